Context: an optimization exercise on an open-source flow, tuned for small area. The choices shown serve that exercise and are no tape-out recipe.
Where RTL was checked, it was by simulation tests only, not by an equivalence proof against the original.
Runs are listed by start time; runs that overlapped did not see each other's results, and the first one shown may already differ from the original design.
Some runs may be left out. An edit can pass the tests and still lose a function that they never use.
Function not checked in runs 4, 15, 17, 21, 25 and 27 to 29: the RTL went through the layout flow alone.

==> design/flow/design.v <==
module VM ( i_product,
            i_money,
            i_buy,
            i_clk,
            i_rst_n,
            o_product,
            o_change,
            o_busy,
            o_no_change,
            o_strobe,
            o_need_more_money,
            o_future_change,
            o_empty);
input          i_clk, i_rst_n;
input   [3:0]  i_product;
input   [15:0] i_money;
input          i_buy;
output reg  [3:0]  o_product;
output reg  [20:0] o_change;
output reg  [20:0] o_future_change;
output reg     o_busy;
output reg     o_no_change;
output reg     o_strobe;
output reg     o_need_more_money;
output reg     o_empty;
parameter LIMIT_50000 = 10;
parameter LIMIT_20000 = 10;
parameter LIMIT_10000 = 10;
parameter LIMIT_5000  = 10;
parameter LIMIT_2000  = 10;
parameter LIMIT_1000  = 10;
parameter LIMIT_500   = 10;
parameter LIMIT_200   = 10;
parameter LIMIT_100   = 10;
parameter LIMIT_50    = 10;
parameter LIMIT_25    = 10;
parameter LIMIT_10    = 10;
parameter LIMIT_5     = 10;
parameter LIMIT_2     = 10;
parameter LIMIT_1     = 10;
parameter LIMIT_TEA       = 10;
parameter LIMIT_AMERICANO = 10;
parameter LIMIT_ESPRESSO  = 10;
parameter LIMIT_LATTE     = 10;
parameter LIMIT_CACAO     = 10;
parameter LIMIT_CHOCOLATE = 10;
parameter LIMIT_MILK      = 10;
parameter LIMIT_CAPUCHINO = 10;
parameter LIMIT_JUSE      = 10;
parameter LIMIT_WATER     = 10;
localparam TEA       = 1;
localparam AMERICANO = 2;
localparam ESPRESSO  = 3;
localparam LATTE     = 4;
localparam CACAO     = 5;
localparam CHOCOLATE = 6;
localparam MILK      = 7;
localparam CAPUCHINO = 8;
localparam JUSE      = 9;
localparam WATER     = 10;  
parameter PRICE_TEA       = 100;
parameter PRICE_AMERICANO = 100;
parameter PRICE_ESPRESSO  = 100;
parameter PRICE_LATTE     = 100;
parameter PRICE_CACAO     = 100;
parameter PRICE_CHOCOLATE = 100;
parameter PRICE_MILK      = 100;
parameter PRICE_CAPUCHINO = 100;
parameter PRICE_JUSE      = 100;
parameter PRICE_WATER     = 100;  
localparam EMPTY              = 0;
localparam START              = 1;
localparam CHOOSE_PRODUCT     = 2;
localparam WAIT_MONEY         = 3;
localparam CALC_CHANGE        = 4;
localparam CALK_AMOUNT_CHANGE = 5;
localparam NO_CHANGE          = 6;
localparam EMPTY_VM           = 7;  
reg [2:0] state_VM, next_state_VM;
reg [clog2(LIMIT_TEA)-1:0]        lim_tea_r, next_lim_tea;
reg [clog2(LIMIT_AMERICANO)-1:0]  lim_americano_r, next_lim_americano;
reg [clog2(LIMIT_ESPRESSO)-1:0]   lim_espresso_r, next_lim_espresso;
reg [clog2(LIMIT_LATTE)-1:0]      lim_latte_r, next_lim_latte;
reg [clog2(LIMIT_CACAO)-1:0]      lim_cacao_r, next_lim_cacao;
reg [clog2(LIMIT_CHOCOLATE)-1:0]  lim_chocolate_r, next_lim_chocolate;
reg [clog2(LIMIT_MILK)-1:0]       lim_milk_r, next_lim_milk;
reg [clog2(LIMIT_CAPUCHINO)-1:0]  lim_capuchino_r, next_lim_capuchino;
reg [clog2(LIMIT_JUSE)-1:0]       lim_juse_r, next_lim_juse;
reg [clog2(LIMIT_WATER)-1:0]      lim_water_r, next_lim_water;
integer product_limit;
reg [clog2(LIMIT_50000):0]     limit_50000, next_limit_50000;
reg [clog2(LIMIT_20000):0]     limit_20000, next_limit_20000;
reg [clog2(LIMIT_10000):0]     limit_10000, next_limit_10000;
reg [clog2(LIMIT_5000):0]      limit_5000, next_limit_5000;
reg [clog2(LIMIT_2000):0]      limit_2000, next_limit_2000;
reg [clog2(LIMIT_1000):0]      limit_1000, next_limit_1000;
reg [clog2(LIMIT_500):0]       limit_500, next_limit_500;
reg [clog2(LIMIT_200):0]       limit_200, next_limit_200;
reg [clog2(LIMIT_100):0]       limit_100, next_limit_100;
reg [clog2(LIMIT_50):0]        limit_50, next_limit_50;
reg [clog2(LIMIT_25):0]        limit_25, next_limit_25;
reg [clog2(LIMIT_10):0]        limit_10, next_limit_10;
reg [clog2(LIMIT_5):0]         limit_5, next_limit_5;
reg [clog2(LIMIT_2):0]         limit_2, next_limit_2;
reg [clog2(LIMIT_1):0]         limit_1, next_limit_1;
integer limit_money;
reg [20:0] money, next_money, change, next_change;
reg [20:0] future_change, next_future_change;
reg [15:0] price, next_price;
reg strobe, take_other_product;
reg [3:0] code_product, next_code_product;
wire empty;
assign empty =  !(|lim_tea_r || |lim_americano_r || 
                  |lim_espresso_r || |lim_latte_r || |lim_cacao_r ||
                  |lim_chocolate_r || |lim_milk_r || |lim_capuchino_r || 
                  |lim_juse_r || |lim_water_r);
always @(posedge i_clk or negedge i_rst_n) begin
  if (!i_rst_n) begin
    state_VM <= START;
    lim_tea_r       <= LIMIT_TEA       ;
    lim_americano_r <= LIMIT_AMERICANO ;
    lim_espresso_r  <= LIMIT_ESPRESSO  ;
    lim_latte_r     <= LIMIT_LATTE     ;
    lim_cacao_r     <= LIMIT_CACAO     ;
    lim_chocolate_r <= LIMIT_CHOCOLATE ;
    lim_milk_r      <= LIMIT_MILK      ;
    lim_capuchino_r <= LIMIT_CAPUCHINO ;
    lim_juse_r      <= LIMIT_JUSE      ;
    lim_water_r     <= LIMIT_WATER     ;
    limit_50000  <= LIMIT_50000 ;
    limit_20000  <= LIMIT_20000 ;
    limit_10000  <= LIMIT_10000 ;
    limit_5000   <= LIMIT_5000  ;
    limit_2000   <= LIMIT_2000  ;
    limit_1000   <= LIMIT_1000  ;
    limit_500    <= LIMIT_500   ;
    limit_200    <= LIMIT_200   ;
    limit_100    <= LIMIT_100   ;
    limit_50     <= LIMIT_50    ;
    limit_25     <= LIMIT_25    ;
    limit_10     <= LIMIT_10    ;
    limit_5      <= LIMIT_5     ;
    limit_2      <= LIMIT_2     ;
    limit_1      <= LIMIT_1     ;
    price  <= 0;
    money  <= 0;
    change <= 0;
    code_product  <= 0; 
    future_change <= 0;  
  end 
  else begin
    state_VM        <= next_state_VM;
    lim_tea_r       <= next_lim_tea;
    lim_americano_r <= next_lim_americano;
    lim_espresso_r  <= next_lim_espresso;
    lim_latte_r     <= next_lim_latte;
    lim_cacao_r     <= next_lim_cacao;
    lim_chocolate_r <= next_lim_chocolate;
    lim_milk_r      <= next_lim_milk;
    lim_capuchino_r <= next_lim_capuchino;
    lim_juse_r      <= next_lim_juse;
    lim_water_r     <= next_lim_water;
    limit_50000  <= next_limit_50000;
    limit_20000  <= next_limit_20000;
    limit_10000  <= next_limit_10000;
    limit_5000   <= next_limit_5000;
    limit_2000   <= next_limit_2000;
    limit_1000   <= next_limit_1000;
    limit_500    <= next_limit_500;
    limit_200    <= next_limit_200;
    limit_100    <= next_limit_100;
    limit_50     <= next_limit_50;
    limit_25     <= next_limit_25;
    limit_10     <= next_limit_10;
    limit_5      <= next_limit_5;
    limit_2      <= next_limit_2;
    limit_1      <= next_limit_1;
    price  <= next_price;
    money  <= next_money;
    change <= next_change;
    future_change <= next_future_change;
    code_product  <= next_code_product;
  end
end
always @* begin
  next_state_VM = state_VM;
  next_lim_tea        = lim_tea_r       ;
  next_lim_americano  = lim_americano_r ;
  next_lim_espresso   = lim_espresso_r  ;
  next_lim_latte      = lim_latte_r     ;
  next_lim_cacao      = lim_cacao_r     ;
  next_lim_chocolate  = lim_chocolate_r ;
  next_lim_milk       = lim_milk_r      ;
  next_lim_capuchino  = lim_capuchino_r ;
  next_lim_juse       = lim_juse_r      ;
  next_lim_water      = lim_water_r     ;
  next_limit_50000 = limit_50000  ;
  next_limit_20000 = limit_20000  ;
  next_limit_10000 = limit_10000  ;
  next_limit_5000  = limit_5000   ;
  next_limit_2000  = limit_2000   ;
  next_limit_1000  = limit_1000   ;
  next_limit_500   = limit_500    ;
  next_limit_200   = limit_200    ;
  next_limit_100   = limit_100    ;
  next_limit_50    = limit_50     ;
  next_limit_25    = limit_25     ;
  next_limit_10    = limit_10     ;
  next_limit_5     = limit_5      ;
  next_limit_2     = limit_2      ;
  next_limit_1     = limit_1      ;
  next_price  = price  ;
  next_money  = money  ;
  next_change = 0 ;
  next_future_change = future_change;
  next_code_product  = code_product ;
  product_limit = 0;
  limit_money = 0;
  take_other_product = 1'b0;
  o_strobe = 1'b0;
  o_no_change = 1'b0;
  o_busy = 1'b0;
  o_empty = 1'b0;
  o_need_more_money = 1'b0;
  case(state_VM)
    START             : if(empty)       next_state_VM = EMPTY;
                        else
                        if(i_buy)       next_state_VM = CHOOSE_PRODUCT;
    CHOOSE_PRODUCT    : begin
                        next_code_product = i_product;
                        o_busy = 1'b1;
                        case(next_code_product)
                          TEA:          product_limit = lim_tea_r;
                          AMERICANO:    product_limit = lim_americano_r;
                          ESPRESSO:     product_limit = lim_espresso_r;
                          LATTE:        product_limit = lim_latte_r;
                          CACAO:        product_limit = lim_cacao_r;
                          CHOCOLATE:    product_limit = lim_chocolate_r;
                          MILK:         product_limit = lim_milk_r;
                          CAPUCHINO:    product_limit = lim_capuchino_r;
                          JUSE:         product_limit = lim_juse_r;
                          WATER:        product_limit = lim_water_r;
                          default:      product_limit = 0;
                        endcase
                        if(product_limit != 0) begin
                          product_limit = product_limit - 1'b1;
                          case(next_code_product)
                            TEA:          begin
                                            next_lim_tea        = product_limit;
                                            next_price          = PRICE_TEA; 
                                          end
                            AMERICANO:    begin
                                            next_lim_americano  = product_limit;
                                            next_price          = PRICE_AMERICANO;
                                          end
                            ESPRESSO:     begin
                                            next_lim_espresso   = product_limit;
                                            next_price          = PRICE_ESPRESSO;
                                          end
                            LATTE:        begin
                                            next_lim_latte      = product_limit;
                                            next_price          = PRICE_LATTE;
                                          end
                            CACAO:        begin
                                            next_lim_cacao      = product_limit;
                                            next_price          = PRICE_CACAO;
                                          end
                            CHOCOLATE:    begin
                                            next_lim_chocolate  = product_limit;
                                            next_price          = PRICE_CHOCOLATE; 
                                          end
                            MILK:         begin
                                            next_lim_milk       = product_limit;
                                            next_price          = PRICE_MILK; 
                                          end
                            CAPUCHINO:    begin
                                            next_lim_capuchino  = product_limit;
                                            next_price          = PRICE_CAPUCHINO; 
                                          end
                            JUSE:         begin
                                            next_lim_juse       = product_limit;
                                            next_price          = PRICE_JUSE; 
                                          end
                            WATER:        begin
                                            next_lim_water      = product_limit;
                                            next_price          = PRICE_WATER; 
                                          end
                            default:      ;
                          endcase
                          take_other_product = 1'b0;
                          next_state_VM = WAIT_MONEY;
                        end
                        else begin
                          take_other_product = 1'b1;
                        end
                      end 
    WAIT_MONEY        : begin
                        o_busy = 1'b1;
                        next_money = money + i_money;
                        case(i_money)
                          50000: limit_money = limit_50000;
                          20000: limit_money = limit_20000;
                          10000: limit_money = limit_10000;
                          5000 : limit_money = limit_5000;
                          2000 : limit_money = limit_2000;
                          1000 : limit_money = limit_1000;
                          500  : limit_money = limit_500;
                          200  : limit_money = limit_200;
                          100  : limit_money = limit_100;
                          50   : limit_money = limit_50;
                          25   : limit_money = limit_25;
                          10   : limit_money = limit_10;
                          5    : limit_money = limit_5;
                          2    : limit_money = limit_2;
                          1    : limit_money = limit_1;
                          default: limit_money = 0;
                        endcase
                        limit_money = limit_money + 1'b1;
                        case(i_money)
                          50000:   next_limit_50000 = limit_money;
                          20000:   next_limit_20000 = limit_money;
                          10000:   next_limit_10000 = limit_money;
                          5000 :   next_limit_5000  = limit_money;
                          2000 :   next_limit_2000  = limit_money;
                          1000 :   next_limit_1000  = limit_money;
                          500  :   next_limit_500   = limit_money;
                          200  :   next_limit_200   = limit_money;
                          100  :   next_limit_100   = limit_money;
                          50   :   next_limit_50    = limit_money;
                          25   :   next_limit_25    = limit_money;
                          10   :   next_limit_10    = limit_money;
                          5    :   next_limit_5     = limit_money;
                          2    :   next_limit_2     = limit_money;
                          1    :   next_limit_1     = limit_money;
                          default:   ;
                        endcase
                        if(next_money >= price) begin
                          next_state_VM = CALC_CHANGE;
                          o_need_more_money = 0;
                        end
                        else o_need_more_money = 1;
                        end
    CALC_CHANGE       : begin
                          next_future_change   = money - price;
                          next_money           = money - price;
                          next_state_VM        = CALK_AMOUNT_CHANGE;
                          o_busy = 1'b1;
                        end
    CALK_AMOUNT_CHANGE: begin
                         case(1'b1)
                          (money >= 50000)&&(limit_50000 != 0): begin
                                                                  next_change = 50000;
                                                                  next_money = money - 50000;
                                                                  next_limit_50000 = limit_50000 - 1'b1;
                                                                 end
                          (money >= 20000)&&(limit_20000 != 0): begin
                                                                  next_change = 20000;
                                                                  next_money = money - 20000;
                                                                  next_limit_20000 = limit_20000 - 1'b1;
                                                                 end
                          (money >= 10000)&&(limit_10000 != 0) :begin
                                                                  next_change = 10000;
                                                                  next_money = money - 10000;
                                                                  next_limit_10000 = limit_10000 - 1'b1;
                                                                 end
                          (money >= 5000)&&(limit_5000 != 0) :begin
                                                                  next_change = 5000;
                                                                  next_money = money - 5000;
                                                                  next_limit_5000 = limit_5000 - 1'b1;
                                                                 end
                          (money >= 2000)&&(limit_2000 != 0) :begin
                                                                  next_change = 2000;
                                                                  next_money = money - 2000;
                                                                  next_limit_2000 = limit_2000 - 1'b1;
                                                                 end
                          (money >= 1000)&&(limit_1000 != 0): begin
                                                                  next_change = 1000;
                                                                  next_money = money - 1000;
                                                                  next_limit_1000 = limit_1000 - 1'b1;
                                                                 end
                          (money >= 500)&&(limit_500 != 0) :begin
                                                                  next_change = 500;
                                                                  next_money = money - 500;
                                                                  next_limit_500 = limit_500 - 1'b1;
                                                                 end
                          (money >= 200)&&(limit_200 != 0): begin
                                                                  next_change = 200;
                                                                  next_money = money - 200;
                                                                  next_limit_200 = limit_200 - 1'b1;
                                                                 end
                          (money >= 100)&&(limit_100 != 0)     : begin
                                                                  next_change = 100;
                                                                  next_money = money - 100;
                                                                  next_limit_100 = limit_100 - 1'b1;
                                                                 end
                          (money >= 50)&&(limit_50 != 0)        : begin
                                                                  next_change = 50;
                                                                  next_money = money - 50;
                                                                  next_limit_50 = limit_50 - 1'b1;
                                                                 end
                          (money >= 25)&&(limit_25 != 0)       : begin
                                                                  next_change = 25;
                                                                  next_money = money - 25;
                                                                  next_limit_25 = limit_25 - 1'b1;
                                                                 end
                          (money >= 10)&&(limit_10 != 0)       : begin
                                                                  next_change = 10;
                                                                  next_money = money - 10;
                                                                  next_limit_10 = limit_10 - 1'b1;
                                                                 end
                          (money >= 5)&&(limit_5 != 0)         : begin
                                                                  next_change = 5;
                                                                  next_money = money - 5;
                                                                  next_limit_5 = limit_5 - 1'b1;
                                                                 end
                          (money >= 2)&&(limit_2 != 0)         : begin
                                                                  next_change = 2;
                                                                  next_money = money - 2;
                                                                  next_limit_2 = limit_2 - 1'b1;
                                                                 end
                          (money >= 1)&&(limit_1 != 0)         : begin
                                                                  next_change = 1;
                                                                  next_money = money - 1;
                                                                  next_limit_1 = limit_1 - 1'b1;
                                                                 end
                        endcase
                        o_busy = 1'b1;
                        if(next_money == 0) begin
                          next_state_VM = START;
                          o_strobe = 1'b1; 
                        end
                        else begin
                          if(limit_1 == 0) next_state_VM = NO_CHANGE;
                        end
                      end
   NO_CHANGE          : begin
                          next_state_VM = START;
                          o_no_change = 1;
                          o_strobe = 1'b1; 
                        end
   EMPTY              : o_empty = 1;
  endcase
end 
always @* begin
  o_change = change;
  o_product = code_product;
  o_future_change = future_change;
end
function integer clog2; 
   input integer value; 
   begin 
     value = value-1; 
     for (clog2=0; value>0; clog2=clog2+1) 
       value = value>>1; 
   end 
endfunction
endmodule
==> design/flow/run.sh <==
#!/bin/bash
# synth_recipe.tcl (not shown) runs the flow's synth.tcl, then flattens the netlist and writes it again
# the make line also repeats each setting of config.mk as NAME=value (left out here)
make -C /OpenROAD-flow-scripts/flow DESIGN_CONFIG=/design/flow/config.mk WORK_HOME=/design/flow/orfs CLKGATE_MAP_FILE= SYNTH_SCRIPT=/design/flow/synth_recipe.tcl finish
==> design/flow/config.mk <==
export PLATFORM = sky130hd
export DESIGN_NAME = VM
export DESIGN_NICKNAME = VM
export VERILOG_FILES = /design/flow/design.v
export SDC_FILE = /design/flow/constraint.sdc
export NUM_CORES = 4
export LEC_CHECK = 0
export CAP_MARGIN = 20
export CORE_MARGIN = 2
export CORE_UTILIZATION = 40
export SLEW_MARGIN = 20
==> design/flow/constraint.sdc <==
create_clock -name core_clock -period 12.0 [get_ports {i_clk}]
set_input_delay 2.4000 -clock core_clock [delete_from_list [all_inputs] [get_ports {i_clk}]]
set_output_delay 2.4000 -clock core_clock [all_outputs]
set_load 0.01 [all_outputs]
==> flow_summary.ini, run 1 <==
[outcome]
status = no timing/DRC/antenna violations

[sta]
setup_viol_count_final = 0
finalHoldViolations = 0
slew_violations = 0
fin_skew_ps = 23.3
rsz0062_at_grt = false
min_period_ps = 9480
slew_headroom_pct = 20.7
period_share_pct = 79.0
hold_ws_ps = 477
tightest_slew_ps = 1180
finalSetupTns_ps = 0
fmax_mhz = 105

[route]
wl_per_cell_um = 27.9
drc = 0
ant_nets = 0
routed_wl_um = 78400
dr_total_vias = 19600
firstDrtPassIters = 10
first_iter_violations = 3373
viasPerCell = 6.98

[clock_network]
numCtsBuffers = 17
cts-root-buf = clkbuf_16
clkSinkCount = 181
ctsHoldBuffers = 0
cts_resized = 0
cts.reportedPaths.clkPinSlew_ps = 80
cts_buffer_depth = 2
post_cts_buffers = 0
cts_tree = done
clock_latency_ps = 480
htree_levels = 4

[placement]
placed_cells = 2779
io_buffers = 68
dp_hpwl_um = 58100
gp_congestion = 1.07

[floorplan]
die-area_mm2 = 0.0444
die_h_um = 211
die_x_um = 211
fp-row-count = 75
initial_core_util_pct = 40.7
core_mm2 = 0.0420
ios = 74

[layout]
syn_to_final_growth_pct = 10.8
drive_gt1_share_pct = 11.0
antenna_cells = 0
fillers = 4284
ff_latch_area_mm2 = 0.00459
finish.utilization_pct = 45.1
layout_common_cells = nand2_1, o21ai_0, nor2_1
multi_input_area_mm2 = 0.0117
layout.nets = 2347
stdcell_count = 2811
layout_commonest_cell = nand2_1

[yosys]
ys_types = 104
netlist_instances = 2246
ys_ff_latch = 181
synth-edff-count = 0
yosys_warnings = 1
synth_area_per_cell_um2 = 7.61
yosysSeqAreaShare_pct = 26.9
ys.flop_type = dfrtp_1
synthesis.area_mm2 = 0.0171
async_flop_share_pct = 100

[global_routing]
antenna_found_initial = 1
grt_max_degree = 86
grt_overflow = 0
grt_pass1_vias = 18200
grt_pass1_wl_um = 117000
grtUsageTotal_pct = 34.8

[worst_setup_path]
reg2reg_slack_ps = 5630
worstPathRequired_ps = 9600
cp-end-kind = output pin
worstSetupPathType = flop to output pin
path_max_fanout = 20
arrival_ps = 7080
cp-start-kind = flop

[min_path]
hold_class = flop to flop

[run]
maxCapViolations = 0
==> registers in the layout, indices dropped and copies added, names as in the netlist, 5 cells and up <==
| signal | count |
|---|---|
| limit_500 | 5 |
| money | 21 |
| limit_5 | 5 |
| limit_50 | 5 |
| change | 16 |
| limit_2000 | 5 |
| limit_50000 | 5 |
| limit_2 | 5 |
| limit_10000 | 5 |
| limit_100 | 5 |
| limit_5000 | 5 |
| limit_10 | 5 |
| limit_1 | 5 |
| limit_200 | 5 |
| limit_20000 | 5 |
| future_change | 21 |
| limit_25 | 5 |
| limit_1000 | 5 |
==> synthesized netlist by cell type, types with 42 or more instances <==
master	n	share of area (%)
ha_1	64	4.7
nand3_1	65	1.9
dfstp_2	51	7.8
o211ai_1	44	1.9
nor2_1	221	4.9
a31oi_1	42	1.5
dfrtp_1	130	19
nor3_1	94	2.8
o21ai_0	225	6.6
clkbuf_1	100	2.2
nand2_1	251	5.5
inv_1	72	1.6
a21oi_1	136	4.0
mux2_2	44	2.9
==> kinds of logic (layout without fill, tap and decap cells) <==
group                      after synthesis  count (layout)  synth area share [%]
AOI/OAI and AO/OA                      763             763                  29.6
adders and majority gates               66              66                  4.86
DFF                                    181             181                  26.9
xor gates and xnor gates                50              50                  2.56
buffers and inverters                  213             235                  5.12
and+or+nand+nor                        916             916                  27.1
other                                    1               5                0.0219
muxes                                   56              56                  3.84
==> through the flow <==
stage	worst slack (ps)	area [µm²]
after CTS	2780	18900
after global routing	2430	18900
after global placement	2800	18400
after detailed placement	2800	18400
after floorplan	4340	17100
final	2520	18900
==> worst max-delay path, stage by stage (launching register included) <==
cell and delay (ps):
dfrtp_1 380, clkinv_1 330, ha_1 810, nand2_1 360, a31oi_1 560, a31oi_2 240
buf_4 290, a221oi_1 500, nor4bb_1 460, nand3_1 340, mux2_2 380, nor3_1 200
nor4bb_1 630, nand3_1 340, o21bai_1 220, clkdlybuf4s50_1 550
==> per-layer routing <==
layer	wire, µm	vias to the layer above	track usage [%]
met5	0	-	0
met4	5170	0	20.0
met3	8440	330	7.37
met2	33300	1314	51.9
met1	31500	9465	46.6
li1	-	8515	-
==> layout make-up <==
cell class              count  share of cell area, %
flip-flops and latches    181                   24.2
inverters                  75                   1.49
repair buffers            128                   5.99
well taps                 539                   3.56
clock inverters            13                  0.680
multi-input cells        1856                   61.6
clock buffers              19                   2.39
==> final timing paths <==
| check | from | depth (start not counted) | endpoint |
|---|---|---|---|
| min | future_change[15] | 2 | future_change[15] |
| max reg2reg | money[3] | 14 | state_VM[1] |
| min reg2reg | future_change[15] | 2 | future_change[15] |
| max in group asynchronous | i_rst_n | 3 | lim_juse_r[0] |
| min in group asynchronous | i_rst_n | 1 | change[15] |
| max | money[3] | 15 | o_strobe |
Power of run 1 is not shown: the default activity estimate is doubtful for this run.
==> run 2: changes to the inputs <==
==> design/flow/design.v (replaced) <==
module VM ( i_product,
            i_money,
            i_buy,
            i_clk,
            i_rst_n,
            o_product,
            o_change,
            o_busy,
            o_no_change,
            o_strobe,
            o_need_more_money,
            o_future_change,
            o_empty);
input          i_clk, i_rst_n;
input   [3:0]  i_product;
input   [15:0] i_money;
input          i_buy;
output     [3:0]  o_product;
output reg [20:0] o_change;
output     [20:0] o_future_change;
output            o_busy;
output            o_no_change;
output            o_strobe;
output            o_need_more_money;
output            o_empty;
localparam PRICE = 100;
localparam S_START  = 3'b000;
localparam S_NOCH   = 3'b001;
localparam S_EMPTY  = 3'b010;
localparam S_CHOOSE = 3'b100;
localparam S_WAIT   = 3'b101;
localparam S_CALC   = 3'b110;
localparam S_PAY    = 3'b111;
reg [2:0] state, next_state;
reg [3:0] sold [1:10];
reg [4:0] cnt [0:14];
reg [20:0] money;
reg [20:0] future_change;
reg [3:0]  code_product;
reg [3:0]  chg;                
function [15:0] denom;
  input integer k;
  case (k)
    0:  denom = 16'd50000;
    1:  denom = 16'd20000;
    2:  denom = 16'd10000;
    3:  denom = 16'd5000;
    4:  denom = 16'd2000;
    5:  denom = 16'd1000;
    6:  denom = 16'd500;
    7:  denom = 16'd200;
    8:  denom = 16'd100;
    9:  denom = 16'd50;
    10: denom = 16'd25;
    11: denom = 16'd10;
    12: denom = 16'd5;
    13: denom = 16'd2;
    default: denom = 16'd1;
  endcase
endfunction
wire st_choose = (state == S_CHOOSE);
wire st_wait   = (state == S_WAIT);
wire st_calc   = (state == S_CALC);
wire st_pay    = (state == S_PAY);
wire st_start  = (state == S_START);
reg [10:1] soldout;
reg        empty;
integer i;
always @* begin
  empty = 1'b1;
  for (i = 1; i <= 10; i = i + 1) begin
    soldout[i] = sold[i][3] & sold[i][1];    
    empty = empty & soldout[i];
  end
end
reg [10:1] sel_prod;
reg        prod_ok;
always @* begin
  prod_ok = 1'b0;
  for (i = 1; i <= 10; i = i + 1) begin
    sel_prod[i] = (i_product == i);
    prod_ok = prod_ok | (sel_prod[i] & ~soldout[i]);
  end
end
reg [14:0] avail, grant;
reg [15:0] dsel;
reg [3:0]  gidx;
reg        seen;
always @* begin
  seen = 1'b0;
  dsel = 16'd0;
  gidx = 4'd0;
  for (i = 0; i < 15; i = i + 1) begin
    avail[i] = (money >= denom(i)) && (cnt[i] != 5'd22);
    grant[i] = avail[i] & ~seen;
    seen = seen | avail[i];
    if (grant[i]) begin
      dsel = dsel | denom(i);
      gidx = gidx | (i + 1);
    end
  end
end
wire [15:0] d_eff = st_pay ? dsel : st_calc ? PRICE[15:0] : 16'd0;
wire [20:0] op    = st_wait ? {5'd0, i_money} : ~{5'd0, d_eff};
wire [20:0] next_money = money + op + {20'd0, ~st_wait};
wire enough    = (next_money >= PRICE);
wire paid_off  = (next_money == 21'd0);
wire one_empty = (cnt[14] == 5'd22);
assign o_busy            = state[2];
assign o_need_more_money = st_wait & ~enough;
assign o_strobe          = (st_pay & paid_off) | (state == S_NOCH);
assign o_no_change       = (state == S_NOCH);
assign o_empty           = (state == S_EMPTY);
assign o_product         = code_product;
assign o_future_change   = future_change;
always @* begin
  o_change = 21'd0;
  for (i = 0; i < 15; i = i + 1)
    if (chg == i + 1) o_change = {5'd0, denom(i)};
end
always @* begin
  next_state = state;
  case (state)
    S_START:  if (empty) next_state = S_EMPTY;
              else if (i_buy) next_state = S_CHOOSE;
    S_CHOOSE: if (prod_ok) next_state = S_WAIT;
    S_WAIT:   if (enough) next_state = S_CALC;
    S_CALC:   next_state = S_PAY;
    S_PAY:    if (paid_off) next_state = S_START;
              else if (one_empty) next_state = S_NOCH;
    S_NOCH:   next_state = S_START;
    default:  ;
  endcase
end
always @(posedge i_clk or negedge i_rst_n) begin
  if (!i_rst_n) begin
    state         <= S_START;
    money         <= 21'd0;
    future_change <= 21'd0;
    code_product  <= 4'd0;
    chg           <= 4'd0;
  end else begin
    state <= next_state;
    money <= next_money;
    if (st_calc) future_change <= next_money;
    if (st_choose) code_product <= i_product;
    chg <= st_pay ? gidx : 4'd0;
  end
end
genvar g;
generate
  for (g = 1; g <= 10; g = g + 1) begin : g_prod
    wire [3:0] tp = {4{st_choose & sel_prod[g] & ~soldout[g]}};
    always @(posedge i_clk or negedge i_rst_n)
      if (!i_rst_n) sold[g] <= 4'd0;
      else sold[g] <= sold[g] ^ (tp & {&sold[g][2:0], &sold[g][1:0], sold[g][0], 1'b1});
  end
  for (g = 0; g < 15; g = g + 1) begin : g_cnt
    wire inc = st_wait & (i_money == denom(g));
    wire dec = st_pay & grant[g];
    wire [4:0] c = cnt[g];
    wire [4:0] t = {5{inc}} & {&c[3:0], &c[2:0], &c[1:0], c[0], 1'b1}
                 | {5{dec}} & {~|c[3:0], ~|c[2:0], ~|c[1:0], ~c[0], 1'b1};
    always @(posedge i_clk or negedge i_rst_n)
      if (!i_rst_n) cnt[g] <= 5'd0;
      else cnt[g] <= cnt[g] ^ t;
  end
endgenerate
endmodule
==> run 2 against run 1 <==
Final area down 40%. Largest cell class unchanged. Non-clock buffer count fell by 55. Critical endpoint unchanged. Global-route usage is 15 points lower. Worst setup slack got worse by 120 ps. Maximum frequency is 1.2% lower. Clock-buffer cell count shrank 2. Register-to-register slack worse by 370 ps. Still clean. Via count decreased by 60%. Critical path depth increased by 4. Hold slack got worse by 16 ps. First-iteration DRC count down 80%. Final cell count shrank 50%.
==> flow_summary.ini, run 2 <==
[outcome]
status = no timing/DRC/antenna violations

[route]
firstDrtPassIters = 5
dr_total_vias = 7887
first_iter_violations = 675
wl_per_cell_um = 17.1
dr_wl_met2_um = 10300
routed_wl_um = 24100
wl_met1_um = 12200
wl_met3_um = 1300
highest_layer = met4
ant_nets = 0
viasPerCell = 5.57
drc = 0

[worst_setup_path]
r2r-start = money[19]
crit_chain = or4_4, nor4_4, and2b_1, a21oi_1, nor4_4, and3_1, o21ai_0, o22a_1, fa_1, fa_1, a21o_1, a221oi_1, o31a_1, o21ai_0, a221oi_1, xnor2_1, or4b_4, o22ai_1, clkdlybuf4s50_1
rr_worst_depth = 20
reg2reg_slack_ps = 5260
slowest_stage = or4b_4
r2r-end = state[2]
critPathMaxStageDelay_ps = 590
path_max_fanout = 7
arrival_ps = 7200
path_delay_family = simple AND/OR/NAND/NOR gates
cp-start-kind = flop
worstPathRequired_ps = 9600
cp-end-kind = output pin
path_buf_inv = 1
worstSetupPathType = flop to output pin

[global_routing]
grt_max_degree = 96
grt_overflow = 0
grtUsageTotal_pct = 19.4
antenna_found_initial = 0
grt_pass1_wl_um = 40100
grt_pass1_vias = 7507

[floorplan]
die_h_um = 160
fp-row-count = 57
ios = 74
core_mm2 = 0.0241
die_x_um = 160
initial_core_util_pct = 40.5
die-area_mm2 = 0.0257

[sta]
finalHoldViolations = 0
rsz0062_at_grt = false
min_period_ps = 9600
slew_violations = 0
period_share_pct = 80.0
tightest_slew_ps = 910
fmax_mhz = 104
fin_skew_ps = 13.9
finalSetupTns_ps = 0
slew_headroom_pct = 39.3
setup_viol_count_final = 0

[min_path]
worstHoldEndpoint = cnt[13][4]
min_from = cnt[13][4]
holdPathStages = 1
hold_class = flop to flop

[layout]
regMostFlops = cnt
largest_reg_flops = 75
reg_top3 = cnt: 75 flops, sold: 40 flops
drive_gt1_share_pct = 6.69
antenna_cells = 0
layout_common_cells = dfrtp_1, nor2_1, nand2_1
syn_to_final_growth_pct = 16.2
layout_commonest_cell = dfrtp_1
design_area_mm2 = 0.0113
layout.nets = 1132

[clock_network]
cts_tree = done
cts.reportedPaths.clkPinSlew_ps = 70
cts_buffer_depth = 2
post_cts_buffers = 0
clock_latency_ps = 440
clkSinkCount = 168
numCtsBuffers = 17
ctsHoldBuffers = 0
cts-root-buf = clkbuf_16
cts_resized = 0
htree_levels = 4

[yosys]
yosysSeqAreaShare_pct = 43.1
yosysMostFrequentCell = dfrtp_1
ys_types = 77
synthesis.area_mm2 = 0.00976
synth_area_leader_cell = dfrtp_1
synth_top_area_share_pct = 43.1
netlist_instances = 1021
synth-edff-count = 0
synth_area_per_cell_um2 = 9.56
synth_commonest_cells = dfrtp_1, nor2_1, nand2_1
ys_top_cells_by_area = dfrtp_1, xnor2_1, xor2_1
ys.flop_type = dfrtp_1
async_flop_share_pct = 100
yosys_warnings = 3
ys_ff_latch = 168

[placement]
placed_cell_area_mm2 = 0.0107
dp_hpwl_um = 17500
io_buffers = 68
gp_congestion = 0.895

[run]
maxCapViolations = 0
## run 2: changes by cell type in the layout (fill, tap and decap cells not counted), moves of 40 or more
cell      before  now
nor3_1        94   39
dfstp_2       51    0
inv_1         72   16
nor2_1       219   98
a21oi_1      135   51
nand2_1      250   79
o21ai_0      225   36
buf_4         60    4
o211ai_1      44    4
## run 2: worst max path at each step
| stage | slack (ps) | depth (start not counted) | to | from |
|---|---|---|---|---|
| 6_report | 2400 | 19 | o_strobe | money[19] |
| 5_1_grt | 2040 | 19 | o_strobe | money[19] |
| 4_1_cts | 2400 | 19 | o_strobe | money[19] |
| 3_5_place_dp | 2510 | 13 | o_strobe | i_money[0] |
| 3_3_place_gp | 2530 | 13 | o_strobe | i_money[1] |
| 2_1_floorplan | 4040 | 11 | o_strobe | i_money[0] |
## run 2: layout make-up
cell class,count,area [µm²]
well taps,324,405
repair buffers,73,723
multi-input cells,802,5330
flip-flops and latches,168,4200
clock buffers,17,425
clock inverters,15,199
inverters,16,60.1
fillers,2310,12800
## run 2: metal layers
layer | up-vias | GRT usage (%)
met5 | - | 0
met1 | 3786 | 29.5
met2 | 236 | 28.5
li1 | 3841 | -
met3 | 24 | 3.87
met4 | 0 | 4.38
## run 2: through the flow
step | cells | worst slack (ps) | hold slack [ps] | util (%)
finish | 1415 | 2400 | 461 | 47.1
global route | 1415 | 2040 | 485 | 47.1
CTS | 1414 | 2400 | 462 | 47.0
detailed placement | 1382 | 2510 | 452 | 44.4
global placement | 1382 | 2530 | 443 | 44.4
floorplan | 1025 | 4040 | 428 | -
## run 2: kinds of logic (layout without fill, tap and decap cells)
logic type                 count (synthesis)  in the layout  share of synthesized area, %
other                                      1              5                        0.0384
and+or+nand+nor                          434            434                          23.9
buffers and inverters                     55            121                          2.49
DFF                                      168            168                          43.1
muxes                                     26             26                          2.90
AOI/OAI and AO/OA                        193            193                          13.3
adders and majority gates                 31             31                          4.13
xor gates and xnor gates                 113            113                          10.1
Power of run 2 is not shown: the default activity estimate is doubtful for this run.
==> run 3: changes to the inputs <==
--- a/design/flow/design.v
+++ b/design/flow/design.v
@@ -58,14 +58,25 @@
     default: denom = 16'd1;
   endcase
 endfunction
+function ge_c;
+  input [20:0] x;
+  input [20:0] k;
+  integer j;
+  reg r;
+  begin
+    r = 1'b1;
+    for (j = 0; j < 21; j = j + 1)
+      r = k[j] ? (x[j] & r) : (x[j] | r);
+    ge_c = r;
+  end
+endfunction
 wire st_choose = (state == S_CHOOSE);
 wire st_wait   = (state == S_WAIT);
 wire st_calc   = (state == S_CALC);
 wire st_pay    = (state == S_PAY);
-wire st_start  = (state == S_START);
+integer i;
 reg [10:1] soldout;
 reg        empty;
-integer i;
 always @* begin
   empty = 1'b1;
   for (i = 1; i <= 10; i = i + 1) begin
@@ -82,7 +93,7 @@
     prod_ok = prod_ok | (sel_prod[i] & ~soldout[i]);
   end
 end
-reg [14:0] avail, grant;
+reg [14:0] avail, grant, nz, hit, upd;
 reg [15:0] dsel;
 reg [3:0]  gidx;
 reg        seen;
@@ -91,21 +102,33 @@
   dsel = 16'd0;
   gidx = 4'd0;
   for (i = 0; i < 15; i = i + 1) begin
-    avail[i] = (money >= denom(i)) && (cnt[i] != 5'd22);
+    nz[i]    = (cnt[i] != 5'd22);
+    hit[i]   = (i_money == denom(i));
+    avail[i] = ge_c(money, {5'd0, denom(i)}) & nz[i];
     grant[i] = avail[i] & ~seen;
     seen = seen | avail[i];
     if (grant[i]) begin
       dsel = dsel | denom(i);
       gidx = gidx | (i + 1);
     end
+    upd[i] = st_wait ? hit[i] : (st_pay & grant[i]);
   end
 end
 wire [15:0] d_eff = st_pay ? dsel : st_calc ? PRICE[15:0] : 16'd0;
 wire [20:0] op    = st_wait ? {5'd0, i_money} : ~{5'd0, d_eff};
-wire [20:0] next_money = money + op + {20'd0, ~st_wait};
-wire enough    = (next_money >= PRICE);
-wire paid_off  = (next_money == 21'd0);
-wire one_empty = (cnt[14] == 5'd22);
+wire [21:0] cy;
+wire [20:0] next_money;
+assign cy[0] = ~st_wait;
+genvar g;
+generate
+  for (g = 0; g < 21; g = g + 1) begin : g_add
+    assign next_money[g] = money[g] ^ op[g] ^ cy[g];
+    assign cy[g+1] = (money[g] & op[g]) | (cy[g] & (money[g] ^ op[g]));
+  end
+endgenerate
+wire enough    = ge_c(next_money, PRICE);
+wire paid_off  = ~|next_money;
+wire one_empty = ~nz[14];
 assign o_busy            = state[2];
 assign o_need_more_money = st_wait & ~enough;
 assign o_strobe          = (st_pay & paid_off) | (state == S_NOCH);
@@ -147,23 +170,18 @@
     chg <= st_pay ? gidx : 4'd0;
   end
 end
-genvar g;
 generate
   for (g = 1; g <= 10; g = g + 1) begin : g_prod
-    wire [3:0] tp = {4{st_choose & sel_prod[g] & ~soldout[g]}};
+    wire tp = st_choose & sel_prod[g] & ~soldout[g];
     always @(posedge i_clk or negedge i_rst_n)
       if (!i_rst_n) sold[g] <= 4'd0;
-      else sold[g] <= sold[g] ^ (tp & {&sold[g][2:0], &sold[g][1:0], sold[g][0], 1'b1});
+      else sold[g] <= sold[g] ^ ({4{tp}} & {&sold[g][2:0], &sold[g][1:0], sold[g][0], 1'b1});
   end
   for (g = 0; g < 15; g = g + 1) begin : g_cnt
-    wire inc = st_wait & (i_money == denom(g));
-    wire dec = st_pay & grant[g];
-    wire [4:0] c = cnt[g];
-    wire [4:0] t = {5{inc}} & {&c[3:0], &c[2:0], &c[1:0], c[0], 1'b1}
-                 | {5{dec}} & {~|c[3:0], ~|c[2:0], ~|c[1:0], ~c[0], 1'b1};
+    wire [4:0] px = cnt[g] ^ {5{~st_wait}};
     always @(posedge i_clk or negedge i_rst_n)
       if (!i_rst_n) cnt[g] <= 5'd0;
-      else cnt[g] <= cnt[g] ^ t;
+      else cnt[g] <= cnt[g] ^ ({5{upd[g]}} & {&px[3:0], &px[2:0], &px[1:0], px[0], 1'b1});
   end
 endgenerate
 endmodule
==> run 3 against run 2 <==
The layout now fails its checks (negative setup slack). Largest cell class unchanged. Critical path depth is 7 higher. Sequential cell count stayed put. Utilization is 6.9 points higher. Clock skew is 2.1 ps lower. Synthesized cell count is 2.3% lower. Non-clock buffer count is 190 higher. Maximum frequency is 28% lower. Sequential share of layout area is 3.9 points lower. Register-to-register slack worse by 4700 ps.
==> flow_summary.ini, run 3 <==
[yosys]
ys.flop_type = dfrtp_1
netlist_instances = 998
yosys.area_share.xor_xnor_pct = 10.0
synth-edff-count = 0
synth_fa_ha_area_share_pct = 5.48
yosysMostFrequentCell = dfrtp_1
synth_area_leader_cell = dfrtp_1
synth_top_area_share_pct = 43.8
synthesis.area_mm2 = 0.00959
async_flop_share_pct = 100
ys_ff_latch = 168
synth_commonest_cells = dfrtp_1, nor2_1, xor2_1
synth_top_family_by_area = simple AND/OR/NAND/NOR gates
synth-compound-area-share_pct = 12.0
ys_types = 65
yosys.area_share.simple_pct = 22.8
yosys_warnings = 3
synth_mux_area_share_pct = 1.63
ys_top_cells_by_area = dfrtp_1, xor2_1, fa_1
synth_area_per_cell_um2 = 9.61
yosysSeqAreaShare_pct = 43.8

[outcome]
check-failures = negative setup slack
status = finished with violations

[worst_setup_path]
worstSetupPathType = input port to output pin
arrival_ps = 10940
slowest_stage = fa_2
cp-start-kind = input port
critPathMaxStageDelay_ps = 550
path_max_fanout = 2
cp-end-kind = output pin
worstPathRequired_ps = 9600
cpMostUsedCell = fa_2

[global_routing]
grt_pass1_vias = 7944
antenna_found_initial = 0
grt_pass1_wl_um = 42200
grtUsageTotal_pct = 21.1
grt_overflow = 0
grt_max_degree = 94

[layout]
layout_common_cells = buf_4, dfrtp_1, nor2_1
antenna_cells = 0
drive_gt1_share_pct = 22.3
regMostFlops = cnt
largest_reg_flops = 75
syn_to_final_growth_pct = 32.0
fillers = 2100
layout_commonest_cell = buf_4
layout.nets = 1285
reg_top3 = cnt: 75 flops, sold: 40 flops

[floorplan]
die_x_um = 159
ios = 74
core_mm2 = 0.0235
die-area_mm2 = 0.0252
initial_core_util_pct = 40.9
die_h_um = 159
fp-row-count = 56

[placement]
io_buffers = 68
dp_hpwl_um = 19700
gp_congestion = 0.930

[sta]
tightest_slew_ps = 985
hold_ws_ps = 465
fmax_mhz = 75.0
period_share_pct = 111
slew_violations = 0
setup_ws_ps = -1340
fin_skew_ps = 11.8
setup_viol_count_final = 2
finalHoldViolations = 0
rsz0062_at_grt = true
min_period_ps = 13340
slew_headroom_pct = 34.4

[clock_network]
clock_latency_ps = 440
htree_levels = 4
cts-root-buf = clkbuf_16
numCtsBuffers = 17
cts_tree = done
clkSinkCount = 168
cts_buffer_depth = 2
cts.reportedPaths.clkPinSlew_ps = 70
ctsHoldBuffers = 0

[route]
firstDrtPassIters = 5
wl_per_cell_um = 16.5
first_iter_violations = 659
dr_total_vias = 8317
drc = 0
viasPerCell = 5.32
ant_nets = 0
routed_wl_um = 25900

[run]
maxCapViolations = 0

[min_path]
hold_class = flop to flop
[run 3: what timing repair did]
action | 4_1_cts | 5_1_grt
resized for setup | 15 | 6
buffers inserted | 3 | 1
endpoints found under the setup margin | 3 | 5
pin swaps | 2 | 1
[run 3: area by class of cell]
type	instances	area (µm²)	share of cell area [%]
clock buffer	17	425	3.36
sequential	168	4200	33.2
clock inverter	15	191	1.51
inverter	46	173	1.36
tap	319	399	3.15
multi-input combinational	736	5130	40.5
timing repair buffer	263	2140	16.9
[run 3: worst max-delay path, delay by kind of cell]
kind            cells  cell delay, ps
buf+inv             2             270
compound gates      1              60
fa+ha+maj          20            7600
simple gates        3             600
[run 3: worst paths after layout]
path                       startpoint                 to  slack, ps  depth (start not counted)
min reg2reg                sold[9][3]         sold[9][3]        460                          1
min                        sold[9][3]         sold[9][3]        460                          1
max in group asynchronous     i_rst_n         cnt[11][1]       8480                          2
max                        i_money[0]  o_need_more_money      -1340                         26
min in group asynchronous     i_rst_n         sold[2][0]       2000                          1
max reg2reg                  money[7]           state[1]        580                         38
[run 3: cell families (layout without fill, tap and decap cells)]
family          after synthesis  in the layout
flops                       168            168
simple gates                400            400
mux                          15             15
fa+ha+maj                    30             30
compound gates              176            176
xor+xnor                    110            110
buf+inv                      98            341
other cells                   1              5
[run 3: metrics by stage]
stage                     worst slack [ps]  instance area [µm²]  utilization [%]  setup TNS, ps  std cells
final                                -1340                12700             53.9          -2670       1564
after global routing                 -1600                12700             53.9          -3200       1564
after CTS                            -1640                12600             53.8          -3240       1564
after detailed placement             -2350                12000             51.1          -5810       1529
after global placement               -2330                12000             51.1          -5670       1529
after floorplan                      -1010                 9700                -          -1980       1002
[run 3: per-layer routing]
layer  GRT usage [%]  vias to the layer above  wire length, µm
li1                -                     4037                -
met1            29.8                     4006            12000
met2            33.2                      238            12100
met3            3.29                       36             1310
met4            7.05                        0              486
met5               0                        -                0
Power of run 3 is not shown: the default activity estimate is doubtful for this run.
==> run 4: changes to the inputs <==
--- a/design/flow/design.v
+++ b/design/flow/design.v
@@ -99,23 +99,22 @@
 reg        seen;
 always @* begin
   seen = 1'b0;
-  dsel = 16'd0;
+  dsel = st_calc ? PRICE[15:0] : 16'd0;
   gidx = 4'd0;
   for (i = 0; i < 15; i = i + 1) begin
     nz[i]    = (cnt[i] != 5'd22);
     hit[i]   = (i_money == denom(i));
-    avail[i] = ge_c(money, {5'd0, denom(i)}) & nz[i];
+    avail[i] = st_pay & ge_c(money, {5'd0, denom(i)}) & nz[i];
     grant[i] = avail[i] & ~seen;
     seen = seen | avail[i];
     if (grant[i]) begin
       dsel = dsel | denom(i);
       gidx = gidx | (i + 1);
     end
-    upd[i] = st_wait ? hit[i] : (st_pay & grant[i]);
+    upd[i] = (st_wait & hit[i]) | grant[i];
   end
 end
-wire [15:0] d_eff = st_pay ? dsel : st_calc ? PRICE[15:0] : 16'd0;
-wire [20:0] op    = st_wait ? {5'd0, i_money} : ~{5'd0, d_eff};
+wire [20:0] op    = st_wait ? {5'd0, i_money} : ~{5'd0, dsel};
 wire [21:0] cy;
 wire [20:0] next_money;
 assign cy[0] = ~st_wait;
@@ -167,7 +166,7 @@
     money <= next_money;
     if (st_calc) future_change <= next_money;
     if (st_choose) code_product <= i_product;
-    chg <= st_pay ? gidx : 4'd0;
+    chg <= gidx;
   end
 end
 generate
==> design/flow/flow/run.sh (new file) <==
#!/bin/bash
# Own layout flow: the standard layout (standard.sh), with
#  - an area-oriented ABC script for the combinational logic (registers are mapped as in the
#    standard synthesis, before ABC runs, so they keep their names and cells),
#  - the smallest buffer on each input and output port,
#  - a clock tree without dummy loads.
# Each tool's full output is in orfs/logs/; make's output is in flow.log here.
set -euo pipefail
W=$PWD
F=$W/flow
cat > "$W/own_synth.tcl" <<EOT
proc abc {args} {
  set i [lsearch -exact \$args -script]
  if {\$i >= 0} { lset args [expr {\$i + 1}] $F/abc_area.script }
  yosys abc {*}\$args
}
source $W/synth_recipe.tcl
EOT
CTS="-sink_clustering_enable -repair_clock_nets -dont_use_dummy_load"
[[ -f $F/cts_args ]] && CTS=$(cat "$F/cts_args")
bash "$W/standard.sh" "SYNTH_SCRIPT=$W/own_synth.tcl" \
  "BUFFER_PORTS_ARGS=-buffer_cell sky130_fd_sc_hd__buf_1" \
  "CTS_ARGS=$CTS" finish > "$W/flow.log" 2>&1
==> design/flow/flow/abc_area.script (new file) <==
strash
&get -n
&st
&synch2
&if -K 6 -a
&mfs
&st
&synch2
&if -K 6 -a
&mfs
&st
&dch -f
&nf -R 1000
&put
topo
dnsize -c
==> design/flow/standard.sh (new file) <==
#!/bin/bash
# synth_recipe.tcl (not shown) runs the flow's synth.tcl, then flattens the netlist and writes it again
# the make line also repeats each setting of config.mk as NAME=value (left out here)
make -C /OpenROAD-flow-scripts/flow DESIGN_CONFIG=/design/flow/config.mk WORK_HOME=/design/flow/orfs CLKGATE_MAP_FILE= SYNTH_SCRIPT=/design/flow/synth_recipe.tcl "${@:-finish}"
removed: design/flow/run.sh
==> run 4 against run 3 <==
First-iteration DRC count is 24% lower. Non-clock buffer count is 11 higher. Critical path depth stayed put. Clock-buffer cell count stayed put. Routed wire length is 9.7% lower. Register-to-register slack worse by 120 ps. The layout still fails its checks (negative setup slack). Sequential cell count stayed put. Final cell count is 4.5% lower. Highest routed layer is now met5. Clock skew is 11 ps higher.
==> flow_summary.ini, run 4 <==
[floorplan]
die_h_um = 154
fp-row-count = 54
die_x_um = 154
die-area_mm2 = 0.0236
initial_core_util_pct = 40.9
ios = 74
core_mm2 = 0.0219

[yosys]
ys_types = 47
synth_top_area_share_pct = 47.0
synthesis.area_mm2 = 0.00895
synth-edff-count = 0
ys_top_cells_by_area = dfrtp_1, xor2_1, xnor2_1
yosys_warnings = 3
synth_commonest_cells = dfrtp_1, nor2_1, nand2_1
yosysMostFrequentCell = dfrtp_1
netlist_instances = 920
synth_area_leader_cell = dfrtp_1
synth_area_per_cell_um2 = 9.73
ys_ff_latch = 168
yosysSeqAreaShare_pct = 47.0
async_flop_share_pct = 100
ys.flop_type = dfrtp_1

[route]
ant_nets = 0
dr_wl_met2_um = 10500
drc = 0
wl_per_cell_um = 15.6
viasPerCell = 5.16
routed_wl_um = 23400
dr_total_vias = 7706
wl_met1_um = 11300
wl_met3_um = 1020
firstDrtPassIters = 5
first_iter_violations = 498
highest_layer = met5

[worst_setup_path]
worstPathRequired_ps = 9600
worstSetupPathType = input port to output pin
cp-end-kind = output pin
arrival_ps = 11430
path_max_fanout = 4
r2r-start = money[18]
cp-start-kind = input port
cp-startpoint = i_money[0]

[sta]
rsz0062_at_grt = true
tightest_slew_ps = 790
setup_ws_ps = -1830
finalHoldViolations = 0
fin_skew_ps = 22.3
period_share_pct = 115
hold_ws_ps = 468
min_period_ps = 13830
setup_viol_count_final = 2
fmax_mhz = 72.3
slew_violations = 0
slew_headroom_pct = 47.3

[global_routing]
grtUsageTotal_pct = 20.4
grt_overflow = 0
grt_pass1_vias = 7519
grt_pass1_wl_um = 38400
antenna_found_initial = 5
grt_max_degree = 67

[clock_network]
ctsHoldBuffers = 0
cts-root-buf = clkbuf_16
htree_levels = 4
numCtsBuffers = 17
clkSinkCount = 168
clock_latency_ps = 440
cts.reportedPaths.clkPinSlew_ps = 60
cts_buffer_depth = 2
cts_tree = done

[min_path]
hold_class = flop to flop
min_from = sold[8][3]

[layout]
stdcell_count = 1493
reg_top3 = cnt: 75 flops, sold: 40 flops
largest_reg_flops = 75
drive_gt1_share_pct = 22.1
layout.nets = 1265
fillers = 1947
regMostFlops = cnt
layout_common_cells = buf_4, dfrtp_1, nor2_1
syn_to_final_growth_pct = 30.9
layout_commonest_cell = buf_4
design_area_mm2 = 0.0117

[placement]
dp_hpwl_um = 17500
gp_congestion = 0.949
io_buffers = 68
placed_cells = 1458
placed_cell_area_mm2 = 0.0111

[outcome]
status = finished with violations
check-failures = negative setup slack

[run]
maxCapViolations = 0
[run 4: cell types whose count changed after synthesis, moves of 12 or more]
cell / delta
clkinv_1: +53
xnor2_1: +18
and4_1: -13
nand4_1: -14
inv_1: -46
nor3_1: +16
clkbuf_1: -43
nand2_1: +31
or3_1: -12
[run 4: worst paths after layout]
| check | cells after the start | slack, ps | end |
|---|---|---|---|
| worst max register to register | 43 | 460 | state[1] |
| worst min register to register | 1 | 470 | sold[8][3] |
| worst max-delay path | 26 | -1830 | o_need_more_money |
| min in group asynchronous | 1 | 2030 | cnt[10][0] |
| worst min-delay path | 1 | 470 | sold[8][3] |
| max in group asynchronous | 3 | 8050 | money[10] |
[run 4: repair_timing]
item	CTS	global route
setup endpoints to repair	2	5
endpoints found under the hold margin	0	0
pin swaps	10	10
setup buffers	10	5
gates resized for setup	12	13
[run 4: cell type report]
type	instances	area [µm²]	area share, %
antenna	3	7.51	0.0640
clock buffer	17	425	3.63
inverter	53	200	1.71
multi-input combinational	698	4710	40.2
sequential	168	4200	35.9
tap	280	350	2.99
timing repair buffer	274	1830	15.6
[run 4: logic make-up after synthesis]
group	Yosys count	share of synthesized area, %
AND/OR/NAND/NOR	371	20.3
flip-flops	168	47.0
AO/OA/AOI/OAI	167	11.9
XOR/XNOR	123	12.0
buffers and inverters	58	2.64
adder cells (fa/ha/maj)	30	5.87
multiplexers	2	0.238
other	1	0.0419
[run 4: critical path, stage by stage]
cell,delay [ps]
buf_2,150
a21oi_4,70
fa_2,370
fa_2,380
fa_2,370
fa_2,370
fa_2,380
fa_2,370
fa_2,370
fa_2,370
fa_2,370
fa_2,370
fa_2,370
fa_2,370
fa_2,380
fa_2,380
fa_2,370
fa_2,370
fa_2,370
fa_2,370
fa_2,370
fa_2,580
nand2_1,60
or4_4,540
a2111oi_4,330
buf_2,200
[run 4: through the flow]
step                setup TNS, ps  setup WS [ps]  utilization [%]
floorplan                   -2460          -1390                -
global placement            -4060          -1990             50.6
detailed placement          -4150          -2000             50.6
CTS                         -3480          -1810             53.1
global route                -4050          -2140             53.5
finish                      -3370          -1830             53.5
[run 4: metal layers]
metal / vias to the layer above / GRT usage (%)
li1: 3819 / -
met1: 3668 / 28.8
met2: 177 / 31.6
met3: 38 / 3.66
met4: 4 / 7.34
met5: - / 0
Power of run 4 is not shown: the default activity estimate is doubtful for this run.
==> run 5: changes to the inputs <==
--- a/design/flow/design.v
+++ b/design/flow/design.v
@@ -114,17 +114,34 @@
     upd[i] = (st_wait & hit[i]) | grant[i];
   end
 end
-wire [20:0] op    = st_wait ? {5'd0, i_money} : ~{5'd0, dsel};
-wire [21:0] cy;
+wire        sub = ~st_wait;
+wire [20:0] op  = st_wait ? {5'd0, i_money} : ~{5'd0, dsel};
 wire [20:0] next_money;
-assign cy[0] = ~st_wait;
+wire [11:0] cl;
+wire [5:0]  c0, c1;
+wire [15:11] s0, s1;
+assign cl[0] = sub;
+assign c0[0] = 1'b0;
+assign c1[0] = 1'b1;
 genvar g;
 generate
-  for (g = 0; g < 21; g = g + 1) begin : g_add
-    assign next_money[g] = money[g] ^ op[g] ^ cy[g];
-    assign cy[g+1] = (money[g] & op[g]) | (cy[g] & (money[g] ^ op[g]));
+  for (g = 0; g < 11; g = g + 1) begin : g_lo
+    assign next_money[g] = money[g] ^ op[g] ^ cl[g];
+    assign cl[g+1] = (money[g] & op[g]) | (cl[g] & (money[g] ^ op[g]));
+  end
+  for (g = 11; g < 16; g = g + 1) begin : g_mid
+    assign s0[g] = money[g] ^ op[g] ^ c0[g-11];
+    assign c0[g-10] = (money[g] & op[g]) | (c0[g-11] & (money[g] ^ op[g]));
+    assign s1[g] = money[g] ^ op[g] ^ c1[g-11];
+    assign c1[g-10] = (money[g] & op[g]) | (c1[g-11] & (money[g] ^ op[g]));
   end
 endgenerate
+assign next_money[15:11] = cl[11] ? s1 : s0;
+wire c16 = cl[11] ? c1[5] : c0[5];
+wire [4:0] hi = money[20:16];
+wire [4:0] hx = hi ^ {5{sub}};
+wire [4:0] hpm = hi ^ {&hx[3:0], &hx[2:0], &hx[1:0], hx[0], 1'b1};    
+assign next_money[20:16] = (c16 ^ sub) ? hpm : hi;
 wire enough    = ge_c(next_money, PRICE);
 wire paid_off  = ~|next_money;
 wire one_empty = ~nz[14];
==> design/flow/run.sh (new file) <==
#!/bin/bash
# synth_recipe.tcl (not shown) runs the flow's synth.tcl, then flattens the netlist and writes it again
# the make line also repeats each setting of config.mk as NAME=value (left out here)
make -C /OpenROAD-flow-scripts/flow DESIGN_CONFIG=/design/flow/config.mk WORK_HOME=/design/flow/orfs CLKGATE_MAP_FILE= SYNTH_SCRIPT=/design/flow/synth_recipe.tcl finish
removed: design/flow/flow/run.sh
removed: design/flow/flow/abc_area.script
removed: design/flow/standard.sh
==> run 5 against run 4 <==
The layout still fails its checks (negative setup slack). Global-route usage grew 0.74 points. Hold slack lost 8.4 ps. Sequential share of layout area shrank 2.9 points. Clock skew decreased by 10 ps. Sequential cell count unchanged. Clock-buffer cell count stayed put. Routed wire length is 15% higher.
==> flow_summary.ini, run 5 <==
[worst_setup_path]
r2r-end = state[1]
r2r-start = money[10]
reg2reg_slack_ps = 1510
worstPathRequired_ps = 9600
rr_worst_depth = 32
worstSetupPathType = flop to output pin
slowest_stage = or4_4
arrival_ps = 10250
cp-start-kind = flop
cpMostUsedCell = fa_2
path_max_fanout = 5
cp-end-kind = output pin
critPathMaxStageDelay_ps = 550

[layout]
reg_top3 = cnt: 75 flops, sold: 40 flops
drive_gt1_share_pct = 19.3
largest_reg_flops = 75
layout.nets = 1303
syn_to_final_growth_pct = 28.0
stdcell_count = 1590
antenna_cells = 0
layout_common_cells = dfrtp_1, buf_4, nor2_1
regMostFlops = cnt
layout_commonest_cell = dfrtp_1

[yosys]
netlist_instances = 1059
yosys.area_share.xor_xnor_pct = 8.97
yosysMostFrequentCell = dfrtp_1
yosys.area_share.simple_pct = 23.9
synth_area_leader_cell = dfrtp_1
ys_types = 70
ys.flop_type = dfrtp_1
ys_ff_latch = 168
synth_mux_area_share_pct = 2.84
async_flop_share_pct = 100
yosys_warnings = 3
synth_area_per_cell_um2 = 9.40
synthesis.area_mm2 = 0.00996
synth_top_family_by_area = simple AND/OR/NAND/NOR gates
synth_fa_ha_area_share_pct = 4.52
synth_commonest_cells = dfrtp_1, nor2_1, nand3_1
synth_top_area_share_pct = 42.2
yosysSeqAreaShare_pct = 42.2
ys_top_cells_by_area = dfrtp_1, xor2_1, xnor2_1
synth-compound-area-share_pct = 13.6
synth-edff-count = 0

[floorplan]
die-area_mm2 = 0.0262
die_h_um = 162
die_x_um = 162
core_mm2 = 0.0244
initial_core_util_pct = 40.8
ios = 74
fp-row-count = 57

[sta]
finalHoldViolations = 0
setup_ws_ps = -650
period_share_pct = 105
tightest_slew_ps = 858
slew_violations = 0
fin_skew_ps = 11.8
fmax_mhz = 79.1
rsz0062_at_grt = true
min_period_ps = 12650
slew_headroom_pct = 42.5
finalSetupTns_ps = -1290
setup_viol_count_final = 2

[global_routing]
grt_max_degree = 77
grtUsageTotal_pct = 21.1
grt_overflow = 0
grt_pass1_vias = 8532
grt_pass1_wl_um = 43900
antenna_found_initial = 0

[route]
firstDrtPassIters = 5
ant_nets = 0
dr_total_vias = 8788
drc = 0
first_iter_violations = 657
wl_per_cell_um = 16.8
routed_wl_um = 26800
viasPerCell = 5.53

[clock_network]
cts.reportedPaths.clkPinSlew_ps = 80
clock_latency_ps = 450
clkSinkCount = 168
htree_levels = 4
cts_buffer_depth = 2
cts_tree = done
ctsHoldBuffers = 0
numCtsBuffers = 17
cts-root-buf = clkbuf_16

[run]
maxCapViolations = 0

[min_path]
worstHoldEndpoint = sold[9][3]
hold_class = flop to flop
min_from = sold[9][3]
holdPathStages = 1

[placement]
placed_cells = 1549
io_buffers = 68
dp_hpwl_um = 20000
gp_congestion = 0.913

[outcome]
status = finished with violations
check-failures = negative setup slack
run 5: metal layers:
layer | routed length (µm) | global-route usage [%]
met1 | 11900 | 27.3
met2 | 12900 | 35.1
met3 | 1130 | 3.73
met4 | 853 | 8.73
met5 | 0 | 0
run 5: cell type report:
cell class	instances	area (µm²)
fill	2256	11600
multi-input combinational	799	5500
sequential	168	4200
timing repair buffer	227	1870
clock buffer	17	425
tap	324	405
clock inverter	15	193
inverter	40	150
run 5: worst max path at each step:
| stage | endpoint | from | slack [ps] |
|---|---|---|---|
| after floorplan | o_need_more_money | i_money[0] | -110 |
| after global placement | o_need_more_money | i_money[0] | -1290 |
| after detailed placement | o_need_more_money | i_money[0] | -1380 |
| after CTS | o_strobe | money[10] | -620 |
| after global routing | o_strobe | money[10] | -900 |
| final | o_strobe | money[10] | -650 |
run 5: stage by stage:
stage / instance area, µm² / util, % / setup slack [ps] / hold WS (ps)
detailed placement: 12000 / 49.3 / -1380 / 449
floorplan: 10000 / - / -110 / 428
CTS: 12700 / 52.1 / -615 / 468
finish: 12700 / 52.2 / -650 / 459
global placement: 12000 / 49.3 / -1290 / 447
global route: 12700 / 52.2 / -901 / 489
run 5: worst max-delay path, delay by kind of cell, from the launching register on:
family	cells	cell delay (ps)
mux	1	170
flops	1	380
buf+inv	4	510
fa+ha+maj	15	5710
compound gates	6	970
simple gates	6	2050
run 5: logic make-up after synthesis:
| group | after synthesis |
|---|---|
| DFF | 168 |
| muxes | 27 |
| adders and majority gates | 27 |
| and+or+nand+nor | 433 |
| AOI/OAI and AO/OA | 205 |
| buffers and inverters | 96 |
| other | 1 |
| xor gates and xnor gates | 102 |
run 5: timing repair:
| item | 4_1_cts | 5_1_grt |
|---|---|---|
| pin swaps | 2 | 7 |
| setup endpoints to repair | 2 | 2 |
| buffers inserted | 5 | 4 |
| gates resized for setup | 22 | 1 |
Power of run 5 is not shown: the default activity estimate is doubtful for this run.
==> run 6: changes to the inputs <==
==> design/flow/flow/run.sh (new file) <==
#!/bin/bash
# Own layout flow: the standard layout (standard.sh), with
#  - an area-oriented ABC script for the combinational logic (registers are mapped as in the
#    standard synthesis, before ABC runs, so they keep their names and cells),
#  - the smallest buffer on each input and output port,
#  - a clock tree without dummy loads.
# Each tool's full output is in orfs/logs/; make's output is in flow.log here.
set -euo pipefail
W=$PWD
F=$W/flow
cat > "$W/own_synth.tcl" <<EOT
proc abc {args} {
  set i [lsearch -exact \$args -script]
  if {\$i >= 0} { lset args [expr {\$i + 1}] $F/abc_area.script }
  yosys abc {*}\$args
}
source $W/synth_recipe.tcl
EOT
CTS="-sink_clustering_enable -repair_clock_nets -dont_use_dummy_load"
[[ -f $F/cts_args ]] && CTS=$(cat "$F/cts_args")
bash "$W/standard.sh" "SYNTH_SCRIPT=$W/own_synth.tcl" \
  "BUFFER_PORTS_ARGS=-buffer_cell sky130_fd_sc_hd__buf_1" \
  "CTS_ARGS=$CTS" finish > "$W/flow.log" 2>&1
==> design/flow/flow/abc_area.script (new file) <==
strash
&get -n
&st
&synch2
&if -K 6 -a
&mfs
&st
&synch2
&if -K 6 -a
&mfs
&st
&dch -f
&nf -R 1000
&put
topo
dnsize -c
==> design/flow/standard.sh (new file) <==
#!/bin/bash
# synth_recipe.tcl (not shown) runs the flow's synth.tcl, then flattens the netlist and writes it again
# the make line also repeats each setting of config.mk as NAME=value (left out here)
make -C /OpenROAD-flow-scripts/flow DESIGN_CONFIG=/design/flow/config.mk WORK_HOME=/design/flow/orfs CLKGATE_MAP_FILE= SYNTH_SCRIPT=/design/flow/synth_recipe.tcl "${@:-finish}"
removed: design/flow/run.sh
==> run 6 against run 5 <==
Hold slack better by 5.6 ps. Sequential cell count stayed put. Area after synthesis is 10% lower. The layout still fails its checks (negative setup slack). Synthesized cell count is 13% lower. Routed wire length is 19% lower.
==> flow_summary.ini, run 6 <==
[route]
routed_wl_um = 21600
ant_nets = 0
drc = 0
firstDrtPassIters = 6
viasPerCell = 5.25
dr_total_vias = 7188
first_iter_violations = 378
wl_per_cell_um = 15.8

[layout]
syn_to_final_growth_pct = 20.3
layout_commonest_cell = dfrtp_1
ff_latch_area_mm2 = 0.00420
fillers = 2110
multi_input_area_mm2 = 0.00472
reg_top3 = cnt: 75 flops, sold: 40 flops
regMostFlops = cnt
design_area_mm2 = 0.0108
layout_common_cells = dfrtp_1, nor2_1, buf_4
drive_gt1_share_pct = 12.9
largest_reg_flops = 75
layout.nets = 1138

[yosys]
synth-edff-count = 0
synth_area_leader_cell = dfrtp_1
synth_commonest_cells = dfrtp_1, nor2_1, nand2_1
ys_ff_latch = 168
yosysSeqAreaShare_pct = 46.9
yosysMostFrequentCell = dfrtp_1
synthesis.area_mm2 = 0.00896
netlist_instances = 917
yosys_warnings = 3
synth_area_per_cell_um2 = 9.78
ys.flop_type = dfrtp_1
ys_types = 51
async_flop_share_pct = 100
synth_top_area_share_pct = 46.9
ys_top_cells_by_area = dfrtp_1, xor2_1, xnor2_1

[outcome]
status = finished with violations
check-failures = negative setup slack

[worst_setup_path]
slowest_stage = or4_4
r2r-end = state[1]
worstPathRequired_ps = 9600
cpMostUsedCell = fa_2
rr_worst_depth = 39
worstSetupPathType = flop to output pin
cp-end-kind = output pin
path_max_fanout = 4
reg2reg_slack_ps = 1000
critPathMaxStageDelay_ps = 540
arrival_ps = 10390
cp-start-kind = flop
r2r-start = money[16]

[min_path]
holdPathStages = 1
min_from = sold[3][3]
worstHoldEndpoint = sold[3][3]
hold_class = flop to flop

[global_routing]
grt_pass1_vias = 7031
grt_overflow = 0
grt_max_degree = 74
grtUsageTotal_pct = 18.7
antenna_found_initial = 3
grt_pass1_wl_um = 35600

[sta]
rsz0062_at_grt = true
tightest_slew_ps = 935
slew_violations = 0
min_period_ps = 12790
period_share_pct = 107
setup_ws_ps = -787
slew_headroom_pct = 36.1
finalHoldViolations = 0
setup_viol_count_final = 2
fmax_mhz = 78.2
fin_skew_ps = 23.1

[floorplan]
die_x_um = 154
ios = 74
die_h_um = 154
initial_core_util_pct = 41.0
die-area_mm2 = 0.0236
fp-row-count = 54
core_mm2 = 0.0219

[clock_network]
clkSinkCount = 168
cts.reportedPaths.clkPinSlew_ps = 80
cts_buffer_depth = 2
htree_levels = 4
clock_latency_ps = 430
cts-root-buf = clkbuf_16
ctsHoldBuffers = 0
numCtsBuffers = 17
cts_tree = done

[placement]
gp_congestion = 0.924
placed_cell_area_mm2 = 0.0102
io_buffers = 68
pre_cts_ws_ps = -600
dp_hpwl_um = 16200

[run]
maxCapViolations = 0
[run 6: timing repair]
| action | in CTS | in global routing |
|---|---|---|
| buffers inserted | 7 | 6 |
| pin swaps | 3 | 7 |
| hold endpoints to repair | 0 | 0 |
| setup endpoints to repair | 2 | 2 |
| gates resized for setup | 5 | 16 |
[run 6: cells by family after synthesis]
family / count (synthesis) / synth area share [%]
and+or+nand+nor: 376 / 21.0
xor gates and xnor gates: 123 / 12.0
buffers and inverters: 52 / 2.39
other: 1 / 0.0418
DFF: 168 / 46.9
muxes: 12 / 1.45
adders and majority gates: 27 / 5.02
AOI/OAI and AO/OA: 158 / 11.2
[run 6: layer usage]
layer  vias to the layer above  track usage (%)  routed length, µm
li1                       3561                -                  -
met3                        30             3.80                932
met4                         2             5.46                365
met1                      3458             25.1               9950
met5                         -                0                 16
met2                       137             30.6              10400
[run 6: final cells by class]
| class | instances | area share (%) |
|---|---|---|
| clock buffer | 17 | 3.95 |
| multi-input combinational | 701 | 43.8 |
| tap | 280 | 3.25 |
| antenna | 2 | 0.0464 |
| timing repair buffer | 153 | 8.34 |
| inverter | 47 | 1.66 |
| sequential | 168 | 39.0 |
[run 6: worst max-delay path, delay by kind of cell, from the launching register on]
kind	cells	cell delay, ps
fa+ha+maj	15	5740
simple gates	12	2990
buf+inv	3	420
compound gates	5	420
flops	1	380
[run 6: worst max-delay path by stage]
stage	end	cells past startpoint	slack, ps	startpoint
CTS	o_strobe	35	-710	money[16]
finish	o_need_more_money	35	-790	money[16]
global placement	o_need_more_money	26	-580	i_money[0]
global route	o_need_more_money	35	-1090	money[16]
floorplan	o_strobe	24	-60	i_money[0]
detailed placement	o_need_more_money	26	-600	i_money[0]
[run 6: per-stage QoR]
stage	util [%]	hold slack (ps)	TNS, ps	std cells
2_1_floorplan	-	428	-104	921
3_3_place_gp	46.4	446	-1100	1336
6_report	49.3	465	-1570	1368
5_1_grt	49.2	479	-2170	1367
3_5_place_dp	46.4	448	-1190	1336
4_1_cts	48.7	466	-1410	1360
Power of run 6 is not shown: the default activity estimate is doubtful for this run.
==> run 7: changes to the inputs <==
--- a/design/flow/design.v
+++ b/design/flow/design.v
@@ -114,6 +114,14 @@
     upd[i] = (st_wait & hit[i]) | grant[i];
   end
 end
+reg [4:0] csel;
+always @* begin
+  csel = 5'd0;
+  for (i = 0; i < 15; i = i + 1)
+    csel = csel | ({5{upd[i]}} & cnt[i]);
+end
+wire [4:0] cx = csel ^ {5{~st_wait}};
+wire [4:0] cnew = csel ^ {&cx[3:0], &cx[2:0], &cx[1:0], cx[0], 1'b1};
 wire        sub = ~st_wait;
 wire [20:0] op  = st_wait ? {5'd0, i_money} : ~{5'd0, dsel};
 wire [20:0] next_money;
@@ -136,8 +144,8 @@
     assign c1[g-10] = (money[g] & op[g]) | (c1[g-11] & (money[g] ^ op[g]));
   end
 endgenerate
-assign next_money[15:11] = cl[11] ? s1 : s0;
-wire c16 = cl[11] ? c1[5] : c0[5];
+assign next_money[15:11] = ({5{cl[11]}} & s1) | ({5{~cl[11]}} & s0);
+wire c16 = (cl[11] & c1[5]) | (~cl[11] & c0[5]);
 wire [4:0] hi = money[20:16];
 wire [4:0] hx = hi ^ {5{sub}};
 wire [4:0] hpm = hi ^ {&hx[3:0], &hx[2:0], &hx[1:0], hx[0], 1'b1};    
@@ -194,10 +202,9 @@
       else sold[g] <= sold[g] ^ ({4{tp}} & {&sold[g][2:0], &sold[g][1:0], sold[g][0], 1'b1});
   end
   for (g = 0; g < 15; g = g + 1) begin : g_cnt
-    wire [4:0] px = cnt[g] ^ {5{~st_wait}};
     always @(posedge i_clk or negedge i_rst_n)
       if (!i_rst_n) cnt[g] <= 5'd0;
-      else cnt[g] <= cnt[g] ^ ({5{upd[g]}} & {&px[3:0], &px[2:0], &px[1:0], px[0], 1'b1});
+      else if (upd[g]) cnt[g] <= cnew;
   end
 endgenerate
 endmodule
==> run 7 against run 6 <==
First-iteration DRC count up 70%. Sequential share of layout area up 1.6 points. Non-clock buffer count down 46. Global-route usage up 1.3 points. Critical endpoint unchanged. Now clean on timing, DRC and antenna. Largest cell class unchanged.
==> flow_summary.ini, run 7 <==
[worst_setup_path]
reg2reg_slack_ps = 2420
slowest_stage = or4_4
critPathMaxStageDelay_ps = 610
r2r-start = money[17]
path_max_fanout = 6
worstPathRequired_ps = 9600
r2r-end = state[1]
cp-end-kind = output pin
arrival_ps = 9250
cpMostUsedCell = fa_2
rr_worst_depth = 38
worstSetupPathType = flop to output pin
cp-start-kind = flop

[sta]
min_period_ps = 11650
fmax_mhz = 85.8
setup_viol_count_final = 0
slew_violations = 0
fin_skew_ps = 25.8
slew_headroom_pct = 31.5
period_share_pct = 97.1
finalHoldViolations = 0
rsz0062_at_grt = true
tightest_slew_ps = 1020

[floorplan]
die_x_um = 153
die-area_mm2 = 0.0233
ios = 74
core_mm2 = 0.0218
initial_core_util_pct = 40.6
fp-row-count = 54
die_h_um = 153

[yosys]
synthesis.area_mm2 = 0.00884
synth_commonest_cells = dfrtp_1, nand2_1, nor2_1
synth_top_area_share_pct = 47.6
synth_area_leader_cell = dfrtp_1
yosysMostFrequentCell = dfrtp_1
yosysSeqAreaShare_pct = 47.6
ys_top_cells_by_area = dfrtp_1, mux2_1, nand2_1
synth-edff-count = 0
synth_area_per_cell_um2 = 10.3
yosys_warnings = 3
ys_ff_latch = 168
ys.flop_type = dfrtp_1
ys_types = 52
async_flop_share_pct = 100
netlist_instances = 856

[route]
wl_per_cell_um = 18.0
firstDrtPassIters = 5
first_iter_violations = 643
ant_nets = 0
routed_wl_um = 22700
viasPerCell = 5.60
drc = 0
dr_total_vias = 7061

[run]
maxCapViolations = 0

[layout]
reg_top3 = cnt: 75 flops, sold: 40 flops
layout.nets = 1035
largest_reg_flops = 75
regMostFlops = cnt
drive_gt1_share_pct = 9.70
design_area_mm2 = 0.0103
syn_to_final_growth_pct = 17.1
layout_common_cells = dfrtp_1, nand2_1, nor2_1
layout_commonest_cell = dfrtp_1
fillers = 2036

[global_routing]
grt_overflow = 0
grtUsageTotal_pct = 19.9
antenna_found_initial = 3
grt_max_degree = 62
grt_pass1_wl_um = 37300
grt_pass1_vias = 6942

[placement]
gp_congestion = 0.955
dp_hpwl_um = 16800
placed_cell_area_mm2 = 0.00966
io_buffers = 68

[min_path]
min_from = sold[9][3]
holdPathStages = 1
hold_class = flop to flop
worstHoldEndpoint = sold[9][3]

[clock_network]
clock_latency_ps = 430
ctsHoldBuffers = 0
clkSinkCount = 168
cts-root-buf = clkbuf_16
htree_levels = 4
numCtsBuffers = 17
cts.reportedPaths.clkPinSlew_ps = 60
cts_tree = done
cts_buffer_depth = 2

[outcome]
status = no timing/DRC/antenna violations
[run 7: repair_timing]
item / CTS / global route
setup endpoints to repair: 2 / 2
hold endpoints to repair: 0 / 0
setup buffers: 1 / 9
pin swaps: 2 / 8
resized for setup: 16 / 26
[run 7: worst max path at each step]
stage / startpoint / end / slack [ps] / cells past startpoint
after CTS: money[10] / o_need_more_money / 9 / 35
final: money[17] / o_need_more_money / 350 / 35
after detailed placement: money[16] / o_strobe / 20 / 35
after global routing: money[17] / o_need_more_money / -80 / 35
after global placement: money[16] / o_strobe / 190 / 35
after floorplan: money[16] / o_need_more_money / 470 / 33
[run 7: worst max-delay path: cells and delay by family, from the launching register on]
family,cells,cell delay (ps)
flops,1,390
compound gates,2,270
buf+inv,5,470
mux,1,260
simple gates,15,3580
fa+ha+maj,10,3470
xor+xnor,2,370
[run 7: routing by layer]
metal  up-vias  global-route usage (%)  share of wire (%)
li1       3356                       -                  -
met1      3515                    28.9                 49
met2       168                    30.7                 46
met3        20                    4.61                4.7
met4         2                    4.28               0.81
met5         -                       0              0.070
[run 7: layout make-up]
class	count	area [µm²]	area share, %
antenna	2	5.00	0.0484
clock buffer	17	425	4.11
inverter	36	135	1.31
multi-input combinational	651	4670	45.2
sequential	168	4210	40.6
tap	280	350	3.39
timing repair buffer	107	553	5.34
[run 7: cells by family (layout without fill, tap and decap cells)]
| kind of cell | after synthesis | after routing | share of synthesized area (%) |
|---|---|---|---|
| XOR/XNOR | 49 | 49 | 4.86 |
| flip-flops | 168 | 168 | 47.6 |
| adder cells (fa/ha/maj) | 31 | 31 | 6.00 |
| buffers and inverters | 41 | 160 | 1.95 |
| multiplexers | 65 | 65 | 8.21 |
| AO/OA/AOI/OAI | 155 | 155 | 12.2 |
| other | 1 | 7 | 0.0424 |
| AND/OR/NAND/NOR | 346 | 346 | 19.2 |
[run 7: through the flow]
step | setup TNS (ps) | util [%] | hold slack, ps | setup slack, ps | instances
CTS | 0 | 46.7 | 467 | 8.79 | 1250
finish | 0 | 47.6 | 461 | 349 | 1261
global route | -125 | 47.5 | 486 | -77.3 | 1259
detailed placement | 0 | 44.4 | 455 | 23.7 | 1232
floorplan | 0 | - | 428 | 468 | 860
global placement | 0 | 44.4 | 448 | 193 | 1232
Power of run 7 is not shown: the default activity estimate is doubtful for this run.
==> run 8: changes to the inputs <==
==> design/flow/flow/cts_args (new file) <==
-sink_clustering_enable -repair_clock_nets -dont_use_dummy_load -buf_list sky130_fd_sc_hd__clkbuf_8 -sink_clustering_size 24 -sink_clustering_max_diameter 120
==> run 8 against run 7 <==
Clock skew up 19 ps. Non-clock buffer count up 1. Largest cell class unchanged. Routed wire length up 0.19%. Via count about the same. Utilization down 0.43 points. Final cell count about the same. Clock-buffer cell count unchanged. Synthesized cell count unchanged.
==> flow_summary.ini, run 8 <==
[outcome]
status = no timing/DRC/antenna violations

[route]
routed_wl_um = 22800
ant_nets = 0
dr_total_vias = 7068
viasPerCell = 5.60
firstDrtPassIters = 5
first_iter_violations = 593
drc = 0
wl_per_cell_um = 18.1

[floorplan]
die-area_mm2 = 0.0233
ios = 74
core_mm2 = 0.0218
initial_core_util_pct = 40.6
die_x_um = 153
die_h_um = 153
fp-row-count = 54

[sta]
slew_headroom_pct = 30.6
tightest_slew_ps = 1030
setup_ws_ps = 253
min_period_ps = 11750
setup_viol_count_final = 0
slew_violations = 0
fmax_mhz = 85.1
fin_skew_ps = 44.4
period_share_pct = 97.9
finalHoldViolations = 0

[min_path]
hold_class = flop to flop
holdPathStages = 1
min_from = sold[9][3]

[clock_network]
cts.reportedPaths.clkPinSlew_ps = 80
ctsHoldBuffers = 0
cts_tree = done
clkSinkCount = 168
cts-root-buf = clkbuf_8
numCtsBuffers = 17
cts_buffer_depth = 2
clock_latency_ps = 470
htree_levels = 4

[worst_setup_path]
worstPathRequired_ps = 9600
cp-startpoint = money[17]
path_max_fanout = 6
r2r-start = money[17]
crit_path_end = o_need_more_money
rr_worst_depth = 37
worstSetupPathType = flop to output pin
r2r-end = state[1]
arrival_ps = 9350
slowest_stage = or4_4
reg2reg_slack_ps = 2220
cp-start-kind = flop
cp-end-kind = output pin
critPathMaxStageDelay_ps = 620
cpMostUsedCell = fa_2

[placement]
dp_hpwl_um = 16800
io_buffers = 68
pre_cts_ws_ps = 23.7
gp_congestion = 0.955

[yosys]
netlist_instances = 856
ys.flop_type = dfrtp_1
synth_area_leader_cell = dfrtp_1
synth_area_per_cell_um2 = 10.3
yosysSeqAreaShare_pct = 47.6
synth_commonest_cells = dfrtp_1, nand2_1, nor2_1
async_flop_share_pct = 100
yosysMostFrequentCell = dfrtp_1
ys_ff_latch = 168
ys_types = 52
synth-edff-count = 0
yosys_warnings = 3
ys_top_cells_by_area = dfrtp_1, mux2_1, nand2_1
synthesis.area_mm2 = 0.00884
synth_top_area_share_pct = 47.6

[layout]
drive_gt1_share_pct = 10.9
layout.nets = 1036
reg_top3 = cnt: 75 flops, sold: 40 flops
largest_reg_flops = 75
layout_commonest_cell = dfrtp_1
multi_input_area_mm2 = 0.00476
syn_to_final_growth_pct = 16.0
regMostFlops = cnt
ff_latch_area_mm2 = 0.00420
fillers = 2060
layout_common_cells = dfrtp_1, nand2_1, nor2_1

[run]
maxCapViolations = 0

[global_routing]
grt_pass1_vias = 6918
antenna_found_initial = 3
grt_max_degree = 62
grt_overflow = 0
grtUsageTotal_pct = 19.7
grt_pass1_wl_um = 36800
==> run 8: changes by cell type in the layout (fill, tap and decap cells not counted), sizes merged <==
cell	previous run	this run
clkbuf	19	20
clkinv	35	34
inv	1	2
==> run 8: cells by family after synthesis <==
family / after synthesis / synth area share, %
flip-flops: 168 / 47.6
other: 1 / 0.0424
multiplexers: 65 / 8.21
AO/OA/AOI/OAI: 155 / 12.2
buffers and inverters: 41 / 1.95
XOR/XNOR: 49 / 4.86
AND/OR/NAND/NOR: 346 / 19.2
adder cells (fa/ha/maj): 31 / 6.00
==> run 8: worst max-delay path: cells and delay by family (launching register included) <==
kind / cells / cell delay (ps)
mux: 1 / 300
fa+ha+maj: 10 / 3560
xor+xnor: 2 / 370
simple gates: 16 / 3700
flops: 1 / 420
buf+inv: 5 / 380
compound gates: 1 / 140
==> run 8: repair_timing <==
item	4_1_cts	5_1_grt
setup buffers	1	10
resized for setup	17	44
pin swaps	1	25
setup endpoints to repair	2	2
==> run 8: layout make-up <==
| cell class | instances | share of cell area [%] |
|---|---|---|
| multi-input cells | 651 | 46.4 |
| clock buffers | 17 | 2.28 |
| well taps | 280 | 3.42 |
| inverters | 36 | 1.34 |
| flip-flops and latches | 168 | 41.0 |
| repair buffers | 108 | 5.48 |
| diodes | 2 | 0.0488 |
==> run 8: how the worst min path moves through the flow <==
| stage | endpoint | slack (ps) |
|---|---|---|
| floorplan | sold[7][3] | 430 |
| global placement | sold[7][3] | 450 |
| detailed placement | sold[8][3] | 450 |
| CTS | sold[4][3] | 470 |
| global route | sold[7][2] | 490 |
| finish | sold[9][3] | 460 |
==> run 8: per-stage QoR <==
step	instances	hold slack, ps	utilization, %	TNS (ps)	instance area, µm²
2_1_floorplan	860	428	-	0	8850
3_3_place_gp	1232	448	44.4	0	9660
3_5_place_dp	1232	455	44.4	0	9660
4_1_cts	1250	471	45.9	0	9980
5_1_grt	1260	491	47.1	-159	10200
6_report	1262	465	47.1	0	10300
==> run 8: metal layers <==
metal	vias up	track usage [%]	wire, µm
li1	3356	-	-
met2	181	29.8	10400
met3	30	4.61	1160
met4	2	5.78	311
met1	3499	28.3	10900
met5	-	0	16
Power of run 8 is not shown: the default activity estimate is doubtful for this run.
==> run 9: changes to the inputs <==
--- a/design/flow/design.v
+++ b/design/flow/design.v
@@ -150,8 +150,15 @@
 wire [4:0] hx = hi ^ {5{sub}};
 wire [4:0] hpm = hi ^ {&hx[3:0], &hx[2:0], &hx[1:0], hx[0], 1'b1};    
 assign next_money[20:16] = (c16 ^ sub) ? hpm : hi;
-wire enough    = ge_c(next_money, PRICE);
-wire paid_off  = ~|next_money;
+wire up_sel0 = c0[5] ^ sub;
+wire up_sel1 = c1[5] ^ sub;
+wire up_z0   = up_sel0 ? ~|hpm : ~|hi;
+wire up_z1   = up_sel1 ? ~|hpm : ~|hi;
+wire hi_z0   = ~|s0 & up_z0;                        
+wire hi_z1   = ~|s1 & up_z1;                        
+wire hi_z    = (cl[11] & hi_z1) | (~cl[11] & hi_z0);
+wire paid_off = hi_z & ~|next_money[10:0];
+wire enough   = ~hi_z | (|next_money[10:7]) | ge_c({14'd0, next_money[6:0]}, PRICE);
 wire one_empty = ~nz[14];
 assign o_busy            = state[2];
 assign o_need_more_money = st_wait & ~enough;
--- a/design/flow/config.mk
+++ b/design/flow/config.mk
@@ -8,4 +8,5 @@
 export CAP_MARGIN = 20
 export CORE_MARGIN = 2
 export CORE_UTILIZATION = 40
+export GPL_TIMING_DRIVEN = 0
 export SLEW_MARGIN = 20
==> run 9 against run 8 <==
Non-clock buffer count shrank 17. Maximum frequency is 2.1% higher. Area after synthesis is essentially flat. First-iteration DRC count increased by 8.1%. Sequential cell count unchanged. Critical path type unchanged. Largest cell class unchanged. Highest routed layer unchanged.
==> flow_summary.ini, run 9 <==
[outcome]
status = no timing/DRC/antenna violations

[layout]
stdcell_count = 1301
layout_commonest_cell = dfrtp_1
largest_reg_flops = 75
layout.nets = 1077
layout_common_cells = dfrtp_1, nor2_1, nand2_1
ff_latch_area_mm2 = 0.00421
reg_top3 = cnt: 75 flops, sold: 40 flops
regMostFlops = cnt
antenna_cells = 0
finish.utilization_pct = 46.2
syn_to_final_growth_pct = 13.6
drive_gt1_share_pct = 6.66
multi_input_area_mm2 = 0.00459
fillers = 2095

[worst_setup_path]
critPathMaxStageDelay_ps = 530
path_buf_inv = 5
cp-end-kind = output pin
path_max_fanout = 16
arrival_ps = 9110
worstPathRequired_ps = 9600
path_delay_family = adder cells
cp-start-kind = flop
cpMostUsedCell = fa_1
slowest_stage = dfrtp_1
worstSetupPathType = flop to output pin

[yosys]
synth_commonest_cells = dfrtp_1, nor2_1, nand2_1
synth_area_per_cell_um2 = 9.68
yosys_warnings = 3
ys.flop_type = dfrtp_1
synthesis.area_mm2 = 0.00885
yosysSeqAreaShare_pct = 47.5
synth-edff-count = 0
ys_types = 53
ys_ff_latch = 168
ys_top_cells_by_area = dfrtp_1, nor2_1, fa_1
synth_top_area_share_pct = 47.5
synth_area_leader_cell = dfrtp_1
yosysMostFrequentCell = dfrtp_1
async_flop_share_pct = 100
netlist_instances = 914

[route]
viasPerCell = 5.67
first_iter_violations = 641
ant_nets = 0
firstDrtPassIters = 6
wl_met3_um = 1320
highest_layer = met5
wl_per_cell_um = 17.6
dr_wl_met2_um = 10100
dr_total_vias = 7379
drc = 0
routed_wl_um = 22900
wl_met1_um = 10600

[global_routing]
grtUsageTotal_pct = 20.0
antenna_found_initial = 1
grt_overflow = 0
grt_pass1_vias = 6985
grt_pass1_wl_um = 37300
grt_max_degree = 33

[placement]
dp_hpwl_um = 17600
io_buffers = 68
pre_cts_ws_ps = -95.9
placed_cells = 1276
gp_congestion = 0.964

[clock_network]
cts_buffer_depth = 2
numCtsBuffers = 17
ctsHoldBuffers = 0
cts.reportedPaths.clkPinSlew_ps = 110
htree_levels = 4
clkSinkCount = 168
clock_latency_ps = 470
cts_tree = done
cts-root-buf = clkbuf_8

[floorplan]
core_mm2 = 0.0218
ios = 74
die_h_um = 153
die-area_mm2 = 0.0233
fp-row-count = 54
die_x_um = 153
initial_core_util_pct = 40.7

[sta]
fmax_mhz = 86.9
setup_ws_ps = 494
setup_viol_count_final = 0
tightest_slew_ps = 1110
period_share_pct = 95.9
slew_violations = 0
slew_headroom_pct = 25.4
fin_skew_ps = 48.1
hold_ws_ps = 475
min_period_ps = 11510
finalHoldViolations = 0

[min_path]
hold_class = flop to flop

[run]
maxCapViolations = 0
## run 9: cell count changes after synthesis, moves of 5 or more
| cell | previous run | this run |
|---|---|---|
| nand4_1 | 5 | 18 |
| a221o_1 | 7 | 2 |
| mux2i_1 | 5 | 13 |
| nor2_1 | 75 | 114 |
| clkinv_1 | 36 | 46 |
| nand2_1 | 113 | 97 |
| a211oi_1 | 2 | 7 |
| a21oi_1 | 23 | 71 |
| a31oi_1 | 8 | 3 |
| mux2_1 | 60 | 15 |
| a222oi_1 | 5 | 12 |
| o21ai_0 | 40 | 46 |
## run 9: cell type report
cell class              count  share of cell area, %
plain buffers               5                  0.373
clock buffers              17                   2.33
inverters                  46                   1.72
multi-input cells         699                   45.6
flip-flops and latches    168                   41.8
well taps                 280                   3.49
repair buffers             86                   4.61
## run 9: through the flow
stage                     instance area (µm²)  setup TNS, ps
after global placement                   9470          -64.7
final                                   10100              0
after detailed placement                 9660          -95.9
after CTS                                9920              0
after floorplan                          8860              0
after global routing                    10100          -26.0
## run 9: logic make-up (layout without fill, tap and decap cells)
group,Yosys count,count (layout),synth area share [%]
AND/OR/NAND/NOR,383,383,20.9
AO/OA/AOI/OAI,203,203,14.9
flip-flops,168,168,47.5
buffers and inverters,51,154,2.38
XOR/XNOR,49,49,4.85
adder cells (fa/ha/maj),31,31,6.00
multiplexers,28,28,3.38
other,1,5,0.0424
## run 9: path summary, 6_finish.rpt
kind | start | end | slack, ps | cells past startpoint
min in group asynchronous | i_rst_n | future_change[18] | 1910 | 1
worst max register to register | state[2] | state[1] | 2490 | 37
max in group asynchronous | i_rst_n | cnt[10][3] | 9220 | 3
worst min-delay path | sold[6][3] | sold[6][3] | 470 | 1
worst min register to register | sold[6][3] | sold[6][3] | 470 | 1
worst max-delay path | state[2] | o_strobe | 490 | 34
## run 9: layer usage
layer	vias up	track usage, %
li1	3507	-
met1	3576	28.6
met2	235	30.2
met3	59	3.84
met4	2	7.76
met5	-	0
## run 9: worst register-to-register path, delay by kind of cell (launching register included)
family	cells	cell delay (ps)
AO/OA/AOI/OAI	4	900
adder cells (fa/ha/maj)	11	4060
buffers and inverters	4	320
flip-flops	1	530
AND/OR/NAND/NOR	18	3610
## run 9: what timing repair did
action | in CTS | in global routing
setup buffers | 0 | 7
pin swaps | 0 | 5
gates resized for setup | 8 | 15
endpoints found under the setup margin | 2 | 2
Power of run 9 is not shown: the default activity estimate is doubtful for this run.
==> run 10: changes to the inputs <==
--- a/design/flow/config.mk
+++ b/design/flow/config.mk
@@ -7,6 +7,7 @@
 export LEC_CHECK = 0
 export CAP_MARGIN = 20
 export CORE_MARGIN = 2
-export CORE_UTILIZATION = 40
+export CORE_UTILIZATION = 60
 export GPL_TIMING_DRIVEN = 0
+export PLACE_DENSITY = 0.75
 export SLEW_MARGIN = 20
==> run 10 against run 9 <==
Still clean on timing, DRC and antenna. Register-to-register slack about the same. Area after synthesis unchanged. Die area down 33%. Clock-buffer cell count unchanged.
==> flow_summary.ini, run 10 <==
[layout]
reg_top3 = cnt: 75 flops, sold: 40 flops
largest_reg_flops = 75
drive_gt1_share_pct = 5.33
regMostFlops = cnt
layout_common_cells = dfrtp_1, nor2_1, nand2_1
ff_latch_area_mm2 = 0.00421
design_area_mm2 = 0.00985
layout_commonest_cell = dfrtp_1
fillers = 1210
syn_to_final_growth_pct = 11.4
layout.nets = 1070
multi_input_area_mm2 = 0.00454

[worst_setup_path]
path_max_fanout = 7
slowest_stage = fa_1
critPathMaxStageDelay_ps = 440
worstPathRequired_ps = 9600
arrival_ps = 9100
cp-end-kind = output pin
cp-start-kind = flop
cpMostUsedCell = fa_1
worstSetupPathType = flop to output pin
reg2reg_slack_ps = 2500

[global_routing]
antenna_found_initial = 1
grt_pass1_vias = 7062
met1_usage_pct = 40.4
grt_pass1_wl_um = 35600
grt_max_degree = 33
use_met3_pct = 5.26
grt_overflow = 0
grtUsageTotal_pct = 28.3
use_met2_pct = 44.2
top_usage_layer = met2

[clock_network]
cts.reportedPaths.clkPinSlew_ps = 90
clock_latency_ps = 460
cts_buffer_depth = 2
numCtsBuffers = 17
cts_tree = done
cts-root-buf = clkbuf_8
clkSinkCount = 168
htree_levels = 4

[route]
firstDrtPassIters = 8
wl_per_cell_um = 17.8
routed_wl_um = 21400
viasPerCell = 6.16
ant_nets = 0
first_iter_violations = 691
dr_total_vias = 7384
drc = 0

[yosys]
ys.flop_type = dfrtp_1
async_flop_share_pct = 100
netlist_instances = 914
yosysSeqAreaShare_pct = 47.5
ys_ff_latch = 168
yosysMostFrequentCell = dfrtp_1
synth_mux_area_share_pct = 3.38
synth-compound-area-share_pct = 14.9
synthesis.area_mm2 = 0.00885
yosys_warnings = 3
synth_top_family_by_area = simple AND/OR/NAND/NOR gates
synth_commonest_cells = dfrtp_1, nor2_1, nand2_1
ys_types = 53
synth-edff-count = 0
ys_top_cells_by_area = dfrtp_1, nor2_1, fa_1
synth_top_area_share_pct = 47.5
synth_area_per_cell_um2 = 9.68
yosys.area_share.xor_xnor_pct = 4.85
synth_area_leader_cell = dfrtp_1
yosys.area_share.simple_pct = 20.9
synth_fa_ha_area_share_pct = 6.00

[min_path]
hold_class = flop to flop

[outcome]
status = no timing/DRC/antenna violations

[floorplan]
core_mm2 = 0.0145
fp-row-count = 44
die-area_mm2 = 0.0157
initial_core_util_pct = 61.1
die_h_um = 125
ios = 74
die_x_um = 125

[sta]
slew_headroom_pct = 23.7
fin_skew_ps = 27.0
setup_viol_count_final = 0
slew_violations = 0
period_share_pct = 95.8
tightest_slew_ps = 1140
finalSetupTns_ps = 0
finalHoldViolations = 0
min_period_ps = 11500
fmax_mhz = 86.9

[placement]
dp_hpwl_um = 16200
placed_cell_area_mm2 = 0.00955
gp_congestion = 0.970
io_buffers = 68

[run]
maxCapViolations = 0
run 10: cell counts after synthesis:
No cell type changed its count.
run 10: routing by layer:
layer / routed length (µm) / vias to the layer above
met3: 1290 / 39
li1: - / 3493
met5: 0 / -
met2: 10000 / 279
met4: 454 / 0
met1: 9620 / 3573
run 10: path summary, 6_finish.rpt:
check,start,to,cells past startpoint
worst max register to register,money[4],state[1],41
max in group asynchronous,i_rst_n,cnt[2][2],5
worst min-delay path,sold[3][3],sold[3][3],1
worst min register to register,sold[3][3],sold[3][3],1
worst max-delay path,money[4],o_strobe,38
min in group asynchronous,i_rst_n,cnt[2][3],1
run 10: metrics by stage:
step,instances,worst slack (ps),util (%),hold WS (ps)
2_1_floorplan,918,1620,-,436
6_report,1199,499,68.0,476
5_1_grt,1198,-30.7,68.0,501
4_1_cts,1195,31.4,67.6,479
3_3_place_gp,1170,353,64.6,452
3_5_place_dp,1178,279,66.0,456
run 10: kinds of logic after synthesis:
kind of cell / after synthesis
flops: 168
other cells: 1
xor+xnor: 49
mux: 28
compound gates: 203
buf+inv: 51
simple gates: 383
fa+ha+maj: 31
run 10: worst max-delay path, delay by kind of cell, from the launching register on:
family                     cells  cell delay [ps]
AOI/OAI and AO/OA              6              930
adders and majority gates     11             4050
DFF                            1              410
buffers and inverters          6              630
and+or+nand+nor               15             2650
run 10: timing repair:
item,CTS,global route
gates resized for setup,2,10
setup endpoints to repair,2,2
pin swaps,0,2
hold buffers,0,0
buffers inserted,0,3
run 10: area by class of cell:
cell class,instances,share of cell area [%]
well taps,184,2.34
diodes,1,0.0254
plain buffers,5,0.381
flip-flops and latches,168,42.7
inverters,46,1.75
multi-input cells,699,46.1
clock buffers,17,2.37
repair buffers,79,4.37
Power of run 10 is not shown: the default activity estimate is doubtful for this run.
==> run 11: changes to the inputs <==
==> design/flow/config.mk (replaced) <==
export PLATFORM = sky130hd
export DESIGN_NAME = VM
export DESIGN_NICKNAME = VM
export VERILOG_FILES = /design/flow/design.v
export SDC_FILE = /design/flow/constraint.sdc
export NUM_CORES = 4
export LEC_CHECK = 0
export CAP_MARGIN = 5
export CORE_MARGIN = 2
export CORE_UTILIZATION = 40
export GPL_TIMING_DRIVEN = 0
export SLEW_MARGIN = 5
==> run 11 against run 10 <==
Highest routed layer is now met5. First-iteration DRC count is 11% higher. Utilization is 22 points lower. Still clean on timing, DRC and antenna. Clock skew is 14 ps higher.
==> flow_summary.ini, run 11 <==
[outcome]
status = no timing/DRC/antenna violations

[clock_network]
cts_tree = done
cts_buffer_depth = 2
ctsHoldBuffers = 0
clkSinkCount = 168
numCtsBuffers = 17
htree_levels = 4
clock_latency_ps = 460
cts.reportedPaths.clkPinSlew_ps = 90
cts-root-buf = clkbuf_8

[worst_setup_path]
reg2reg_slack_ps = 2520
cp-start-kind = flop
cp-startpoint = state[2]
path_depth = 34
path_delay_family = adder cells
critPathMaxStageDelay_ps = 530
r2r-end = state[1]
path_buf_inv = 5
cpMostUsedCell = fa_1
cp-end-kind = output pin
slowest_stage = dfrtp_1
crit_path_end = o_strobe
path_max_fanout = 16
worstSetupPathType = flop to output pin
r2r-start = state[2]
arrival_ps = 9090
worstPathRequired_ps = 9600
rr_worst_depth = 37

[layout]
multi_input_area_mm2 = 0.00456
fillers = 2126
layout_common_cells = dfrtp_1, nor2_1, nand2_1
layout.nets = 1076
regMostFlops = cnt
design_area_mm2 = 0.00999
largest_reg_flops = 75
layout_commonest_cell = dfrtp_1
syn_to_final_growth_pct = 13.0
ff_latch_area_mm2 = 0.00421
reg_top3 = cnt: 75 flops, sold: 40 flops
drive_gt1_share_pct = 6.27
antenna_cells = 0

[yosys]
synthesis.area_mm2 = 0.00885
ys_types = 53
ys_top_cells_by_area = dfrtp_1, nor2_1, fa_1
netlist_instances = 914
synth_top_area_share_pct = 47.5
synth_commonest_cells = dfrtp_1, nor2_1, nand2_1
synth-edff-count = 0
yosysMostFrequentCell = dfrtp_1
synth_area_leader_cell = dfrtp_1
ys_ff_latch = 168
ys.flop_type = dfrtp_1
synth_area_per_cell_um2 = 9.68
yosys_warnings = 3
async_flop_share_pct = 100
yosysSeqAreaShare_pct = 47.5

[route]
routed_wl_um = 23000
wl_per_cell_um = 17.7
firstDrtPassIters = 7
viasPerCell = 5.64
drc = 0
first_iter_violations = 764
dr_total_vias = 7337
ant_nets = 0

[sta]
finalSetupTns_ps = 0
fin_skew_ps = 40.7
hold_ws_ps = 475
min_period_ps = 11490
slew_headroom_pct = 13.1
setup_viol_count_final = 0
rsz0062_at_grt = false
finalHoldViolations = 0
tightest_slew_ps = 1300
period_share_pct = 95.7
fmax_mhz = 87.1
slew_violations = 0

[global_routing]
antenna_found_initial = 1
grt_overflow = 0
grtUsageTotal_pct = 20.0
grt_pass1_wl_um = 37100
grt_max_degree = 39
grt_pass1_vias = 6934

[floorplan]
ios = 74
initial_core_util_pct = 40.7
die-area_mm2 = 0.0233
fp-row-count = 54
die_x_um = 153
die_h_um = 153
core_mm2 = 0.0218

[run]
maxCapViolations = 0

[min_path]
min_from = sold[1][2]
hold_class = flop to flop

[placement]
dp_hpwl_um = 17600
gp_congestion = 0.964
placed_cell_area_mm2 = 0.00962
io_buffers = 68
-- run 11: metal layers --
layer	vias up	GRT usage [%]	wire length [µm]
li1	3517	-	-
met1	3548	28.4	10900
met2	230	31.0	10500
met3	40	3.50	1120
met4	2	6.88	501
met5	-	0	12
-- run 11: through the flow --
step	utilization, %	setup WS (ps)	instances
6_report	45.9	513	1300
5_1_grt	45.9	13.2	1300
4_1_cts	45.4	8.13	1291
3_5_place_dp	44.2	-54.0	1274
3_3_place_gp	43.5	-64.7	1266
2_1_floorplan	-	1620	918
-- run 11: worst min-delay path by stage --
| stage | slack, ps | endpoint | depth (start not counted) |
|---|---|---|---|
| after CTS | 480 | sold[9][3] | 1 |
| after global placement | 450 | sold[9][3] | 1 |
| after detailed placement | 450 | sold[6][3] | 1 |
| after global routing | 500 | sold[6][3] | 1 |
| final | 470 | sold[1][2] | 1 |
| after floorplan | 440 | sold[3][3] | 1 |
-- run 11: timing repair --
item                                    CTS  global route
setup buffers                             0             9
resized for setup                         7            15
gates cloned                              0             0
endpoints found under the setup margin    2             2
pin swaps                                 0             5
-- run 11: cell families after synthesis --
kind of cell             Yosys count  synth area share, %
flip-flops                       168                 47.5
AO/OA/AOI/OAI                    203                 14.9
XOR/XNOR                          49                 4.85
buffers and inverters             51                 2.38
AND/OR/NAND/NOR                  383                 20.9
adder cells (fa/ha/maj)           31                 6.00
other                              1               0.0424
multiplexers                      28                 3.38
-- run 11: area by class of cell --
class                           instances  area share (%)
Multi-Input combinational cell        699            45.7
Clock buffer                           17            2.34
Buffer                                  5           0.376
Inverter                               46            1.73
Sequential cell                       168            42.1
Tap cell                              280            3.51
Timing Repair Buffer                   85            4.32
Power of run 11 is not shown: the default activity estimate is doubtful for this run.
==> run 12: changes to the inputs <==
==> design/flow/flow/run.sh (replaced) <==
#!/bin/bash
# Own layout flow: the standard layout (standard.sh), with
#  - an area-oriented ABC script for the combinational logic and no quick ABC pass inside
#    Yosys's synth (registers are mapped as in the standard synthesis, before ABC runs, so
#    they keep their names and cells),
#  - the smallest buffer on each input and output port,
#  - a clock tree without dummy loads.
# Each tool's full output is in orfs/logs/; make's output is in flow.log here.
set -euo pipefail
W=$PWD
F=$W/flow
# synth_recipe.tcl with Yosys's quick ABC pass inside synth skipped (-noabc), so that the
# full adders are extracted from the RTL's own adder structure, and ABC's final mapping run
# with the area script.
{
  cat <<EOT
proc abc {args} {
  set i [lsearch -exact \$args -script]
  if {\$i >= 0} { lset args [expr {\$i + 1}] $F/abc_area.script }
  yosys abc {*}\$args
}
EOT
  sed 's/yosys synth -nofsm -noshare /yosys synth -nofsm -noshare -noabc /' "$W/synth_recipe.tcl"
} > "$W/own_synth.tcl"
CTS="-sink_clustering_enable -repair_clock_nets -dont_use_dummy_load"
[[ -f $F/cts_args ]] && CTS=$(cat "$F/cts_args")
bash "$W/standard.sh" "SYNTH_SCRIPT=$W/own_synth.tcl" \
  "BUFFER_PORTS_ARGS=-buffer_cell sky130_fd_sc_hd__buf_1" \
  "CTS_ARGS=$CTS" finish > "$W/flow.log" 2>&1
==> design/flow/flow/abc_area.script (replaced) <==
strash
&get -n
&st
&synch2
&if -K 6 -a
&mfs
&st
&synch2
&if -K 6 -a
&mfs
&st
&dch -f
&nf -R 1000
&put
strash
&get -n
&st
&synch2
&if -K 6 -a
&mfs
&st
&dch -f
&nf -R 1000
&put
topo
dnsize -c
--- a/design/flow/config.mk
+++ b/design/flow/config.mk
@@ -7,6 +7,7 @@
 export LEC_CHECK = 0
 export CAP_MARGIN = 5
 export CORE_MARGIN = 2
-export CORE_UTILIZATION = 40
+export CORE_UTILIZATION = 65
 export GPL_TIMING_DRIVEN = 0
+export PLACE_DENSITY = 0.8
 export SLEW_MARGIN = 5
==> run 12 against run 11 <==
Clock-buffer cell count unchanged. Maximum frequency shrank 1.9%. Synthesized cell count decreased by 5.0%. Largest cell class unchanged.
==> flow_summary.ini, run 12 <==
[sta]
hold_ws_ps = 473
rsz0062_at_grt = false
period_share_pct = 97.6
fmax_mhz = 85.4
min_period_ps = 11710
slew_headroom_pct = 10.8
setup_viol_count_final = 0
tightest_slew_ps = 1330
fin_skew_ps = 29.1
finalHoldViolations = 0
slew_violations = 0

[yosys]
netlist_instances = 868
synth_top_area_share_pct = 48.0
ys_types = 54
ys.flop_type = dfrtp_1
ys_ff_latch = 168
ys_top_cells_by_area = dfrtp_1, fa_1, nor2_1
synth-edff-count = 0
synth_area_leader_cell = dfrtp_1
async_flop_share_pct = 100
yosys_warnings = 3
yosysSeqAreaShare_pct = 48.0
synthesis.area_mm2 = 0.00877
synth_commonest_cells = dfrtp_1, nor2_1, nand2_1
yosysMostFrequentCell = dfrtp_1
synth_area_per_cell_um2 = 10.1

[route]
wl_per_cell_um = 20.4
drc = 0
routed_wl_um = 23700
firstDrtPassIters = 7
viasPerCell = 6.52
dr_total_vias = 7586
ant_nets = 0
first_iter_violations = 738

[clock_network]
cts_buffer_depth = 2
clock_latency_ps = 470
cts.reportedPaths.clkPinSlew_ps = 80
htree_levels = 4
cts-root-buf = clkbuf_8
numCtsBuffers = 17
ctsHoldBuffers = 0
cts_tree = done
clkSinkCount = 168

[floorplan]
ios = 74
die_h_um = 120
die_x_um = 120
initial_core_util_pct = 66.5
core_mm2 = 0.0132
fp-row-count = 42
die-area_mm2 = 0.0144

[global_routing]
grt_overflow = 0
antenna_found_initial = 0
grt_max_degree = 41
grt_pass1_wl_um = 38300
grt_pass1_vias = 7519
grtUsageTotal_pct = 34.4

[worst_setup_path]
path_buf_inv = 3
path_max_fanout = 7
worstPathRequired_ps = 9600
cp-end-kind = output pin
worstSetupPathType = flop to output pin
critPathMaxStageDelay_ps = 500
path_delay_family = adder cells
cpMostUsedCell = fa_2
arrival_ps = 9310
cp-start-kind = flop
slowest_stage = dfrtp_2

[placement]
dp_hpwl_um = 17500
io_buffers = 68
gp_congestion = 0.939

[layout]
syn_to_final_growth_pct = 14.4
largest_reg_flops = 75
layout_commonest_cell = dfrtp_1
antenna_cells = 0
reg_top3 = cnt: 75 flops, sold: 40 flops
layout_common_cells = dfrtp_1, nor2_1, nand2_1
drive_gt1_share_pct = 10.6
regMostFlops = cnt
layout.nets = 1045

[outcome]
status = no timing/DRC/antenna violations

[min_path]
hold_class = flop to flop

[run]
maxCapViolations = 0
[run 12: cell count changes in the layout (fill, tap and decap cells not counted), sizes merged, moves of 6 or more]
cell | previous run | this run
nand3 | 30 | 38
a221o | 2 | 8
clkinv | 45 | 37
nand4b | 14 | 3
mux2i | 13 | 21
a21oi | 71 | 46
mux2 | 15 | 25
a222oi | 12 | 6
nand2 | 97 | 83
nor2 | 114 | 98
o31ai | 5 | 12
buf | 90 | 104
[run 12: timing repair]
item                                    CTS  global route
gates cloned                              0             0
endpoints found under the setup margin    2             2
buffers inserted                         16             6
pin swaps                                11            12
gates resized for setup                  38            18
[run 12: area by class of cell]
class	count	area, µm²
fill	923	3160
tap	176	220
sequential	168	4220
timing repair buffer	99	564
inverter	37	140
buffer	5	37.5
clock buffer	17	234
multi-input combinational	662	4620
[run 12: logic make-up after synthesis]
| family | count (synthesis) | share of synthesized area [%] |
|---|---|---|
| and+or+nand+nor | 348 | 19.1 |
| DFF | 168 | 48.0 |
| muxes | 46 | 5.61 |
| other | 1 | 0.0428 |
| buffers and inverters | 42 | 2.01 |
| AOI/OAI and AO/OA | 184 | 14.4 |
| adders and majority gates | 32 | 6.19 |
| xor gates and xnor gates | 47 | 4.70 |
[run 12: routing by layer]
layer	wire (µm)	track usage, %	up-vias
met1	9500	44.0	3728
met2	11800	57.2	394
li1	-	-	3391
met3	1540	7.41	73
met4	872	13.9	0
met5	0	0	-
[run 12: final timing paths]
check,start,slack (ps),endpoint,cells after the start
min in group asynchronous,i_rst_n,1970,cnt[13][4],1
worst min-delay path,sold[2][3],470,sold[2][3],1
max in group asynchronous,i_rst_n,9140,money[13],3
worst max-delay path,money[8],290,o_strobe,36
worst max register to register,money[8],2330,state[2],37
worst min register to register,sold[2][3],470,sold[2][3],1
[run 12: per-stage QoR]
step	std cells	instance area [µm²]	TNS (ps)	worst slack, ps	util (%)
global placement	1116	9260	-2120	-1160	70.2
finish	1164	10000	0	291	76.1
detailed placement	1125	9440	-2390	-1300	71.6
CTS	1158	9930	0	41.8	75.3
floorplan	872	8780	0	304	-
global route	1164	10000	0	2.79	76.1
Power of run 12 is not shown: the default activity estimate is doubtful for this run.
==> run 13: changes to the inputs <==
==> design/flow/flow/cts_args (replaced) <==
-sink_clustering_enable -repair_clock_nets -dont_use_dummy_load -buf_list sky130_fd_sc_hd__clkbuf_4 sky130_fd_sc_hd__clkbuf_8
==> run 13 against run 12 <==
The run now fails in 4_1_cts. Synthesized cell count unchanged. Area after synthesis is the same.
==> flow_summary.ini, run 13 <==
[outcome]
error_line = [ERROR STA-0564] clock_tree_synthesis positional arguments not supported.
failed_stage = 4_1_cts
status = did not finish

[placement]
io_buffers = 68
placed_cell_area_mm2 = 0.00944
dp_hpwl_um = 17500
gp_congestion = 0.939

[yosys]
ys_types = 54
yosys_warnings = 3
ys.flop_type = dfrtp_1
synth_area_leader_cell = dfrtp_1
synthesis.area_mm2 = 0.00877
netlist_instances = 868
yosysMostFrequentCell = dfrtp_1
ys_ff_latch = 168
synth_area_per_cell_um2 = 10.1
async_flop_share_pct = 100
yosysSeqAreaShare_pct = 48.0
synth_commonest_cells = dfrtp_1, nor2_1, nand2_1
ys_top_cells_by_area = dfrtp_1, fa_1, nor2_1
synth-edff-count = 0
synth_top_area_share_pct = 48.0

[floorplan]
die_x_um = 120
die_h_um = 120
ios = 74
fp-row-count = 42
initial_core_util_pct = 66.5
==> run 13: cell counts after synthesis <==
No cell type changed its count.
==> run 13: how the worst min path moves through the flow <==
stage,start,to,slack [ps],cells after the start
3_5_place_dp,sold[1][3],sold[1][3],460,1
2_1_floorplan,sold[10][3],sold[10][3],440,1
3_3_place_gp,sold[9][3],sold[9][3],450,1
==> run 13: logic make-up after synthesis <==
logic type | count (synthesis) | synth area share [%]
compound gates | 184 | 14.4
mux | 46 | 5.61
other cells | 1 | 0.0428
fa+ha+maj | 32 | 6.19
simple gates | 348 | 19.1
xor+xnor | 47 | 4.70
buf+inv | 42 | 2.01
flops | 168 | 48.0
==> run 13: metrics by stage <==
stage               cells  hold slack [ps]  worst slack (ps)  utilization (%)
floorplan             872              437               304                -
global placement     1116              448             -1160             70.2
detailed placement   1125              456             -1300             71.6
==> run 14: changes to the inputs <==
==> design/flow/flow/cts_args (replaced) <==
-sink_clustering_enable -repair_clock_nets -dont_use_dummy_load -buf_list {sky130_fd_sc_hd__clkbuf_4 sky130_fd_sc_hd__clkbuf_8}
==> run 14 against run 13 <==
Now clean on timing, DRC and antenna. Area after synthesis is the same. Synthesized cell count is the same.
==> flow_summary.ini, run 14 <==
[outcome]
status = no timing/DRC/antenna violations

[worst_setup_path]
path_buf_inv = 3
arrival_ps = 9310
cp-start-kind = flop
cp-end-kind = output pin
slowest_stage = dfrtp_2
worstPathRequired_ps = 9600
worstSetupPathType = flop to output pin
path_depth = 36
path_delay_family = adder cells
rr_worst_depth = 37
path_max_fanout = 7
cpMostUsedCell = fa_2
critPathMaxStageDelay_ps = 500

[sta]
min_period_ps = 11710
tightest_slew_ps = 1330
hold_ws_ps = 473
fmax_mhz = 85.4
slew_headroom_pct = 10.8
period_share_pct = 97.6
fin_skew_ps = 29.1
finalHoldViolations = 0
rsz0062_at_grt = false
setup_viol_count_final = 0
slew_violations = 0
finalSetupTns_ps = 0

[clock_network]
cts.reportedPaths.clkPinSlew_ps = 80
cts_tree = done
clock_latency_ps = 470
numCtsBuffers = 17
cts-root-buf = clkbuf_8
cts_buffer_depth = 2
clkSinkCount = 168
htree_levels = 4

[yosys]
ys_types = 54
yosys_warnings = 3
yosysMostFrequentCell = dfrtp_1
async_flop_share_pct = 100
netlist_instances = 868
ys_top_cells_by_area = dfrtp_1, fa_1, nor2_1
synthesis.area_mm2 = 0.00877
yosysSeqAreaShare_pct = 48.0
synth_top_area_share_pct = 48.0
synth_commonest_cells = dfrtp_1, nor2_1, nand2_1
synth_area_per_cell_um2 = 10.1
synth_area_leader_cell = dfrtp_1
ys.flop_type = dfrtp_1
synth-edff-count = 0
ys_ff_latch = 168

[layout]
layout_commonest_cell = dfrtp_1
antenna_cells = 0
reg_top3 = cnt: 75 flops, sold: 40 flops
largest_reg_flops = 75
layout.nets = 1045
layout_common_cells = dfrtp_1, nor2_1, nand2_1
finish.utilization_pct = 76.1
regMostFlops = cnt
syn_to_final_growth_pct = 14.4
drive_gt1_share_pct = 10.6

[global_routing]
grt_overflow = 0
grt_pass1_wl_um = 38300
grt_max_degree = 41
grtUsageTotal_pct = 34.4
antenna_found_initial = 0
grt_pass1_vias = 7519

[route]
drc = 0
firstDrtPassIters = 7
dr_total_vias = 7586
ant_nets = 0
first_iter_violations = 738
wl_per_cell_um = 20.4
viasPerCell = 6.52
routed_wl_um = 23700

[run]
maxCapViolations = 0

[floorplan]
initial_core_util_pct = 66.5
die-area_mm2 = 0.0144
fp-row-count = 42
core_mm2 = 0.0132
die_x_um = 120
ios = 74
die_h_um = 120

[min_path]
hold_class = flop to flop
holdPathStages = 1

[placement]
gp_congestion = 0.939
io_buffers = 68
dp_hpwl_um = 17500
==> run 14: cell counts after synthesis <==
No cell type changed its count.
==> run 14: final cells by class <==
| class | count | area (µm²) |
|---|---|---|
| Buffer | 5 | 37.5 |
| Clock buffer | 17 | 234 |
| Fill cell | 923 | 3160 |
| Inverter | 37 | 140 |
| Multi-Input combinational cell | 662 | 4620 |
| Sequential cell | 168 | 4220 |
| Tap cell | 176 | 220 |
| Timing Repair Buffer | 99 | 564 |
==> run 14: metal layers <==
layer	track usage (%)	up-vias	share of wire (%)
met5	0	-	0
met4	13.9	0	3.7
met3	7.41	73	6.5
met2	57.2	394	50
met1	44.0	3728	40
li1	-	3391	-
==> run 14: kinds of logic after synthesis <==
kind of cell / Yosys count / share of synthesized area [%]
DFF: 168 / 48.0
buffers and inverters: 42 / 2.01
muxes: 46 / 5.61
other: 1 / 0.0428
and+or+nand+nor: 348 / 19.1
AOI/OAI and AO/OA: 184 / 14.4
xor gates and xnor gates: 47 / 4.70
adders and majority gates: 32 / 6.19
==> run 14: stage by stage <==
step	instance area [µm²]	cells	setup WS, ps
6_report	10000	1164	291
5_1_grt	10000	1164	2.79
4_1_cts	9930	1158	41.8
3_5_place_dp	9440	1125	-1300
3_3_place_gp	9260	1116	-1160
2_1_floorplan	8780	872	304
==> run 14: what timing repair did <==
item,in CTS,in global routing
endpoints found under the setup margin,2,2
hold buffers,0,0
gates resized for setup,38,18
buffers inserted,16,6
pin swaps,11,12
==> run 14: worst reg2reg max path: cells and delay by family (launching register included) <==
kind	cells	cell delay [ps]
AOI/OAI and AO/OA	9	1430
DFF	1	500
muxes	1	120
buffers and inverters	2	320
and+or+nand+nor	14	3360
adders and majority gates	11	3870
==> run 14: worst paths after layout <==
kind	start	end	slack, ps
setup / recovery	money[8]	o_strobe	290
hold / removal	sold[2][3]	sold[2][3]	470
setup reg to reg	money[8]	state[2]	2330
hold reg to reg	sold[2][3]	sold[2][3]	470
max in group asynchronous	i_rst_n	money[13]	9140
min in group asynchronous	i_rst_n	cnt[13][4]	1970
Power of run 14 is not shown: the default activity estimate is doubtful for this run.
==> run 15: changes to the inputs <==
--- a/design/flow/design.v
+++ b/design/flow/design.v
@@ -157,7 +157,7 @@
 wire hi_z0   = ~|s0 & up_z0;                        
 wire hi_z1   = ~|s1 & up_z1;                        
 wire hi_z    = (cl[11] & hi_z1) | (~cl[11] & hi_z0);
-wire paid_off = hi_z & ~|next_money[10:0];
+wire paid_off = ~|money[20:16] & (money[15:0] == dsel);
 wire enough   = ~hi_z | (|next_money[10:7]) | ge_c({14'd0, next_money[6:0]}, PRICE);
 wire one_empty = ~nz[14];
 assign o_busy            = state[2];
--- a/design/flow/flow/run.sh
+++ b/design/flow/flow/run.sh
@@ -20,7 +20,7 @@
   yosys abc {*}\$args
 }
 EOT
-  sed 's/yosys synth -nofsm -noshare /yosys synth -nofsm -noshare -noabc /' "$W/synth_recipe.tcl"
+  sed 's/yosys synth -nofsm -noshare /yosys synth -nofsm -noshare /' "$W/synth_recipe.tcl"
 } > "$W/own_synth.tcl"
 CTS="-sink_clustering_enable -repair_clock_nets -dont_use_dummy_load"
 [[ -f $F/cts_args ]] && CTS=$(cat "$F/cts_args")
==> design/flow/flow/abc_area.script (replaced) <==
strash
&get -n
&st
&synch2
&if -K 6 -a
&mfs
&st
&synch2
&if -K 6 -a
&mfs
&st
&dch -f
&nf -R 1000
&put
topo
dnsize -c
==> design/flow/flow/cts_args (replaced) <==
-sink_clustering_enable -repair_clock_nets -dont_use_dummy_load -buf_list sky130_fd_sc_hd__clkbuf_8 -sink_clustering_size 24 -sink_clustering_max_diameter 120
==> run 15 against run 14 <==
Critical path depth down 4. Critical endpoint is now o_need_more_money. Synthesized cell count up 6.0%. Non-clock buffer count down 24.
==> flow_summary.ini, run 15 <==
[yosys]
synth_top_family_by_area = simple AND/OR/NAND/NOR gates
ys_top_cells_by_area = dfrtp_1, nor2_1, fa_1
yosysSeqAreaShare_pct = 46.9
ys_ff_latch = 168
synth_area_leader_cell = dfrtp_1
synth-compound-area-share_pct = 14.8
ys_types = 55
synthesis.area_mm2 = 0.00896
synth_area_per_cell_um2 = 9.74
synth_mux_area_share_pct = 4.19
yosysMostFrequentCell = dfrtp_1
yosys_warnings = 3
async_flop_share_pct = 100
netlist_instances = 920
synth_fa_ha_area_share_pct = 5.92
yosys.area_share.simple_pct = 20.2
ys.flop_type = dfrtp_1
synth-edff-count = 0
synth_commonest_cells = dfrtp_1, nor2_1, nand2_1
synth_top_area_share_pct = 46.9
yosys.area_share.xor_xnor_pct = 5.67

[floorplan]
die_h_um = 121
die_x_um = 121
core_mm2 = 0.0133
ios = 74
fp-row-count = 42
die-area_mm2 = 0.0147
initial_core_util_pct = 67.1

[worst_setup_path]
critPathMaxStageDelay_ps = 630
path_delay_family = adder cells
arrival_ps = 9130
cpMostUsedCell = fa_1
r2r-start = money[16]
cp-startpoint = money[16]
path_buf_inv = 7
path_depth = 32
crit_path_end = o_need_more_money
path_max_fanout = 8
worstPathRequired_ps = 9600
rr_worst_depth = 35
slowest_stage = or4_4
cp-start-kind = flop
worstSetupPathType = flop to output pin
r2r-end = state[2]
cp-end-kind = output pin
reg2reg_slack_ps = 2400

[sta]
rsz0062_at_grt = false
slew_headroom_pct = 18.7
hold_ws_ps = 471
setup_viol_count_final = 0
tightest_slew_ps = 1220
finalHoldViolations = 0
fin_skew_ps = 30.8
slew_violations = 0
min_period_ps = 11530
finalSetupTns_ps = 0
period_share_pct = 96.1
fmax_mhz = 86.8

[global_routing]
antenna_found_initial = 1
grtUsageTotal_pct = 31.2
grt_pass1_wl_um = 35100
grt_pass1_vias = 7087
grt_max_degree = 40
grt_overflow = 0

[route]
dr_total_vias = 7619
firstDrtPassIters = 6
drc = 0
ant_nets = 0
first_iter_violations = 692
viasPerCell = 6.39
wl_per_cell_um = 18.5
routed_wl_um = 22100

[layout]
design_area_mm2 = 0.00988
layout_common_cells = dfrtp_1, nor2_1, nand2_1
drive_gt1_share_pct = 4.43
largest_reg_flops = 75
reg_top3 = cnt: 75 flops, sold: 40 flops
fillers = 1036
stdcell_count = 1193
layout_commonest_cell = dfrtp_1
regMostFlops = cnt
layout.nets = 1072
syn_to_final_growth_pct = 10.2

[clock_network]
clock_latency_ps = 460
cts_buffer_depth = 2
post_cts_buffers = 0
numCtsBuffers = 17
htree_levels = 4
cts.reportedPaths.clkPinSlew_ps = 80
cts-root-buf = clkbuf_8
clkSinkCount = 168
cts_tree = done

[min_path]
min_from = sold[9][3]
hold_class = flop to flop

[placement]
placed_cell_area_mm2 = 0.00958
dp_hpwl_um = 16800
placed_cells = 1175
io_buffers = 68
gp_congestion = 1.01

[run]
maxCapViolations = 0

[outcome]
status = no timing/DRC/antenna violations
run 15: metal layers:
metal,track usage (%),part of all wire (%),up-vias
li1,-,-,3507
met1,43.4,43,3702
met4,11.4,2.7,0
met3,7.19,7.7,56
met5,0,0,-
met2,48.3,46,354
run 15: cell families after synthesis:
logic type	after synthesis
AND/OR/NAND/NOR	374
multiplexers	35
adder cells (fa/ha/maj)	31
flip-flops	168
AO/OA/AOI/OAI	204
buffers and inverters	49
other	1
XOR/XNOR	58
run 15: per-stage QoR:
| step | util, % | worst slack [ps] |
|---|---|---|
| floorplan | - | 1590 |
| global placement | 70.8 | 594 |
| detailed placement | 71.8 | 454 |
| CTS | 73.6 | 23.3 |
| global route | 74.0 | 31.4 |
| finish | 74.0 | 473 |
run 15: layout make-up:
cell class                 count  area [µm²]  area share [%]
tap                          176         220            2.23
buffer                         5        37.5           0.380
sequential                   168        4200            42.5
inverter                      44         165            1.67
multi-input combinational    707        4660            47.1
clock buffer                  17         234            2.37
timing repair buffer          75         359            3.63
antenna                        1        2.50          0.0253
run 15: worst min-delay path by stage:
stage                       endpoint  depth (start not counted)
after floorplan           sold[3][3]                          1
after global placement    sold[3][3]                          1
after detailed placement  sold[7][3]                          1
after CTS                 sold[9][3]                          1
after global routing      sold[7][3]                          1
final                     sold[9][3]                          1
run 15: timing repair:
item / in CTS / in global routing
setup endpoints to repair: 1 / 1
gates resized for setup: 1 / 8
hold buffers: 0 / 0
hold endpoints to repair: 0 / 0
Power of run 15 is not shown: the default activity estimate is doubtful for this run.
==> run 16: changes to the inputs <==
--- a/design/flow/design.v
+++ b/design/flow/design.v
@@ -157,7 +157,7 @@
 wire hi_z0   = ~|s0 & up_z0;                        
 wire hi_z1   = ~|s1 & up_z1;                        
 wire hi_z    = (cl[11] & hi_z1) | (~cl[11] & hi_z0);
-wire paid_off = ~|money[20:16] & (money[15:0] == dsel);
+wire paid_off = hi_z & ~|next_money[10:0];
 wire enough   = ~hi_z | (|next_money[10:7]) | ge_c({14'd0, next_money[6:0]}, PRICE);
 wire one_empty = ~nz[14];
 assign o_busy            = state[2];
==> design/flow/flow/run.sh (replaced) <==
#!/bin/bash
# Own layout flow: the standard layout (standard.sh), with
#  - an area-oriented ABC script for the combinational logic (registers are mapped as in the
#    standard synthesis, before ABC runs, so they keep their names and cells),
#  - the smallest buffer on each input and output port,
#  - a clock tree without dummy loads.
# Each tool's full output is in orfs/logs/; make's output is in flow.log here.
set -euo pipefail
W=$PWD
F=$W/flow
cat > "$W/own_synth.tcl" <<EOT
proc abc {args} {
  set i [lsearch -exact \$args -script]
  if {\$i >= 0} { lset args [expr {\$i + 1}] $F/abc_area.script }
  yosys abc {*}\$args
}
source $W/synth_recipe.tcl
EOT
CTS="-sink_clustering_enable -repair_clock_nets -dont_use_dummy_load"
[[ -f $F/cts_args ]] && CTS=$(cat "$F/cts_args")
bash "$W/standard.sh" "SYNTH_SCRIPT=$W/own_synth.tcl" \
  "BUFFER_PORTS_ARGS=-buffer_cell sky130_fd_sc_hd__buf_1" \
  "CTS_ARGS=$CTS" finish > "$W/flow.log" 2>&1
==> run 16 against run 15 <==
Still clean. Worst setup slack improved by 15 ps. Clock skew rose by 3.9 ps. Final area shrank 1.2%. Hold slack is essentially flat. Final cell count is 0.42% lower. Maximum frequency up 0.13%. Non-clock buffer count is 2 higher. Clock-buffer cell count unchanged. Highest routed layer unchanged.
==> flow_summary.ini, run 16 <==
[sta]
period_share_pct = 95.9
tightest_slew_ps = 1300
fmax_mhz = 86.9
setup_viol_count_final = 0
min_period_ps = 11510
slew_headroom_pct = 12.2
finalHoldViolations = 0
slew_violations = 0
setup_ws_ps = 488
fin_skew_ps = 34.7

[global_routing]
grtUsageTotal_pct = 30.0
grt_pass1_wl_um = 33900
grt_pass1_vias = 6719
grt_max_degree = 40
grt_overflow = 0
antenna_found_initial = 0

[worst_setup_path]
worstPathRequired_ps = 9600
path_max_fanout = 6
worstSetupPathType = flop to output pin
rr_worst_depth = 41
arrival_ps = 9110
cpMostUsedCell = fa_1
reg2reg_slack_ps = 2480
slowest_stage = fa_1
cp-end-kind = output pin
r2r-end = state[1]
cp-start-kind = flop
cp-startpoint = money[4]
critPathMaxStageDelay_ps = 440
r2r-start = money[4]

[layout]
regMostFlops = cnt
drive_gt1_share_pct = 4.64
layout.nets = 1068
largest_reg_flops = 75
antenna_cells = 0
reg_top3 = cnt: 75 flops, sold: 40 flops
layout_commonest_cell = dfrtp_1
syn_to_final_growth_pct = 10.4
layout_common_cells = dfrtp_1, nor2_1, nand2_1

[placement]
gp_congestion = 0.959
pre_cts_ws_ps = 403
io_buffers = 68
dp_hpwl_um = 15700

[min_path]
worstHoldEndpoint = sold[6][3]
hold_class = flop to flop
min_from = sold[6][3]
holdPathStages = 1

[floorplan]
ios = 74
initial_core_util_pct = 66.8
core_mm2 = 0.0132
fp-row-count = 42
die_x_um = 121
die-area_mm2 = 0.0146
die_h_um = 121

[yosys]
ys_top_cells_by_area = dfrtp_1, nor2_1, fa_1
yosys.area_share.xor_xnor_pct = 4.85
synth_top_family_by_area = simple AND/OR/NAND/NOR gates
yosys.area_share.simple_pct = 20.9
synth_commonest_cells = dfrtp_1, nor2_1, nand2_1
synth-compound-area-share_pct = 14.9
synth_fa_ha_area_share_pct = 6.00
synth_area_leader_cell = dfrtp_1
synth_area_per_cell_um2 = 9.68
async_flop_share_pct = 100
synth_mux_area_share_pct = 3.38
yosysSeqAreaShare_pct = 47.5
synthesis.area_mm2 = 0.00885
yosys_warnings = 3
ys_ff_latch = 168
synth_top_area_share_pct = 47.5
ys.flop_type = dfrtp_1
synth-edff-count = 0
netlist_instances = 914
ys_types = 53
yosysMostFrequentCell = dfrtp_1

[route]
first_iter_violations = 677
firstDrtPassIters = 6
drc = 0
wl_per_cell_um = 17.6
viasPerCell = 6.24
dr_total_vias = 7415
ant_nets = 0
dr_wl_met2_um = 9450
wl_met3_um = 1570
highest_layer = met4
routed_wl_um = 20900
wl_met1_um = 9320

[clock_network]
cts.reportedPaths.clkPinSlew_ps = 80
clock_latency_ps = 460
cts_buffer_depth = 2
clkSinkCount = 168
numCtsBuffers = 17
cts_tree = done
cts-root-buf = clkbuf_8
ctsHoldBuffers = 0
htree_levels = 4

[outcome]
status = no timing/DRC/antenna violations

[run]
maxCapViolations = 0
==> run 16: changes by cell type in the layout (fill, tap and decap cells not counted), sizes merged, moves of 4 or more <==
cell   previous run  this run
xor2             31        27
nor4              8        14
o21a              8         3
nand2            93        97
a31oi            11         3
xnor2            27        22
nand3            45        30
mux2             20        15
o31ai            11         5
o41ai             1         6
a21oi            61        71
nor3             22        31
==> run 16: metal layers <==
layer  track usage (%)  up-vias
met5                 0        -
met4              11.1        0
met3              7.03       47
met2              44.5      334
met1              43.3     3536
li1                  -     3498
==> run 16: cell type report <==
class,count,area [µm²]
buffer,5,37.5
sequential,168,4210
inverter,46,173
clock buffer,17,234
multi-input combinational,699,4520
fill,1018,3480
timing repair buffer,77,372
tap,176,220
==> run 16: worst max-delay path by stage <==
stage,slack (ps),to,depth (start not counted)
5_1_grt,-20,o_strobe,38
2_1_floorplan,1620,o_strobe,25
3_5_place_dp,400,o_strobe,35
4_1_cts,120,o_strobe,38
3_3_place_gp,490,o_strobe,35
6_report,490,o_strobe,38
==> run 16: stage by stage <==
step	instances	instance area (µm²)	TNS (ps)	utilization [%]	hold WS, ps
floorplan	918	8860	0	-	436
CTS	1185	9700	0	73.2	474
detailed placement	1168	9460	0	71.4	458
finish	1188	9760	0	73.7	471
global placement	1162	9340	0	70.5	449
global route	1188	9760	-18.4	73.7	485
==> run 16: critical path: cells and delay by family, from the launching register on <==
kind | cells | cell delay, ps
AOI/OAI and AO/OA | 6 | 980
adders and majority gates | 11 | 4040
buffers and inverters | 6 | 610
DFF | 1 | 410
and+or+nand+nor | 15 | 2650
==> run 16: timing repair <==
action | 4_1_cts | 5_1_grt
setup endpoints to repair | 2 | 2
pin swaps | 0 | 1
buffers inserted | 0 | 3
gates resized for setup | 2 | 8
==> run 16: kinds of logic (layout without fill, tap and decap cells) <==
group | after synthesis | in the layout
AND/OR/NAND/NOR | 383 | 383
AO/OA/AOI/OAI | 203 | 203
flip-flops | 168 | 168
buffers and inverters | 51 | 145
XOR/XNOR | 49 | 49
adder cells (fa/ha/maj) | 31 | 31
multiplexers | 28 | 28
other | 1 | 5
Power of run 16 is not shown: the default activity estimate is doubtful for this run.
==> run 17: changes to the inputs <==
--- a/design/flow/design.v
+++ b/design/flow/design.v
@@ -125,40 +125,40 @@
 wire        sub = ~st_wait;
 wire [20:0] op  = st_wait ? {5'd0, i_money} : ~{5'd0, dsel};
 wire [20:0] next_money;
-wire [11:0] cl;
-wire [5:0]  c0, c1;
-wire [15:11] s0, s1;
+wire [8:0]  cl;
+wire [8:0]  c0, c1;
+wire [15:8] s0, s1;
 assign cl[0] = sub;
 assign c0[0] = 1'b0;
 assign c1[0] = 1'b1;
 genvar g;
 generate
-  for (g = 0; g < 11; g = g + 1) begin : g_lo
+  for (g = 0; g < 8; g = g + 1) begin : g_lo
     assign next_money[g] = money[g] ^ op[g] ^ cl[g];
     assign cl[g+1] = (money[g] & op[g]) | (cl[g] & (money[g] ^ op[g]));
   end
-  for (g = 11; g < 16; g = g + 1) begin : g_mid
-    assign s0[g] = money[g] ^ op[g] ^ c0[g-11];
-    assign c0[g-10] = (money[g] & op[g]) | (c0[g-11] & (money[g] ^ op[g]));
-    assign s1[g] = money[g] ^ op[g] ^ c1[g-11];
-    assign c1[g-10] = (money[g] & op[g]) | (c1[g-11] & (money[g] ^ op[g]));
+  for (g = 8; g < 16; g = g + 1) begin : g_mid
+    assign s0[g] = money[g] ^ op[g] ^ c0[g-8];
+    assign c0[g-7] = (money[g] & op[g]) | (c0[g-8] & (money[g] ^ op[g]));
+    assign s1[g] = money[g] ^ op[g] ^ c1[g-8];
+    assign c1[g-7] = (money[g] & op[g]) | (c1[g-8] & (money[g] ^ op[g]));
   end
 endgenerate
-assign next_money[15:11] = ({5{cl[11]}} & s1) | ({5{~cl[11]}} & s0);
-wire c16 = (cl[11] & c1[5]) | (~cl[11] & c0[5]);
+assign next_money[15:8] = ({8{cl[8]}} & s1) | ({8{~cl[8]}} & s0);
+wire c16 = (cl[8] & c1[8]) | (~cl[8] & c0[8]);
 wire [4:0] hi = money[20:16];
 wire [4:0] hx = hi ^ {5{sub}};
 wire [4:0] hpm = hi ^ {&hx[3:0], &hx[2:0], &hx[1:0], hx[0], 1'b1};    
 assign next_money[20:16] = (c16 ^ sub) ? hpm : hi;
-wire up_sel0 = c0[5] ^ sub;
-wire up_sel1 = c1[5] ^ sub;
+wire up_sel0 = c0[8] ^ sub;
+wire up_sel1 = c1[8] ^ sub;
 wire up_z0   = up_sel0 ? ~|hpm : ~|hi;
 wire up_z1   = up_sel1 ? ~|hpm : ~|hi;
 wire hi_z0   = ~|s0 & up_z0;                        
 wire hi_z1   = ~|s1 & up_z1;                        
-wire hi_z    = (cl[11] & hi_z1) | (~cl[11] & hi_z0);
-wire paid_off = hi_z & ~|next_money[10:0];
-wire enough   = ~hi_z | (|next_money[10:7]) | ge_c({14'd0, next_money[6:0]}, PRICE);
+wire hi_z    = (cl[8] & hi_z1) | (~cl[8] & hi_z0);
+wire paid_off = hi_z & ~|next_money[7:0];
+wire enough   = ~hi_z | next_money[7] | ge_c({14'd0, next_money[6:0]}, PRICE);
 wire one_empty = ~nz[14];
 assign o_busy            = state[2];
 assign o_need_more_money = st_wait & ~enough;
==> run 17 against run 16 <==
Critical path depth is 5 lower. Still clean. Maximum frequency is 0.20% higher. Sequential share of layout area is 0.78 points lower. Largest cell class unchanged.
==> flow_summary.ini, run 17 <==
[clock_network]
cts_resized = 0
clock_latency_ps = 460
clkSinkCount = 168
numCtsBuffers = 17
htree_levels = 4
cts.reportedPaths.clkPinSlew_ps = 70
cts_buffer_depth = 2
post_cts_buffers = 0
ctsHoldBuffers = 0
cts-root-buf = clkbuf_8
cts_tree = done

[worst_setup_path]
arrival_ps = 9090
worstPathRequired_ps = 9600
cp-start-kind = flop
cpMostUsedCell = fa_1
worstSetupPathType = flop to output pin
cp-end-kind = output pin
path_max_fanout = 12
critPathMaxStageDelay_ps = 560
slowest_stage = or4_1

[yosys]
ys_types = 55
ys_top_cells_by_area = dfrtp_1, fa_1, nor2_1
synth_top_area_share_pct = 46.8
ys.flop_type = dfrtp_1
ys_ff_latch = 168
netlist_instances = 905
synth_commonest_cells = dfrtp_1, nor2_1, nand2_1
synth_area_leader_cell = dfrtp_1
synthesis.area_mm2 = 0.00898
yosysMostFrequentCell = dfrtp_1
yosysSeqAreaShare_pct = 46.8
synth_area_per_cell_um2 = 9.93
async_flop_share_pct = 100
synth-edff-count = 0
yosys_warnings = 3

[placement]
placed_cell_area_mm2 = 0.00967
pre_cts_ws_ps = 560
gp_congestion = 0.963
io_buffers = 68
placed_cells = 1164
dp_hpwl_um = 16500

[sta]
period_share_pct = 95.7
setup_viol_count_final = 0
slew_headroom_pct = 12.2
min_period_ps = 11490
setup_ws_ps = 511
finalSetupTns_ps = 0
finalHoldViolations = 0
fmax_mhz = 87.0
tightest_slew_ps = 1300
fin_skew_ps = 23.8
slew_violations = 0
rsz0062_at_grt = false

[floorplan]
core_mm2 = 0.0133
die-area_mm2 = 0.0148
ios = 74
die_x_um = 122
fp-row-count = 42
die_h_um = 122
initial_core_util_pct = 67.3

[outcome]
status = no timing/DRC/antenna violations

[route]
firstDrtPassIters = 6
drc = 0
first_iter_violations = 695
ant_nets = 0
dr_total_vias = 7497
viasPerCell = 6.35
routed_wl_um = 21800
wl_per_cell_um = 18.5

[layout]
reg_top3 = cnt: 75 flops, sold: 40 flops
drive_gt1_share_pct = 4.58
fillers = 996
layout_commonest_cell = dfrtp_1
design_area_mm2 = 0.00994
largest_reg_flops = 75
layout_common_cells = dfrtp_1, nor2_1, nand2_1
syn_to_final_growth_pct = 10.6
layout.nets = 1064
regMostFlops = cnt
antenna_cells = 0
stdcell_count = 1181

[global_routing]
grt_pass1_wl_um = 35600
antenna_found_initial = 0
grt_overflow = 0
grt_pass1_vias = 7137
grtUsageTotal_pct = 31.2
grt_max_degree = 41

[min_path]
hold_class = flop to flop

[run]
maxCapViolations = 0
[run 17: changes by cell type after synthesis, sizes merged, moves of 6 or more]
cell | previous run | this run
a21oi | 71 | 62
a221o | 2 | 9
a222oi | 12 | 5
clkinv | 46 | 58
mux2i | 13 | 22
nand2 | 97 | 77
nand3 | 30 | 37
nor2 | 114 | 90
nor2b | 12 | 18
nor3 | 31 | 21
nor4 | 14 | 5
o21ai | 46 | 53
[run 17: worst paths after layout]
check                      startpoint    endpoint  slack, ps  cells past startpoint
setup / recovery            money[17]    o_strobe        510                     33
hold / removal             sold[7][3]  sold[7][3]        470                      1
setup reg to reg            money[17]    state[1]       2530                     35
hold reg to reg            sold[7][3]  sold[7][3]        470                      1
max in group asynchronous     i_rst_n  cnt[11][0]       9360                      4
min in group asynchronous     i_rst_n   money[14]       1770                      1
[run 17: through the flow]
stage / hold WS, ps / util (%)
floorplan: 436 / -
global placement: 448 / 71.0
detailed placement: 455 / 72.4
CTS: 472 / 74.2
global route: 496 / 74.5
finish: 468 / 74.5
[run 17: per-layer routing]
layer	track usage [%]	vias up	part of all wire, %
met5	0	-	0
met4	9.48	0	2.3
met3	5.48	43	7.5
met2	47.9	337	46
met1	46.1	3630	44
li1	-	3487	-
[run 17: cells by family after synthesis]
| logic type | synth area share, % |
|---|---|
| compound gates | 15.3 |
| xor+xnor | 4.78 |
| flops | 46.8 |
| other cells | 0.0417 |
| mux | 4.58 |
| simple gates | 19.1 |
| fa+ha+maj | 6.57 |
| buf+inv | 2.84 |
[run 17: critical path: cells and delay by family, from the launching register on]
kind	cells	cell delay, ps
simple gates	14	4400
flops	1	430
fa+ha+maj	8	2280
mux	1	220
buf+inv	5	480
compound gates	5	820
[run 17: area by class of cell]
type	instances	area (µm²)	area share, %
clock buffers	17	234	2.35
repair buffers	79	409	4.12
well taps	176	220	2.22
multi-input cells	678	4620	46.4
plain buffers	5	37.5	0.378
flip-flops and latches	168	4200	42.3
inverters	58	218	2.19
Power of run 17 is not shown: the default activity estimate is doubtful for this run.
==> run 18: changes to the inputs <==
--- a/design/flow/design.v
+++ b/design/flow/design.v
@@ -125,40 +125,40 @@
 wire        sub = ~st_wait;
 wire [20:0] op  = st_wait ? {5'd0, i_money} : ~{5'd0, dsel};
 wire [20:0] next_money;
-wire [8:0]  cl;
-wire [8:0]  c0, c1;
-wire [15:8] s0, s1;
+wire [11:0] cl;
+wire [5:0]  c0, c1;
+wire [15:11] s0, s1;
 assign cl[0] = sub;
 assign c0[0] = 1'b0;
 assign c1[0] = 1'b1;
 genvar g;
 generate
-  for (g = 0; g < 8; g = g + 1) begin : g_lo
+  for (g = 0; g < 11; g = g + 1) begin : g_lo
     assign next_money[g] = money[g] ^ op[g] ^ cl[g];
     assign cl[g+1] = (money[g] & op[g]) | (cl[g] & (money[g] ^ op[g]));
   end
-  for (g = 8; g < 16; g = g + 1) begin : g_mid
-    assign s0[g] = money[g] ^ op[g] ^ c0[g-8];
-    assign c0[g-7] = (money[g] & op[g]) | (c0[g-8] & (money[g] ^ op[g]));
-    assign s1[g] = money[g] ^ op[g] ^ c1[g-8];
-    assign c1[g-7] = (money[g] & op[g]) | (c1[g-8] & (money[g] ^ op[g]));
+  for (g = 11; g < 16; g = g + 1) begin : g_mid
+    assign s0[g] = money[g] ^ op[g] ^ c0[g-11];
+    assign c0[g-10] = (money[g] & op[g]) | (c0[g-11] & (money[g] ^ op[g]));
+    assign s1[g] = money[g] ^ op[g] ^ c1[g-11];
+    assign c1[g-10] = (money[g] & op[g]) | (c1[g-11] & (money[g] ^ op[g]));
   end
 endgenerate
-assign next_money[15:8] = ({8{cl[8]}} & s1) | ({8{~cl[8]}} & s0);
-wire c16 = (cl[8] & c1[8]) | (~cl[8] & c0[8]);
+assign next_money[15:11] = ({5{cl[11]}} & s1) | ({5{~cl[11]}} & s0);
+wire c16 = (cl[11] & c1[5]) | (~cl[11] & c0[5]);
 wire [4:0] hi = money[20:16];
 wire [4:0] hx = hi ^ {5{sub}};
 wire [4:0] hpm = hi ^ {&hx[3:0], &hx[2:0], &hx[1:0], hx[0], 1'b1};    
 assign next_money[20:16] = (c16 ^ sub) ? hpm : hi;
-wire up_sel0 = c0[8] ^ sub;
-wire up_sel1 = c1[8] ^ sub;
+wire up_sel0 = c0[5] ^ sub;
+wire up_sel1 = c1[5] ^ sub;
 wire up_z0   = up_sel0 ? ~|hpm : ~|hi;
 wire up_z1   = up_sel1 ? ~|hpm : ~|hi;
 wire hi_z0   = ~|s0 & up_z0;                        
 wire hi_z1   = ~|s1 & up_z1;                        
-wire hi_z    = (cl[8] & hi_z1) | (~cl[8] & hi_z0);
-wire paid_off = hi_z & ~|next_money[7:0];
-wire enough   = ~hi_z | next_money[7] | ge_c({14'd0, next_money[6:0]}, PRICE);
+wire hi_z    = (cl[11] & hi_z1) | (~cl[11] & hi_z0);
+wire paid_off = hi_z & ~|next_money[10:0];
+wire enough   = ~hi_z | (|next_money[10:7]) | ge_c({14'd0, next_money[6:0]}, PRICE);
 wire one_empty = ~nz[14];
 assign o_busy            = state[2];
 assign o_need_more_money = st_wait & ~enough;
--- a/design/flow/config.mk
+++ b/design/flow/config.mk
@@ -7,7 +7,7 @@
 export LEC_CHECK = 0
 export CAP_MARGIN = 5
 export CORE_MARGIN = 2
-export CORE_UTILIZATION = 65
+export CORE_UTILIZATION = 72
 export GPL_TIMING_DRIVEN = 0
-export PLACE_DENSITY = 0.8
+export PLACE_DENSITY = 0.85
 export SLEW_MARGIN = 5
==> run 18 against run 17 <==
Critical endpoint unchanged. Worst setup slack improved by 14 ps. Utilization increased by 6.9 points. Clock-buffer cell count unchanged. Routed wire length increased by 5.4%. Die area decreased by 11%.
==> flow_summary.ini, run 18 <==
[sta]
hold_ws_ps = 476
finalSetupTns_ps = 0
setup_viol_count_final = 0
slew_violations = 0
fmax_mhz = 87.1
fin_skew_ps = 33.3
finalHoldViolations = 0
period_share_pct = 95.6
min_period_ps = 11480
rsz0062_at_grt = false
slew_headroom_pct = 12.0
tightest_slew_ps = 1310

[yosys]
yosys.area_share.xor_xnor_pct = 4.85
ys_ff_latch = 168
ys.flop_type = dfrtp_1
async_flop_share_pct = 100
yosysMostFrequentCell = dfrtp_1
synth_top_area_share_pct = 47.5
yosys.area_share.simple_pct = 20.9
synth_top_family_by_area = simple AND/OR/NAND/NOR gates
synth_mux_area_share_pct = 3.38
yosys_warnings = 3
yosysSeqAreaShare_pct = 47.5
synth_area_leader_cell = dfrtp_1
synth-compound-area-share_pct = 14.9
synth_fa_ha_area_share_pct = 6.00
synth_commonest_cells = dfrtp_1, nor2_1, nand2_1
ys_top_cells_by_area = dfrtp_1, nor2_1, fa_1
synthesis.area_mm2 = 0.00885
netlist_instances = 914
synth-edff-count = 0
ys_types = 53
synth_area_per_cell_um2 = 9.68

[layout]
reg_top3 = cnt: 75 flops, sold: 40 flops
layout_commonest_cell = dfrtp_1
drive_gt1_share_pct = 5.41
layout.nets = 1072
fillers = 797
largest_reg_flops = 75
regMostFlops = cnt
stdcell_count = 1163
layout_common_cells = dfrtp_1, nor2_1, nand2_1
syn_to_final_growth_pct = 10.4
antenna_cells = 0

[outcome]
status = no timing/DRC/antenna violations

[placement]
placed_cells = 1138
io_buffers = 68
gp_congestion = 1.01
dp_hpwl_um = 16700

[worst_setup_path]
critPathMaxStageDelay_ps = 610
slowest_stage = or4_1
arrival_ps = 9080
cp-end-kind = output pin
cp-start-kind = flop
path_delay_family = simple AND/OR/NAND/NOR gates
worstSetupPathType = flop to output pin
path_max_fanout = 7
worstPathRequired_ps = 9600
cpMostUsedCell = fa_1
path_buf_inv = 5

[route]
firstDrtPassIters = 6
viasPerCell = 6.74
wl_per_cell_um = 19.8
ant_nets = 0
dr_total_vias = 7833
drc = 0
first_iter_violations = 842
routed_wl_um = 23000

[clock_network]
clock_latency_ps = 480
cts_tree = done
clkSinkCount = 168
htree_levels = 4
numCtsBuffers = 17
cts.reportedPaths.clkPinSlew_ps = 70
cts_buffer_depth = 2
cts-root-buf = clkbuf_8

[floorplan]
die_x_um = 115
initial_core_util_pct = 73.6
die_h_um = 115
ios = 74
fp-row-count = 40
die-area_mm2 = 0.0132
core_mm2 = 0.0120

[global_routing]
use_met3_pct = 9.54
grt_overflow = 0
grt_pass1_wl_um = 37500
antenna_found_initial = 0
grt_pass1_vias = 7508
use_met2_pct = 57.7
met1_usage_pct = 49.6
top_usage_layer = met2
grt_max_degree = 40
grtUsageTotal_pct = 36.7

[run]
maxCapViolations = 0

[min_path]
hold_class = flop to flop
==> run 18: cell count changes after synthesis, sizes merged, moves of 7 or more <==
cell	change
nand2	+20
nand3	-7
nor2	+24
nor3	+10
o21ai	-7
a222oi	+7
clkinv	-12
a21oi	+9
nor4	+9
mux2i	-9
a221o	-7
==> run 18: worst paths after layout <==
kind | startpoint | end | slack, ps | depth (start not counted)
setup / recovery | money[17] | o_strobe | 520 | 38
setup reg to reg | money[17] | state[2] | 2480 | 41
max in group asynchronous | i_rst_n | cnt[6][2] | 8840 | 4
min in group asynchronous | i_rst_n | code_product[2] | 2000 | 1
hold / removal | future_change[1] | future_change[1] | 480 | 2
hold reg to reg | future_change[1] | future_change[1] | 480 | 2
==> run 18: repair_timing <==
action | 4_1_cts | 5_1_grt
setup buffers | 0 | 8
resized for setup | 2 | 13
hold buffers | 0 | 0
endpoints found under the setup margin | 2 | 2
pin swaps | 0 | 4
endpoints found under the hold margin | 0 | 0
==> run 18: metal layers <==
layer | wire, µm | vias up
li1 | - | 3503
met1 | 9340 | 3792
met2 | 10900 | 457
met3 | 1900 | 81
met4 | 811 | 0
met5 | 0 | -
==> run 18: cells by family (layout without fill, tap and decap cells) <==
logic type               count (synthesis)  count (layout)
AO/OA/AOI/OAI                          203             203
XOR/XNOR                                49              49
adder cells (fa/ha/maj)                 31              31
buffers and inverters                   51             149
flip-flops                             168             168
multiplexers                            28              28
other                                    1               5
AND/OR/NAND/NOR                        383             383
==> run 18: worst min-delay path, delay by kind of cell, from the launching register on <==
family | cells | cell delay (ps)
flip-flops | 1 | 330
AO/OA/AOI/OAI | 1 | 60
AND/OR/NAND/NOR | 1 | 50
==> run 18: per-stage QoR <==
step / area (µm²) / setup WS (ps) / util, %
after detailed placement: 9410 / 305 / 78.4
after floorplan: 8860 / 1620 / -
final: 9770 / 525 / 81.3
after global placement: 9300 / 453 / 77.4
after CTS: 9650 / 16.1 / 80.3
after global routing: 9770 / 19.2 / 81.3
==> run 18: area by class of cell <==
type | count | area [µm²] | area share [%]
tap | 147 | 184 | 1.88
sequential | 168 | 4210 | 43.0
clock buffer | 17 | 234 | 2.39
timing repair buffer | 81 | 408 | 4.18
multi-input combinational | 699 | 4530 | 46.3
inverter | 46 | 173 | 1.77
buffer | 5 | 37.5 | 0.384
Power of run 18 is not shown: the default activity estimate is doubtful for this run.
==> run 19: changes to the inputs <==
==> design/flow/flow/run.sh (replaced) <==
#!/bin/bash
# Own layout flow: the standard layout (standard.sh), with
#  - an area-oriented ABC script for the combinational logic and no quick ABC pass inside
#    Yosys's synth (registers are mapped as in the standard synthesis, before ABC runs, so
#    they keep their names and cells),
#  - the smallest buffer on each input and output port,
#  - a clock tree without dummy loads.
# Each tool's full output is in orfs/logs/; make's output is in flow.log here.
set -euo pipefail
W=$PWD
F=$W/flow
# synth_recipe.tcl with Yosys's quick ABC pass inside synth skipped (-noabc), so that the
# full adders are extracted from the RTL's own adder structure, and ABC's final mapping run
# with the area script.
{
  cat <<EOT
proc abc {args} {
  set i [lsearch -exact \$args -script]
  if {\$i >= 0} { lset args [expr {\$i + 1}] $F/abc_area.script }
  yosys abc {*}\$args
}
EOT
  sed 's/yosys synth -nofsm -noshare /yosys synth -nofsm -noshare /' "$W/synth_recipe.tcl"
} > "$W/own_synth.tcl"
CTS="-sink_clustering_enable -repair_clock_nets -dont_use_dummy_load"
[[ -f $F/cts_args ]] && CTS=$(cat "$F/cts_args")
# further make variables, one per line
EXTRA=()
if [[ -f $F/make_args ]]; then mapfile -t EXTRA < "$F/make_args"; fi
bash "$W/standard.sh" "SYNTH_SCRIPT=$W/own_synth.tcl" \
  "BUFFER_PORTS_ARGS=-buffer_cell sky130_fd_sc_hd__buf_1" \
  "CTS_ARGS=$CTS" "${EXTRA[@]}" finish > "$W/flow.log" 2>&1
==> design/flow/flow/make_args (new file) <==
RECOVER_POWER=100
--- a/design/flow/config.mk
+++ b/design/flow/config.mk
@@ -7,7 +7,7 @@
 export LEC_CHECK = 0
 export CAP_MARGIN = 5
 export CORE_MARGIN = 2
-export CORE_UTILIZATION = 72
+export CORE_UTILIZATION = 65
 export GPL_TIMING_DRIVEN = 0
-export PLACE_DENSITY = 0.85
+export PLACE_DENSITY = 0.8
 export SLEW_MARGIN = 5
==> run 19 against run 18 <==
Now fails the layout checks on max-capacitance violations, max-slew violations. Clock-buffer cell count stayed put. Synthesized cell count stayed put. Worst setup slack got worse by 75 ps. Final area is 1.4% lower. Non-clock buffer count is 4 lower. First-iteration DRC count is 11% lower. Maximum frequency shrank 0.65%. Area after synthesis unchanged. Final cell count up 2.1%. Utilization fell by 8.6 points. Die area increased by 10%. Critical path depth did not move. Highest routed layer unchanged.
==> flow_summary.ini, run 19 <==
[run]
maxCapViolations = 8

[placement]
placed_cells = 1168
dp_hpwl_um = 15700
io_buffers = 68
gp_congestion = 0.959

[clock_network]
cts.reportedPaths.clkPinSlew_ps = 80
cts_tree = done
numCtsBuffers = 17
cts-root-buf = clkbuf_8
htree_levels = 4
cts_buffer_depth = 2
clock_latency_ps = 460
ctsHoldBuffers = 0
clkSinkCount = 168

[yosys]
ys_top_cells_by_area = dfrtp_1, nor2_1, fa_1
netlist_instances = 914
yosys_warnings = 3
synthesis.area_mm2 = 0.00885
ys_types = 53
synth_top_area_share_pct = 47.5
yosysMostFrequentCell = dfrtp_1
ys.flop_type = dfrtp_1
yosysSeqAreaShare_pct = 47.5
synth_area_per_cell_um2 = 9.68
synth-edff-count = 0
ys_ff_latch = 168
async_flop_share_pct = 100
synth_commonest_cells = dfrtp_1, nor2_1, nand2_1
synth_area_leader_cell = dfrtp_1

[worst_setup_path]
reg2reg_slack_ps = 2460
critPathMaxStageDelay_ps = 440
slowest_stage = fa_1
cpMostUsedCell = fa_1
cp-start-kind = flop
worstPathRequired_ps = 9600
worstSetupPathType = flop to output pin
rr_worst_depth = 41
path_max_fanout = 6
cp-end-kind = output pin
arrival_ps = 9150

[route]
firstDrtPassIters = 6
first_iter_violations = 746
drc = 0
ant_nets = 0
viasPerCell = 6.30
routed_wl_um = 20900
dr_total_vias = 7490
wl_per_cell_um = 17.6

[sta]
finalSetupTns_ps = 0
setup_viol_count_final = 0
slew_headroom_pct = -31.0
hold_ws_ps = 472
finalHoldViolations = 0
fin_skew_ps = 34.0
min_period_ps = 11550
tightest_slew_ps = 1960
slew_violations = 201
fmax_mhz = 86.6
period_share_pct = 96.2

[layout]
regMostFlops = cnt
layout_commonest_cell = dfrtp_1
antenna_cells = 0
layout.nets = 1068
layout_common_cells = dfrtp_1, nor2_1, nand2_1
drive_gt1_share_pct = 3.16
largest_reg_flops = 75
syn_to_final_growth_pct = 8.94
reg_top3 = cnt: 75 flops, sold: 40 flops
stdcell_count = 1188
fillers = 1044

[global_routing]
grt_overflow = 0
grt_pass1_wl_um = 33900
grt_pass1_vias = 6719
antenna_found_initial = 0
grtUsageTotal_pct = 30.0
grt_max_degree = 40

[min_path]
holdPathStages = 1
hold_class = flop to flop

[outcome]
check-failures = max-capacitance violations, max-slew violations
status = finished with violations

[floorplan]
die_h_um = 121
die_x_um = 121
fp-row-count = 42
initial_core_util_pct = 66.8
die-area_mm2 = 0.0146
core_mm2 = 0.0132
ios = 74
## run 19: cell types whose count changed in the layout (fill, tap and decap cells not counted), sizes merged
| cell | before | now |
|---|---|---|
| clkbuf | 17 | 31 |
| buf | 86 | 68 |
| clkinv | 45 | 46 |
| inv | 1 | 0 |
## run 19: worst paths after layout
kind | start | to
min in group asynchronous | i_rst_n | future_change[20]
hold reg to reg | sold[6][3] | sold[6][3]
setup / recovery | money[4] | o_strobe
max in group asynchronous | i_rst_n | cnt[3][0]
hold / removal | sold[6][3] | sold[6][3]
setup reg to reg | money[4] | state[2]
## run 19: cell type report
class	instances	area [µm²]	area share (%)
Clock buffer	17	234	2.43
Tap cell	176	220	2.29
Inverter	46	173	1.79
Sequential cell	168	4210	43.6
Multi-Input combinational cell	699	4470	46.4
Timing Repair Buffer	77	297	3.08
Buffer	5	37.5	0.390
## run 19: cells by family after synthesis
kind of cell | share of synthesized area (%)
AOI/OAI and AO/OA | 14.9
muxes | 3.38
and+or+nand+nor | 20.9
DFF | 47.5
other | 0.0424
adders and majority gates | 6.00
buffers and inverters | 2.38
xor gates and xnor gates | 4.85
## run 19: worst max-delay path, delay by kind of cell (launching register included)
kind,cells,cell delay (ps)
DFF,1,410
AOI/OAI and AO/OA,6,990
buffers and inverters,6,620
adders and majority gates,11,4030
and+or+nand+nor,15,2640
## run 19: through the flow
step	utilization, %	setup slack [ps]	instance area, µm²
finish	72.8	450	9640
global placement	70.5	492	9340
detailed placement	71.4	403	9460
CTS	73.2	116	9700
global route	72.8	-4.38	9640
floorplan	-	1620	8860
## run 19: metal layers
layer	vias to the layer above	GRT usage (%)	share of wire [%]
met5	-	0	0
met4	0	11.1	2.6
met3	45	7.03	7.7
met2	324	44.5	46
met1	3612	43.3	44
li1	3509	-	-
## run 19: what timing repair did
item | CTS | global route
setup endpoints to repair | 2 | 2
setup buffers | 0 | 3
gates resized for setup | 2 | 8
pin swaps | 0 | 1
Power of run 19 is not shown: the default activity estimate is doubtful for this run.
==> run 20: changes to the inputs <==
==> design/flow/flow/abc_area.script (replaced) <==
strash
&get -n
&st
&synch2
&if -K 6 -a
&mfs
&st
&synch2
&if -K 6 -a
&mfs
&st
&dch -f
&put
amap
topo
dnsize -c
removed: design/flow/flow/make_args
==> run 20 against run 19 <==
The run now finishes clean. Clock-buffer cell count is the same. Routed wire length grew 8.2%. Sequential cell count is the same. Critical path type unchanged. Hold slack gained 5.7 ps. Worst setup slack lost 170 ps. Critical endpoint is now o_need_more_money. Largest cell class is now registers. Maximum frequency shrank 1.4%. Register-to-register slack lost 670 ps. Non-clock buffer count grew 19. Via count grew 6.0%. Die area shrank 0.31%.
==> flow_summary.ini, run 20 <==
[outcome]
status = no timing/DRC/antenna violations

[layout]
regMostFlops = cnt
fillers = 969
largest_reg_flops = 75
drive_gt1_share_pct = 8.36
layout_common_cells = clkinv_1, dfrtp_1, nor2_1
finish.utilization_pct = 75.8
layout.nets = 1169
antenna_cells = 0
syn_to_final_growth_pct = 13.8
reg_top3 = cnt: 75 flops, sold: 40 flops
layout_commonest_cell = clkinv_1

[global_routing]
grtUsageTotal_pct = 33.1
grt_max_degree = 41
grt_pass1_wl_um = 37600
antenna_found_initial = 0
grt_pass1_vias = 7642
grt_overflow = 0

[sta]
tightest_slew_ps = 1140
finalHoldViolations = 0
fin_skew_ps = 21.7
finalSetupTns_ps = 0
period_share_pct = 97.7
min_period_ps = 11720
setup_ws_ps = 280
setup_viol_count_final = 0
slew_headroom_pct = 22.2
fmax_mhz = 85.3
slew_violations = 0

[floorplan]
ios = 74
die_x_um = 120
initial_core_util_pct = 66.6
die-area_mm2 = 0.0145
die_h_um = 120
core_mm2 = 0.0132
fp-row-count = 42

[clock_network]
numCtsBuffers = 17
cts.reportedPaths.clkPinSlew_ps = 80
cts-root-buf = clkbuf_8
clkSinkCount = 168
cts_tree = done
htree_levels = 4
ctsHoldBuffers = 0
clock_latency_ps = 470
cts_buffer_depth = 2

[yosys]
yosysMostFrequentCell = clkinv_1
netlist_instances = 996
ys_top_cells_by_area = dfrtp_1, clkinv_1, nor2_1
synthesis.area_mm2 = 0.00882
synth_area_leader_cell = dfrtp_1
synth_top_area_share_pct = 47.7
ys_ff_latch = 168
ys.flop_type = dfrtp_1
synth_area_per_cell_um2 = 8.85
yosys_warnings = 3
async_flop_share_pct = 100
ys_types = 47
synth-edff-count = 0
synth_commonest_cells = clkinv_1, dfrtp_1, nor2_1
yosysSeqAreaShare_pct = 47.7

[worst_setup_path]
path_delay_family = adder cells
cp-end-kind = output pin
worstSetupPathType = flop to output pin
arrival_ps = 9320
slowest_stage = or4_4
path_max_fanout = 5
worstPathRequired_ps = 9600
cpMostUsedCell = fa_2
critPathMaxStageDelay_ps = 510
cp-start-kind = flop
path_buf_inv = 6

[placement]
io_buffers = 68
dp_hpwl_um = 16900
gp_congestion = 1.02
pre_cts_ws_ps = -741

[route]
ant_nets = 0
routed_wl_um = 22600
viasPerCell = 6.16
dr_total_vias = 7940
drc = 0
wl_per_cell_um = 17.6
first_iter_violations = 748
firstDrtPassIters = 8

[run]
maxCapViolations = 0

[min_path]
hold_class = flop to flop
==> run 20: layout make-up <==
type	instances	area, µm²	area share, %
timing repair buffer	96	532	5.30
clock buffer	17	234	2.33
sequential	168	4200	41.9
multi-input combinational	653	4150	41.4
inverter	174	656	6.54
tap	176	220	2.20
buffer	5	37.5	0.374
==> run 20: worst register-to-register path, delay by kind of cell (launching register included) <==
family,cells,cell delay (ps)
buffers and inverters,7,800
AO/OA/AOI/OAI,9,1780
flip-flops,1,430
adder cells (fa/ha/maj),11,3720
AND/OR/NAND/NOR,19,3340
==> run 20: per-stage QoR <==
| stage | area [µm²] | instances | hold WS, ps |
|---|---|---|---|
| after floorplan | 8830 | 1000 | 449 |
| after global placement | 9310 | 1244 | 460 |
| after detailed placement | 9480 | 1254 | 468 |
| after CTS | 9880 | 1280 | 476 |
| after global routing | 10000 | 1289 | 494 |
| final | 10000 | 1289 | 477 |
==> run 20: worst paths after layout <==
| check | from | cells after the start | slack, ps | endpoint |
|---|---|---|---|---|
| min in group asynchronous | i_rst_n | 1 | 1940 | sold[8][3] |
| worst max register to register | money[19] | 46 | 1790 | state[0] |
| max in group asynchronous | i_rst_n | 3 | 9180 | cnt[4][0] |
| worst min-delay path | cnt[1][0] | 1 | 480 | cnt[1][0] |
| worst max-delay path | money[19] | 40 | 280 | o_need_more_money |
| worst min register to register | cnt[1][0] | 1 | 480 | cnt[1][0] |
==> run 20: cell families (layout without fill, tap and decap cells) <==
family / count (synthesis) / after routing / synth area share, %
flip-flops: 168 / 168 / 47.7
AO/OA/AOI/OAI: 277 / 277 / 20.3
buffers and inverters: 179 / 292 / 7.83
AND/OR/NAND/NOR: 340 / 340 / 18.1
other: 1 / 5 / 0.0425
adder cells (fa/ha/maj): 31 / 31 / 6.02
==> run 20: what timing repair did <==
| action | 4_1_cts | 5_1_grt |
|---|---|---|
| buffers inserted | 9 | 8 |
| setup endpoints to repair | 2 | 2 |
| gates cloned | 0 | 0 |
| pin swaps | 7 | 17 |
| gates resized for setup | 23 | 23 |
==> run 20: per-layer routing <==
metal	global-route usage, %	routed length [µm]	vias to the layer above
li1	-	-	3777
met3	6.60	1710	56
met5	0	0	-
met4	12.9	602	0
met2	51.0	10500	345
met1	46.9	9870	3762
Power of run 20 is not shown: the default activity estimate is doubtful for this run.
==> run 21: changes to the inputs <==
--- a/design/flow/design.v
+++ b/design/flow/design.v
@@ -145,17 +145,19 @@
   end
 endgenerate
 assign next_money[15:11] = ({5{cl[11]}} & s1) | ({5{~cl[11]}} & s0);
-wire c16 = (cl[11] & c1[5]) | (~cl[11] & c0[5]);
+wire [5:0] ch;
+assign ch[0] = (cl[11] & c1[5]) | (~cl[11] & c0[5]);
+generate
+  for (g = 16; g < 21; g = g + 1) begin : g_hi
+    assign next_money[g] = money[g] ^ sub ^ ch[g-16];
+    assign ch[g-15] = (money[g] & sub) | (ch[g-16] & (money[g] ^ sub));
+  end
+endgenerate
 wire [4:0] hi = money[20:16];
-wire [4:0] hx = hi ^ {5{sub}};
-wire [4:0] hpm = hi ^ {&hx[3:0], &hx[2:0], &hx[1:0], hx[0], 1'b1};    
-assign next_money[20:16] = (c16 ^ sub) ? hpm : hi;
-wire up_sel0 = c0[5] ^ sub;
-wire up_sel1 = c1[5] ^ sub;
-wire up_z0   = up_sel0 ? ~|hpm : ~|hi;
-wire up_z1   = up_sel1 ? ~|hpm : ~|hi;
-wire hi_z0   = ~|s0 & up_z0;                        
-wire hi_z1   = ~|s1 & up_z1;                        
+wire up_z0   = sub ? (hi == 5'd1) : (hi == 5'd0);   
+wire up_z1   = sub ? (hi == 5'd0) : (hi == 5'd31);  
+wire hi_z0   = ~|s0 & (c0[5] ? up_z1 : up_z0);      
+wire hi_z1   = ~|s1 & (c1[5] ? up_z1 : up_z0);      
 wire hi_z    = (cl[11] & hi_z1) | (~cl[11] & hi_z0);
 wire paid_off = hi_z & ~|next_money[10:0];
 wire enough   = ~hi_z | (|next_money[10:7]) | ge_c({14'd0, next_money[6:0]}, PRICE);
==> design/flow/flow/run.sh (replaced) <==
#!/bin/bash
# Own layout flow: the standard layout (standard.sh), with
#  - an area-oriented ABC script for the combinational logic (registers are mapped as in the
#    standard synthesis, before ABC runs, so they keep their names and cells),
#  - the smallest buffer on each input and output port,
#  - a clock tree without dummy loads.
# Each tool's full output is in orfs/logs/; make's output is in flow.log here.
set -euo pipefail
W=$PWD
F=$W/flow
cat > "$W/own_synth.tcl" <<EOT
proc abc {args} {
  set i [lsearch -exact \$args -script]
  if {\$i >= 0} { lset args [expr {\$i + 1}] $F/abc_area.script }
  yosys abc {*}\$args
}
source $W/synth_recipe.tcl
EOT
CTS="-sink_clustering_enable -repair_clock_nets -dont_use_dummy_load"
[[ -f $F/cts_args ]] && CTS=$(cat "$F/cts_args")
bash "$W/standard.sh" "SYNTH_SCRIPT=$W/own_synth.tcl" \
  "BUFFER_PORTS_ARGS=-buffer_cell sky130_fd_sc_hd__buf_1" \
  "CTS_ARGS=$CTS" finish > "$W/flow.log" 2>&1
==> design/flow/flow/abc_area.script (replaced) <==
strash
&get -n
&st
&synch2
&if -K 6 -a
&mfs
&st
&synch2
&if -K 6 -a
&mfs
&st
&dch -f
&nf -R 1000
&put
topo
dnsize -c
==> run 21 against run 20 <==
First-iteration DRC count down 12%. Still clean. Highest routed layer unchanged. Utilization shrank 1.1 points. Hold slack worse by 3.9 ps.
==> flow_summary.ini, run 21 <==
[layout]
antenna_cells = 0
layout.nets = 1083
reg_top3 = cnt: 75 flops, sold: 40 flops
drive_gt1_share_pct = 5.87
syn_to_final_growth_pct = 11.3
design_area_mm2 = 0.00992
layout_common_cells = dfrtp_1, nor2_1, nand2_1
regMostFlops = cnt
largest_reg_flops = 75
layout_commonest_cell = dfrtp_1
fillers = 981
finish.utilization_pct = 74.6

[floorplan]
die-area_mm2 = 0.0147
ios = 74
core_mm2 = 0.0133
die_x_um = 121
die_h_um = 121
initial_core_util_pct = 67.0
fp-row-count = 42

[sta]
finalHoldViolations = 0
setup_viol_count_final = 0
slew_headroom_pct = 17.7
min_period_ps = 11680
period_share_pct = 97.4
tightest_slew_ps = 1230
fin_skew_ps = 31.3
fmax_mhz = 85.6
slew_violations = 0

[global_routing]
grt_overflow = 0
grt_pass1_vias = 7151
top_usage_layer = met2
grt_pass1_wl_um = 35600
antenna_found_initial = 0
use_met3_pct = 6.77
met1_usage_pct = 43.6
use_met2_pct = 48.8
grtUsageTotal_pct = 31.1
grt_max_degree = 40

[worst_setup_path]
worstSetupPathType = flop to output pin
rr_worst_depth = 37
path_max_fanout = 6
path_delay_family = adder cells
r2r-start = money[17]
crit_path_end = o_need_more_money
slowest_stage = or4_4
path_buf_inv = 3
path_depth = 33
cp-end-kind = output pin
worstPathRequired_ps = 9600
cpMostUsedCell = fa_1
arrival_ps = 9280
reg2reg_slack_ps = 1780
critPathMaxStageDelay_ps = 580
r2r-end = future_change[20]
cp-start-kind = flop
cp-startpoint = money[17]

[yosys]
async_flop_share_pct = 100
yosysSeqAreaShare_pct = 47.2
ys_types = 52
ys_ff_latch = 168
synth_area_leader_cell = dfrtp_1
synth_top_area_share_pct = 47.2
yosys_warnings = 3
synth-edff-count = 0
synthesis.area_mm2 = 0.00891
yosysMostFrequentCell = dfrtp_1
synth_commonest_cells = dfrtp_1, nor2_1, nand2_1
ys_top_cells_by_area = dfrtp_1, nor2_1, fa_1
synth_area_per_cell_um2 = 9.63
netlist_instances = 925
ys.flop_type = dfrtp_1

[clock_network]
cts-root-buf = clkbuf_8
cts.reportedPaths.clkPinSlew_ps = 70
clock_latency_ps = 480
clkSinkCount = 168
numCtsBuffers = 17
htree_levels = 4
cts_tree = done
cts_buffer_depth = 2

[route]
dr_total_vias = 7504
first_iter_violations = 656
wl_per_cell_um = 18.0
firstDrtPassIters = 7
routed_wl_um = 21600
ant_nets = 0
drc = 0
viasPerCell = 6.26

[placement]
io_buffers = 68
gp_congestion = 0.942
placed_cell_area_mm2 = 0.00956
dp_hpwl_um = 16100

[min_path]
hold_class = flop to flop

[run]
maxCapViolations = 0

[outcome]
status = no timing/DRC/antenna violations
[run 21: cell count changes after synthesis, sizes merged, moves of 15 or more]
cell and delta:
mux2i +26, a21oi -17, nand4b +16, clkinv -110, xor2 +30, a221o +15, o22ai -43
[run 21: kinds of logic after synthesis]
| group | synth area share [%] |
|---|---|
| adder cells (fa/ha/maj) | 6.85 |
| other | 0.0421 |
| multiplexers | 3.05 |
| XOR/XNOR | 4.23 |
| flip-flops | 47.2 |
| AO/OA/AOI/OAI | 15.0 |
| AND/OR/NAND/NOR | 20.5 |
| buffers and inverters | 3.12 |
[run 21: layer usage]
| layer | wire [µm] | part of all wire, % | vias up |
|---|---|---|---|
| met5 | 0 | 0 | - |
| met4 | 442 | 2.0 | 0 |
| met3 | 1650 | 7.7 | 46 |
| met2 | 10200 | 47 | 308 |
| met1 | 9330 | 43 | 3639 |
| li1 | - | - | 3511 |
[run 21: layout make-up]
type                       count  area (µm²)  share of cell area, %
clock buffer                  17         234                   2.36
multi-input combinational    692        4600                   46.3
buffer                         5        37.5                  0.378
sequential                   168        4200                   42.4
inverter                      64         240                   2.42
timing repair buffer          77         387                   3.90
tap                          176         220                   2.22
[run 21: per-stage QoR]
stage	instances	TNS (ps)	hold slack (ps)	worst slack [ps]
final	1199	0	473	316
after CTS	1199	0	473	9.02
after detailed placement	1181	-56.7	456	-56.7
after global routing	1199	-46.4	489	-37.2
after global placement	1173	0	448	75.2
after floorplan	929	0	436	1110
[run 21: worst min-delay path by stage]
| stage | from | to | slack [ps] | cells past startpoint |
|---|---|---|---|---|
| floorplan | sold[10][3] | sold[10][3] | 440 | 1 |
| global placement | sold[10][3] | sold[10][3] | 450 | 1 |
| detailed placement | sold[4][3] | sold[4][3] | 460 | 1 |
| CTS | sold[4][3] | sold[4][3] | 470 | 1 |
| global route | sold[1][3] | sold[1][3] | 490 | 1 |
| finish | sold[4][3] | sold[4][3] | 470 | 1 |
[run 21: timing repair]
action	CTS	global route
hold buffers	0	0
gates cloned	0	0
buffers inserted	1	0
pin swaps	4	5
setup endpoints to repair	2	2
gates resized for setup	7	20
Power of run 21 is not shown: the default activity estimate is doubtful for this run.
==> run 22: changes to the inputs <==
--- a/design/flow/design.v
+++ b/design/flow/design.v
@@ -145,19 +145,17 @@
   end
 endgenerate
 assign next_money[15:11] = ({5{cl[11]}} & s1) | ({5{~cl[11]}} & s0);
-wire [5:0] ch;
-assign ch[0] = (cl[11] & c1[5]) | (~cl[11] & c0[5]);
-generate
-  for (g = 16; g < 21; g = g + 1) begin : g_hi
-    assign next_money[g] = money[g] ^ sub ^ ch[g-16];
-    assign ch[g-15] = (money[g] & sub) | (ch[g-16] & (money[g] ^ sub));
-  end
-endgenerate
+wire c16 = (cl[11] & c1[5]) | (~cl[11] & c0[5]);
 wire [4:0] hi = money[20:16];
-wire up_z0   = sub ? (hi == 5'd1) : (hi == 5'd0);   
-wire up_z1   = sub ? (hi == 5'd0) : (hi == 5'd31);  
-wire hi_z0   = ~|s0 & (c0[5] ? up_z1 : up_z0);      
-wire hi_z1   = ~|s1 & (c1[5] ? up_z1 : up_z0);      
+wire [4:0] hx = hi ^ {5{sub}};
+wire [4:0] hpm = hi ^ {&hx[3:0], &hx[2:0], &hx[1:0], hx[0], 1'b1};    
+assign next_money[20:16] = (c16 ^ sub) ? hpm : hi;
+wire up_sel0 = c0[5] ^ sub;
+wire up_sel1 = c1[5] ^ sub;
+wire up_z0   = up_sel0 ? ~|hpm : ~|hi;
+wire up_z1   = up_sel1 ? ~|hpm : ~|hi;
+wire hi_z0   = ~|s0 & up_z0;                        
+wire hi_z1   = ~|s1 & up_z1;                        
 wire hi_z    = (cl[11] & hi_z1) | (~cl[11] & hi_z0);
 wire paid_off = hi_z & ~|next_money[10:0];
 wire enough   = ~hi_z | (|next_money[10:7]) | ge_c({14'd0, next_money[6:0]}, PRICE);
==> design/flow/flow/run.sh (replaced) <==
#!/bin/bash
# Own layout flow: the standard layout (standard.sh), with
#  - an area-oriented ABC script for the combinational logic and no quick ABC pass inside
#    Yosys's synth (registers are mapped as in the standard synthesis, before ABC runs, so
#    they keep their names and cells),
#  - the smallest buffer on each input and output port,
#  - a clock tree without dummy loads.
# Each tool's full output is in orfs/logs/; make's output is in flow.log here.
set -euo pipefail
W=$PWD
F=$W/flow
# synth_recipe.tcl with Yosys's quick ABC pass inside synth skipped (-noabc), so that the
# full adders are extracted from the RTL's own adder structure, and ABC's final mapping run
# with the area script.
{
  cat <<EOT
proc abc {args} {
  set i [lsearch -exact \$args -script]
  if {\$i >= 0} { lset args [expr {\$i + 1}] $F/abc_area.script }
  yosys abc {*}\$args
}
EOT
  sed 's/yosys synth -nofsm -noshare /yosys synth -nofsm -noshare /' "$W/synth_recipe.tcl"
} > "$W/own_synth.tcl"
CTS="-sink_clustering_enable -repair_clock_nets -dont_use_dummy_load"
[[ -f $F/cts_args ]] && CTS=$(cat "$F/cts_args")
# further make variables, one per line
EXTRA=()
if [[ -f $F/make_args ]]; then mapfile -t EXTRA < "$F/make_args"; fi
bash "$W/standard.sh" "SYNTH_SCRIPT=$W/own_synth.tcl" \
  "BUFFER_PORTS_ARGS=-buffer_cell sky130_fd_sc_hd__buf_1" \
  "CTS_ARGS=$CTS" "${EXTRA[@]}" finish > "$W/flow.log" 2>&1
==> design/flow/flow/make_args (new file) <==
RECOVER_POWER=30
==> run 22 against run 21 <==
The layout now fails its checks (max-capacitance violations, max-slew violations). Sequential cell count stayed put. Hold slack worse by 1.8 ps. Utilization shrank 1.3 points. Synthesized cell count shrank 1.2%. Worst setup slack improved by 140 ps. Die area decreased by 0.69%. Maximum frequency increased by 1.2%. Via count down 0.25%. Global-route usage fell by 1.2 points. Area after synthesis decreased by 0.72%. Critical path type unchanged.
==> flow_summary.ini, run 22 <==
[global_routing]
antenna_found_initial = 0
grtUsageTotal_pct = 30.0
grt_max_degree = 40
grt_overflow = 0
use_met2_pct = 44.5
top_usage_layer = met2
grt_pass1_wl_um = 33900
use_met3_pct = 7.03
met1_usage_pct = 43.3
grt_pass1_vias = 6719

[sta]
tightest_slew_ps = 2050
finalHoldViolations = 0
min_period_ps = 11540
slew_violations = 114
fin_skew_ps = 34.2
period_share_pct = 96.2
slew_headroom_pct = -37.0
finalSetupTns_ps = 0
fmax_mhz = 86.7
setup_viol_count_final = 0

[yosys]
synth_commonest_cells = dfrtp_1, nor2_1, nand2_1
async_flop_share_pct = 100
synthesis.area_mm2 = 0.00885
synth-edff-count = 0
ys_ff_latch = 168
synth_area_leader_cell = dfrtp_1
netlist_instances = 914
ys.flop_type = dfrtp_1
synth_area_per_cell_um2 = 9.68
ys_types = 53
yosysMostFrequentCell = dfrtp_1
yosys_warnings = 3
yosysSeqAreaShare_pct = 47.5
ys_top_cells_by_area = dfrtp_1, nor2_1, fa_1
synth_top_area_share_pct = 47.5

[min_path]
hold_class = flop to flop

[clock_network]
cts_buffer_depth = 2
htree_levels = 4
numCtsBuffers = 17
clock_latency_ps = 460
cts.reportedPaths.clkPinSlew_ps = 80
ctsHoldBuffers = 0
cts_tree = done
cts-root-buf = clkbuf_8
clkSinkCount = 168

[floorplan]
die_x_um = 121
core_mm2 = 0.0132
die_h_um = 121
die-area_mm2 = 0.0146
fp-row-count = 42
initial_core_util_pct = 66.8
ios = 74

[worst_setup_path]
worstPathRequired_ps = 9600
reg2reg_slack_ps = 2470
cp-start-kind = flop
cp-end-kind = output pin
cpMostUsedCell = fa_1
arrival_ps = 9140
slowest_stage = fa_1
path_max_fanout = 6
worstSetupPathType = flop to output pin
critPathMaxStageDelay_ps = 430

[outcome]
check-failures = max-capacitance violations, max-slew violations
status = finished with violations

[layout]
layout_commonest_cell = dfrtp_1
antenna_cells = 0
ff_latch_area_mm2 = 0.00421
layout.nets = 1068
multi_input_area_mm2 = 0.00452
reg_top3 = cnt: 75 flops, sold: 40 flops
syn_to_final_growth_pct = 9.79
regMostFlops = cnt
drive_gt1_share_pct = 4.25
fillers = 1027
largest_reg_flops = 75
layout_common_cells = dfrtp_1, nor2_1, nand2_1

[route]
wl_per_cell_um = 17.6
firstDrtPassIters = 6
viasPerCell = 6.30
ant_nets = 0
routed_wl_um = 20900
first_iter_violations = 676
drc = 0
dr_total_vias = 7485

[run]
maxCapViolations = 3

[placement]
dp_hpwl_um = 15700
gp_congestion = 0.959
io_buffers = 68
[run 22: cells by family after synthesis]
logic type,synth area share (%)
mux,3.38
buf+inv,2.38
flops,47.5
xor+xnor,4.85
fa+ha+maj,6.00
simple gates,20.9
other cells,0.0424
compound gates,14.9
[run 22: per-stage QoR]
stage	cell area [µm²]	std cells	hold slack, ps	utilization, %	worst slack [ps]
2_1_floorplan	8860	918	436	-	1620
3_3_place_gp	9340	1162	449	70.5	492
3_5_place_dp	9460	1168	458	71.4	403
4_1_cts	9700	1185	474	73.2	116
5_1_grt	9710	1188	485	73.3	-18.4
6_report	9710	1188	471	73.3	460
[run 22: metal layers]
metal | up-vias | part of all wire [%] | wire length [µm]
met4 | 0 | 2.7 | 569
met1 | 3576 | 44 | 9180
met3 | 48 | 8.3 | 1740
met2 | 358 | 45 | 9420
li1 | 3503 | - | -
met5 | - | 0 | 0
[run 22: path summary, 6_finish.rpt]
check | start | endpoint | cells after the start
min in group asynchronous | i_rst_n | future_change[20] | 1
setup reg to reg | money[4] | state[2] | 41
hold reg to reg | sold[6][3] | sold[6][3] | 1
hold / removal | sold[6][3] | sold[6][3] | 1
setup / recovery | money[4] | o_strobe | 38
max in group asynchronous | i_rst_n | cnt[13][3] | 3
[run 22: area by class of cell]
type,instances,area share (%)
clock buffer,17,2.41
tap,176,2.27
buffer,5,0.386
multi-input combinational,699,46.5
timing repair buffer,77,3.31
inverter,46,1.78
sequential,168,43.3
[run 22: critical path: cells and delay by family, from the launching register on]
family                     cells  cell delay [ps]
and+or+nand+nor               15             2660
AOI/OAI and AO/OA              6              980
buffers and inverters          6              610
adders and majority gates     11             4030
DFF                            1              400
[run 22: repair_timing]
action                     in CTS  in global routing
setup endpoints to repair       2                  2
setup buffers                   0                  3
gates cloned                    0                  0
pin swaps                       0                  1
gates resized for setup         2                  8
Power of run 22 is not shown: the default activity estimate is doubtful for this run.
==> run 23: changes to the inputs <==
--- a/design/flow/flow/run.sh
+++ b/design/flow/flow/run.sh
@@ -27,6 +27,7 @@
 # further make variables, one per line
 EXTRA=()
 if [[ -f $F/make_args ]]; then mapfile -t EXTRA < "$F/make_args"; fi
+if [[ -f $F/post_grt.tcl ]]; then EXTRA+=("POST_GLOBAL_ROUTE_TCL=$F/post_grt.tcl"); fi
 bash "$W/standard.sh" "SYNTH_SCRIPT=$W/own_synth.tcl" \
   "BUFFER_PORTS_ARGS=-buffer_cell sky130_fd_sc_hd__buf_1" \
   "CTS_ARGS=$CTS" "${EXTRA[@]}" finish > "$W/flow.log" 2>&1
==> design/flow/flow/make_args (replaced) <==
RECOVER_POWER=100
==> design/flow/flow/post_grt.tcl (new file) <==
# After power recovery (which downsizes gates off the critical paths), fix any slew or
# capacitance limit it broke, then legalize and reroute the touched nets.
global_route -start_incremental
repair_design -verbose -slew_margin $::env(SLEW_MARGIN) -cap_margin $::env(CAP_MARGIN)
detailed_placement
global_route -end_incremental
estimate_parasitics -global_routing
==> run 23 against run 22 <==
The run now finishes clean. Critical path depth unchanged. Final area rose by 0.22%. Worst setup slack gained 9.0 ps. Maximum frequency about the same. Final cell count rose by 0.17%. Utilization is 0.16 points higher. Hold slack is essentially flat. First-iteration DRC count rose by 0.59%. Global-route usage did not move. Sequential cell count did not move. Highest routed layer unchanged.
==> flow_summary.ini, run 23 <==
[global_routing]
grt_max_degree = 40
antenna_found_initial = 0
grtUsageTotal_pct = 30.0
grt_overflow = 0
grt_pass1_vias = 6719
grt_pass1_wl_um = 33900

[yosys]
netlist_instances = 914
synth_top_area_share_pct = 47.5
synth-edff-count = 0
synth_commonest_cells = dfrtp_1, nor2_1, nand2_1
yosys_warnings = 3
ys.flop_type = dfrtp_1
synth_area_leader_cell = dfrtp_1
async_flop_share_pct = 100
yosysMostFrequentCell = dfrtp_1
synthesis.area_mm2 = 0.00885
ys_top_cells_by_area = dfrtp_1, nor2_1, fa_1
ys_ff_latch = 168
ys_types = 53
yosysSeqAreaShare_pct = 47.5
synth_area_per_cell_um2 = 9.68

[clock_network]
cts-root-buf = clkbuf_8
clock_latency_ps = 460
ctsHoldBuffers = 0
clkSinkCount = 168
cts_resized = 2
post_cts_buffers = 0
cts.reportedPaths.clkPinSlew_ps = 80
cts_buffer_depth = 2
cts_tree = done
htree_levels = 4
numCtsBuffers = 17

[worst_setup_path]
cp-end-kind = output pin
worstPathRequired_ps = 9600
cp-start-kind = flop
slowest_stage = fa_1
path_buf_inv = 6
path_delay_family = adder cells
path_max_fanout = 6
arrival_ps = 9130
worstSetupPathType = flop to output pin
cpMostUsedCell = fa_1
critPathMaxStageDelay_ps = 440

[layout]
regMostFlops = cnt
layout.nets = 1070
layout_commonest_cell = dfrtp_1
syn_to_final_growth_pct = 10.0
reg_top3 = cnt: 75 flops, sold: 40 flops
largest_reg_flops = 75
layout_common_cells = dfrtp_1, nor2_1, nand2_1
antenna_cells = 0
fillers = 1026
drive_gt1_share_pct = 4.54

[floorplan]
fp-row-count = 42
die_h_um = 121
core_mm2 = 0.0132
ios = 74
die_x_um = 121
die-area_mm2 = 0.0146
initial_core_util_pct = 66.8

[route]
firstDrtPassIters = 6
wl_per_cell_um = 17.7
routed_wl_um = 21000
drc = 0
first_iter_violations = 680
ant_nets = 0
viasPerCell = 6.30
dr_total_vias = 7494

[placement]
io_buffers = 68
gp_congestion = 0.959
dp_hpwl_um = 15700

[sta]
fmax_mhz = 86.7
fin_skew_ps = 34.2
hold_ws_ps = 472
setup_viol_count_final = 0
slew_violations = 0
finalSetupTns_ps = 0
tightest_slew_ps = 1290
period_share_pct = 96.1
finalHoldViolations = 0
min_period_ps = 11530
slew_headroom_pct = 13.0

[min_path]
hold_class = flop to flop

[run]
maxCapViolations = 0

[outcome]
status = no timing/DRC/antenna violations
## run 23: final cells by class
type	instances	area (µm²)	share of cell area, %
inverters	46	173	1.77
repair buffers	79	343	3.52
flip-flops and latches	168	4210	43.2
clock buffers	17	234	2.40
multi-input cells	699	4520	46.4
plain buffers	5	37.5	0.386
well taps	176	220	2.26
## run 23: kinds of logic after synthesis
group                    after synthesis  share of synthesized area [%]
AO/OA/AOI/OAI                        203                           14.9
XOR/XNOR                              49                           4.85
adder cells (fa/ha/maj)               31                           6.00
buffers and inverters                 51                           2.38
flip-flops                           168                           47.5
multiplexers                          28                           3.38
other                                  1                         0.0424
AND/OR/NAND/NOR                      383                           20.9
## run 23: path summary, 6_finish.rpt
check / startpoint / cells past startpoint / slack [ps] / end
worst max-delay path: money[4] / 38 / 470 / o_strobe
worst min-delay path: sold[6][3] / 1 / 470 / sold[6][3]
worst max register to register: money[4] / 41 / 2460 / state[1]
worst min register to register: sold[6][3] / 1 / 470 / sold[6][3]
max in group asynchronous: i_rst_n / 6 / 8000 / cnt[0][0]
min in group asynchronous: i_rst_n / 1 / 1960 / future_change[20]
## run 23: metrics by stage
| stage | util (%) | worst slack, ps | instance area [µm²] | std cells |
|---|---|---|---|---|
| after floorplan | - | 1620 | 8860 | 918 |
| after global placement | 70.5 | 492 | 9340 | 1162 |
| after detailed placement | 71.4 | 403 | 9460 | 1168 |
| after CTS | 73.2 | 116 | 9700 | 1185 |
| final | 73.5 | 469 | 9730 | 1190 |
## run 23: per-layer routing
metal / vias up / global-route usage [%] / part of all wire (%)
li1: 3502 / - / -
met2: 361 / 44.5 / 45
met3: 53 / 7.03 / 8.2
met5: - / 0 / 0
met4: 0 / 11.1 / 2.7
met1: 3578 / 43.3 / 44
Power of run 23 is not shown: the default activity estimate is doubtful for this run.
==> run 24: changes to the inputs <==
--- a/design/flow/design.v
+++ b/design/flow/design.v
@@ -150,15 +150,8 @@
 wire [4:0] hx = hi ^ {5{sub}};
 wire [4:0] hpm = hi ^ {&hx[3:0], &hx[2:0], &hx[1:0], hx[0], 1'b1};    
 assign next_money[20:16] = (c16 ^ sub) ? hpm : hi;
-wire up_sel0 = c0[5] ^ sub;
-wire up_sel1 = c1[5] ^ sub;
-wire up_z0   = up_sel0 ? ~|hpm : ~|hi;
-wire up_z1   = up_sel1 ? ~|hpm : ~|hi;
-wire hi_z0   = ~|s0 & up_z0;                        
-wire hi_z1   = ~|s1 & up_z1;                        
-wire hi_z    = (cl[11] & hi_z1) | (~cl[11] & hi_z0);
-wire paid_off = hi_z & ~|next_money[10:0];
-wire enough   = ~hi_z | (|next_money[10:7]) | ge_c({14'd0, next_money[6:0]}, PRICE);
+wire enough    = ge_c(next_money, PRICE);
+wire paid_off  = ~|next_money;
 wire one_empty = ~nz[14];
 assign o_busy            = state[2];
 assign o_need_more_money = st_wait & ~enough;
==> design/flow/flow/run.sh (replaced) <==
#!/bin/bash
# Own layout flow: the standard layout (standard.sh) with these changes:
#  - ABC maps the combinational logic with an area-oriented script (abc_area.script);
#    registers are mapped before ABC runs, as in the standard synthesis, so they keep
#    their names and cells;
#  - each input and output port gets the smallest buffer (buf_1);
#  - the clock tree uses clkbuf_8 and no dummy loads (cts_args);
#  - after global routing, power recovery downsizes gates off the critical paths and
#    post_grt.tcl then repairs any slew or capacitance limit that broke.
# Each tool's full output is in orfs/logs/; make's output is in flow.log here.
set -euo pipefail
W=$PWD
F=$W/flow
{
  cat <<EOT
proc abc {args} {
  set i [lsearch -exact \$args -script]
  if {\$i >= 0} { lset args [expr {\$i + 1}] $F/abc_area.script }
  yosys abc {*}\$args
}
EOT
  cat "$W/synth_recipe.tcl"
} > "$W/own_synth.tcl"
CTS="-sink_clustering_enable -repair_clock_nets -dont_use_dummy_load"
[[ -f $F/cts_args ]] && CTS=$(cat "$F/cts_args")
# further make variables, one per line
EXTRA=()
if [[ -f $F/make_args ]]; then mapfile -t EXTRA < "$F/make_args"; fi
if [[ -f $F/post_grt.tcl ]]; then EXTRA+=("POST_GLOBAL_ROUTE_TCL=$F/post_grt.tcl"); fi
bash "$W/standard.sh" "SYNTH_SCRIPT=$W/own_synth.tcl" \
  "BUFFER_PORTS_ARGS=-buffer_cell sky130_fd_sc_hd__buf_1" \
  "CTS_ARGS=$CTS" "${EXTRA[@]}" finish > "$W/flow.log" 2>&1
==> run 24 against run 23 <==
Still clean. Maximum frequency is 2.8% lower. Global-route usage is 1.5 points higher. Sequential cell count stayed put. Routed wire length is 8.5% higher. Clock skew is 9.5 ps lower. First-iteration DRC count is 18% higher. Register-to-register slack worse by 510 ps.
==> flow_summary.ini, run 24 <==
[worst_setup_path]
arrival_ps = 9460
cp-end-kind = output pin
path_max_fanout = 5
cp-start-kind = flop
critPathMaxStageDelay_ps = 610
cpMostUsedCell = fa_2
worstPathRequired_ps = 9600
slowest_stage = or4_4
worstSetupPathType = flop to output pin

[clock_network]
cts_tree = done
clkSinkCount = 168
clock_latency_ps = 460
cts_resized = 37
cts_buffer_depth = 2
post_cts_buffers = 7
ctsHoldBuffers = 0
cts.reportedPaths.clkPinSlew_ps = 80
numCtsBuffers = 17
htree_levels = 4
cts-root-buf = clkbuf_8

[outcome]
status = no timing/DRC/antenna violations

[yosys]
netlist_instances = 856
synth_top_area_share_pct = 47.6
yosysMostFrequentCell = dfrtp_1
ys_types = 52
synthesis.area_mm2 = 0.00884
ys.flop_type = dfrtp_1
ys_top_cells_by_area = dfrtp_1, mux2_1, nand2_1
ys_ff_latch = 168
synth_area_leader_cell = dfrtp_1
yosys_warnings = 3
yosysSeqAreaShare_pct = 47.6
synth-edff-count = 0
async_flop_share_pct = 100
synth_area_per_cell_um2 = 10.3
synth_commonest_cells = dfrtp_1, nand2_1, nor2_1

[placement]
placed_cell_area_mm2 = 0.00947
io_buffers = 68
dp_hpwl_um = 16100
gp_congestion = 0.939

[sta]
slew_headroom_pct = 11.4
slew_violations = 0
finalHoldViolations = 0
finalSetupTns_ps = 0
min_period_ps = 11860
fmax_mhz = 84.3
period_share_pct = 98.8
hold_ws_ps = 462
setup_viol_count_final = 0
tightest_slew_ps = 1320
fin_skew_ps = 24.7

[global_routing]
grt_overflow = 0
antenna_found_initial = 0
grt_pass1_wl_um = 36000
grt_max_degree = 45
grtUsageTotal_pct = 31.5
grt_pass1_vias = 7247

[floorplan]
die_h_um = 121
die-area_mm2 = 0.0145
fp-row-count = 42
ios = 74
core_mm2 = 0.0132
initial_core_util_pct = 66.7
die_x_um = 121

[layout]
largest_reg_flops = 75
antenna_cells = 0
regMostFlops = cnt
drive_gt1_share_pct = 12.5
design_area_mm2 = 0.0103
layout_commonest_cell = dfrtp_1
layout.nets = 1040
fillers = 897
syn_to_final_growth_pct = 16.5
layout_common_cells = dfrtp_1, nand2_1, nor2_1
reg_top3 = cnt: 75 flops, sold: 40 flops

[min_path]
hold_class = flop to flop

[route]
dr_total_vias = 7459
wl_per_cell_um = 19.7
firstDrtPassIters = 9
ant_nets = 0
viasPerCell = 6.43
drc = 0
routed_wl_um = 22800
first_iter_violations = 805

[run]
maxCapViolations = 0
## run 24: cell count changes after synthesis, sizes merged, moves of 7 or more
cell,previous run,this run
nand4,18,5
mux2i,13,5
clkinv,46,36
nand2,97,113
nor2,114,75
a21oi,71,23
mux2,15,60
a222oi,12,5
## run 24: through the flow
step                      std cells  utilization [%]  worst slack [ps]
final                          1160             77.7               142
after CTS                      1134             74.9              36.2
after detailed placement       1110             71.5             -1100
after global placement         1104             70.4              -910
after floorplan                 860                -               468
## run 24: path summary, 6_finish.rpt
| check | startpoint | to | slack [ps] | cells past startpoint |
|---|---|---|---|---|
| max | money[19] | o_need_more_money | 140 | 33 |
| min | sold[9][3] | sold[9][3] | 460 | 1 |
| max reg2reg | money[19] | state[1] | 1950 | 37 |
| min reg2reg | sold[9][3] | sold[9][3] | 460 | 1 |
| max in group asynchronous | i_rst_n | cnt[6][4] | 8780 | 5 |
| min in group asynchronous | i_rst_n | money[19] | 1870 | 1 |
## run 24: final cells by class
class	count	area, µm²	share of cell area [%]
flip-flops and latches	168	4210	40.9
plain buffers	5	37.5	0.365
well taps	176	220	2.14
clock buffers	17	234	2.27
repair buffers	107	611	5.93
multi-input cells	651	4850	47.1
inverters	36	138	1.34
## run 24: cells by family (layout without fill, tap and decap cells)
group	Yosys count	count (layout)	share of synthesized area, %
xor+xnor	49	49	4.86
fa+ha+maj	31	31	6.00
mux	65	65	8.21
simple gates	346	346	19.2
flops	168	168	47.6
compound gates	155	155	12.2
other cells	1	5	0.0424
buf+inv	41	165	1.95
## run 24: worst max-delay path, delay by kind of cell, from the launching register on
| family | cells | cell delay, ps |
|---|---|---|
| AOI/OAI and AO/OA | 3 | 550 |
| muxes | 1 | 330 |
| DFF | 1 | 410 |
| xor gates and xnor gates | 2 | 400 |
| adders and majority gates | 11 | 3790 |
| buffers and inverters | 6 | 380 |
| and+or+nand+nor | 10 | 3140 |
## run 24: routing by layer
metal  track usage [%]  vias up  share of wire, %
met5                 0        -                 0
li1                  -     3375                 -
met1              43.4     3714                43
met3              7.97       53               6.9
met2              50.1      317                48
met4              8.58        0               2.3
Power of run 24 is not shown: the default activity estimate is doubtful for this run.
==> run 25: changes to the inputs <==
--- a/design/flow/design.v
+++ b/design/flow/design.v
@@ -150,8 +150,15 @@
 wire [4:0] hx = hi ^ {5{sub}};
 wire [4:0] hpm = hi ^ {&hx[3:0], &hx[2:0], &hx[1:0], hx[0], 1'b1};    
 assign next_money[20:16] = (c16 ^ sub) ? hpm : hi;
-wire enough    = ge_c(next_money, PRICE);
-wire paid_off  = ~|next_money;
+wire up_sel0 = c0[5] ^ sub;
+wire up_sel1 = c1[5] ^ sub;
+wire up_z0   = up_sel0 ? ~|hpm : ~|hi;
+wire up_z1   = up_sel1 ? ~|hpm : ~|hi;
+wire hi_z0   = ~|s0 & up_z0;                        
+wire hi_z1   = ~|s1 & up_z1;                        
+wire hi_z    = (cl[11] & hi_z1) | (~cl[11] & hi_z0);
+wire paid_off = hi_z & ~|next_money[10:0];
+wire enough   = ~hi_z | (|next_money[10:7]) | ge_c({14'd0, next_money[6:0]}, PRICE);
 wire one_empty = ~nz[14];
 assign o_busy            = state[2];
 assign o_need_more_money = st_wait & ~enough;
@@ -204,7 +211,10 @@
   for (g = 0; g < 15; g = g + 1) begin : g_cnt
     always @(posedge i_clk or negedge i_rst_n)
       if (!i_rst_n) cnt[g] <= 5'd0;
-      else if (upd[g]) cnt[g] <= cnew;
+      else begin
+        cnt[g][0] <= cnt[g][0] ^ upd[g];
+        if (upd[g]) cnt[g][4:1] <= cnew[4:1];
+      end
   end
 endgenerate
 endmodule
==> run 25 against run 24 <==
Still clean. Maximum frequency grew 2.2%. Final area is 5.3% lower. Clock-buffer cell count unchanged. Non-clock buffer count fell by 27. Synthesized cell count increased by 4.4%. First-iteration DRC count shrank 22%. Register-to-register slack gained 680 ps. Via count fell by 4.4%. Area after synthesis shrank 0.45%. Die area shrank 0.44%. Final cell count up 0.95%. Worst setup slack better by 260 ps. Critical path type unchanged. Critical endpoint is now o_strobe.
==> flow_summary.ini, run 25 <==
[outcome]
status = no timing/DRC/antenna violations

[yosys]
yosys.area_share.simple_pct = 19.4
ys_ff_latch = 168
netlist_instances = 894
synth_area_per_cell_um2 = 9.84
synthesis.area_mm2 = 0.00880
synth_area_leader_cell = dfrtp_1
yosys.area_share.xor_xnor_pct = 3.68
yosysMostFrequentCell = dfrtp_1
ys_top_cells_by_area = dfrtp_1, nand2_1, fa_1
synth_mux_area_share_pct = 4.22
yosys_warnings = 3
synth_top_family_by_area = simple AND/OR/NAND/NOR gates
yosysSeqAreaShare_pct = 47.8
ys.flop_type = dfrtp_1
synth-edff-count = 0
ys_types = 56
synth_fa_ha_area_share_pct = 8.16
synth-compound-area-share_pct = 13.8
synth_top_area_share_pct = 47.8
async_flop_share_pct = 100
synth_commonest_cells = dfrtp_1, nand2_1, nor2_1

[layout]
layout_commonest_cell = dfrtp_1
syn_to_final_growth_pct = 10.8
regMostFlops = cnt
reg_top3 = cnt: 75 flops, sold: 40 flops
largest_reg_flops = 75
layout.nets = 1066
design_area_mm2 = 0.00975
layout_common_cells = dfrtp_1, nand2_1, nor2_1
ff_latch_area_mm2 = 0.00421
antenna_cells = 0
fillers = 1017
multi_input_area_mm2 = 0.00447
drive_gt1_share_pct = 6.13
stdcell_count = 1171

[floorplan]
ios = 74
die_x_um = 120
die_h_um = 120
die-area_mm2 = 0.0145
initial_core_util_pct = 66.4
core_mm2 = 0.0132
fp-row-count = 42

[route]
firstDrtPassIters = 6
ant_nets = 0
routed_wl_um = 20900
first_iter_violations = 627
wl_per_cell_um = 17.8
drc = 0
dr_total_vias = 7131
viasPerCell = 6.09

[sta]
setup_viol_count_final = 0
finalSetupTns_ps = 0
finalHoldViolations = 0
min_period_ps = 11600
tightest_slew_ps = 1240
fin_skew_ps = 32.8
slew_violations = 0
slew_headroom_pct = 16.8
period_share_pct = 96.6
fmax_mhz = 86.2

[worst_setup_path]
cp-start-kind = flop
cpMostUsedCell = fa_1
critPathMaxStageDelay_ps = 580
r2r-start = money[17]
worstPathRequired_ps = 9600
r2r-end = state[2]
worstSetupPathType = flop to output pin
slowest_stage = or4_4
rr_worst_depth = 35
arrival_ps = 9200
cp-end-kind = output pin
path_max_fanout = 5
reg2reg_slack_ps = 2630

[clock_network]
clock_latency_ps = 460
ctsHoldBuffers = 0
cts_resized = 8
cts_buffer_depth = 2
htree_levels = 4
clkSinkCount = 168
cts.reportedPaths.clkPinSlew_ps = 70
post_cts_buffers = 2
numCtsBuffers = 17
cts-root-buf = clkbuf_8
cts_tree = done

[min_path]
min_from = sold[6][3]
holdPathStages = 1
hold_class = flop to flop
worstHoldEndpoint = sold[6][3]

[placement]
gp_congestion = 0.905
io_buffers = 68
dp_hpwl_um = 15500
placed_cells = 1149
placed_cell_area_mm2 = 0.00941

[run]
maxCapViolations = 0

[global_routing]
grt_pass1_vias = 7101
grtUsageTotal_pct = 30.5
antenna_found_initial = 0
grt_max_degree = 40
grt_overflow = 0
grt_pass1_wl_um = 34600
run 25: cell count changes after synthesis, sizes merged, moves of 6 or more:
cell / previous run / this run
clkinv: 36 / 58
mux2i: 5 / 18
and3: 12 / 5
nor2: 75 / 93
a22oi: 9 / 17
mux2: 60 / 17
a221o: 7 / 1
nor3: 28 / 22
nand3: 31 / 38
xor2: 26 / 19
a21oi: 23 / 39
nand4: 5 / 11
o21ai: 40 / 65
ha: 12 / 27
run 25: stage by stage:
stage | worst slack [ps] | utilization, % | hold WS, ps
final | 402 | 73.6 | 473
after CTS | 36.3 | 73.2 | 473
after detailed placement | -104 | 71.1 | 456
after global placement | -17.4 | 70.1 | 445
after floorplan | 1070 | - | 428
run 25: worst max-delay path by stage:
| stage | start | slack (ps) | depth (start not counted) | end |
|---|---|---|---|---|
| CTS | money[17] | 40 | 35 | o_strobe |
| global placement | money[17] | -20 | 34 | o_need_more_money |
| floorplan | money[17] | 1070 | 34 | o_strobe |
| finish | money[17] | 400 | 34 | o_strobe |
| detailed placement | money[17] | -100 | 34 | o_need_more_money |
run 25: final cells by class:
class,instances,share of cell area (%)
multi-input cells,667,45.8
flip-flops and latches,168,43.1
repair buffers,80,3.76
clock buffers,17,2.40
well taps,176,2.26
inverters,58,2.23
plain buffers,5,0.385
run 25: cell families after synthesis:
group | Yosys count
simple gates | 355
buf+inv | 63
other cells | 1
xor+xnor | 37
compound gates | 189
flops | 168
fa+ha+maj | 46
mux | 35
run 25: worst max-delay path: cells and delay by family, from the launching register on:
| kind | cells | cell delay, ps |
|---|---|---|
| AO/OA/AOI/OAI | 3 | 510 |
| flip-flops | 1 | 440 |
| AND/OR/NAND/NOR | 15 | 3580 |
| buffers and inverters | 5 | 450 |
| adder cells (fa/ha/maj) | 11 | 3740 |
run 25: layer usage:
layer  up-vias  GRT usage (%)  part of all wire [%]
met4         0           11.6                   2.5
li1       3408              -                     -
met2       242           47.5                    46
met3        46           6.65                   5.9
met5         -              0                     0
met1      3435           42.6                    45
Power of run 25 is not shown: the default activity estimate is doubtful for this run.
==> run 26: changes to the inputs <==
--- a/design/flow/design.v
+++ b/design/flow/design.v
@@ -211,10 +211,7 @@
   for (g = 0; g < 15; g = g + 1) begin : g_cnt
     always @(posedge i_clk or negedge i_rst_n)
       if (!i_rst_n) cnt[g] <= 5'd0;
-      else begin
-        cnt[g][0] <= cnt[g][0] ^ upd[g];
-        if (upd[g]) cnt[g][4:1] <= cnew[4:1];
-      end
+      else if (upd[g]) cnt[g] <= cnew;
   end
 endgenerate
 endmodule
==> run 26 against run 25 <==
Area after synthesis rose by 0.54%. Synthesized cell count grew 2.2%. Critical path depth grew 4. Maximum frequency grew 0.58%. Highest routed layer unchanged.
==> flow_summary.ini, run 26 <==
[sta]
finalSetupTns_ps = 0
slew_violations = 0
fmax_mhz = 86.7
setup_viol_count_final = 0
tightest_slew_ps = 1290
slew_headroom_pct = 13.0
min_period_ps = 11530
period_share_pct = 96.1
hold_ws_ps = 472
finalHoldViolations = 0
fin_skew_ps = 34.2

[clock_network]
ctsHoldBuffers = 0
cts_buffer_depth = 2
htree_levels = 4
clkSinkCount = 168
clock_latency_ps = 460
numCtsBuffers = 17
cts_tree = done
cts_resized = 2
post_cts_buffers = 0
cts-root-buf = clkbuf_8
cts.reportedPaths.clkPinSlew_ps = 80

[yosys]
synthesis.area_mm2 = 0.00885
synth-edff-count = 0
synth_area_per_cell_um2 = 9.68
netlist_instances = 914
ys_top_cells_by_area = dfrtp_1, nor2_1, fa_1
ys_ff_latch = 168
yosys_warnings = 3
synth_area_leader_cell = dfrtp_1
synth_commonest_cells = dfrtp_1, nor2_1, nand2_1
yosysSeqAreaShare_pct = 47.5
ys.flop_type = dfrtp_1
synth_top_area_share_pct = 47.5
yosysMostFrequentCell = dfrtp_1
async_flop_share_pct = 100
ys_types = 53

[route]
drc = 0
dr_total_vias = 7494
routed_wl_um = 21000
firstDrtPassIters = 6
viasPerCell = 6.30
wl_per_cell_um = 17.7
first_iter_violations = 680
ant_nets = 0

[floorplan]
initial_core_util_pct = 66.8
die_h_um = 121
fp-row-count = 42
die_x_um = 121
ios = 74
die-area_mm2 = 0.0146
core_mm2 = 0.0132

[layout]
layout.nets = 1070
syn_to_final_growth_pct = 10.0
drive_gt1_share_pct = 4.54
stdcell_count = 1190
layout_common_cells = dfrtp_1, nor2_1, nand2_1
regMostFlops = cnt
design_area_mm2 = 0.00973
antenna_cells = 0
largest_reg_flops = 75
reg_top3 = cnt: 75 flops, sold: 40 flops
layout_commonest_cell = dfrtp_1

[worst_setup_path]
cpMostUsedCell = fa_1
slowest_stage = fa_1
worstPathRequired_ps = 9600
cp-end-kind = output pin
path_buf_inv = 6
cp-start-kind = flop
path_max_fanout = 6
arrival_ps = 9130
worstSetupPathType = flop to output pin
critPathMaxStageDelay_ps = 440
path_delay_family = adder cells

[global_routing]
antenna_found_initial = 0
grt_pass1_vias = 6719
grt_overflow = 0
grt_pass1_wl_um = 33900
grtUsageTotal_pct = 30.0
grt_max_degree = 40

[placement]
io_buffers = 68
placed_cells = 1168
placed_cell_area_mm2 = 0.00946
gp_congestion = 0.959
dp_hpwl_um = 15700

[min_path]
hold_class = flop to flop

[outcome]
status = no timing/DRC/antenna violations

[run]
maxCapViolations = 0
[run 26: cell count changes after synthesis, moves of 11 or more]
| cell | before | now |
|---|---|---|
| o21ai_0 | 65 | 46 |
| nand2_1 | 108 | 97 |
| clkinv_1 | 58 | 46 |
| ha_1 | 27 | 12 |
| a22oi_1 | 17 | 5 |
| a21oi_1 | 39 | 71 |
| nor2_1 | 93 | 114 |
[run 26: worst reg2reg max path, delay by kind of cell (launching register included)]
family                     cells  cell delay [ps]
buffers and inverters          5              470
DFF                            1              400
adders and majority gates     11             4040
AOI/OAI and AO/OA              5              860
and+or+nand+nor               20             3690
[run 26: layout make-up]
type	instances	area [µm²]
Sequential cell	168	4210
Buffer	5	37.5
Multi-Input combinational cell	699	4520
Fill cell	1026	3510
Tap cell	176	220
Timing Repair Buffer	79	343
Clock buffer	17	234
Inverter	46	173
[run 26: worst paths after layout]
check / startpoint / endpoint / slack, ps / cells after the start
worst max-delay path: money[4] / o_strobe / 470 / 38
worst min-delay path: sold[6][3] / sold[6][3] / 470 / 1
worst max register to register: money[4] / state[1] / 2460 / 41
worst min register to register: sold[6][3] / sold[6][3] / 470 / 1
max in group asynchronous: i_rst_n / cnt[0][0] / 8000 / 6
min in group asynchronous: i_rst_n / future_change[20] / 1960 / 1
[run 26: logic make-up after synthesis]
| logic type | Yosys count | synth area share, % |
|---|---|---|
| xor+xnor | 49 | 4.85 |
| other cells | 1 | 0.0424 |
| compound gates | 203 | 14.9 |
| buf+inv | 51 | 2.38 |
| mux | 28 | 3.38 |
| fa+ha+maj | 31 | 6.00 |
| simple gates | 383 | 20.9 |
| flops | 168 | 47.5 |
[run 26: stage by stage]
stage / util [%] / setup slack [ps]
2_1_floorplan: - / 1620
3_3_place_gp: 70.5 / 492
3_5_place_dp: 71.4 / 403
4_1_cts: 73.2 / 116
6_report: 73.5 / 469
[run 26: per-layer routing]
layer	wire length [µm]	part of all wire, %	vias to the layer above	global-route usage, %
li1	-	-	3502	-
met1	9170	44	3578	43.3
met2	9550	45	361	44.5
met3	1730	8.2	53	7.03
met4	567	2.7	0	11.1
met5	0	0	-	0
Power of run 26 is not shown: the default activity estimate is doubtful for this run.
==> run 27: changes to the inputs <==
--- a/design/flow/design.v
+++ b/design/flow/design.v
@@ -27,10 +27,10 @@
 localparam S_START  = 3'b000;
 localparam S_NOCH   = 3'b001;
 localparam S_EMPTY  = 3'b010;
-localparam S_CHOOSE = 3'b100;
-localparam S_WAIT   = 3'b101;
-localparam S_CALC   = 3'b110;
-localparam S_PAY    = 3'b111;
+localparam S_CHOOSE = 3'b110;
+localparam S_WAIT   = 3'b100;
+localparam S_CALC   = 3'b111;
+localparam S_PAY    = 3'b101;
 reg [2:0] state, next_state;
 reg [3:0] sold [1:10];
 reg [4:0] cnt [0:14];
==> run 27 against run 26 <==
Non-clock buffer count is 3 higher. Critical path depth unchanged. Via count down 0.32%. Highest routed layer unchanged.
==> flow_summary.ini, run 27 <==
[sta]
finalSetupTns_ps = 0
min_period_ps = 11570
setup_viol_count_final = 0
hold_ws_ps = 471
tightest_slew_ps = 1230
fmax_mhz = 86.4
finalHoldViolations = 0
fin_skew_ps = 33.7
period_share_pct = 96.4
slew_headroom_pct = 18.0
slew_violations = 0

[yosys]
synth-compound-area-share_pct = 15.1
synth_area_leader_cell = dfrtp_1
yosys.area_share.simple_pct = 20.3
synth_top_family_by_area = simple AND/OR/NAND/NOR gates
synth_area_per_cell_um2 = 9.66
synth_commonest_cells = dfrtp_1, nor2_1, nand2_1
ys_ff_latch = 168
ys_types = 55
yosys.area_share.xor_xnor_pct = 4.78
yosysMostFrequentCell = dfrtp_1
netlist_instances = 911
synth_fa_ha_area_share_pct = 6.03
yosys_warnings = 3
synthesis.area_mm2 = 0.00880
ys.flop_type = dfrtp_1
async_flop_share_pct = 100
yosysSeqAreaShare_pct = 47.8
synth-edff-count = 0
ys_top_cells_by_area = dfrtp_1, nor2_1, fa_1
synth_mux_area_share_pct = 3.53
synth_top_area_share_pct = 47.8

[worst_setup_path]
path_buf_inv = 6
path_delay_family = adder cells
cp-start-kind = flop
worstPathRequired_ps = 9600
cpMostUsedCell = fa_1
path_max_fanout = 7
worstSetupPathType = flop to output pin
arrival_ps = 9170
critPathMaxStageDelay_ps = 550
slowest_stage = or4_4
cp-end-kind = output pin

[floorplan]
fp-row-count = 42
ios = 74
die-area_mm2 = 0.0145
die_x_um = 120
initial_core_util_pct = 66.4
die_h_um = 120
core_mm2 = 0.0132

[global_routing]
grt_pass1_vias = 6999
grt_pass1_wl_um = 34700
grt_overflow = 0
grtUsageTotal_pct = 30.7
antenna_found_initial = 0
grt_max_degree = 42

[layout]
layout_common_cells = dfrtp_1, nor2_1, nand2_1
regMostFlops = cnt
largest_reg_flops = 75
fillers = 1007
syn_to_final_growth_pct = 11.6
reg_top3 = cnt: 75 flops, sold: 40 flops
drive_gt1_share_pct = 6.51
layout_commonest_cell = dfrtp_1
layout.nets = 1070
antenna_cells = 0
finish.utilization_pct = 74.2

[outcome]
status = no timing/DRC/antenna violations

[clock_network]
cts_buffer_depth = 2
cts_resized = 8
ctsHoldBuffers = 0
post_cts_buffers = 0
clkSinkCount = 168
cts_tree = done
cts.reportedPaths.clkPinSlew_ps = 80
numCtsBuffers = 17
clock_latency_ps = 460
htree_levels = 4
cts-root-buf = clkbuf_8

[route]
drc = 0
firstDrtPassIters = 6
routed_wl_um = 21800
first_iter_violations = 845
ant_nets = 0
dr_total_vias = 7470
wl_per_cell_um = 18.3
viasPerCell = 6.28

[placement]
io_buffers = 68
dp_hpwl_um = 15700
gp_congestion = 0.991

[min_path]
hold_class = flop to flop

[run]
maxCapViolations = 0
==> run 27: cells by family (layout without fill, tap and decap cells) <==
| group | count (synthesis) | after routing |
|---|---|---|
| and+or+nand+nor | 379 | 379 |
| muxes | 29 | 29 |
| AOI/OAI and AO/OA | 204 | 204 |
| buffers and inverters | 51 | 150 |
| DFF | 168 | 168 |
| xor gates and xnor gates | 48 | 48 |
| adders and majority gates | 31 | 31 |
| other | 1 | 5 |
==> run 27: metrics by stage <==
step | std cells | area, µm² | worst slack, ps
floorplan | 915 | 8810 | 1330
global placement | 1159 | 9290 | 190
detailed placement | 1166 | 9430 | 149
CTS | 1183 | 9700 | 48.3
finish | 1190 | 9820 | 430
==> run 27: worst paths after layout <==
path	start	to	slack [ps]	cells after the start
worst max-delay path	money[5]	o_strobe	430	38
worst max register to register	money[5]	state[2]	2600	40
max in group asynchronous	i_rst_n	cnt[12][3]	8340	4
worst min-delay path	sold[10][3]	sold[10][3]	470	1
min in group asynchronous	i_rst_n	future_change[10]	2040	1
worst min register to register	sold[10][3]	sold[10][3]	470	1
==> run 27: area by class of cell <==
cell class	instances	area, µm²	area share (%)
buffer	5	37.5	0.382
timing repair buffer	82	374	3.81
multi-input combinational	696	4580	46.6
clock buffer	17	234	2.38
tap	176	220	2.24
sequential	168	4210	42.8
inverter	46	173	1.76
==> run 27: per-layer routing <==
layer  global-route usage [%]  routed length (µm)  up-vias
li1                         -                   -     3489
met1                     43.3                9290     3621
met2                     48.6               10400      323
met3                     6.60                1650       37
met4                     8.94                 421        0
met5                        0                   0        -
Power of run 27 is not shown: the default activity estimate is doubtful for this run.
==> run 28: changes to the inputs <==
--- a/design/flow/design.v
+++ b/design/flow/design.v
@@ -27,10 +27,10 @@
 localparam S_START  = 3'b000;
 localparam S_NOCH   = 3'b001;
 localparam S_EMPTY  = 3'b010;
-localparam S_CHOOSE = 3'b110;
-localparam S_WAIT   = 3'b100;
-localparam S_CALC   = 3'b111;
-localparam S_PAY    = 3'b101;
+localparam S_CHOOSE = 3'b100;
+localparam S_WAIT   = 3'b101;
+localparam S_CALC   = 3'b110;
+localparam S_PAY    = 3'b111;
 reg [2:0] state, next_state;
 reg [3:0] sold [1:10];
 reg [4:0] cnt [0:14];
@@ -123,7 +123,7 @@
 wire [4:0] cx = csel ^ {5{~st_wait}};
 wire [4:0] cnew = csel ^ {&cx[3:0], &cx[2:0], &cx[1:0], cx[0], 1'b1};
 wire        sub = ~st_wait;
-wire [20:0] op  = st_wait ? {5'd0, i_money} : ~{5'd0, dsel};
+wire [20:0] op  = {{5{sub}}, ~dsel & ({16{sub}} | i_money)};
 wire [20:0] next_money;
 wire [11:0] cl;
 wire [5:0]  c0, c1;
==> run 28 against run 27 <==
Via count shrank 1.3%. Sequential cell count is the same. Routed wire length grew 3.4%. Die area shrank 0.36%. Synthesized cell count shrank 5.6%. Worst setup slack gained 5.3 ps. Register-to-register slack gained 70 ps.
==> flow_summary.ini, run 28 <==
[outcome]
status = no timing/DRC/antenna violations

[yosys]
synthesis.area_mm2 = 0.00877
synth_area_leader_cell = dfrtp_1
synth-edff-count = 0
ys_types = 52
yosys_warnings = 3
synth_area_per_cell_um2 = 10.2
async_flop_share_pct = 100
ys_ff_latch = 168
ys_top_cells_by_area = dfrtp_1, mux2_1, fa_1
ys.flop_type = dfrtp_1
synth_top_area_share_pct = 48.0
yosysSeqAreaShare_pct = 48.0
netlist_instances = 860
yosysMostFrequentCell = dfrtp_1
synth_commonest_cells = dfrtp_1, nand2_1, nor2_1

[layout]
syn_to_final_growth_pct = 11.7
design_area_mm2 = 0.00979
multi_input_area_mm2 = 0.00448
fillers = 951
largest_reg_flops = 75
reg_top3 = cnt: 75 flops, sold: 40 flops
layout.nets = 1027
regMostFlops = cnt
layout_common_cells = dfrtp_1, nand2_1, nor2_1
layout_commonest_cell = dfrtp_1
antenna_cells = 0
finish.utilization_pct = 74.2
ff_latch_area_mm2 = 0.00421
drive_gt1_share_pct = 6.39

[global_routing]
grt_pass1_vias = 7270
grt_pass1_wl_um = 36300
grt_max_degree = 43
antenna_found_initial = 0
grtUsageTotal_pct = 32.3
grt_overflow = 0

[worst_setup_path]
worstSetupPathType = flop to output pin
arrival_ps = 9160
slowest_stage = dfrtp_2
worstPathRequired_ps = 9600
path_max_fanout = 7
critPathMaxStageDelay_ps = 460
cp-start-kind = flop
cpMostUsedCell = fa_1
cp-end-kind = output pin

[clock_network]
post_cts_buffers = 0
htree_levels = 4
clock_latency_ps = 460
cts_resized = 4
cts_tree = done
numCtsBuffers = 17
cts_buffer_depth = 2
cts-root-buf = clkbuf_8
ctsHoldBuffers = 0
cts.reportedPaths.clkPinSlew_ps = 90
clkSinkCount = 168

[route]
drc = 0
dr_total_vias = 7373
routed_wl_um = 22500
ant_nets = 0
first_iter_violations = 793
wl_per_cell_um = 19.6
viasPerCell = 6.43
firstDrtPassIters = 9

[min_path]
hold_class = flop to flop

[floorplan]
ios = 74
initial_core_util_pct = 66.5
core_mm2 = 0.0132
die-area_mm2 = 0.0144
fp-row-count = 42
die_x_um = 120
die_h_um = 120

[placement]
gp_congestion = 1.03
placed_cell_area_mm2 = 0.00945
dp_hpwl_um = 16700
io_buffers = 68

[sta]
fmax_mhz = 86.5
slew_headroom_pct = 17.3
min_period_ps = 11560
fin_skew_ps = 29.4
setup_viol_count_final = 0
tightest_slew_ps = 1230
finalHoldViolations = 0
period_share_pct = 96.4
slew_violations = 0

[run]
maxCapViolations = 0
-- run 28: cell count changes after synthesis, sizes merged, moves of 7 or more --
| cell | previous run | this run |
|---|---|---|
| mux2 | 16 | 46 |
| nand4 | 9 | 17 |
| nand3 | 50 | 29 |
| nor3 | 30 | 21 |
| mux2i | 13 | 6 |
| a21oi | 73 | 50 |
| a22oi | 19 | 9 |
| nor2 | 120 | 90 |
-- run 28: per-layer routing --
metal | track usage [%] | part of all wire, % | vias to the layer above
li1 | - | - | 3356
met1 | 42.3 | 41 | 3636
met2 | 52.0 | 48 | 315
met3 | 7.75 | 7.4 | 66
met4 | 13.3 | 3.3 | 0
met5 | 0 | 0 | -
-- run 28: path summary, 6_finish.rpt --
check | cells after the start | endpoint | slack, ps | from
setup / recovery | 38 | o_need_more_money | 440 | money[18]
hold / removal | 1 | sold[8][3] | 480 | sold[8][3]
setup reg to reg | 43 | state[2] | 2670 | money[18]
hold reg to reg | 1 | sold[8][3] | 480 | sold[8][3]
max in group asynchronous | 5 | sold[4][3] | 8460 | i_rst_n
min in group asynchronous | 1 | future_change[19] | 2050 | i_rst_n
-- run 28: logic make-up (layout without fill, tap and decap cells) --
group,Yosys count,count (layout),share of synthesized area (%)
DFF,168,168,48.0
AOI/OAI and AO/OA,178,178,13.5
other,1,5,0.0428
and+or+nand+nor,332,332,18.6
muxes,52,52,6.59
xor gates and xnor gates,49,49,4.90
adders and majority gates,31,31,6.05
buffers and inverters,49,156,2.31
-- run 28: stage by stage --
| stage | worst slack, ps | std cells | setup TNS (ps) | hold slack, ps |
|---|---|---|---|---|
| final | 436 | 1147 | 0 | 477 |
| after CTS | 13.7 | 1137 | 0 | 477 |
| after detailed placement | 243 | 1120 | 0 | 458 |
| after global placement | -235 | 1108 | -235 | 441 |
| after floorplan | 1200 | 864 | 0 | 428 |
-- run 28: critical path: cells and delay by family (launching register included) --
family                     cells  cell delay (ps)
AOI/OAI and AO/OA              5              980
adders and majority gates     11             3990
buffers and inverters          7              770
DFF                            1              460
and+or+nand+nor               15             2510
-- run 28: cell type report --
cell class | count | area share (%)
Buffer | 5 | 0.383
Clock buffer | 17 | 2.39
Inverter | 44 | 1.69
Multi-Input combinational cell | 647 | 45.7
Sequential cell | 168 | 43.0
Tap cell | 176 | 2.25
Timing Repair Buffer | 90 | 4.61
Power of run 28 is not shown: the default activity estimate is doubtful for this run.
==> run 29: changes to the inputs <==
--- a/design/flow/design.v
+++ b/design/flow/design.v
@@ -58,6 +58,27 @@
     default: denom = 16'd1;
   endcase
 endfunction
+function [3:0] dcode;
+  input integer k;
+  case (k)
+    0: dcode = 4'd2;
+    1: dcode = 4'd1;
+    2: dcode = 4'd3;
+    3: dcode = 4'd4;
+    4: dcode = 4'd5;
+    5: dcode = 4'd6;
+    6: dcode = 4'd7;
+    7: dcode = 4'd8;
+    8: dcode = 4'd9;
+    9: dcode = 4'd10;
+    10: dcode = 4'd14;
+    11: dcode = 4'd12;
+    12: dcode = 4'd15;
+    13: dcode = 4'd11;
+    14: dcode = 4'd13;
+    default: dcode = 4'd0;
+  endcase
+endfunction
 function ge_c;
   input [20:0] x;
   input [20:0] k;
@@ -109,7 +130,7 @@
     seen = seen | avail[i];
     if (grant[i]) begin
       dsel = dsel | denom(i);
-      gidx = gidx | (i + 1);
+      gidx = gidx | dcode(i);
     end
     upd[i] = (st_wait & hit[i]) | grant[i];
   end
@@ -170,7 +191,7 @@
 always @* begin
   o_change = 21'd0;
   for (i = 0; i < 15; i = i + 1)
-    if (chg == i + 1) o_change = {5'd0, denom(i)};
+    if (chg == dcode(i)) o_change = {5'd0, denom(i)};
 end
 always @* begin
   next_state = state;
==> run 29 against run 28 <==
Die area increased by 0.62%. Routed wire length decreased by 6.8%. Register-to-register slack got worse by 200 ps. Maximum frequency increased by 0.64%. Worst setup slack improved by 73 ps. Critical endpoint is now o_strobe. Global-route usage decreased by 2.3 points. Sequential share of layout area increased by 0.18 points. Synthesized cell count increased by 4.5%. First-iteration DRC count decreased by 11%. Hold slack got worse by 10 ps.
==> flow_summary.ini, run 29 <==
[outcome]
status = no timing/DRC/antenna violations

[clock_network]
cts.reportedPaths.clkPinSlew_ps = 90
cts_tree = done
htree_levels = 4
numCtsBuffers = 17
clkSinkCount = 168
clock_latency_ps = 470
cts-root-buf = clkbuf_8
ctsHoldBuffers = 0
cts_resized = 1
post_cts_buffers = 0
cts_buffer_depth = 2

[yosys]
synth_area_leader_cell = dfrtp_1
synthesis.area_mm2 = 0.00882
async_flop_share_pct = 100
ys_types = 59
synth_commonest_cells = dfrtp_1, nor2_1, nand2_1
yosysSeqAreaShare_pct = 47.7
synth_top_area_share_pct = 47.7
synth-edff-count = 0
yosys_warnings = 3
synth_area_per_cell_um2 = 9.81
ys_ff_latch = 168
netlist_instances = 899
ys_top_cells_by_area = dfrtp_1, nor2_1, fa_1
ys.flop_type = dfrtp_1
yosysMostFrequentCell = dfrtp_1

[sta]
tightest_slew_ps = 1280
min_period_ps = 11490
setup_ws_ps = 509
period_share_pct = 95.8
setup_viol_count_final = 0
fmax_mhz = 87.0
slew_headroom_pct = 14.0
fin_skew_ps = 21.7
finalHoldViolations = 0
finalSetupTns_ps = 0
slew_violations = 0

[layout]
multi_input_area_mm2 = 0.00449
reg_top3 = cnt: 75 flops, sold: 40 flops
drive_gt1_share_pct = 4.79
regMostFlops = cnt
layout_commonest_cell = dfrtp_1
ff_latch_area_mm2 = 0.00420
syn_to_final_growth_pct = 10.5
layout_common_cells = dfrtp_1, nor2_1, nand2_1
antenna_cells = 0
fillers = 987
largest_reg_flops = 75
layout.nets = 1058

[worst_setup_path]
path_buf_inv = 5
cp-startpoint = money[17]
path_delay_family = adder cells
path_max_fanout = 6
r2r-start = money[17]
worstSetupPathType = flop to output pin
cpMostUsedCell = fa_1
arrival_ps = 9090
slowest_stage = dfrtp_1
critPathMaxStageDelay_ps = 460
cp-start-kind = flop
cp-end-kind = output pin
worstPathRequired_ps = 9600

[floorplan]
initial_core_util_pct = 66.6
core_mm2 = 0.0132
die_x_um = 121
ios = 74
fp-row-count = 42
die_h_um = 121
die-area_mm2 = 0.0145

[min_path]
hold_class = flop to flop
min_from = sold[6][3]

[route]
dr_total_vias = 7332
firstDrtPassIters = 5
first_iter_violations = 708
viasPerCell = 6.22
ant_nets = 0
drc = 0
routed_wl_um = 21000
wl_per_cell_um = 17.8

[placement]
gp_congestion = 0.913
dp_hpwl_um = 15300
pre_cts_ws_ps = 509
io_buffers = 68

[run]
maxCapViolations = 0

[global_routing]
grt_pass1_vias = 6891
grt_overflow = 0
grtUsageTotal_pct = 30.0
antenna_found_initial = 0
grt_pass1_wl_um = 34000
grt_max_degree = 41
run 29: changes by cell type after synthesis, sizes merged, moves of 5 or more:
cell    delta
a22o       -5
or3        -6
mux2      -28
nor2      +16
a22oi      -6
mux2i     +10
a221o      +9
nand3     +13
or2        +5
o21ai     +28
clkinv     +7
xnor2      +5
run 29: metal layers:
metal  vias to the layer above  part of all wire (%)  global-route usage, %
met4                         0                   2.1                   8.65
li1                       3459                     -                      -
met5                         -                     0                      0
met2                       279                    46                   46.5
met3                        51                   6.3                   5.75
met1                      3543                    46                   43.7
run 29: path summary, 6_finish.rpt:
check                             end  slack [ps]  depth (start not counted)
min in group asynchronous  sold[2][2]        2000                          1
max in group asynchronous   cnt[1][2]        8710                          2
min reg2reg                sold[6][3]         470                          1
max reg2reg                  state[2]        2470                         40
max                          o_strobe         510                         34
min                        sold[6][3]         470                          1
run 29: layout make-up:
class	count	area share (%)
Buffer	5	0.385
Timing Repair Buffer	82	3.74
Inverter	51	1.96
Multi-Input combinational cell	679	46.1
Sequential cell	168	43.1
Tap cell	176	2.26
Clock buffer	17	2.40
run 29: cells by family (layout without fill, tap and decap cells):
logic type / after synthesis / count (layout) / synth area share [%]
AOI/OAI and AO/OA: 206 / 206 / 15.2
xor gates and xnor gates: 50 / 50 / 4.96
adders and majority gates: 31 / 31 / 6.01
buffers and inverters: 56 / 155 / 2.60
DFF: 168 / 168 / 47.7
muxes: 34 / 34 / 4.11
other: 1 / 5 / 0.0425
and+or+nand+nor: 353 / 353 / 19.4
run 29: metrics by stage:
stage / utilization (%) / hold WS (ps) / area (µm²) / std cells
after floorplan: - / 428 / 8840 / 903
after global placement: 70.3 / 448 / 9310 / 1147
after detailed placement: 71.5 / 444 / 9470 / 1154
after CTS: 73.3 / 467 / 9700 / 1171
final: 73.6 / 467 / 9750 / 1178
Power of run 29 is not shown: the default activity estimate is doubtful for this run.

## what the ideal ports hide
Ports are ideal in the flow. The routed layouts listed here were re-timed in OpenROAD. Step 1: set_driving_cell puts a clkbuf_16 on i_clk and a buf_2 on each other input, an assumption about the parent block. Step 2, shift: input delay + t, output delay - t, t = (earliest + latest rising clock arrival at the registers) / 2. This alone moves slack from input paths to output paths. a / b / c = ideal / step 1 / step 2; a / b = the first two.
run	t (ns)	setup WS [ns]	hold WS [ns]	worst register clock-pin slew, ns
run 1	0.528	2.518 / 2.460 / 2.662	0.477 / 0.477 / 0.477	0.09 / 0.09
run 2	0.485	2.398 / 2.349 / 2.410	0.461 / 0.461 / 0.461	0.08 / 0.08
run 3	0.484	-1.342 / -1.393 / -1.393	0.465 / 0.465 / 0.465	0.08 / 0.08
run 4	0.475	-1.834 / -1.855 / -1.855	0.468 / 0.468 / 0.468	0.08 / 0.08
run 5	0.487	-0.650 / -0.695 / -0.630	0.459 / 0.459 / 0.459	0.08 / 0.08
run 6	0.459	-0.787 / -0.831 / -0.638	0.465 / 0.465 / 0.465	0.08 / 0.08
run 7	0.460	0.349 / 0.307 / 0.767	0.461 / 0.461 / 0.461	0.07 / 0.07
run 8	0.487	0.253 / 0.215 / 0.702	0.465 / 0.465 / 0.465	0.10 / 0.10
run 9	0.488	0.494 / 0.452 / 0.940	0.475 / 0.475 / 0.475	0.11 / 0.11
run 10	0.490	0.499 / 0.458 / 0.867	0.476 / 0.476 / 0.476	0.09 / 0.09
run 11	0.495	0.513 / 0.471 / 0.966	0.475 / 0.475 / 0.475	0.11 / 0.11
run 12	0.498	0.291 / 0.252 / 0.750	0.473 / 0.473 / 0.473	0.10 / 0.10
run 14	0.498	0.291 / 0.252 / 0.750	0.473 / 0.473 / 0.473	0.10 / 0.10
run 15	0.489	0.473 / 0.435 / 0.924	0.471 / 0.471 / 0.471	0.10 / 0.10
run 16	0.484	0.488 / 0.449 / 0.890	0.471 / 0.471 / 0.471	0.09 / 0.09
run 17	0.486	0.511 / 0.474 / 0.960	0.468 / 0.468 / 0.468	0.09 / 0.09
run 18	0.499	0.525 / 0.486 / 0.903	0.476 / 0.476 / 0.476	0.10 / 0.10
run 19	0.486	0.450 / 0.411 / 0.882	0.472 / 0.472 / 0.472	0.09 / 0.09
run 20	0.493	0.280 / 0.242 / 0.735	0.477 / 0.477 / 0.477	0.08 / 0.08
run 21	0.501	0.316 / 0.277 / 0.778	0.473 / 0.473 / 0.473	0.10 / 0.10
run 22	0.486	0.460 / 0.421 / 0.897	0.471 / 0.471 / 0.471	0.09 / 0.09
run 23	0.480	0.469 / 0.430 / 0.894	0.472 / 0.472 / 0.472	0.09 / 0.09
run 24	0.483	0.142 / 0.103 / 0.439	0.462 / 0.462 / 0.462	0.09 / 0.09
run 25	0.485	0.402 / 0.366 / 0.851	0.473 / 0.473 / 0.473	0.09 / 0.09
run 26	0.480	0.469 / 0.430 / 0.894	0.472 / 0.472 / 0.472	0.09 / 0.09
run 27	0.484	0.430 / 0.392 / 0.727	0.471 / 0.471 / 0.471	0.10 / 0.10
run 28	0.483	0.436 / 0.398 / 0.726	0.477 / 0.477 / 0.477	0.09 / 0.09
run 29	0.495	0.509 / 0.473 / 0.968	0.467 / 0.467 / 0.467	0.09 / 0.09
The setup slack of run 3, which loses most, moves by -0.051 ns with the drivers and by -0.051 ns with both steps.
